What follows belongs to an exercise in optimizing a design on an open flow for small area; a production flow would make more cautious choices.
At most, simulation tests tie the RTL to the original design; equivalence was not proved.
The runs stand in the order in which they began. Some may have run side by side, so a run need not build on the results above it, and the first need not be the original design.
Some runs may be left out. An edit can pass the tests and still lose a function that they never use.
Function not checked in runs 2 and 3: the RTL went through the layout flow alone.
Power figures rest on the tool's default switching activity, not on a simulated workload.

## flow/design.v

```verilog
`timescale 1ns / 1ps
module mmu_l2tlb_plru_4way (
    input            clk,
    input            rstn,
    input      [3:0] i_update_way_4,
    output reg [3:0] o_replace_way_4
);
    reg [2:0] state;
    always @(posedge clk or negedge rstn) begin
        if (!rstn) begin
            state <= 3'b000;
        end else begin
            case (i_update_way_4)
                4'b1000: begin
                    state[2] <= 1'b1;
                    state[0] <= 1'b1;
                end
                4'b0100: begin
                    state[2] <= 1'b1;
                    state[0] <= 1'b0;
                end
                4'b0010: begin
                    state[2] <= 1'b0;
                    state[1] <= 1'b1;
                end
                4'b0001: begin
                    state[2] <= 1'b0;
                    state[1] <= 1'b0;
                end
                default: begin
                    state <= state;
                end
            endcase
        end
    end
    always @(*) begin
        case (state)
            3'b000:  o_replace_way_4 = 4'b0001;
            3'b001:  o_replace_way_4 = 4'b0010;
            3'b010:  o_replace_way_4 = 4'b0100;
            3'b011:  o_replace_way_4 = 4'b1000;
            3'b100:  o_replace_way_4 = 4'b0100;
            3'b101:  o_replace_way_4 = 4'b1000;
            3'b110:  o_replace_way_4 = 4'b0001;
            3'b111:  o_replace_way_4 = 4'b0010;
        endcase
    end
endmodule
`timescale 1ns / 1ps
module mmu_l2tlb_replace (
    input            rstn,
    input            clk,
    input      [1:0] i_update_en_2,
    input      [7:0] i_update_position_8,
    input      [3:0] i_update_way_4,
    input      [3:0] i_l21_valid_4,
    input      [3:0] i_l22_valid_4,
    input      [1:0] i_replace_en_2,
    input      [5:0] i_l21_replace_position_6,
    input      [7:0] i_l22_replace_position_8,
    output reg [3:0] o_replace_way_4
);
    wire [3:0] w_replace_way_64 [ 63:0];
    wire [3:0] w_replace_way_256[255:0];
    mmu_l2tlb_plru_4way plru_64_inst0 (
        .clk            (clk),
        .rstn           (rstn),
        .i_update_way_4 ((i_update_en_2 == 2'b10 && i_update_position_8 == 8'd0) ? i_update_way_4 : 4'b0),
        .o_replace_way_4(w_replace_way_64[0])
    );
    mmu_l2tlb_plru_4way plru_64_inst1 (
        .clk            (clk),
        .rstn           (rstn),
        .i_update_way_4 ((i_update_en_2 == 2'b10 && i_update_position_8 == 8'd1) ? i_update_way_4 : 4'b0),
        .o_replace_way_4(w_replace_way_64[1])
    );
    mmu_l2tlb_plru_4way plru_64_inst2 (
        .clk            (clk),
        .rstn           (rstn),
        .i_update_way_4 ((i_update_en_2 == 2'b10 && i_update_position_8 == 8'd2) ? i_update_way_4 : 4'b0),
        .o_replace_way_4(w_replace_way_64[2])
    );
    mmu_l2tlb_plru_4way plru_64_inst3 (
        .clk            (clk),
        .rstn           (rstn),
        .i_update_way_4 ((i_update_en_2 == 2'b10 && i_update_position_8 == 8'd3) ? i_update_way_4 : 4'b0),
        .o_replace_way_4(w_replace_way_64[3])
    );
    mmu_l2tlb_plru_4way plru_64_inst4 (
        .clk            (clk),
        .rstn           (rstn),
        .i_update_way_4 ((i_update_en_2 == 2'b10 && i_update_position_8 == 8'd4) ? i_update_way_4 : 4'b0),
        .o_replace_way_4(w_replace_way_64[4])
    );
    mmu_l2tlb_plru_4way plru_64_inst5 (
        .clk            (clk),
        .rstn           (rstn),
        .i_update_way_4 ((i_update_en_2 == 2'b10 && i_update_position_8 == 8'd5) ? i_update_way_4 : 4'b0),
        .o_replace_way_4(w_replace_way_64[5])
    );
    mmu_l2tlb_plru_4way plru_64_inst6 (
        .clk            (clk),
        .rstn           (rstn),
        .i_update_way_4 ((i_update_en_2 == 2'b10 && i_update_position_8 == 8'd6) ? i_update_way_4 : 4'b0),
        .o_replace_way_4(w_replace_way_64[6])
    );
    mmu_l2tlb_plru_4way plru_64_inst7 (
        .clk            (clk),
        .rstn           (rstn),
        .i_update_way_4 ((i_update_en_2 == 2'b10 && i_update_position_8 == 8'd7) ? i_update_way_4 : 4'b0),
        .o_replace_way_4(w_replace_way_64[7])
    );
    mmu_l2tlb_plru_4way plru_64_inst8 (
        .clk            (clk),
        .rstn           (rstn),
        .i_update_way_4 ((i_update_en_2 == 2'b10 && i_update_position_8 == 8'd8) ? i_update_way_4 : 4'b0),
        .o_replace_way_4(w_replace_way_64[8])
    );
    mmu_l2tlb_plru_4way plru_64_inst9 (
        .clk            (clk),
        .rstn           (rstn),
        .i_update_way_4 ((i_update_en_2 == 2'b10 && i_update_position_8 == 8'd9) ? i_update_way_4 : 4'b0),
        .o_replace_way_4(w_replace_way_64[9])
    );
    mmu_l2tlb_plru_4way plru_64_inst10 (
        .clk            (clk),
        .rstn           (rstn),
        .i_update_way_4 ((i_update_en_2 == 2'b10 && i_update_position_8 == 8'd10) ? i_update_way_4 : 4'b0),
        .o_replace_way_4(w_replace_way_64[10])
    );
    mmu_l2tlb_plru_4way plru_64_inst11 (
        .clk            (clk),
        .rstn           (rstn),
        .i_update_way_4 ((i_update_en_2 == 2'b10 && i_update_position_8 == 8'd11) ? i_update_way_4 : 4'b0),
        .o_replace_way_4(w_replace_way_64[11])
    );
    mmu_l2tlb_plru_4way plru_64_inst12 (
        .clk            (clk),
        .rstn           (rstn),
        .i_update_way_4 ((i_update_en_2 == 2'b10 && i_update_position_8 == 8'd12) ? i_update_way_4 : 4'b0),
        .o_replace_way_4(w_replace_way_64[12])
    );
    mmu_l2tlb_plru_4way plru_64_inst13 (
        .clk            (clk),
        .rstn           (rstn),
        .i_update_way_4 ((i_update_en_2 == 2'b10 && i_update_position_8 == 8'd13) ? i_update_way_4 : 4'b0),
        .o_replace_way_4(w_replace_way_64[13])
    );
    mmu_l2tlb_plru_4way plru_64_inst14 (
        .clk            (clk),
        .rstn           (rstn),
        .i_update_way_4 ((i_update_en_2 == 2'b10 && i_update_position_8 == 8'd14) ? i_update_way_4 : 4'b0),
        .o_replace_way_4(w_replace_way_64[14])
    );
    mmu_l2tlb_plru_4way plru_64_inst15 (
        .clk            (clk),
        .rstn           (rstn),
        .i_update_way_4 ((i_update_en_2 == 2'b10 && i_update_position_8 == 8'd15) ? i_update_way_4 : 4'b0),
        .o_replace_way_4(w_replace_way_64[15])
    );
    mmu_l2tlb_plru_4way plru_64_inst16 (
        .clk            (clk),
        .rstn           (rstn),
        .i_update_way_4 ((i_update_en_2 == 2'b10 && i_update_position_8 == 8'd16) ? i_update_way_4 : 4'b0),
        .o_replace_way_4(w_replace_way_64[16])
    );
    mmu_l2tlb_plru_4way plru_64_inst17 (
        .clk            (clk),
        .rstn           (rstn),
        .i_update_way_4 ((i_update_en_2 == 2'b10 && i_update_position_8 == 8'd17) ? i_update_way_4 : 4'b0),
        .o_replace_way_4(w_replace_way_64[17])
    );
    mmu_l2tlb_plru_4way plru_64_inst18 (
        .clk            (clk),
        .rstn           (rstn),
        .i_update_way_4 ((i_update_en_2 == 2'b10 && i_update_position_8 == 8'd18) ? i_update_way_4 : 4'b0),
        .o_replace_way_4(w_replace_way_64[18])
    );
    mmu_l2tlb_plru_4way plru_64_inst19 (
        .clk            (clk),
        .rstn           (rstn),
        .i_update_way_4 ((i_update_en_2 == 2'b10 && i_update_position_8 == 8'd19) ? i_update_way_4 : 4'b0),
        .o_replace_way_4(w_replace_way_64[19])
    );
    mmu_l2tlb_plru_4way plru_64_inst20 (
        .clk            (clk),
        .rstn           (rstn),
        .i_update_way_4 ((i_update_en_2 == 2'b10 && i_update_position_8 == 8'd20) ? i_update_way_4 : 4'b0),
        .o_replace_way_4(w_replace_way_64[20])
    );
    mmu_l2tlb_plru_4way plru_64_inst21 (
        .clk            (clk),
        .rstn           (rstn),
        .i_update_way_4 ((i_update_en_2 == 2'b10 && i_update_position_8 == 8'd21) ? i_update_way_4 : 4'b0),
        .o_replace_way_4(w_replace_way_64[21])
    );
    mmu_l2tlb_plru_4way plru_64_inst22 (
        .clk            (clk),
        .rstn           (rstn),
        .i_update_way_4 ((i_update_en_2 == 2'b10 && i_update_position_8 == 8'd22) ? i_update_way_4 : 4'b0),
        .o_replace_way_4(w_replace_way_64[22])
    );
    mmu_l2tlb_plru_4way plru_64_inst23 (
        .clk            (clk),
        .rstn           (rstn),
        .i_update_way_4 ((i_update_en_2 == 2'b10 && i_update_position_8 == 8'd23) ? i_update_way_4 : 4'b0),
        .o_replace_way_4(w_replace_way_64[23])
    );
    mmu_l2tlb_plru_4way plru_64_inst24 (
        .clk            (clk),
        .rstn           (rstn),
        .i_update_way_4 ((i_update_en_2 == 2'b10 && i_update_position_8 == 8'd24) ? i_update_way_4 : 4'b0),
        .o_replace_way_4(w_replace_way_64[24])
    );
    mmu_l2tlb_plru_4way plru_64_inst25 (
        .clk            (clk),
        .rstn           (rstn),
        .i_update_way_4 ((i_update_en_2 == 2'b10 && i_update_position_8 == 8'd25) ? i_update_way_4 : 4'b0),
        .o_replace_way_4(w_replace_way_64[25])
    );
    mmu_l2tlb_plru_4way plru_64_inst26 (
        .clk            (clk),
        .rstn           (rstn),
        .i_update_way_4 ((i_update_en_2 == 2'b10 && i_update_position_8 == 8'd26) ? i_update_way_4 : 4'b0),
        .o_replace_way_4(w_replace_way_64[26])
    );
    mmu_l2tlb_plru_4way plru_64_inst27 (
        .clk            (clk),
        .rstn           (rstn),
        .i_update_way_4 ((i_update_en_2 == 2'b10 && i_update_position_8 == 8'd27) ? i_update_way_4 : 4'b0),
        .o_replace_way_4(w_replace_way_64[27])
    );
    mmu_l2tlb_plru_4way plru_64_inst28 (
        .clk            (clk),
        .rstn           (rstn),
        .i_update_way_4 ((i_update_en_2 == 2'b10 && i_update_position_8 == 8'd28) ? i_update_way_4 : 4'b0),
        .o_replace_way_4(w_replace_way_64[28])
    );
    mmu_l2tlb_plru_4way plru_64_inst29 (
        .clk            (clk),
        .rstn           (rstn),
        .i_update_way_4 ((i_update_en_2 == 2'b10 && i_update_position_8 == 8'd29) ? i_update_way_4 : 4'b0),
        .o_replace_way_4(w_replace_way_64[29])
    );
    mmu_l2tlb_plru_4way plru_64_inst30 (
        .clk            (clk),
        .rstn           (rstn),
        .i_update_way_4 ((i_update_en_2 == 2'b10 && i_update_position_8 == 8'd30) ? i_update_way_4 : 4'b0),
        .o_replace_way_4(w_replace_way_64[30])
    );
    mmu_l2tlb_plru_4way plru_64_inst31 (
        .clk            (clk),
        .rstn           (rstn),
        .i_update_way_4 ((i_update_en_2 == 2'b10 && i_update_position_8 == 8'd31) ? i_update_way_4 : 4'b0),
        .o_replace_way_4(w_replace_way_64[31])
    );
    mmu_l2tlb_plru_4way plru_64_inst32 (
        .clk            (clk),
        .rstn           (rstn),
        .i_update_way_4 ((i_update_en_2 == 2'b10 && i_update_position_8 == 8'd32) ? i_update_way_4 : 4'b0),
        .o_replace_way_4(w_replace_way_64[32])
    );
    mmu_l2tlb_plru_4way plru_64_inst33 (
        .clk            (clk),
        .rstn           (rstn),
        .i_update_way_4 ((i_update_en_2 == 2'b10 && i_update_position_8 == 8'd33) ? i_update_way_4 : 4'b0),
        .o_replace_way_4(w_replace_way_64[33])
    );
    mmu_l2tlb_plru_4way plru_64_inst34 (
        .clk            (clk),
        .rstn           (rstn),
        .i_update_way_4 ((i_update_en_2 == 2'b10 && i_update_position_8 == 8'd34) ? i_update_way_4 : 4'b0),
        .o_replace_way_4(w_replace_way_64[34])
    );
    mmu_l2tlb_plru_4way plru_64_inst35 (
        .clk            (clk),
        .rstn           (rstn),
        .i_update_way_4 ((i_update_en_2 == 2'b10 && i_update_position_8 == 8'd35) ? i_update_way_4 : 4'b0),
        .o_replace_way_4(w_replace_way_64[35])
    );
    mmu_l2tlb_plru_4way plru_64_inst36 (
        .clk            (clk),
        .rstn           (rstn),
        .i_update_way_4 ((i_update_en_2 == 2'b10 && i_update_position_8 == 8'd36) ? i_update_way_4 : 4'b0),
        .o_replace_way_4(w_replace_way_64[36])
    );
    mmu_l2tlb_plru_4way plru_64_inst37 (
        .clk            (clk),
        .rstn           (rstn),
        .i_update_way_4 ((i_update_en_2 == 2'b10 && i_update_position_8 == 8'd37) ? i_update_way_4 : 4'b0),
        .o_replace_way_4(w_replace_way_64[37])
    );
    mmu_l2tlb_plru_4way plru_64_inst38 (
        .clk            (clk),
        .rstn           (rstn),
        .i_update_way_4 ((i_update_en_2 == 2'b10 && i_update_position_8 == 8'd38) ? i_update_way_4 : 4'b0),
        .o_replace_way_4(w_replace_way_64[38])
    );
    mmu_l2tlb_plru_4way plru_64_inst39 (
        .clk            (clk),
        .rstn           (rstn),
        .i_update_way_4 ((i_update_en_2 == 2'b10 && i_update_position_8 == 8'd39) ? i_update_way_4 : 4'b0),
        .o_replace_way_4(w_replace_way_64[39])
    );
    mmu_l2tlb_plru_4way plru_64_inst40 (
        .clk            (clk),
        .rstn           (rstn),
        .i_update_way_4 ((i_update_en_2 == 2'b10 && i_update_position_8 == 8'd40) ? i_update_way_4 : 4'b0),
        .o_replace_way_4(w_replace_way_64[40])
    );
    mmu_l2tlb_plru_4way plru_64_inst41 (
        .clk            (clk),
        .rstn           (rstn),
        .i_update_way_4 ((i_update_en_2 == 2'b10 && i_update_position_8 == 8'd41) ? i_update_way_4 : 4'b0),
        .o_replace_way_4(w_replace_way_64[41])
    );
    mmu_l2tlb_plru_4way plru_64_inst42 (
        .clk            (clk),
        .rstn           (rstn),
        .i_update_way_4 ((i_update_en_2 == 2'b10 && i_update_position_8 == 8'd42) ? i_update_way_4 : 4'b0),
        .o_replace_way_4(w_replace_way_64[42])
    );
    mmu_l2tlb_plru_4way plru_64_inst43 (
        .clk            (clk),
        .rstn           (rstn),
        .i_update_way_4 ((i_update_en_2 == 2'b10 && i_update_position_8 == 8'd43) ? i_update_way_4 : 4'b0),
        .o_replace_way_4(w_replace_way_64[43])
    );
    mmu_l2tlb_plru_4way plru_64_inst44 (
        .clk            (clk),
        .rstn           (rstn),
        .i_update_way_4 ((i_update_en_2 == 2'b10 && i_update_position_8 == 8'd44) ? i_update_way_4 : 4'b0),
        .o_replace_way_4(w_replace_way_64[44])
    );
    mmu_l2tlb_plru_4way plru_64_inst45 (
        .clk            (clk),
        .rstn           (rstn),
        .i_update_way_4 ((i_update_en_2 == 2'b10 && i_update_position_8 == 8'd45) ? i_update_way_4 : 4'b0),
        .o_replace_way_4(w_replace_way_64[45])
    );
    mmu_l2tlb_plru_4way plru_64_inst46 (
        .clk            (clk),
        .rstn           (rstn),
        .i_update_way_4 ((i_update_en_2 == 2'b10 && i_update_position_8 == 8'd46) ? i_update_way_4 : 4'b0),
        .o_replace_way_4(w_replace_way_64[46])
    );
    mmu_l2tlb_plru_4way plru_64_inst47 (
        .clk            (clk),
        .rstn           (rstn),
        .i_update_way_4 ((i_update_en_2 == 2'b10 && i_update_position_8 == 8'd47) ? i_update_way_4 : 4'b0),
        .o_replace_way_4(w_replace_way_64[47])
    );
    mmu_l2tlb_plru_4way plru_64_inst48 (
        .clk            (clk),
        .rstn           (rstn),
        .i_update_way_4 ((i_update_en_2 == 2'b10 && i_update_position_8 == 8'd48) ? i_update_way_4 : 4'b0),
        .o_replace_way_4(w_replace_way_64[48])
    );
    mmu_l2tlb_plru_4way plru_64_inst49 (
        .clk            (clk),
        .rstn           (rstn),
        .i_update_way_4 ((i_update_en_2 == 2'b10 && i_update_position_8 == 8'd49) ? i_update_way_4 : 4'b0),
        .o_replace_way_4(w_replace_way_64[49])
    );
    mmu_l2tlb_plru_4way plru_64_inst50 (
        .clk            (clk),
        .rstn           (rstn),
        .i_update_way_4 ((i_update_en_2 == 2'b10 && i_update_position_8 == 8'd50) ? i_update_way_4 : 4'b0),
        .o_replace_way_4(w_replace_way_64[50])
    );
    mmu_l2tlb_plru_4way plru_64_inst51 (
        .clk            (clk),
        .rstn           (rstn),
        .i_update_way_4 ((i_update_en_2 == 2'b10 && i_update_position_8 == 8'd51) ? i_update_way_4 : 4'b0),
        .o_replace_way_4(w_replace_way_64[51])
    );
    mmu_l2tlb_plru_4way plru_64_inst52 (
        .clk            (clk),
        .rstn           (rstn),
        .i_update_way_4 ((i_update_en_2 == 2'b10 && i_update_position_8 == 8'd52) ? i_update_way_4 : 4'b0),
        .o_replace_way_4(w_replace_way_64[52])
    );
    mmu_l2tlb_plru_4way plru_64_inst53 (
        .clk            (clk),
        .rstn           (rstn),
        .i_update_way_4 ((i_update_en_2 == 2'b10 && i_update_position_8 == 8'd53) ? i_update_way_4 : 4'b0),
        .o_replace_way_4(w_replace_way_64[53])
    );
    mmu_l2tlb_plru_4way plru_64_inst54 (
        .clk            (clk),
        .rstn           (rstn),
        .i_update_way_4 ((i_update_en_2 == 2'b10 && i_update_position_8 == 8'd54) ? i_update_way_4 : 4'b0),
        .o_replace_way_4(w_replace_way_64[54])
    );
    mmu_l2tlb_plru_4way plru_64_inst55 (
        .clk            (clk),
        .rstn           (rstn),
        .i_update_way_4 ((i_update_en_2 == 2'b10 && i_update_position_8 == 8'd55) ? i_update_way_4 : 4'b0),
        .o_replace_way_4(w_replace_way_64[55])
    );
    mmu_l2tlb_plru_4way plru_64_inst56 (
        .clk            (clk),
        .rstn           (rstn),
        .i_update_way_4 ((i_update_en_2 == 2'b10 && i_update_position_8 == 8'd56) ? i_update_way_4 : 4'b0),
        .o_replace_way_4(w_replace_way_64[56])
    );
    mmu_l2tlb_plru_4way plru_64_inst57 (
        .clk            (clk),
        .rstn           (rstn),
        .i_update_way_4 ((i_update_en_2 == 2'b10 && i_update_position_8 == 8'd57) ? i_update_way_4 : 4'b0),
        .o_replace_way_4(w_replace_way_64[57])
    );
    mmu_l2tlb_plru_4way plru_64_inst58 (
        .clk            (clk),
        .rstn           (rstn),
        .i_update_way_4 ((i_update_en_2 == 2'b10 && i_update_position_8 == 8'd58) ? i_update_way_4 : 4'b0),
        .o_replace_way_4(w_replace_way_64[58])
    );
    mmu_l2tlb_plru_4way plru_64_inst59 (
        .clk            (clk),
        .rstn           (rstn),
        .i_update_way_4 ((i_update_en_2 == 2'b10 && i_update_position_8 == 8'd59) ? i_update_way_4 : 4'b0),
        .o_replace_way_4(w_replace_way_64[59])
    );
    mmu_l2tlb_plru_4way plru_64_inst60 (
        .clk            (clk),
        .rstn           (rstn),
        .i_update_way_4 ((i_update_en_2 == 2'b10 && i_update_position_8 == 8'd60) ? i_update_way_4 : 4'b0),
        .o_replace_way_4(w_replace_way_64[60])
    );
    mmu_l2tlb_plru_4way plru_64_inst61 (
        .clk            (clk),
        .rstn           (rstn),
        .i_update_way_4 ((i_update_en_2 == 2'b10 && i_update_position_8 == 8'd61) ? i_update_way_4 : 4'b0),
        .o_replace_way_4(w_replace_way_64[61])
    );
    mmu_l2tlb_plru_4way plru_64_inst62 (
        .clk            (clk),
        .rstn           (rstn),
        .i_update_way_4 ((i_update_en_2 == 2'b10 && i_update_position_8 == 8'd62) ? i_update_way_4 : 4'b0),
        .o_replace_way_4(w_replace_way_64[62])
    );
    mmu_l2tlb_plru_4way plru_64_inst63 (
        .clk            (clk),
        .rstn           (rstn),
        .i_update_way_4 ((i_update_en_2 == 2'b10 && i_update_position_8 == 8'd63) ? i_update_way_4 : 4'b0),
        .o_replace_way_4(w_replace_way_64[63])
    );
    mmu_l2tlb_plru_4way plru_256_inst0 (
        .clk            (clk),
        .rstn           (rstn),
        .i_update_way_4 ((i_update_en_2 == 2'b01 && i_update_position_8 == 8'd0) ? i_update_way_4 : 4'b0),
        .o_replace_way_4(w_replace_way_256[0])
    );
    mmu_l2tlb_plru_4way plru_256_inst1 (
        .clk            (clk),
        .rstn           (rstn),
        .i_update_way_4 ((i_update_en_2 == 2'b01 && i_update_position_8 == 8'd1) ? i_update_way_4 : 4'b0),
        .o_replace_way_4(w_replace_way_256[1])
    );
    mmu_l2tlb_plru_4way plru_256_inst2 (
        .clk            (clk),
        .rstn           (rstn),
        .i_update_way_4 ((i_update_en_2 == 2'b01 && i_update_position_8 == 8'd2) ? i_update_way_4 : 4'b0),
        .o_replace_way_4(w_replace_way_256[2])
    );
    mmu_l2tlb_plru_4way plru_256_inst3 (
        .clk            (clk),
        .rstn           (rstn),
        .i_update_way_4 ((i_update_en_2 == 2'b01 && i_update_position_8 == 8'd3) ? i_update_way_4 : 4'b0),
        .o_replace_way_4(w_replace_way_256[3])
    );
    mmu_l2tlb_plru_4way plru_256_inst4 (
        .clk            (clk),
        .rstn           (rstn),
        .i_update_way_4 ((i_update_en_2 == 2'b01 && i_update_position_8 == 8'd4) ? i_update_way_4 : 4'b0),
        .o_replace_way_4(w_replace_way_256[4])
    );
    mmu_l2tlb_plru_4way plru_256_inst5 (
        .clk            (clk),
        .rstn           (rstn),
        .i_update_way_4 ((i_update_en_2 == 2'b01 && i_update_position_8 == 8'd5) ? i_update_way_4 : 4'b0),
        .o_replace_way_4(w_replace_way_256[5])
    );
    mmu_l2tlb_plru_4way plru_256_inst6 (
        .clk            (clk),
        .rstn           (rstn),
        .i_update_way_4 ((i_update_en_2 == 2'b01 && i_update_position_8 == 8'd6) ? i_update_way_4 : 4'b0),
        .o_replace_way_4(w_replace_way_256[6])
    );
    mmu_l2tlb_plru_4way plru_256_inst7 (
        .clk            (clk),
        .rstn           (rstn),
        .i_update_way_4 ((i_update_en_2 == 2'b01 && i_update_position_8 == 8'd7) ? i_update_way_4 : 4'b0),
        .o_replace_way_4(w_replace_way_256[7])
    );
    mmu_l2tlb_plru_4way plru_256_inst8 (
        .clk            (clk),
        .rstn           (rstn),
        .i_update_way_4 ((i_update_en_2 == 2'b01 && i_update_position_8 == 8'd8) ? i_update_way_4 : 4'b0),
        .o_replace_way_4(w_replace_way_256[8])
    );
    mmu_l2tlb_plru_4way plru_256_inst9 (
        .clk            (clk),
        .rstn           (rstn),
        .i_update_way_4 ((i_update_en_2 == 2'b01 && i_update_position_8 == 8'd9) ? i_update_way_4 : 4'b0),
        .o_replace_way_4(w_replace_way_256[9])
    );
    mmu_l2tlb_plru_4way plru_256_inst10 (
        .clk            (clk),
        .rstn           (rstn),
        .i_update_way_4 ((i_update_en_2 == 2'b01 && i_update_position_8 == 8'd10) ? i_update_way_4 : 4'b0),
        .o_replace_way_4(w_replace_way_256[10])
    );
    mmu_l2tlb_plru_4way plru_256_inst11 (
        .clk            (clk),
        .rstn           (rstn),
        .i_update_way_4 ((i_update_en_2 == 2'b01 && i_update_position_8 == 8'd11) ? i_update_way_4 : 4'b0),
        .o_replace_way_4(w_replace_way_256[11])
    );
    mmu_l2tlb_plru_4way plru_256_inst12 (
        .clk            (clk),
        .rstn           (rstn),
        .i_update_way_4 ((i_update_en_2 == 2'b01 && i_update_position_8 == 8'd12) ? i_update_way_4 : 4'b0),
        .o_replace_way_4(w_replace_way_256[12])
    );
    mmu_l2tlb_plru_4way plru_256_inst13 (
        .clk            (clk),
        .rstn           (rstn),
        .i_update_way_4 ((i_update_en_2 == 2'b01 && i_update_position_8 == 8'd13) ? i_update_way_4 : 4'b0),
        .o_replace_way_4(w_replace_way_256[13])
    );
    mmu_l2tlb_plru_4way plru_256_inst14 (
        .clk            (clk),
        .rstn           (rstn),
        .i_update_way_4 ((i_update_en_2 == 2'b01 && i_update_position_8 == 8'd14) ? i_update_way_4 : 4'b0),
        .o_replace_way_4(w_replace_way_256[14])
    );
    mmu_l2tlb_plru_4way plru_256_inst15 (
        .clk            (clk),
        .rstn           (rstn),
        .i_update_way_4 ((i_update_en_2 == 2'b01 && i_update_position_8 == 8'd15) ? i_update_way_4 : 4'b0),
        .o_replace_way_4(w_replace_way_256[15])
    );
    mmu_l2tlb_plru_4way plru_256_inst16 (
        .clk            (clk),
        .rstn           (rstn),
        .i_update_way_4 ((i_update_en_2 == 2'b01 && i_update_position_8 == 8'd16) ? i_update_way_4 : 4'b0),
        .o_replace_way_4(w_replace_way_256[16])
    );
    mmu_l2tlb_plru_4way plru_256_inst17 (
        .clk            (clk),
        .rstn           (rstn),
        .i_update_way_4 ((i_update_en_2 == 2'b01 && i_update_position_8 == 8'd17) ? i_update_way_4 : 4'b0),
        .o_replace_way_4(w_replace_way_256[17])
    );
    mmu_l2tlb_plru_4way plru_256_inst18 (
        .clk            (clk),
        .rstn           (rstn),
        .i_update_way_4 ((i_update_en_2 == 2'b01 && i_update_position_8 == 8'd18) ? i_update_way_4 : 4'b0),
        .o_replace_way_4(w_replace_way_256[18])
    );
    mmu_l2tlb_plru_4way plru_256_inst19 (
        .clk            (clk),
        .rstn           (rstn),
        .i_update_way_4 ((i_update_en_2 == 2'b01 && i_update_position_8 == 8'd19) ? i_update_way_4 : 4'b0),
        .o_replace_way_4(w_replace_way_256[19])
    );
    mmu_l2tlb_plru_4way plru_256_inst20 (
        .clk            (clk),
        .rstn           (rstn),
        .i_update_way_4 ((i_update_en_2 == 2'b01 && i_update_position_8 == 8'd20) ? i_update_way_4 : 4'b0),
        .o_replace_way_4(w_replace_way_256[20])
    );
    mmu_l2tlb_plru_4way plru_256_inst21 (
        .clk            (clk),
        .rstn           (rstn),
        .i_update_way_4 ((i_update_en_2 == 2'b01 && i_update_position_8 == 8'd21) ? i_update_way_4 : 4'b0),
        .o_replace_way_4(w_replace_way_256[21])
    );
    mmu_l2tlb_plru_4way plru_256_inst22 (
        .clk            (clk),
        .rstn           (rstn),
        .i_update_way_4 ((i_update_en_2 == 2'b01 && i_update_position_8 == 8'd22) ? i_update_way_4 : 4'b0),
        .o_replace_way_4(w_replace_way_256[22])
    );
    mmu_l2tlb_plru_4way plru_256_inst23 (
        .clk            (clk),
        .rstn           (rstn),
        .i_update_way_4 ((i_update_en_2 == 2'b01 && i_update_position_8 == 8'd23) ? i_update_way_4 : 4'b0),
        .o_replace_way_4(w_replace_way_256[23])
    );
    mmu_l2tlb_plru_4way plru_256_inst24 (
        .clk            (clk),
        .rstn           (rstn),
        .i_update_way_4 ((i_update_en_2 == 2'b01 && i_update_position_8 == 8'd24) ? i_update_way_4 : 4'b0),
        .o_replace_way_4(w_replace_way_256[24])
    );
    mmu_l2tlb_plru_4way plru_256_inst25 (
        .clk            (clk),
        .rstn           (rstn),
        .i_update_way_4 ((i_update_en_2 == 2'b01 && i_update_position_8 == 8'd25) ? i_update_way_4 : 4'b0),
        .o_replace_way_4(w_replace_way_256[25])
    );
    mmu_l2tlb_plru_4way plru_256_inst26 (
        .clk            (clk),
        .rstn           (rstn),
        .i_update_way_4 ((i_update_en_2 == 2'b01 && i_update_position_8 == 8'd26) ? i_update_way_4 : 4'b0),
        .o_replace_way_4(w_replace_way_256[26])
    );
    mmu_l2tlb_plru_4way plru_256_inst27 (
        .clk            (clk),
        .rstn           (rstn),
        .i_update_way_4 ((i_update_en_2 == 2'b01 && i_update_position_8 == 8'd27) ? i_update_way_4 : 4'b0),
        .o_replace_way_4(w_replace_way_256[27])
    );
    mmu_l2tlb_plru_4way plru_256_inst28 (
        .clk            (clk),
        .rstn           (rstn),
        .i_update_way_4 ((i_update_en_2 == 2'b01 && i_update_position_8 == 8'd28) ? i_update_way_4 : 4'b0),
        .o_replace_way_4(w_replace_way_256[28])
    );
    mmu_l2tlb_plru_4way plru_256_inst29 (
        .clk            (clk),
        .rstn           (rstn),
        .i_update_way_4 ((i_update_en_2 == 2'b01 && i_update_position_8 == 8'd29) ? i_update_way_4 : 4'b0),
        .o_replace_way_4(w_replace_way_256[29])
    );
    mmu_l2tlb_plru_4way plru_256_inst30 (
        .clk            (clk),
        .rstn           (rstn),
        .i_update_way_4 ((i_update_en_2 == 2'b01 && i_update_position_8 == 8'd30) ? i_update_way_4 : 4'b0),
        .o_replace_way_4(w_replace_way_256[30])
    );
    mmu_l2tlb_plru_4way plru_256_inst31 (
        .clk            (clk),
        .rstn           (rstn),
        .i_update_way_4 ((i_update_en_2 == 2'b01 && i_update_position_8 == 8'd31) ? i_update_way_4 : 4'b0),
        .o_replace_way_4(w_replace_way_256[31])
    );
    mmu_l2tlb_plru_4way plru_256_inst32 (
        .clk            (clk),
        .rstn           (rstn),
        .i_update_way_4 ((i_update_en_2 == 2'b01 && i_update_position_8 == 8'd32) ? i_update_way_4 : 4'b0),
        .o_replace_way_4(w_replace_way_256[32])
    );
    mmu_l2tlb_plru_4way plru_256_inst33 (
        .clk            (clk),
        .rstn           (rstn),
        .i_update_way_4 ((i_update_en_2 == 2'b01 && i_update_position_8 == 8'd33) ? i_update_way_4 : 4'b0),
        .o_replace_way_4(w_replace_way_256[33])
    );
    mmu_l2tlb_plru_4way plru_256_inst34 (
        .clk            (clk),
        .rstn           (rstn),
        .i_update_way_4 ((i_update_en_2 == 2'b01 && i_update_position_8 == 8'd34) ? i_update_way_4 : 4'b0),
        .o_replace_way_4(w_replace_way_256[34])
    );
    mmu_l2tlb_plru_4way plru_256_inst35 (
        .clk            (clk),
        .rstn           (rstn),
        .i_update_way_4 ((i_update_en_2 == 2'b01 && i_update_position_8 == 8'd35) ? i_update_way_4 : 4'b0),
        .o_replace_way_4(w_replace_way_256[35])
    );
    mmu_l2tlb_plru_4way plru_256_inst36 (
        .clk            (clk),
        .rstn           (rstn),
        .i_update_way_4 ((i_update_en_2 == 2'b01 && i_update_position_8 == 8'd36) ? i_update_way_4 : 4'b0),
        .o_replace_way_4(w_replace_way_256[36])
    );
    mmu_l2tlb_plru_4way plru_256_inst37 (
        .clk            (clk),
        .rstn           (rstn),
        .i_update_way_4 ((i_update_en_2 == 2'b01 && i_update_position_8 == 8'd37) ? i_update_way_4 : 4'b0),
        .o_replace_way_4(w_replace_way_256[37])
    );
    mmu_l2tlb_plru_4way plru_256_inst38 (
        .clk            (clk),
        .rstn           (rstn),
        .i_update_way_4 ((i_update_en_2 == 2'b01 && i_update_position_8 == 8'd38) ? i_update_way_4 : 4'b0),
        .o_replace_way_4(w_replace_way_256[38])
    );
    mmu_l2tlb_plru_4way plru_256_inst39 (
        .clk            (clk),
        .rstn           (rstn),
        .i_update_way_4 ((i_update_en_2 == 2'b01 && i_update_position_8 == 8'd39) ? i_update_way_4 : 4'b0),
        .o_replace_way_4(w_replace_way_256[39])
    );
    mmu_l2tlb_plru_4way plru_256_inst40 (
        .clk            (clk),
        .rstn           (rstn),
        .i_update_way_4 ((i_update_en_2 == 2'b01 && i_update_position_8 == 8'd40) ? i_update_way_4 : 4'b0),
        .o_replace_way_4(w_replace_way_256[40])
    );
    mmu_l2tlb_plru_4way plru_256_inst41 (
        .clk            (clk),
        .rstn           (rstn),
        .i_update_way_4 ((i_update_en_2 == 2'b01 && i_update_position_8 == 8'd41) ? i_update_way_4 : 4'b0),
        .o_replace_way_4(w_replace_way_256[41])
    );
    mmu_l2tlb_plru_4way plru_256_inst42 (
        .clk            (clk),
        .rstn           (rstn),
        .i_update_way_4 ((i_update_en_2 == 2'b01 && i_update_position_8 == 8'd42) ? i_update_way_4 : 4'b0),
        .o_replace_way_4(w_replace_way_256[42])
    );
    mmu_l2tlb_plru_4way plru_256_inst43 (
        .clk            (clk),
        .rstn           (rstn),
        .i_update_way_4 ((i_update_en_2 == 2'b01 && i_update_position_8 == 8'd43) ? i_update_way_4 : 4'b0),
        .o_replace_way_4(w_replace_way_256[43])
    );
    mmu_l2tlb_plru_4way plru_256_inst44 (
        .clk            (clk),
        .rstn           (rstn),
        .i_update_way_4 ((i_update_en_2 == 2'b01 && i_update_position_8 == 8'd44) ? i_update_way_4 : 4'b0),
        .o_replace_way_4(w_replace_way_256[44])
    );
    mmu_l2tlb_plru_4way plru_256_inst45 (
        .clk            (clk),
        .rstn           (rstn),
        .i_update_way_4 ((i_update_en_2 == 2'b01 && i_update_position_8 == 8'd45) ? i_update_way_4 : 4'b0),
        .o_replace_way_4(w_replace_way_256[45])
    );
    mmu_l2tlb_plru_4way plru_256_inst46 (
        .clk            (clk),
        .rstn           (rstn),
        .i_update_way_4 ((i_update_en_2 == 2'b01 && i_update_position_8 == 8'd46) ? i_update_way_4 : 4'b0),
        .o_replace_way_4(w_replace_way_256[46])
    );
    mmu_l2tlb_plru_4way plru_256_inst47 (
        .clk            (clk),
        .rstn           (rstn),
        .i_update_way_4 ((i_update_en_2 == 2'b01 && i_update_position_8 == 8'd47) ? i_update_way_4 : 4'b0),
        .o_replace_way_4(w_replace_way_256[47])
    );
    mmu_l2tlb_plru_4way plru_256_inst48 (
        .clk            (clk),
        .rstn           (rstn),
        .i_update_way_4 ((i_update_en_2 == 2'b01 && i_update_position_8 == 8'd48) ? i_update_way_4 : 4'b0),
        .o_replace_way_4(w_replace_way_256[48])
    );
    mmu_l2tlb_plru_4way plru_256_inst49 (
        .clk            (clk),
        .rstn           (rstn),
        .i_update_way_4 ((i_update_en_2 == 2'b01 && i_update_position_8 == 8'd49) ? i_update_way_4 : 4'b0),
        .o_replace_way_4(w_replace_way_256[49])
    );
    mmu_l2tlb_plru_4way plru_256_inst50 (
        .clk            (clk),
        .rstn           (rstn),
        .i_update_way_4 ((i_update_en_2 == 2'b01 && i_update_position_8 == 8'd50) ? i_update_way_4 : 4'b0),
        .o_replace_way_4(w_replace_way_256[50])
    );
    mmu_l2tlb_plru_4way plru_256_inst51 (
        .clk            (clk),
        .rstn           (rstn),
        .i_update_way_4 ((i_update_en_2 == 2'b01 && i_update_position_8 == 8'd51) ? i_update_way_4 : 4'b0),
        .o_replace_way_4(w_replace_way_256[51])
    );
    mmu_l2tlb_plru_4way plru_256_inst52 (
        .clk            (clk),
        .rstn           (rstn),
        .i_update_way_4 ((i_update_en_2 == 2'b01 && i_update_position_8 == 8'd52) ? i_update_way_4 : 4'b0),
        .o_replace_way_4(w_replace_way_256[52])
    );
    mmu_l2tlb_plru_4way plru_256_inst53 (
        .clk            (clk),
        .rstn           (rstn),
        .i_update_way_4 ((i_update_en_2 == 2'b01 && i_update_position_8 == 8'd53) ? i_update_way_4 : 4'b0),
        .o_replace_way_4(w_replace_way_256[53])
    );
    mmu_l2tlb_plru_4way plru_256_inst54 (
        .clk            (clk),
        .rstn           (rstn),
        .i_update_way_4 ((i_update_en_2 == 2'b01 && i_update_position_8 == 8'd54) ? i_update_way_4 : 4'b0),
        .o_replace_way_4(w_replace_way_256[54])
    );
    mmu_l2tlb_plru_4way plru_256_inst55 (
        .clk            (clk),
        .rstn           (rstn),
        .i_update_way_4 ((i_update_en_2 == 2'b01 && i_update_position_8 == 8'd55) ? i_update_way_4 : 4'b0),
        .o_replace_way_4(w_replace_way_256[55])
    );
    mmu_l2tlb_plru_4way plru_256_inst56 (
        .clk            (clk),
        .rstn           (rstn),
        .i_update_way_4 ((i_update_en_2 == 2'b01 && i_update_position_8 == 8'd56) ? i_update_way_4 : 4'b0),
        .o_replace_way_4(w_replace_way_256[56])
    );
    mmu_l2tlb_plru_4way plru_256_inst57 (
        .clk            (clk),
        .rstn           (rstn),
        .i_update_way_4 ((i_update_en_2 == 2'b01 && i_update_position_8 == 8'd57) ? i_update_way_4 : 4'b0),
        .o_replace_way_4(w_replace_way_256[57])
    );
    mmu_l2tlb_plru_4way plru_256_inst58 (
        .clk            (clk),
        .rstn           (rstn),
        .i_update_way_4 ((i_update_en_2 == 2'b01 && i_update_position_8 == 8'd58) ? i_update_way_4 : 4'b0),
        .o_replace_way_4(w_replace_way_256[58])
    );
    mmu_l2tlb_plru_4way plru_256_inst59 (
        .clk            (clk),
        .rstn           (rstn),
        .i_update_way_4 ((i_update_en_2 == 2'b01 && i_update_position_8 == 8'd59) ? i_update_way_4 : 4'b0),
        .o_replace_way_4(w_replace_way_256[59])
    );
    mmu_l2tlb_plru_4way plru_256_inst60 (
        .clk            (clk),
        .rstn           (rstn),
        .i_update_way_4 ((i_update_en_2 == 2'b01 && i_update_position_8 == 8'd60) ? i_update_way_4 : 4'b0),
        .o_replace_way_4(w_replace_way_256[60])
    );
    mmu_l2tlb_plru_4way plru_256_inst61 (
        .clk            (clk),
        .rstn           (rstn),
        .i_update_way_4 ((i_update_en_2 == 2'b01 && i_update_position_8 == 8'd61) ? i_update_way_4 : 4'b0),
        .o_replace_way_4(w_replace_way_256[61])
    );
    mmu_l2tlb_plru_4way plru_256_inst62 (
        .clk            (clk),
        .rstn           (rstn),
        .i_update_way_4 ((i_update_en_2 == 2'b01 && i_update_position_8 == 8'd62) ? i_update_way_4 : 4'b0),
        .o_replace_way_4(w_replace_way_256[62])
    );
    mmu_l2tlb_plru_4way plru_256_inst63 (
        .clk            (clk),
        .rstn           (rstn),
        .i_update_way_4 ((i_update_en_2 == 2'b01 && i_update_position_8 == 8'd63) ? i_update_way_4 : 4'b0),
        .o_replace_way_4(w_replace_way_256[63])
    );
    mmu_l2tlb_plru_4way plru_256_inst64 (
        .clk            (clk),
        .rstn           (rstn),
        .i_update_way_4 ((i_update_en_2 == 2'b01 && i_update_position_8 == 8'd64) ? i_update_way_4 : 4'b0),
        .o_replace_way_4(w_replace_way_256[64])
    );
    mmu_l2tlb_plru_4way plru_256_inst65 (
        .clk            (clk),
        .rstn           (rstn),
        .i_update_way_4 ((i_update_en_2 == 2'b01 && i_update_position_8 == 8'd65) ? i_update_way_4 : 4'b0),
        .o_replace_way_4(w_replace_way_256[65])
    );
    mmu_l2tlb_plru_4way plru_256_inst66 (
        .clk            (clk),
        .rstn           (rstn),
        .i_update_way_4 ((i_update_en_2 == 2'b01 && i_update_position_8 == 8'd66) ? i_update_way_4 : 4'b0),
        .o_replace_way_4(w_replace_way_256[66])
    );
    mmu_l2tlb_plru_4way plru_256_inst67 (
        .clk            (clk),
        .rstn           (rstn),
        .i_update_way_4 ((i_update_en_2 == 2'b01 && i_update_position_8 == 8'd67) ? i_update_way_4 : 4'b0),
        .o_replace_way_4(w_replace_way_256[67])
    );
    mmu_l2tlb_plru_4way plru_256_inst68 (
        .clk            (clk),
        .rstn           (rstn),
        .i_update_way_4 ((i_update_en_2 == 2'b01 && i_update_position_8 == 8'd68) ? i_update_way_4 : 4'b0),
        .o_replace_way_4(w_replace_way_256[68])
    );
    mmu_l2tlb_plru_4way plru_256_inst69 (
        .clk            (clk),
        .rstn           (rstn),
        .i_update_way_4 ((i_update_en_2 == 2'b01 && i_update_position_8 == 8'd69) ? i_update_way_4 : 4'b0),
        .o_replace_way_4(w_replace_way_256[69])
    );
    mmu_l2tlb_plru_4way plru_256_inst70 (
        .clk            (clk),
        .rstn           (rstn),
        .i_update_way_4 ((i_update_en_2 == 2'b01 && i_update_position_8 == 8'd70) ? i_update_way_4 : 4'b0),
        .o_replace_way_4(w_replace_way_256[70])
    );
    mmu_l2tlb_plru_4way plru_256_inst71 (
        .clk            (clk),
        .rstn           (rstn),
        .i_update_way_4 ((i_update_en_2 == 2'b01 && i_update_position_8 == 8'd71) ? i_update_way_4 : 4'b0),
        .o_replace_way_4(w_replace_way_256[71])
    );
    mmu_l2tlb_plru_4way plru_256_inst72 (
        .clk            (clk),
        .rstn           (rstn),
        .i_update_way_4 ((i_update_en_2 == 2'b01 && i_update_position_8 == 8'd72) ? i_update_way_4 : 4'b0),
        .o_replace_way_4(w_replace_way_256[72])
    );
    mmu_l2tlb_plru_4way plru_256_inst73 (
        .clk            (clk),
        .rstn           (rstn),
        .i_update_way_4 ((i_update_en_2 == 2'b01 && i_update_position_8 == 8'd73) ? i_update_way_4 : 4'b0),
        .o_replace_way_4(w_replace_way_256[73])
    );
    mmu_l2tlb_plru_4way plru_256_inst74 (
        .clk            (clk),
        .rstn           (rstn),
        .i_update_way_4 ((i_update_en_2 == 2'b01 && i_update_position_8 == 8'd74) ? i_update_way_4 : 4'b0),
        .o_replace_way_4(w_replace_way_256[74])
    );
    mmu_l2tlb_plru_4way plru_256_inst75 (
        .clk            (clk),
        .rstn           (rstn),
        .i_update_way_4 ((i_update_en_2 == 2'b01 && i_update_position_8 == 8'd75) ? i_update_way_4 : 4'b0),
        .o_replace_way_4(w_replace_way_256[75])
    );
    mmu_l2tlb_plru_4way plru_256_inst76 (
        .clk            (clk),
        .rstn           (rstn),
        .i_update_way_4 ((i_update_en_2 == 2'b01 && i_update_position_8 == 8'd76) ? i_update_way_4 : 4'b0),
        .o_replace_way_4(w_replace_way_256[76])
    );
    mmu_l2tlb_plru_4way plru_256_inst77 (
        .clk            (clk),
        .rstn           (rstn),
        .i_update_way_4 ((i_update_en_2 == 2'b01 && i_update_position_8 == 8'd77) ? i_update_way_4 : 4'b0),
        .o_replace_way_4(w_replace_way_256[77])
    );
    mmu_l2tlb_plru_4way plru_256_inst78 (
        .clk            (clk),
        .rstn           (rstn),
        .i_update_way_4 ((i_update_en_2 == 2'b01 && i_update_position_8 == 8'd78) ? i_update_way_4 : 4'b0),
        .o_replace_way_4(w_replace_way_256[78])
    );
    mmu_l2tlb_plru_4way plru_256_inst79 (
        .clk            (clk),
        .rstn           (rstn),
        .i_update_way_4 ((i_update_en_2 == 2'b01 && i_update_position_8 == 8'd79) ? i_update_way_4 : 4'b0),
        .o_replace_way_4(w_replace_way_256[79])
    );
    mmu_l2tlb_plru_4way plru_256_inst80 (
        .clk            (clk),
        .rstn           (rstn),
        .i_update_way_4 ((i_update_en_2 == 2'b01 && i_update_position_8 == 8'd80) ? i_update_way_4 : 4'b0),
        .o_replace_way_4(w_replace_way_256[80])
    );
    mmu_l2tlb_plru_4way plru_256_inst81 (
        .clk            (clk),
        .rstn           (rstn),
        .i_update_way_4 ((i_update_en_2 == 2'b01 && i_update_position_8 == 8'd81) ? i_update_way_4 : 4'b0),
        .o_replace_way_4(w_replace_way_256[81])
    );
    mmu_l2tlb_plru_4way plru_256_inst82 (
        .clk            (clk),
        .rstn           (rstn),
        .i_update_way_4 ((i_update_en_2 == 2'b01 && i_update_position_8 == 8'd82) ? i_update_way_4 : 4'b0),
        .o_replace_way_4(w_replace_way_256[82])
    );
    mmu_l2tlb_plru_4way plru_256_inst83 (
        .clk            (clk),
        .rstn           (rstn),
        .i_update_way_4 ((i_update_en_2 == 2'b01 && i_update_position_8 == 8'd83) ? i_update_way_4 : 4'b0),
        .o_replace_way_4(w_replace_way_256[83])
    );
    mmu_l2tlb_plru_4way plru_256_inst84 (
        .clk            (clk),
        .rstn           (rstn),
        .i_update_way_4 ((i_update_en_2 == 2'b01 && i_update_position_8 == 8'd84) ? i_update_way_4 : 4'b0),
        .o_replace_way_4(w_replace_way_256[84])
    );
    mmu_l2tlb_plru_4way plru_256_inst85 (
        .clk            (clk),
        .rstn           (rstn),
        .i_update_way_4 ((i_update_en_2 == 2'b01 && i_update_position_8 == 8'd85) ? i_update_way_4 : 4'b0),
        .o_replace_way_4(w_replace_way_256[85])
    );
    mmu_l2tlb_plru_4way plru_256_inst86 (
        .clk            (clk),
        .rstn           (rstn),
        .i_update_way_4 ((i_update_en_2 == 2'b01 && i_update_position_8 == 8'd86) ? i_update_way_4 : 4'b0),
        .o_replace_way_4(w_replace_way_256[86])
    );
    mmu_l2tlb_plru_4way plru_256_inst87 (
        .clk            (clk),
        .rstn           (rstn),
        .i_update_way_4 ((i_update_en_2 == 2'b01 && i_update_position_8 == 8'd87) ? i_update_way_4 : 4'b0),
        .o_replace_way_4(w_replace_way_256[87])
    );
    mmu_l2tlb_plru_4way plru_256_inst88 (
        .clk            (clk),
        .rstn           (rstn),
        .i_update_way_4 ((i_update_en_2 == 2'b01 && i_update_position_8 == 8'd88) ? i_update_way_4 : 4'b0),
        .o_replace_way_4(w_replace_way_256[88])
    );
    mmu_l2tlb_plru_4way plru_256_inst89 (
        .clk            (clk),
        .rstn           (rstn),
        .i_update_way_4 ((i_update_en_2 == 2'b01 && i_update_position_8 == 8'd89) ? i_update_way_4 : 4'b0),
        .o_replace_way_4(w_replace_way_256[89])
    );
    mmu_l2tlb_plru_4way plru_256_inst90 (
        .clk            (clk),
        .rstn           (rstn),
        .i_update_way_4 ((i_update_en_2 == 2'b01 && i_update_position_8 == 8'd90) ? i_update_way_4 : 4'b0),
        .o_replace_way_4(w_replace_way_256[90])
    );
    mmu_l2tlb_plru_4way plru_256_inst91 (
        .clk            (clk),
        .rstn           (rstn),
        .i_update_way_4 ((i_update_en_2 == 2'b01 && i_update_position_8 == 8'd91) ? i_update_way_4 : 4'b0),
        .o_replace_way_4(w_replace_way_256[91])
    );
    mmu_l2tlb_plru_4way plru_256_inst92 (
        .clk            (clk),
        .rstn           (rstn),
        .i_update_way_4 ((i_update_en_2 == 2'b01 && i_update_position_8 == 8'd92) ? i_update_way_4 : 4'b0),
        .o_replace_way_4(w_replace_way_256[92])
    );
    mmu_l2tlb_plru_4way plru_256_inst93 (
        .clk            (clk),
        .rstn           (rstn),
        .i_update_way_4 ((i_update_en_2 == 2'b01 && i_update_position_8 == 8'd93) ? i_update_way_4 : 4'b0),
        .o_replace_way_4(w_replace_way_256[93])
    );
    mmu_l2tlb_plru_4way plru_256_inst94 (
        .clk            (clk),
        .rstn           (rstn),
        .i_update_way_4 ((i_update_en_2 == 2'b01 && i_update_position_8 == 8'd94) ? i_update_way_4 : 4'b0),
        .o_replace_way_4(w_replace_way_256[94])
    );
    mmu_l2tlb_plru_4way plru_256_inst95 (
        .clk            (clk),
        .rstn           (rstn),
        .i_update_way_4 ((i_update_en_2 == 2'b01 && i_update_position_8 == 8'd95) ? i_update_way_4 : 4'b0),
        .o_replace_way_4(w_replace_way_256[95])
    );
    mmu_l2tlb_plru_4way plru_256_inst96 (
        .clk            (clk),
        .rstn           (rstn),
        .i_update_way_4 ((i_update_en_2 == 2'b01 && i_update_position_8 == 8'd96) ? i_update_way_4 : 4'b0),
        .o_replace_way_4(w_replace_way_256[96])
    );
    mmu_l2tlb_plru_4way plru_256_inst97 (
        .clk            (clk),
        .rstn           (rstn),
        .i_update_way_4 ((i_update_en_2 == 2'b01 && i_update_position_8 == 8'd97) ? i_update_way_4 : 4'b0),
        .o_replace_way_4(w_replace_way_256[97])
    );
    mmu_l2tlb_plru_4way plru_256_inst98 (
        .clk            (clk),
        .rstn           (rstn),
        .i_update_way_4 ((i_update_en_2 == 2'b01 && i_update_position_8 == 8'd98) ? i_update_way_4 : 4'b0),
        .o_replace_way_4(w_replace_way_256[98])
    );
    mmu_l2tlb_plru_4way plru_256_inst99 (
        .clk            (clk),
        .rstn           (rstn),
        .i_update_way_4 ((i_update_en_2 == 2'b01 && i_update_position_8 == 8'd99) ? i_update_way_4 : 4'b0),
        .o_replace_way_4(w_replace_way_256[99])
    );
    mmu_l2tlb_plru_4way plru_256_inst100 (
        .clk            (clk),
        .rstn           (rstn),
        .i_update_way_4 ((i_update_en_2 == 2'b01 && i_update_position_8 == 8'd100) ? i_update_way_4 : 4'b0),
        .o_replace_way_4(w_replace_way_256[100])
    );
    mmu_l2tlb_plru_4way plru_256_inst101 (
        .clk            (clk),
        .rstn           (rstn),
        .i_update_way_4 ((i_update_en_2 == 2'b01 && i_update_position_8 == 8'd101) ? i_update_way_4 : 4'b0),
        .o_replace_way_4(w_replace_way_256[101])
    );
    mmu_l2tlb_plru_4way plru_256_inst102 (
        .clk            (clk),
        .rstn           (rstn),
        .i_update_way_4 ((i_update_en_2 == 2'b01 && i_update_position_8 == 8'd102) ? i_update_way_4 : 4'b0),
        .o_replace_way_4(w_replace_way_256[102])
    );
    mmu_l2tlb_plru_4way plru_256_inst103 (
        .clk            (clk),
        .rstn           (rstn),
        .i_update_way_4 ((i_update_en_2 == 2'b01 && i_update_position_8 == 8'd103) ? i_update_way_4 : 4'b0),
        .o_replace_way_4(w_replace_way_256[103])
    );
    mmu_l2tlb_plru_4way plru_256_inst104 (
        .clk            (clk),
        .rstn           (rstn),
        .i_update_way_4 ((i_update_en_2 == 2'b01 && i_update_position_8 == 8'd104) ? i_update_way_4 : 4'b0),
        .o_replace_way_4(w_replace_way_256[104])
    );
    mmu_l2tlb_plru_4way plru_256_inst105 (
        .clk            (clk),
        .rstn           (rstn),
        .i_update_way_4 ((i_update_en_2 == 2'b01 && i_update_position_8 == 8'd105) ? i_update_way_4 : 4'b0),
        .o_replace_way_4(w_replace_way_256[105])
    );
    mmu_l2tlb_plru_4way plru_256_inst106 (
        .clk            (clk),
        .rstn           (rstn),
        .i_update_way_4 ((i_update_en_2 == 2'b01 && i_update_position_8 == 8'd106) ? i_update_way_4 : 4'b0),
        .o_replace_way_4(w_replace_way_256[106])
    );
    mmu_l2tlb_plru_4way plru_256_inst107 (
        .clk            (clk),
        .rstn           (rstn),
        .i_update_way_4 ((i_update_en_2 == 2'b01 && i_update_position_8 == 8'd107) ? i_update_way_4 : 4'b0),
        .o_replace_way_4(w_replace_way_256[107])
    );
    mmu_l2tlb_plru_4way plru_256_inst108 (
        .clk            (clk),
        .rstn           (rstn),
        .i_update_way_4 ((i_update_en_2 == 2'b01 && i_update_position_8 == 8'd108) ? i_update_way_4 : 4'b0),
        .o_replace_way_4(w_replace_way_256[108])
    );
    mmu_l2tlb_plru_4way plru_256_inst109 (
        .clk            (clk),
        .rstn           (rstn),
        .i_update_way_4 ((i_update_en_2 == 2'b01 && i_update_position_8 == 8'd109) ? i_update_way_4 : 4'b0),
        .o_replace_way_4(w_replace_way_256[109])
    );
    mmu_l2tlb_plru_4way plru_256_inst110 (
        .clk            (clk),
        .rstn           (rstn),
        .i_update_way_4 ((i_update_en_2 == 2'b01 && i_update_position_8 == 8'd110) ? i_update_way_4 : 4'b0),
        .o_replace_way_4(w_replace_way_256[110])
    );
    mmu_l2tlb_plru_4way plru_256_inst111 (
        .clk            (clk),
        .rstn           (rstn),
        .i_update_way_4 ((i_update_en_2 == 2'b01 && i_update_position_8 == 8'd111) ? i_update_way_4 : 4'b0),
        .o_replace_way_4(w_replace_way_256[111])
    );
    mmu_l2tlb_plru_4way plru_256_inst112 (
        .clk            (clk),
        .rstn           (rstn),
        .i_update_way_4 ((i_update_en_2 == 2'b01 && i_update_position_8 == 8'd112) ? i_update_way_4 : 4'b0),
        .o_replace_way_4(w_replace_way_256[112])
    );
    mmu_l2tlb_plru_4way plru_256_inst113 (
        .clk            (clk),
        .rstn           (rstn),
        .i_update_way_4 ((i_update_en_2 == 2'b01 && i_update_position_8 == 8'd113) ? i_update_way_4 : 4'b0),
        .o_replace_way_4(w_replace_way_256[113])
    );
    mmu_l2tlb_plru_4way plru_256_inst114 (
        .clk            (clk),
        .rstn           (rstn),
        .i_update_way_4 ((i_update_en_2 == 2'b01 && i_update_position_8 == 8'd114) ? i_update_way_4 : 4'b0),
        .o_replace_way_4(w_replace_way_256[114])
    );
    mmu_l2tlb_plru_4way plru_256_inst115 (
        .clk            (clk),
        .rstn           (rstn),
        .i_update_way_4 ((i_update_en_2 == 2'b01 && i_update_position_8 == 8'd115) ? i_update_way_4 : 4'b0),
        .o_replace_way_4(w_replace_way_256[115])
    );
    mmu_l2tlb_plru_4way plru_256_inst116 (
        .clk            (clk),
        .rstn           (rstn),
        .i_update_way_4 ((i_update_en_2 == 2'b01 && i_update_position_8 == 8'd116) ? i_update_way_4 : 4'b0),
        .o_replace_way_4(w_replace_way_256[116])
    );
    mmu_l2tlb_plru_4way plru_256_inst117 (
        .clk            (clk),
        .rstn           (rstn),
        .i_update_way_4 ((i_update_en_2 == 2'b01 && i_update_position_8 == 8'd117) ? i_update_way_4 : 4'b0),
        .o_replace_way_4(w_replace_way_256[117])
    );
    mmu_l2tlb_plru_4way plru_256_inst118 (
        .clk            (clk),
        .rstn           (rstn),
        .i_update_way_4 ((i_update_en_2 == 2'b01 && i_update_position_8 == 8'd118) ? i_update_way_4 : 4'b0),
        .o_replace_way_4(w_replace_way_256[118])
    );
    mmu_l2tlb_plru_4way plru_256_inst119 (
        .clk            (clk),
        .rstn           (rstn),
        .i_update_way_4 ((i_update_en_2 == 2'b01 && i_update_position_8 == 8'd119) ? i_update_way_4 : 4'b0),
        .o_replace_way_4(w_replace_way_256[119])
    );
    mmu_l2tlb_plru_4way plru_256_inst120 (
        .clk            (clk),
        .rstn           (rstn),
        .i_update_way_4 ((i_update_en_2 == 2'b01 && i_update_position_8 == 8'd120) ? i_update_way_4 : 4'b0),
        .o_replace_way_4(w_replace_way_256[120])
    );
    mmu_l2tlb_plru_4way plru_256_inst121 (
        .clk            (clk),
        .rstn           (rstn),
        .i_update_way_4 ((i_update_en_2 == 2'b01 && i_update_position_8 == 8'd121) ? i_update_way_4 : 4'b0),
        .o_replace_way_4(w_replace_way_256[121])
    );
    mmu_l2tlb_plru_4way plru_256_inst122 (
        .clk            (clk),
        .rstn           (rstn),
        .i_update_way_4 ((i_update_en_2 == 2'b01 && i_update_position_8 == 8'd122) ? i_update_way_4 : 4'b0),
        .o_replace_way_4(w_replace_way_256[122])
    );
    mmu_l2tlb_plru_4way plru_256_inst123 (
        .clk            (clk),
        .rstn           (rstn),
        .i_update_way_4 ((i_update_en_2 == 2'b01 && i_update_position_8 == 8'd123) ? i_update_way_4 : 4'b0),
        .o_replace_way_4(w_replace_way_256[123])
    );
    mmu_l2tlb_plru_4way plru_256_inst124 (
        .clk            (clk),
        .rstn           (rstn),
        .i_update_way_4 ((i_update_en_2 == 2'b01 && i_update_position_8 == 8'd124) ? i_update_way_4 : 4'b0),
        .o_replace_way_4(w_replace_way_256[124])
    );
    mmu_l2tlb_plru_4way plru_256_inst125 (
        .clk            (clk),
        .rstn           (rstn),
        .i_update_way_4 ((i_update_en_2 == 2'b01 && i_update_position_8 == 8'd125) ? i_update_way_4 : 4'b0),
        .o_replace_way_4(w_replace_way_256[125])
    );
    mmu_l2tlb_plru_4way plru_256_inst126 (
        .clk            (clk),
        .rstn           (rstn),
        .i_update_way_4 ((i_update_en_2 == 2'b01 && i_update_position_8 == 8'd126) ? i_update_way_4 : 4'b0),
        .o_replace_way_4(w_replace_way_256[126])
    );
    mmu_l2tlb_plru_4way plru_256_inst127 (
        .clk            (clk),
        .rstn           (rstn),
        .i_update_way_4 ((i_update_en_2 == 2'b01 && i_update_position_8 == 8'd127) ? i_update_way_4 : 4'b0),
        .o_replace_way_4(w_replace_way_256[127])
    );
    mmu_l2tlb_plru_4way plru_256_inst128 (
        .clk            (clk),
        .rstn           (rstn),
        .i_update_way_4 ((i_update_en_2 == 2'b01 && i_update_position_8 == 8'd128) ? i_update_way_4 : 4'b0),
        .o_replace_way_4(w_replace_way_256[128])
    );
    mmu_l2tlb_plru_4way plru_256_inst129 (
        .clk            (clk),
        .rstn           (rstn),
        .i_update_way_4 ((i_update_en_2 == 2'b01 && i_update_position_8 == 8'd129) ? i_update_way_4 : 4'b0),
        .o_replace_way_4(w_replace_way_256[129])
    );
    mmu_l2tlb_plru_4way plru_256_inst130 (
        .clk            (clk),
        .rstn           (rstn),
        .i_update_way_4 ((i_update_en_2 == 2'b01 && i_update_position_8 == 8'd130) ? i_update_way_4 : 4'b0),
        .o_replace_way_4(w_replace_way_256[130])
    );
    mmu_l2tlb_plru_4way plru_256_inst131 (
        .clk            (clk),
        .rstn           (rstn),
        .i_update_way_4 ((i_update_en_2 == 2'b01 && i_update_position_8 == 8'd131) ? i_update_way_4 : 4'b0),
        .o_replace_way_4(w_replace_way_256[131])
    );
    mmu_l2tlb_plru_4way plru_256_inst132 (
        .clk            (clk),
        .rstn           (rstn),
        .i_update_way_4 ((i_update_en_2 == 2'b01 && i_update_position_8 == 8'd132) ? i_update_way_4 : 4'b0),
        .o_replace_way_4(w_replace_way_256[132])
    );
    mmu_l2tlb_plru_4way plru_256_inst133 (
        .clk            (clk),
        .rstn           (rstn),
        .i_update_way_4 ((i_update_en_2 == 2'b01 && i_update_position_8 == 8'd133) ? i_update_way_4 : 4'b0),
        .o_replace_way_4(w_replace_way_256[133])
    );
    mmu_l2tlb_plru_4way plru_256_inst134 (
        .clk            (clk),
        .rstn           (rstn),
        .i_update_way_4 ((i_update_en_2 == 2'b01 && i_update_position_8 == 8'd134) ? i_update_way_4 : 4'b0),
        .o_replace_way_4(w_replace_way_256[134])
    );
    mmu_l2tlb_plru_4way plru_256_inst135 (
        .clk            (clk),
        .rstn           (rstn),
        .i_update_way_4 ((i_update_en_2 == 2'b01 && i_update_position_8 == 8'd135) ? i_update_way_4 : 4'b0),
        .o_replace_way_4(w_replace_way_256[135])
    );
    mmu_l2tlb_plru_4way plru_256_inst136 (
        .clk            (clk),
        .rstn           (rstn),
        .i_update_way_4 ((i_update_en_2 == 2'b01 && i_update_position_8 == 8'd136) ? i_update_way_4 : 4'b0),
        .o_replace_way_4(w_replace_way_256[136])
    );
    mmu_l2tlb_plru_4way plru_256_inst137 (
        .clk            (clk),
        .rstn           (rstn),
        .i_update_way_4 ((i_update_en_2 == 2'b01 && i_update_position_8 == 8'd137) ? i_update_way_4 : 4'b0),
        .o_replace_way_4(w_replace_way_256[137])
    );
    mmu_l2tlb_plru_4way plru_256_inst138 (
        .clk            (clk),
        .rstn           (rstn),
        .i_update_way_4 ((i_update_en_2 == 2'b01 && i_update_position_8 == 8'd138) ? i_update_way_4 : 4'b0),
        .o_replace_way_4(w_replace_way_256[138])
    );
    mmu_l2tlb_plru_4way plru_256_inst139 (
        .clk            (clk),
        .rstn           (rstn),
        .i_update_way_4 ((i_update_en_2 == 2'b01 && i_update_position_8 == 8'd139) ? i_update_way_4 : 4'b0),
        .o_replace_way_4(w_replace_way_256[139])
    );
    mmu_l2tlb_plru_4way plru_256_inst140 (
        .clk            (clk),
        .rstn           (rstn),
        .i_update_way_4 ((i_update_en_2 == 2'b01 && i_update_position_8 == 8'd140) ? i_update_way_4 : 4'b0),
        .o_replace_way_4(w_replace_way_256[140])
    );
    mmu_l2tlb_plru_4way plru_256_inst141 (
        .clk            (clk),
        .rstn           (rstn),
        .i_update_way_4 ((i_update_en_2 == 2'b01 && i_update_position_8 == 8'd141) ? i_update_way_4 : 4'b0),
        .o_replace_way_4(w_replace_way_256[141])
    );
    mmu_l2tlb_plru_4way plru_256_inst142 (
        .clk            (clk),
        .rstn           (rstn),
        .i_update_way_4 ((i_update_en_2 == 2'b01 && i_update_position_8 == 8'd142) ? i_update_way_4 : 4'b0),
        .o_replace_way_4(w_replace_way_256[142])
    );
    mmu_l2tlb_plru_4way plru_256_inst143 (
        .clk            (clk),
        .rstn           (rstn),
        .i_update_way_4 ((i_update_en_2 == 2'b01 && i_update_position_8 == 8'd143) ? i_update_way_4 : 4'b0),
        .o_replace_way_4(w_replace_way_256[143])
    );
    mmu_l2tlb_plru_4way plru_256_inst144 (
        .clk            (clk),
        .rstn           (rstn),
        .i_update_way_4 ((i_update_en_2 == 2'b01 && i_update_position_8 == 8'd144) ? i_update_way_4 : 4'b0),
        .o_replace_way_4(w_replace_way_256[144])
    );
    mmu_l2tlb_plru_4way plru_256_inst145 (
        .clk            (clk),
        .rstn           (rstn),
        .i_update_way_4 ((i_update_en_2 == 2'b01 && i_update_position_8 == 8'd145) ? i_update_way_4 : 4'b0),
        .o_replace_way_4(w_replace_way_256[145])
    );
    mmu_l2tlb_plru_4way plru_256_inst146 (
        .clk            (clk),
        .rstn           (rstn),
        .i_update_way_4 ((i_update_en_2 == 2'b01 && i_update_position_8 == 8'd146) ? i_update_way_4 : 4'b0),
        .o_replace_way_4(w_replace_way_256[146])
    );
    mmu_l2tlb_plru_4way plru_256_inst147 (
        .clk            (clk),
        .rstn           (rstn),
        .i_update_way_4 ((i_update_en_2 == 2'b01 && i_update_position_8 == 8'd147) ? i_update_way_4 : 4'b0),
        .o_replace_way_4(w_replace_way_256[147])
    );
    mmu_l2tlb_plru_4way plru_256_inst148 (
        .clk            (clk),
        .rstn           (rstn),
        .i_update_way_4 ((i_update_en_2 == 2'b01 && i_update_position_8 == 8'd148) ? i_update_way_4 : 4'b0),
        .o_replace_way_4(w_replace_way_256[148])
    );
    mmu_l2tlb_plru_4way plru_256_inst149 (
        .clk            (clk),
        .rstn           (rstn),
        .i_update_way_4 ((i_update_en_2 == 2'b01 && i_update_position_8 == 8'd149) ? i_update_way_4 : 4'b0),
        .o_replace_way_4(w_replace_way_256[149])
    );
    mmu_l2tlb_plru_4way plru_256_inst150 (
        .clk            (clk),
        .rstn           (rstn),
        .i_update_way_4 ((i_update_en_2 == 2'b01 && i_update_position_8 == 8'd150) ? i_update_way_4 : 4'b0),
        .o_replace_way_4(w_replace_way_256[150])
    );
    mmu_l2tlb_plru_4way plru_256_inst151 (
        .clk            (clk),
        .rstn           (rstn),
        .i_update_way_4 ((i_update_en_2 == 2'b01 && i_update_position_8 == 8'd151) ? i_update_way_4 : 4'b0),
        .o_replace_way_4(w_replace_way_256[151])
    );
    mmu_l2tlb_plru_4way plru_256_inst152 (
        .clk            (clk),
        .rstn           (rstn),
        .i_update_way_4 ((i_update_en_2 == 2'b01 && i_update_position_8 == 8'd152) ? i_update_way_4 : 4'b0),
        .o_replace_way_4(w_replace_way_256[152])
    );
    mmu_l2tlb_plru_4way plru_256_inst153 (
        .clk            (clk),
        .rstn           (rstn),
        .i_update_way_4 ((i_update_en_2 == 2'b01 && i_update_position_8 == 8'd153) ? i_update_way_4 : 4'b0),
        .o_replace_way_4(w_replace_way_256[153])
    );
    mmu_l2tlb_plru_4way plru_256_inst154 (
        .clk            (clk),
        .rstn           (rstn),
        .i_update_way_4 ((i_update_en_2 == 2'b01 && i_update_position_8 == 8'd154) ? i_update_way_4 : 4'b0),
        .o_replace_way_4(w_replace_way_256[154])
    );
    mmu_l2tlb_plru_4way plru_256_inst155 (
        .clk            (clk),
        .rstn           (rstn),
        .i_update_way_4 ((i_update_en_2 == 2'b01 && i_update_position_8 == 8'd155) ? i_update_way_4 : 4'b0),
        .o_replace_way_4(w_replace_way_256[155])
    );
    mmu_l2tlb_plru_4way plru_256_inst156 (
        .clk            (clk),
        .rstn           (rstn),
        .i_update_way_4 ((i_update_en_2 == 2'b01 && i_update_position_8 == 8'd156) ? i_update_way_4 : 4'b0),
        .o_replace_way_4(w_replace_way_256[156])
    );
    mmu_l2tlb_plru_4way plru_256_inst157 (
        .clk            (clk),
        .rstn           (rstn),
        .i_update_way_4 ((i_update_en_2 == 2'b01 && i_update_position_8 == 8'd157) ? i_update_way_4 : 4'b0),
        .o_replace_way_4(w_replace_way_256[157])
    );
    mmu_l2tlb_plru_4way plru_256_inst158 (
        .clk            (clk),
        .rstn           (rstn),
        .i_update_way_4 ((i_update_en_2 == 2'b01 && i_update_position_8 == 8'd158) ? i_update_way_4 : 4'b0),
        .o_replace_way_4(w_replace_way_256[158])
    );
    mmu_l2tlb_plru_4way plru_256_inst159 (
        .clk            (clk),
        .rstn           (rstn),
        .i_update_way_4 ((i_update_en_2 == 2'b01 && i_update_position_8 == 8'd159) ? i_update_way_4 : 4'b0),
        .o_replace_way_4(w_replace_way_256[159])
    );
    mmu_l2tlb_plru_4way plru_256_inst160 (
        .clk            (clk),
        .rstn           (rstn),
        .i_update_way_4 ((i_update_en_2 == 2'b01 && i_update_position_8 == 8'd160) ? i_update_way_4 : 4'b0),
        .o_replace_way_4(w_replace_way_256[160])
    );
    mmu_l2tlb_plru_4way plru_256_inst161 (
        .clk            (clk),
        .rstn           (rstn),
        .i_update_way_4 ((i_update_en_2 == 2'b01 && i_update_position_8 == 8'd161) ? i_update_way_4 : 4'b0),
        .o_replace_way_4(w_replace_way_256[161])
    );
    mmu_l2tlb_plru_4way plru_256_inst162 (
        .clk            (clk),
        .rstn           (rstn),
        .i_update_way_4 ((i_update_en_2 == 2'b01 && i_update_position_8 == 8'd162) ? i_update_way_4 : 4'b0),
        .o_replace_way_4(w_replace_way_256[162])
    );
    mmu_l2tlb_plru_4way plru_256_inst163 (
        .clk            (clk),
        .rstn           (rstn),
        .i_update_way_4 ((i_update_en_2 == 2'b01 && i_update_position_8 == 8'd163) ? i_update_way_4 : 4'b0),
        .o_replace_way_4(w_replace_way_256[163])
    );
    mmu_l2tlb_plru_4way plru_256_inst164 (
        .clk            (clk),
        .rstn           (rstn),
        .i_update_way_4 ((i_update_en_2 == 2'b01 && i_update_position_8 == 8'd164) ? i_update_way_4 : 4'b0),
        .o_replace_way_4(w_replace_way_256[164])
    );
    mmu_l2tlb_plru_4way plru_256_inst165 (
        .clk            (clk),
        .rstn           (rstn),
        .i_update_way_4 ((i_update_en_2 == 2'b01 && i_update_position_8 == 8'd165) ? i_update_way_4 : 4'b0),
        .o_replace_way_4(w_replace_way_256[165])
    );
    mmu_l2tlb_plru_4way plru_256_inst166 (
        .clk            (clk),
        .rstn           (rstn),
        .i_update_way_4 ((i_update_en_2 == 2'b01 && i_update_position_8 == 8'd166) ? i_update_way_4 : 4'b0),
        .o_replace_way_4(w_replace_way_256[166])
    );
    mmu_l2tlb_plru_4way plru_256_inst167 (
        .clk            (clk),
        .rstn           (rstn),
        .i_update_way_4 ((i_update_en_2 == 2'b01 && i_update_position_8 == 8'd167) ? i_update_way_4 : 4'b0),
        .o_replace_way_4(w_replace_way_256[167])
    );
    mmu_l2tlb_plru_4way plru_256_inst168 (
        .clk            (clk),
        .rstn           (rstn),
        .i_update_way_4 ((i_update_en_2 == 2'b01 && i_update_position_8 == 8'd168) ? i_update_way_4 : 4'b0),
        .o_replace_way_4(w_replace_way_256[168])
    );
    mmu_l2tlb_plru_4way plru_256_inst169 (
        .clk            (clk),
        .rstn           (rstn),
        .i_update_way_4 ((i_update_en_2 == 2'b01 && i_update_position_8 == 8'd169) ? i_update_way_4 : 4'b0),
        .o_replace_way_4(w_replace_way_256[169])
    );
    mmu_l2tlb_plru_4way plru_256_inst170 (
        .clk            (clk),
        .rstn           (rstn),
        .i_update_way_4 ((i_update_en_2 == 2'b01 && i_update_position_8 == 8'd170) ? i_update_way_4 : 4'b0),
        .o_replace_way_4(w_replace_way_256[170])
    );
    mmu_l2tlb_plru_4way plru_256_inst171 (
        .clk            (clk),
        .rstn           (rstn),
        .i_update_way_4 ((i_update_en_2 == 2'b01 && i_update_position_8 == 8'd171) ? i_update_way_4 : 4'b0),
        .o_replace_way_4(w_replace_way_256[171])
    );
    mmu_l2tlb_plru_4way plru_256_inst172 (
        .clk            (clk),
        .rstn           (rstn),
        .i_update_way_4 ((i_update_en_2 == 2'b01 && i_update_position_8 == 8'd172) ? i_update_way_4 : 4'b0),
        .o_replace_way_4(w_replace_way_256[172])
    );
    mmu_l2tlb_plru_4way plru_256_inst173 (
        .clk            (clk),
        .rstn           (rstn),
        .i_update_way_4 ((i_update_en_2 == 2'b01 && i_update_position_8 == 8'd173) ? i_update_way_4 : 4'b0),
        .o_replace_way_4(w_replace_way_256[173])
    );
    mmu_l2tlb_plru_4way plru_256_inst174 (
        .clk            (clk),
        .rstn           (rstn),
        .i_update_way_4 ((i_update_en_2 == 2'b01 && i_update_position_8 == 8'd174) ? i_update_way_4 : 4'b0),
        .o_replace_way_4(w_replace_way_256[174])
    );
    mmu_l2tlb_plru_4way plru_256_inst175 (
        .clk            (clk),
        .rstn           (rstn),
        .i_update_way_4 ((i_update_en_2 == 2'b01 && i_update_position_8 == 8'd175) ? i_update_way_4 : 4'b0),
        .o_replace_way_4(w_replace_way_256[175])
    );
    mmu_l2tlb_plru_4way plru_256_inst176 (
        .clk            (clk),
        .rstn           (rstn),
        .i_update_way_4 ((i_update_en_2 == 2'b01 && i_update_position_8 == 8'd176) ? i_update_way_4 : 4'b0),
        .o_replace_way_4(w_replace_way_256[176])
    );
    mmu_l2tlb_plru_4way plru_256_inst177 (
        .clk            (clk),
        .rstn           (rstn),
        .i_update_way_4 ((i_update_en_2 == 2'b01 && i_update_position_8 == 8'd177) ? i_update_way_4 : 4'b0),
        .o_replace_way_4(w_replace_way_256[177])
    );
    mmu_l2tlb_plru_4way plru_256_inst178 (
        .clk            (clk),
        .rstn           (rstn),
        .i_update_way_4 ((i_update_en_2 == 2'b01 && i_update_position_8 == 8'd178) ? i_update_way_4 : 4'b0),
        .o_replace_way_4(w_replace_way_256[178])
    );
    mmu_l2tlb_plru_4way plru_256_inst179 (
        .clk            (clk),
        .rstn           (rstn),
        .i_update_way_4 ((i_update_en_2 == 2'b01 && i_update_position_8 == 8'd179) ? i_update_way_4 : 4'b0),
        .o_replace_way_4(w_replace_way_256[179])
    );
    mmu_l2tlb_plru_4way plru_256_inst180 (
        .clk            (clk),
        .rstn           (rstn),
        .i_update_way_4 ((i_update_en_2 == 2'b01 && i_update_position_8 == 8'd180) ? i_update_way_4 : 4'b0),
        .o_replace_way_4(w_replace_way_256[180])
    );
    mmu_l2tlb_plru_4way plru_256_inst181 (
        .clk            (clk),
        .rstn           (rstn),
        .i_update_way_4 ((i_update_en_2 == 2'b01 && i_update_position_8 == 8'd181) ? i_update_way_4 : 4'b0),
        .o_replace_way_4(w_replace_way_256[181])
    );
    mmu_l2tlb_plru_4way plru_256_inst182 (
        .clk            (clk),
        .rstn           (rstn),
        .i_update_way_4 ((i_update_en_2 == 2'b01 && i_update_position_8 == 8'd182) ? i_update_way_4 : 4'b0),
        .o_replace_way_4(w_replace_way_256[182])
    );
    mmu_l2tlb_plru_4way plru_256_inst183 (
        .clk            (clk),
        .rstn           (rstn),
        .i_update_way_4 ((i_update_en_2 == 2'b01 && i_update_position_8 == 8'd183) ? i_update_way_4 : 4'b0),
        .o_replace_way_4(w_replace_way_256[183])
    );
    mmu_l2tlb_plru_4way plru_256_inst184 (
        .clk            (clk),
        .rstn           (rstn),
        .i_update_way_4 ((i_update_en_2 == 2'b01 && i_update_position_8 == 8'd184) ? i_update_way_4 : 4'b0),
        .o_replace_way_4(w_replace_way_256[184])
    );
    mmu_l2tlb_plru_4way plru_256_inst185 (
        .clk            (clk),
        .rstn           (rstn),
        .i_update_way_4 ((i_update_en_2 == 2'b01 && i_update_position_8 == 8'd185) ? i_update_way_4 : 4'b0),
        .o_replace_way_4(w_replace_way_256[185])
    );
    mmu_l2tlb_plru_4way plru_256_inst186 (
        .clk            (clk),
        .rstn           (rstn),
        .i_update_way_4 ((i_update_en_2 == 2'b01 && i_update_position_8 == 8'd186) ? i_update_way_4 : 4'b0),
        .o_replace_way_4(w_replace_way_256[186])
    );
    mmu_l2tlb_plru_4way plru_256_inst187 (
        .clk            (clk),
        .rstn           (rstn),
        .i_update_way_4 ((i_update_en_2 == 2'b01 && i_update_position_8 == 8'd187) ? i_update_way_4 : 4'b0),
        .o_replace_way_4(w_replace_way_256[187])
    );
    mmu_l2tlb_plru_4way plru_256_inst188 (
        .clk            (clk),
        .rstn           (rstn),
        .i_update_way_4 ((i_update_en_2 == 2'b01 && i_update_position_8 == 8'd188) ? i_update_way_4 : 4'b0),
        .o_replace_way_4(w_replace_way_256[188])
    );
    mmu_l2tlb_plru_4way plru_256_inst189 (
        .clk            (clk),
        .rstn           (rstn),
        .i_update_way_4 ((i_update_en_2 == 2'b01 && i_update_position_8 == 8'd189) ? i_update_way_4 : 4'b0),
        .o_replace_way_4(w_replace_way_256[189])
    );
    mmu_l2tlb_plru_4way plru_256_inst190 (
        .clk            (clk),
        .rstn           (rstn),
        .i_update_way_4 ((i_update_en_2 == 2'b01 && i_update_position_8 == 8'd190) ? i_update_way_4 : 4'b0),
        .o_replace_way_4(w_replace_way_256[190])
    );
    mmu_l2tlb_plru_4way plru_256_inst191 (
        .clk            (clk),
        .rstn           (rstn),
        .i_update_way_4 ((i_update_en_2 == 2'b01 && i_update_position_8 == 8'd191) ? i_update_way_4 : 4'b0),
        .o_replace_way_4(w_replace_way_256[191])
    );
    mmu_l2tlb_plru_4way plru_256_inst192 (
        .clk            (clk),
        .rstn           (rstn),
        .i_update_way_4 ((i_update_en_2 == 2'b01 && i_update_position_8 == 8'd192) ? i_update_way_4 : 4'b0),
        .o_replace_way_4(w_replace_way_256[192])
    );
    mmu_l2tlb_plru_4way plru_256_inst193 (
        .clk            (clk),
        .rstn           (rstn),
        .i_update_way_4 ((i_update_en_2 == 2'b01 && i_update_position_8 == 8'd193) ? i_update_way_4 : 4'b0),
        .o_replace_way_4(w_replace_way_256[193])
    );
    mmu_l2tlb_plru_4way plru_256_inst194 (
        .clk            (clk),
        .rstn           (rstn),
        .i_update_way_4 ((i_update_en_2 == 2'b01 && i_update_position_8 == 8'd194) ? i_update_way_4 : 4'b0),
        .o_replace_way_4(w_replace_way_256[194])
    );
    mmu_l2tlb_plru_4way plru_256_inst195 (
        .clk            (clk),
        .rstn           (rstn),
        .i_update_way_4 ((i_update_en_2 == 2'b01 && i_update_position_8 == 8'd195) ? i_update_way_4 : 4'b0),
        .o_replace_way_4(w_replace_way_256[195])
    );
    mmu_l2tlb_plru_4way plru_256_inst196 (
        .clk            (clk),
        .rstn           (rstn),
        .i_update_way_4 ((i_update_en_2 == 2'b01 && i_update_position_8 == 8'd196) ? i_update_way_4 : 4'b0),
        .o_replace_way_4(w_replace_way_256[196])
    );
    mmu_l2tlb_plru_4way plru_256_inst197 (
        .clk            (clk),
        .rstn           (rstn),
        .i_update_way_4 ((i_update_en_2 == 2'b01 && i_update_position_8 == 8'd197) ? i_update_way_4 : 4'b0),
        .o_replace_way_4(w_replace_way_256[197])
    );
    mmu_l2tlb_plru_4way plru_256_inst198 (
        .clk            (clk),
        .rstn           (rstn),
        .i_update_way_4 ((i_update_en_2 == 2'b01 && i_update_position_8 == 8'd198) ? i_update_way_4 : 4'b0),
        .o_replace_way_4(w_replace_way_256[198])
    );
    mmu_l2tlb_plru_4way plru_256_inst199 (
        .clk            (clk),
        .rstn           (rstn),
        .i_update_way_4 ((i_update_en_2 == 2'b01 && i_update_position_8 == 8'd199) ? i_update_way_4 : 4'b0),
        .o_replace_way_4(w_replace_way_256[199])
    );
    mmu_l2tlb_plru_4way plru_256_inst200 (
        .clk            (clk),
        .rstn           (rstn),
        .i_update_way_4 ((i_update_en_2 == 2'b01 && i_update_position_8 == 8'd200) ? i_update_way_4 : 4'b0),
        .o_replace_way_4(w_replace_way_256[200])
    );
    mmu_l2tlb_plru_4way plru_256_inst201 (
        .clk            (clk),
        .rstn           (rstn),
        .i_update_way_4 ((i_update_en_2 == 2'b01 && i_update_position_8 == 8'd201) ? i_update_way_4 : 4'b0),
        .o_replace_way_4(w_replace_way_256[201])
    );
    mmu_l2tlb_plru_4way plru_256_inst202 (
        .clk            (clk),
        .rstn           (rstn),
        .i_update_way_4 ((i_update_en_2 == 2'b01 && i_update_position_8 == 8'd202) ? i_update_way_4 : 4'b0),
        .o_replace_way_4(w_replace_way_256[202])
    );
    mmu_l2tlb_plru_4way plru_256_inst203 (
        .clk            (clk),
        .rstn           (rstn),
        .i_update_way_4 ((i_update_en_2 == 2'b01 && i_update_position_8 == 8'd203) ? i_update_way_4 : 4'b0),
        .o_replace_way_4(w_replace_way_256[203])
    );
    mmu_l2tlb_plru_4way plru_256_inst204 (
        .clk            (clk),
        .rstn           (rstn),
        .i_update_way_4 ((i_update_en_2 == 2'b01 && i_update_position_8 == 8'd204) ? i_update_way_4 : 4'b0),
        .o_replace_way_4(w_replace_way_256[204])
    );
    mmu_l2tlb_plru_4way plru_256_inst205 (
        .clk            (clk),
        .rstn           (rstn),
        .i_update_way_4 ((i_update_en_2 == 2'b01 && i_update_position_8 == 8'd205) ? i_update_way_4 : 4'b0),
        .o_replace_way_4(w_replace_way_256[205])
    );
    mmu_l2tlb_plru_4way plru_256_inst206 (
        .clk            (clk),
        .rstn           (rstn),
        .i_update_way_4 ((i_update_en_2 == 2'b01 && i_update_position_8 == 8'd206) ? i_update_way_4 : 4'b0),
        .o_replace_way_4(w_replace_way_256[206])
    );
    mmu_l2tlb_plru_4way plru_256_inst207 (
        .clk            (clk),
        .rstn           (rstn),
        .i_update_way_4 ((i_update_en_2 == 2'b01 && i_update_position_8 == 8'd207) ? i_update_way_4 : 4'b0),
        .o_replace_way_4(w_replace_way_256[207])
    );
    mmu_l2tlb_plru_4way plru_256_inst208 (
        .clk            (clk),
        .rstn           (rstn),
        .i_update_way_4 ((i_update_en_2 == 2'b01 && i_update_position_8 == 8'd208) ? i_update_way_4 : 4'b0),
        .o_replace_way_4(w_replace_way_256[208])
    );
    mmu_l2tlb_plru_4way plru_256_inst209 (
        .clk            (clk),
        .rstn           (rstn),
        .i_update_way_4 ((i_update_en_2 == 2'b01 && i_update_position_8 == 8'd209) ? i_update_way_4 : 4'b0),
        .o_replace_way_4(w_replace_way_256[209])
    );
    mmu_l2tlb_plru_4way plru_256_inst210 (
        .clk            (clk),
        .rstn           (rstn),
        .i_update_way_4 ((i_update_en_2 == 2'b01 && i_update_position_8 == 8'd210) ? i_update_way_4 : 4'b0),
        .o_replace_way_4(w_replace_way_256[210])
    );
    mmu_l2tlb_plru_4way plru_256_inst211 (
        .clk            (clk),
        .rstn           (rstn),
        .i_update_way_4 ((i_update_en_2 == 2'b01 && i_update_position_8 == 8'd211) ? i_update_way_4 : 4'b0),
        .o_replace_way_4(w_replace_way_256[211])
    );
    mmu_l2tlb_plru_4way plru_256_inst212 (
        .clk            (clk),
        .rstn           (rstn),
        .i_update_way_4 ((i_update_en_2 == 2'b01 && i_update_position_8 == 8'd212) ? i_update_way_4 : 4'b0),
        .o_replace_way_4(w_replace_way_256[212])
    );
    mmu_l2tlb_plru_4way plru_256_inst213 (
        .clk            (clk),
        .rstn           (rstn),
        .i_update_way_4 ((i_update_en_2 == 2'b01 && i_update_position_8 == 8'd213) ? i_update_way_4 : 4'b0),
        .o_replace_way_4(w_replace_way_256[213])
    );
    mmu_l2tlb_plru_4way plru_256_inst214 (
        .clk            (clk),
        .rstn           (rstn),
        .i_update_way_4 ((i_update_en_2 == 2'b01 && i_update_position_8 == 8'd214) ? i_update_way_4 : 4'b0),
        .o_replace_way_4(w_replace_way_256[214])
    );
    mmu_l2tlb_plru_4way plru_256_inst215 (
        .clk            (clk),
        .rstn           (rstn),
        .i_update_way_4 ((i_update_en_2 == 2'b01 && i_update_position_8 == 8'd215) ? i_update_way_4 : 4'b0),
        .o_replace_way_4(w_replace_way_256[215])
    );
    mmu_l2tlb_plru_4way plru_256_inst216 (
        .clk            (clk),
        .rstn           (rstn),
        .i_update_way_4 ((i_update_en_2 == 2'b01 && i_update_position_8 == 8'd216) ? i_update_way_4 : 4'b0),
        .o_replace_way_4(w_replace_way_256[216])
    );
    mmu_l2tlb_plru_4way plru_256_inst217 (
        .clk            (clk),
        .rstn           (rstn),
        .i_update_way_4 ((i_update_en_2 == 2'b01 && i_update_position_8 == 8'd217) ? i_update_way_4 : 4'b0),
        .o_replace_way_4(w_replace_way_256[217])
    );
    mmu_l2tlb_plru_4way plru_256_inst218 (
        .clk            (clk),
        .rstn           (rstn),
        .i_update_way_4 ((i_update_en_2 == 2'b01 && i_update_position_8 == 8'd218) ? i_update_way_4 : 4'b0),
        .o_replace_way_4(w_replace_way_256[218])
    );
    mmu_l2tlb_plru_4way plru_256_inst219 (
        .clk            (clk),
        .rstn           (rstn),
        .i_update_way_4 ((i_update_en_2 == 2'b01 && i_update_position_8 == 8'd219) ? i_update_way_4 : 4'b0),
        .o_replace_way_4(w_replace_way_256[219])
    );
    mmu_l2tlb_plru_4way plru_256_inst220 (
        .clk            (clk),
        .rstn           (rstn),
        .i_update_way_4 ((i_update_en_2 == 2'b01 && i_update_position_8 == 8'd220) ? i_update_way_4 : 4'b0),
        .o_replace_way_4(w_replace_way_256[220])
    );
    mmu_l2tlb_plru_4way plru_256_inst221 (
        .clk            (clk),
        .rstn           (rstn),
        .i_update_way_4 ((i_update_en_2 == 2'b01 && i_update_position_8 == 8'd221) ? i_update_way_4 : 4'b0),
        .o_replace_way_4(w_replace_way_256[221])
    );
    mmu_l2tlb_plru_4way plru_256_inst222 (
        .clk            (clk),
        .rstn           (rstn),
        .i_update_way_4 ((i_update_en_2 == 2'b01 && i_update_position_8 == 8'd222) ? i_update_way_4 : 4'b0),
        .o_replace_way_4(w_replace_way_256[222])
    );
    mmu_l2tlb_plru_4way plru_256_inst223 (
        .clk            (clk),
        .rstn           (rstn),
        .i_update_way_4 ((i_update_en_2 == 2'b01 && i_update_position_8 == 8'd223) ? i_update_way_4 : 4'b0),
        .o_replace_way_4(w_replace_way_256[223])
    );
    mmu_l2tlb_plru_4way plru_256_inst224 (
        .clk            (clk),
        .rstn           (rstn),
        .i_update_way_4 ((i_update_en_2 == 2'b01 && i_update_position_8 == 8'd224) ? i_update_way_4 : 4'b0),
        .o_replace_way_4(w_replace_way_256[224])
    );
    mmu_l2tlb_plru_4way plru_256_inst225 (
        .clk            (clk),
        .rstn           (rstn),
        .i_update_way_4 ((i_update_en_2 == 2'b01 && i_update_position_8 == 8'd225) ? i_update_way_4 : 4'b0),
        .o_replace_way_4(w_replace_way_256[225])
    );
    mmu_l2tlb_plru_4way plru_256_inst226 (
        .clk            (clk),
        .rstn           (rstn),
        .i_update_way_4 ((i_update_en_2 == 2'b01 && i_update_position_8 == 8'd226) ? i_update_way_4 : 4'b0),
        .o_replace_way_4(w_replace_way_256[226])
    );
    mmu_l2tlb_plru_4way plru_256_inst227 (
        .clk            (clk),
        .rstn           (rstn),
        .i_update_way_4 ((i_update_en_2 == 2'b01 && i_update_position_8 == 8'd227) ? i_update_way_4 : 4'b0),
        .o_replace_way_4(w_replace_way_256[227])
    );
    mmu_l2tlb_plru_4way plru_256_inst228 (
        .clk            (clk),
        .rstn           (rstn),
        .i_update_way_4 ((i_update_en_2 == 2'b01 && i_update_position_8 == 8'd228) ? i_update_way_4 : 4'b0),
        .o_replace_way_4(w_replace_way_256[228])
    );
    mmu_l2tlb_plru_4way plru_256_inst229 (
        .clk            (clk),
        .rstn           (rstn),
        .i_update_way_4 ((i_update_en_2 == 2'b01 && i_update_position_8 == 8'd229) ? i_update_way_4 : 4'b0),
        .o_replace_way_4(w_replace_way_256[229])
    );
    mmu_l2tlb_plru_4way plru_256_inst230 (
        .clk            (clk),
        .rstn           (rstn),
        .i_update_way_4 ((i_update_en_2 == 2'b01 && i_update_position_8 == 8'd230) ? i_update_way_4 : 4'b0),
        .o_replace_way_4(w_replace_way_256[230])
    );
    mmu_l2tlb_plru_4way plru_256_inst231 (
        .clk            (clk),
        .rstn           (rstn),
        .i_update_way_4 ((i_update_en_2 == 2'b01 && i_update_position_8 == 8'd231) ? i_update_way_4 : 4'b0),
        .o_replace_way_4(w_replace_way_256[231])
    );
    mmu_l2tlb_plru_4way plru_256_inst232 (
        .clk            (clk),
        .rstn           (rstn),
        .i_update_way_4 ((i_update_en_2 == 2'b01 && i_update_position_8 == 8'd232) ? i_update_way_4 : 4'b0),
        .o_replace_way_4(w_replace_way_256[232])
    );
    mmu_l2tlb_plru_4way plru_256_inst233 (
        .clk            (clk),
        .rstn           (rstn),
        .i_update_way_4 ((i_update_en_2 == 2'b01 && i_update_position_8 == 8'd233) ? i_update_way_4 : 4'b0),
        .o_replace_way_4(w_replace_way_256[233])
    );
    mmu_l2tlb_plru_4way plru_256_inst234 (
        .clk            (clk),
        .rstn           (rstn),
        .i_update_way_4 ((i_update_en_2 == 2'b01 && i_update_position_8 == 8'd234) ? i_update_way_4 : 4'b0),
        .o_replace_way_4(w_replace_way_256[234])
    );
    mmu_l2tlb_plru_4way plru_256_inst235 (
        .clk            (clk),
        .rstn           (rstn),
        .i_update_way_4 ((i_update_en_2 == 2'b01 && i_update_position_8 == 8'd235) ? i_update_way_4 : 4'b0),
        .o_replace_way_4(w_replace_way_256[235])
    );
    mmu_l2tlb_plru_4way plru_256_inst236 (
        .clk            (clk),
        .rstn           (rstn),
        .i_update_way_4 ((i_update_en_2 == 2'b01 && i_update_position_8 == 8'd236) ? i_update_way_4 : 4'b0),
        .o_replace_way_4(w_replace_way_256[236])
    );
    mmu_l2tlb_plru_4way plru_256_inst237 (
        .clk            (clk),
        .rstn           (rstn),
        .i_update_way_4 ((i_update_en_2 == 2'b01 && i_update_position_8 == 8'd237) ? i_update_way_4 : 4'b0),
        .o_replace_way_4(w_replace_way_256[237])
    );
    mmu_l2tlb_plru_4way plru_256_inst238 (
        .clk            (clk),
        .rstn           (rstn),
        .i_update_way_4 ((i_update_en_2 == 2'b01 && i_update_position_8 == 8'd238) ? i_update_way_4 : 4'b0),
        .o_replace_way_4(w_replace_way_256[238])
    );
    mmu_l2tlb_plru_4way plru_256_inst239 (
        .clk            (clk),
        .rstn           (rstn),
        .i_update_way_4 ((i_update_en_2 == 2'b01 && i_update_position_8 == 8'd239) ? i_update_way_4 : 4'b0),
        .o_replace_way_4(w_replace_way_256[239])
    );
    mmu_l2tlb_plru_4way plru_256_inst240 (
        .clk            (clk),
        .rstn           (rstn),
        .i_update_way_4 ((i_update_en_2 == 2'b01 && i_update_position_8 == 8'd240) ? i_update_way_4 : 4'b0),
        .o_replace_way_4(w_replace_way_256[240])
    );
    mmu_l2tlb_plru_4way plru_256_inst241 (
        .clk            (clk),
        .rstn           (rstn),
        .i_update_way_4 ((i_update_en_2 == 2'b01 && i_update_position_8 == 8'd241) ? i_update_way_4 : 4'b0),
        .o_replace_way_4(w_replace_way_256[241])
    );
    mmu_l2tlb_plru_4way plru_256_inst242 (
        .clk            (clk),
        .rstn           (rstn),
        .i_update_way_4 ((i_update_en_2 == 2'b01 && i_update_position_8 == 8'd242) ? i_update_way_4 : 4'b0),
        .o_replace_way_4(w_replace_way_256[242])
    );
    mmu_l2tlb_plru_4way plru_256_inst243 (
        .clk            (clk),
        .rstn           (rstn),
        .i_update_way_4 ((i_update_en_2 == 2'b01 && i_update_position_8 == 8'd243) ? i_update_way_4 : 4'b0),
        .o_replace_way_4(w_replace_way_256[243])
    );
    mmu_l2tlb_plru_4way plru_256_inst244 (
        .clk            (clk),
        .rstn           (rstn),
        .i_update_way_4 ((i_update_en_2 == 2'b01 && i_update_position_8 == 8'd244) ? i_update_way_4 : 4'b0),
        .o_replace_way_4(w_replace_way_256[244])
    );
    mmu_l2tlb_plru_4way plru_256_inst245 (
        .clk            (clk),
        .rstn           (rstn),
        .i_update_way_4 ((i_update_en_2 == 2'b01 && i_update_position_8 == 8'd245) ? i_update_way_4 : 4'b0),
        .o_replace_way_4(w_replace_way_256[245])
    );
    mmu_l2tlb_plru_4way plru_256_inst246 (
        .clk            (clk),
        .rstn           (rstn),
        .i_update_way_4 ((i_update_en_2 == 2'b01 && i_update_position_8 == 8'd246) ? i_update_way_4 : 4'b0),
        .o_replace_way_4(w_replace_way_256[246])
    );
    mmu_l2tlb_plru_4way plru_256_inst247 (
        .clk            (clk),
        .rstn           (rstn),
        .i_update_way_4 ((i_update_en_2 == 2'b01 && i_update_position_8 == 8'd247) ? i_update_way_4 : 4'b0),
        .o_replace_way_4(w_replace_way_256[247])
    );
    mmu_l2tlb_plru_4way plru_256_inst248 (
        .clk            (clk),
        .rstn           (rstn),
        .i_update_way_4 ((i_update_en_2 == 2'b01 && i_update_position_8 == 8'd248) ? i_update_way_4 : 4'b0),
        .o_replace_way_4(w_replace_way_256[248])
    );
    mmu_l2tlb_plru_4way plru_256_inst249 (
        .clk            (clk),
        .rstn           (rstn),
        .i_update_way_4 ((i_update_en_2 == 2'b01 && i_update_position_8 == 8'd249) ? i_update_way_4 : 4'b0),
        .o_replace_way_4(w_replace_way_256[249])
    );
    mmu_l2tlb_plru_4way plru_256_inst250 (
        .clk            (clk),
        .rstn           (rstn),
        .i_update_way_4 ((i_update_en_2 == 2'b01 && i_update_position_8 == 8'd250) ? i_update_way_4 : 4'b0),
        .o_replace_way_4(w_replace_way_256[250])
    );
    mmu_l2tlb_plru_4way plru_256_inst251 (
        .clk            (clk),
        .rstn           (rstn),
        .i_update_way_4 ((i_update_en_2 == 2'b01 && i_update_position_8 == 8'd251) ? i_update_way_4 : 4'b0),
        .o_replace_way_4(w_replace_way_256[251])
    );
    mmu_l2tlb_plru_4way plru_256_inst252 (
        .clk            (clk),
        .rstn           (rstn),
        .i_update_way_4 ((i_update_en_2 == 2'b01 && i_update_position_8 == 8'd252) ? i_update_way_4 : 4'b0),
        .o_replace_way_4(w_replace_way_256[252])
    );
    mmu_l2tlb_plru_4way plru_256_inst253 (
        .clk            (clk),
        .rstn           (rstn),
        .i_update_way_4 ((i_update_en_2 == 2'b01 && i_update_position_8 == 8'd253) ? i_update_way_4 : 4'b0),
        .o_replace_way_4(w_replace_way_256[253])
    );
    mmu_l2tlb_plru_4way plru_256_inst254 (
        .clk            (clk),
        .rstn           (rstn),
        .i_update_way_4 ((i_update_en_2 == 2'b01 && i_update_position_8 == 8'd254) ? i_update_way_4 : 4'b0),
        .o_replace_way_4(w_replace_way_256[254])
    );
    mmu_l2tlb_plru_4way plru_256_inst255 (
        .clk            (clk),
        .rstn           (rstn),
        .i_update_way_4 ((i_update_en_2 == 2'b01 && i_update_position_8 == 8'd255) ? i_update_way_4 : 4'b0),
        .o_replace_way_4(w_replace_way_256[255])
    );
    always @(*) begin
        o_replace_way_4 = 4'b0000;
        if (i_replace_en_2[1]) begin
            if (i_l21_valid_4[0] == 1'b0) begin
                o_replace_way_4 = 4'b0001;
            end else if (i_l21_valid_4[1] == 1'b0) begin
                o_replace_way_4 = 4'b0010;
            end else if (i_l21_valid_4[2] == 1'b0) begin
                o_replace_way_4 = 4'b0100;
            end else if (i_l21_valid_4[3] == 1'b0) begin
                o_replace_way_4 = 4'b1000;
            end else begin
                o_replace_way_4 = w_replace_way_64[i_l21_replace_position_6];
            end
        end else if (i_replace_en_2[0]) begin
            if (i_l22_valid_4[0] == 1'b0) begin
                o_replace_way_4 = 4'b0001;
            end else if (i_l22_valid_4[1] == 1'b0) begin
                o_replace_way_4 = 4'b0010;
            end else if (i_l22_valid_4[2] == 1'b0) begin
                o_replace_way_4 = 4'b0100;
            end else if (i_l22_valid_4[3] == 1'b0) begin
                o_replace_way_4 = 4'b1000;
            end else begin
                o_replace_way_4 = w_replace_way_256[i_l22_replace_position_8];
            end
        end else begin
            o_replace_way_4 = 4'b0000;   
        end
    end
endmodule
```

## flow/run.sh

```bash
#!/bin/bash
# synth_recipe.tcl (not shown) runs the flow's synth.tcl, then flattens the netlist and writes it again
# the make line also repeats each setting of config.mk as NAME=value (left out here)
make -C /OpenROAD-flow-scripts/flow DESIGN_CONFIG=/design/flow/config.mk WORK_HOME=/design/flow/orfs CLKGATE_MAP_FILE= SYNTH_SCRIPT=/design/flow/synth_recipe.tcl finish
```

## flow/config.mk

```make
export PLATFORM = sky130hd
export DESIGN_NAME = mmu_l2tlb_replace
export DESIGN_NICKNAME = mmu_l2tlb_replace
export VERILOG_FILES = /design/flow/design.v
export SDC_FILE = /design/flow/constraint.sdc
export NUM_CORES = 4
export LEC_CHECK = 0
export CAP_MARGIN = 20
export CORE_MARGIN = 2
export CORE_UTILIZATION = 25
export SLEW_MARGIN = 20
```

## flow/constraint.sdc

```tcl
create_clock -name core_clock -period 14.0 [get_ports {clk}]
set_input_delay 2.8000 -clock core_clock [delete_from_list [all_inputs] [get_ports {clk}]]
set_output_delay 2.8000 -clock core_clock [all_outputs]
set_load 0.01 [all_outputs]
```

==> results of run 1 <==
==> final timing paths <==
path	from	end	depth (start not counted)
min in group asynchronous	rstn	plru_64_inst52.state[1]	1
setup reg to reg	plru_256_inst255.state[0]	plru_256_inst255.state[0]	2
setup / recovery	i_l22_replace_position_8[7]	o_replace_way_4[1]	12
hold / removal	plru_256_inst158.state[1]	plru_256_inst158.state[1]	2
max in group asynchronous	rstn	plru_256_inst75.state[2]	3
hold reg to reg	plru_256_inst158.state[1]	plru_256_inst158.state[1]	2
==> cells in the final DEF (no fill, tap or decap), types with 12 or more instances in the layout <==
master,n
nand2_1,499
clkinv_2,22
and4_1,17
nand2b_1,17
o2111ai_1,43
o21ai_0,1523
a21oi_1,172
clkbuf_8,22
o22ai_1,25
xnor2_1,228
xnor2_2,12
nor3_2,12
a2111oi_0,38
a221oi_1,43
or4_1,42
dfrtp_1,960
a22oi_1,20
buf_4,289
a32oi_1,15
nor2b_1,73
nand3_1,203
nand4_1,471
diode_2,27
clkbuf_16,112
nand4b_1,30
xor2_1,201
inv_1,72
nor4_2,38
nor2_1,250
buf_12,15
a31oi_1,516
nor4_1,405
nor4b_1,38
clkbuf_1,21
clkdlybuf4s50_1,32
nand4bb_1,13
nor2_4,22
nor3_1,180
==> cells in the mapped netlist (all sizes together), types with 72 or more instances <==
cell and n:
nor2 273, nor3 192, nand4 471, xnor2 241, buf 179, nor2b 73
nand2 502, a31oi 516, o21ai 1525, nor4 444, xor2 211, a21oi 174
dfrtp 960, inv 72, clkbuf 531, nand3 203
==> power by group <==
group          total [mW]  internal, mW  switching [mW]
sequential           2.81          2.79          0.0226
clock                3.11          1.78            1.33
combinational       0.591         0.105           0.486
total                6.51          4.68            1.83
==> final cells by class <==
cell class	instances	area (um2)
Timing Repair Buffer	351	2902
Sequential cell	960	24020
Multi-Input combinational cell	5378	32550
Clock inverter	51	663.1
Fill cell	24760	165400
Tap cell	3132	3919
Antenna cell	27	67.56
Inverter	72	270.3
Clock buffer	155	3184
==> logic make-up (layout without fill, tap and decap cells) <==
logic type | Yosys count | after routing
simple gates | 2420 | 2420
other cells | 0 | 27
compound gates | 2502 | 2502
fa+ha+maj | 1 | 1
buf+inv | 782 | 629
mux | 3 | 3
flops | 960 | 960
xor+xnor | 452 | 452
==> worst min-delay path, stage by stage (launching register included) <==
cell and delay [ns]:
dfrtp_1 0.35, o21ai_0 0.08, o21ai_0 0.06
==> per-stage QoR <==
step | hold WS (ns) | utilization [%]
5_1_grt | 0.5492 | 28.98
6_report | 0.5272 | 29.00
3_3_place_gp | 0.5059 | 27.22
3_5_place_dp | 0.5148 | 27.30
4_1_cts | 0.5266 | 28.95
2_1_floorplan | 0.4911 | -
==> layer usage <==
| metal | global-route usage, % | routed length (um) |
|---|---|---|
| met5 | 0 | 218 |
| met4 | 23.33 | 33430 |
| met3 | 8.521 | 38700 |
| met2 | 54.09 | 191800 |
| met1 | 45.78 | 176100 |
==> qor.yml, run 1 <==
run_status:
  outcome: "no timing/DRC/antenna violations"
placement:
  place.gp.congestion: 1.109
  dpl.hpwl_mm: 318.9
  place_area_mm2: 0.06360
  pre_cts_ws_ns: 2.481
  portBuffers: 43
  place_inst: 9892
sta:
  rsz0062_at_grt: "false"
  min_period_over_period_pct: 84.44
  slew_viol_final: 0
  tns_ns: 0
  fin_worst_skew_ns: 0
  max_slew_margin_pct: 12.50
  finalSetupViolCount: 0
  setup_ws_ns: 2.178
  hold_violations: 0
  worst_pin_slew_ns: 1.303
  max_freq_ghz: 0.08459
  period_needed_ns: 11.82
detailed_routing:
  first_pass_iters: 8
  drtIter0Drc: 10380
  antenna_left: 0
  wl_per_cell_um: 43.48
  drcViolationCount: 0
  totalWireLength_mm: 440.3
  viasPerCell: 6.553
  via_count: 66350
clocking:
  path_clk_slew_ns: 0.06
  cts_tree: "yes"
  worstSkewPairLatency_ns: 0.83
  cts_buffer_depth: 3
  cts_buffers: 111
  ctsHoldBuffers: 0
  postCtsResizedCells: 0
  clkSinkCount: 960
  htree_levels: 3
  cts-root-buf: "clkbuf_16"
  cts_setup_buffers: 0
floorplan:
  dieArea_mm2: 0.2385
  die_w_um: 488.4
  core-area_mm2: 0.2330
  io_pins: 44
  core.rowCount: 177
  die_h_um: 488.4
  initial_core_util_pct: 25.18
yosys:
  netlist.area_leader.share_pct: 40.96
  netlist_instances: 7120
  ys_seq_area_share_pct: 40.96
  synth_seq_cells: 960
  ys_async_sr_fraction_pct: 100.0
  synth-xor-area-share_pct: 6.749
  synthAdderAreaFrac_pct: 0.01706
  netlist_top_cells_area: "dfrtp_1, o21ai_0, a31oi_1"
  synth_compound_area_share_pct: 24.14
  synth_edf_count: 0
  yosysTopAreaCell: "dfrtp_1"
  ys_types: 79
  syn_area_mm2: 0.05866
  synthFlopType: "dfrtp_1"
  yosys-mux-area-fraction_pct: 0.05119
  synth_warnings: 2
  syn-num-nets: 7160
  synth-simple-area-share_pct: 22.72
  synth_top_family_by_area: "compound AO/OA/AOI/OAI gates"
  avgSynthCellArea_um2: 8.238
critical_path:
  cp_top_family: "simple AND/OR/NAND/NOR gates"
  cp-start-kind: "primary input"
  required_ns: 11.20
  critPathMaxStageDelay_ns: 1.06
  criticalPathCategory: "in2out"
  rrSetupSlack_ns: 12.43
  crit_fanout: 17
  slowest_stage: "nor3_1"
  crit_arrival_ns: 9.02
  critPathCaptureType: "output pin"
  cp_cell_sequence: "clkdlybuf4s50_1, and4b_1, buf_4, nand4_1, o21ai_0, nor3_1, and4_1, nand3_1, nor4_1, buf_4, o2111ai_1, clkdlybuf4s50_1"
  critical_path_buf_inv_count: 4
global_route:
  gr-total-overflow: 0
  grt_max_degree: 161
  antenna_found_initial: 56
  grt_pass1_vias: 60830
  track_usage_pct: 35.90
  grt_pass1_wl_mm: 581.2
flow_run:
  drv_cap: 0
cells_and_area:
  synthToLayoutAreaGrowth_pct: 15.20
  fin_area_mm2: 0.06757
  drive_above_1_share_pct: 9.602
  final_nets: 6914
  fin_cells: 10130
pwr:
  power_density_mw_per_mm2: 96.37
  peakVddDrop_mv: 0.09594
  total_power_mw: 6.512
  p_leak_nw: 23.80
worst_hold_path:
  hold_class: "reg2reg"
==> run 2: changes to the inputs <==
==> flow/design.v (replaced) <==
`timescale 1ns / 1ps
module mmu_l2tlb_plru_4way (
    input            clk,
    input            r,
    input            rv,
    input            c_hi,
    input            c1,
    input            c3,
    input            cv_lo,
    input            cv_hi,
    output reg [2:0] state
);
    wire k_lo = ~(rv & cv_lo);   
    wire k_hi = ~(rv & cv_hi);   
    always @(posedge clk) begin
        state[2] <= (state[2] & k_lo) | (r & c_hi);
        state[1] <= (state[1] & k_lo) | (r & c1);
        state[0] <= (state[0] & k_hi) | (r & c3);
    end
endmodule
module mmu_l2tlb_plru_rd16 (
    input  [47:0] states,   
    input  [15:0] sel,
    output [ 2:0] state
);
    wire [15:0] b2, b1, b0;
    genvar c;
    generate
        for (c = 0; c < 16; c = c + 1) begin : g_c
            assign b2[c] = states[3*c+2];
            assign b1[c] = states[3*c+1];
            assign b0[c] = states[3*c];
        end
    endgenerate
    assign state = {|(b2 & sel), |(b1 & sel), |(b0 & sel)};
endmodule
`timescale 1ns / 1ps
module mmu_l2tlb_replace (
    input            rstn,
    input            clk,
    input      [1:0] i_update_en_2,
    input      [7:0] i_update_position_8,
    input      [3:0] i_update_way_4,
    input      [3:0] i_l21_valid_4,
    input      [3:0] i_l22_valid_4,
    input      [1:0] i_replace_en_2,
    input      [5:0] i_l21_replace_position_6,
    input      [7:0] i_l22_replace_position_8,
    output reg [3:0] o_replace_way_4
);
    localparam NR = 20;
    localparam NC = 16;
    reg valid;
    always @(posedge clk or negedge rstn) begin
        if (!rstn) valid <= 1'b0;
        else valid <= 1'b1;
    end
    wire upd22 = (i_update_en_2 == 2'b01);
    wire upd21 = (i_update_en_2 == 2'b10) && (i_update_position_8[7:6] == 2'b00);
    wire w3 = (i_update_way_4 == 4'b1000);
    wire w2 = (i_update_way_4 == 4'b0100);
    wire w1 = (i_update_way_4 == 4'b0010);
    wire w0 = (i_update_way_4 == 4'b0001);
    wire [NR-1:0] r_sel;
    wire [NR-1:0] rv_sel;
    wire [NC-1:0] c_hi, c1, c3, cv_lo, cv_hi;
    genvar gr, gc;
    generate
        for (gr = 0; gr < NR; gr = gr + 1) begin : g_row
            if (gr < 16) begin : g_l22
                assign r_sel[gr] = upd22 && (i_update_position_8[7:4] == gr);
            end else begin : g_l21
                assign r_sel[gr] = upd21 && (i_update_position_8[5:4] == gr - 16);
            end
            assign rv_sel[gr] = r_sel[gr] | ~valid;
        end
        for (gc = 0; gc < NC; gc = gc + 1) begin : g_col
            wire cm = (i_update_position_8[3:0] == gc);
            assign c_hi[gc]  = cm & (w3 | w2);
            assign c1[gc]    = cm & w1;
            assign c3[gc]    = cm & w3;
            assign cv_lo[gc] = (cm & (w1 | w0)) | ~valid;
            assign cv_hi[gc] = (cm & (w3 | w2)) | ~valid;
        end
    endgenerate
    wire [2:0] st[0:NR*NC-1];
    generate
        for (gr = 0; gr < NR; gr = gr + 1) begin : g_r
            for (gc = 0; gc < NC; gc = gc + 1) begin : g_c
                mmu_l2tlb_plru_4way plru (
                    .clk  (clk),
                    .r    (r_sel[gr]),
                    .rv   (rv_sel[gr]),
                    .c_hi (c_hi[gc]),
                    .c1   (c1[gc]),
                    .c3   (c3[gc]),
                    .cv_lo(cv_lo[gc]),
                    .cv_hi(cv_hi[gc]),
                    .state(st[gr*NC+gc])
                );
            end
        end
    endgenerate
    wire       rd21 = i_replace_en_2[1];
    wire [3:0] rd_col = rd21 ? i_l21_replace_position_6[3:0] : i_l22_replace_position_8[3:0];
    wire [3:0] vbits = rd21 ? i_l21_valid_4 : i_l22_valid_4;
    wire [NR-1:0] rd_row;
    wire [NC-1:0] rd_colsel;
    wire [NR-1:0] row_s2, row_s1, row_s0;
    generate
        for (gr = 0; gr < NR; gr = gr + 1) begin : g_rdrow
            if (gr < 16) begin : g_l22
                assign rd_row[gr] = valid & ~rd21 & (i_l22_replace_position_8[7:4] == gr);
            end else begin : g_l21
                assign rd_row[gr] = valid & rd21 & (i_l21_replace_position_6[5:4] == gr - 16);
            end
            wire [3*NC-1:0] row_states;
            for (gc = 0; gc < NC; gc = gc + 1) begin : g_rdcol
                assign row_states[3*gc+2:3*gc] = st[gr*NC+gc];
            end
            mmu_l2tlb_plru_rd16 rd (
                .states(row_states),
                .sel   (rd_colsel),
                .state ({row_s2[gr], row_s1[gr], row_s0[gr]})
            );
        end
        for (gc = 0; gc < NC; gc = gc + 1) begin : g_rdcolsel
            assign rd_colsel[gc] = (rd_col == gc);
        end
    endgenerate
    wire [2:0] s = {|(row_s2 & rd_row), |(row_s1 & rd_row), |(row_s0 & rd_row)};
    wire [1:0] idx = {s[1] ^ s[2], s[0]};
    always @(*) begin
        if (i_replace_en_2 == 2'b00) begin
            o_replace_way_4 = 4'b0000;
        end else if (!vbits[0]) begin
            o_replace_way_4 = 4'b0001;
        end else if (!vbits[1]) begin
            o_replace_way_4 = 4'b0010;
        end else if (!vbits[2]) begin
            o_replace_way_4 = 4'b0100;
        end else if (!vbits[3]) begin
            o_replace_way_4 = 4'b1000;
        end else begin
            o_replace_way_4 = 4'b0001 << idx;
        end
    end
endmodule
--- a/flow/config.mk
+++ b/flow/config.mk
@@ -5,7 +5,10 @@
 export SDC_FILE = /design/flow/constraint.sdc
 export NUM_CORES = 4
 export LEC_CHECK = 0
+export ABC_AREA = 0
 export CAP_MARGIN = 20
 export CORE_MARGIN = 2
-export CORE_UTILIZATION = 25
+export CORE_UTILIZATION = 70
 export SLEW_MARGIN = 20
+export SYNTH_HIERARCHICAL = 1
+export SYNTH_MINIMUM_KEEP_SIZE = 0
==> run 2 against run 1 <==
Against the previous run:
- clock skew is 0.017 ns higher
- highest routed layer unchanged
- synthesized area is 37% lower
- non-clock buffer count is 158 lower
- combinational power is 46% lower
- final area is 36% lower
- hold slack worse by 0.052 ns
- critical path type unchanged
- largest power group is now sequential cells
- core utilization is 53 points higher
- clock power is 14% lower
- largest cell class is now flip-flops and latches
- flip-flop and latch count is 1 higher
- first-iteration DRC count is 36% lower
- synthesized cell count is 52% lower
- clock-buffer cell count is 19 lower
==> qor.yml, run 2 <==
clocking:
  cts_tree: "yes"
  cts-root-buf: "clkbuf_16"
  cts_setup_buffers: 0
  path_clk_slew_ns: 0.06
  ctsHoldBuffers: 0
  postCtsResizedCells: 0
  worstSkewPairLatency_ns: 0.68
  clkSinkCount: 961
  htree_levels: 3
  cts_buffer_depth: 3
  cts_buffers: 93
sta:
  max_slew_margin_pct: 10.59
  worst_pin_slew_ns: 1.341
  fin_worst_skew_ns: 0.01717
  period_needed_ns: 11.78
  slew_viol_final: 0
  rsz0062_at_grt: "false"
  finalSetupViolCount: 0
  min_period_over_period_pct: 84.17
  hold_violations: 0
  tns_ns: 0
  setup_ws_ns: 2.217
  max_freq_ghz: 0.08487
cells_and_area:
  multiInputGateArea_mm2: 0.01793
  ff_latch_area_mm2: 0.01924
  final_common_cell: "a22o_1"
  regMostFlops: "g_r.g_c.plru.state"
  final_nets: 3744
  drive_above_1_share_pct: 11.43
  fin_util_pct: 82.00
  nFillCells: 3104
  mostFrequentLayoutCells: "a22o_1, dfxtp_1, nand2_1, a221oi_1, buf_4"
  synthToLayoutAreaGrowth_pct: 16.51
  fin_area_mm2: 0.04292
  largest_reg_flops: 960
  top_regs: "g_r.g_c.plru.state: 960 flops, valid: 1 flops"
detailed_routing:
  drcViolationCount: 0
  first_pass_iters: 16
  met2WireLength_mm: 61.52
  top_layer: "met5"
  antenna_left: 0
  drtIter0Drc: 6681
  via_count: 36840
  wl_met3_mm: 24.40
  m1WireLength_mm: 49.90
  totalWireLength_mm: 153.8
  viasPerCell: 8.239
  wl_per_cell_um: 34.39
critical_path:
  cp_top_family: "compound AO/OA/AOI/OAI gates"
  critPathCaptureType: "output pin"
  crit_arrival_ns: 8.98
  cp-start-kind: "primary input"
  cp_cell_sequence: "clkdlybuf4s50_1, buf_4, nor2_1, a32oi_1, nor2_4, buf_4, a22o_1, a221oi_1, nand4_1, mux2i_1, o21ai_0, or4b_1, o2111ai_2, xor2_2, a32o_1, clkdlybuf4s50_1"
  criticalPathCategory: "in2out"
  required_ns: 11.20
  critical_path_buf_inv_count: 4
  rrSetupSlack_ns: 11.28
  critPathMaxStageDelay_ns: 0.97
  slowest_stage: "a221oi_1"
  crit_fanout: 33
global_route:
  gr-total-overflow: 0
  grt_pass1_wl_mm: 224.6
  track_usage_pct: 55.49
  antenna_found_initial: 2
  grt_max_degree: 61
  grt_pass1_vias: 35250
flow_run:
  drv_cap: 0
yosys:
  synth_seq_cells: 961
  syn-num-nets: 3483
  yosysTopAreaCell: "dfxtp_1"
  synthFlopType: "dfxtp_1"
  avgSynthCellArea_um2: 10.70
  netlist.area_leader.share_pct: 52.17
  syn_area_mm2: 0.03684
  synth_edf_count: 0
  netlist_instances: 3443
  netlist_top_cells_area: "dfxtp_1, a22o_1, nand2_1"
  ys_async_sr_fraction_pct: 0.1041
  ys_types: 60
  synth_common_cells: "a22o_1, dfxtp_1, nand2_1"
  synth_most_common_cell: "a22o_1"
  ys_seq_area_share_pct: 52.24
  synth_warnings: 8
floorplan:
  core-area_mm2: 0.05234
  dieArea_mm2: 0.05448
  die_h_um: 233.4
  core.rowCount: 84
  initial_core_util_pct: 70.38
  io_pins: 44
  die_w_um: 233.4
run_status:
  outcome: "no timing/DRC/antenna violations"
pwr:
  p_leak_nw: 16.63
  peakVddDrop_mv: 0.1310
  total_power_mw: 5.727
  power_density_mw_per_mm2: 133.4
placement:
  dpl.hpwl_mm: 91.59
  place_area_mm2: 0.03948
  pre_cts_ws_ns: 2.861
  place.gp.congestion: 1.046
  portBuffers: 43
worst_hold_path:
  hold_class: "reg2reg"
run 2: cell count changes in the layout (fill, tap and decap cells not counted), moves of 201 or more:
| cell | change |
|---|---|
| dfxtp_1 | +960 |
| xor2_1 | -201 |
| a22o_1 | +1198 |
| xnor2_1 | -226 |
| a31oi_1 | -510 |
| nand4_1 | -407 |
| o21ai_0 | -1518 |
| dfrtp_1 | -960 |
| nor4_1 | -404 |
run 2: per-stage QoR:
step / hold slack, ns / instances
6_report: 0.4753 / 4471
5_1_grt: 0.4833 / 4469
4_1_cts: 0.4731 / 4456
3_5_place_dp: 0.4531 / 4284
3_3_place_gp: 0.4521 / 4283
2_1_floorplan: 0.4398 / 3443
run 2: worst paths after layout:
path                                                   start                           end  depth (start not counted)
worst min-delay path            g_r[1].g_c[14].plru.state[2]  g_r[1].g_c[14].plru.state[2]                          1
worst max register to register                         valid  g_r[8].g_c[15].plru.state[2]                          5
max in group asynchronous                               rstn                         valid                          1
worst max-delay path                       i_replace_en_2[1]            o_replace_way_4[2]                         16
min in group asynchronous                               rstn                         valid                          1
worst min register to register  g_r[1].g_c[14].plru.state[2]  g_r[1].g_c[14].plru.state[2]                          1
run 2: cell type report:
class                   instances  area share (%)
well taps                     688           2.006
flip-flops and latches        961           44.84
clock buffers                 136           6.460
inverters                       8         0.06996
repair buffers                193           3.737
diodes                          2         0.01166
multi-input cells            2447           41.77
clock inverters                36           1.111
run 2: logic make-up after synthesis:
group | synth area share [%]
XOR/XNOR | 0.09172
multiplexers | 0.6351
flip-flops | 52.24
AO/OA/AOI/OAI | 36.56
AND/OR/NAND/NOR | 10.01
buffers and inverters | 0.4585
other | 0.01018
run 2: where the power goes:
group | switching (mW) | internal, mW | leakage (nW)
sequential | 0.00288 | 2.73 | 7.74
combinational | 0.254 | 0.0639 | 7.29
clock | 1.11 | 1.56 | 1.60
run 2: per-module statistics from Yosys (local to each module, per instance):
module,flip-flops and latches,times used
mmu_l2tlb_plru_4way,3,320
mmu_l2tlb_replace,1,1
mmu_l2tlb_plru_rd16,0,20
run 2: layer usage:
metal  up-vias  global-route usage (%)
li1      14500                       -
met1     17410                   64.45
met4         2                   51.23
met3      1128                   23.52
met5         -                  0.1838
met2      3798                   76.84
==> run 3: changes to the inputs <==
--- a/flow/config.mk
+++ b/flow/config.mk
@@ -8,7 +8,7 @@
 export ABC_AREA = 0
 export CAP_MARGIN = 20
 export CORE_MARGIN = 2
-export CORE_UTILIZATION = 70
+export CORE_UTILIZATION = 55
 export SLEW_MARGIN = 20
 export SYNTH_HIERARCHICAL = 1
 export SYNTH_MINIMUM_KEEP_SIZE = 0
==> run 3 against run 2 <==
Against the previous run:
- core utilization is 17 points lower
- clock power is 1% lower
- routed wire length is 3.7% higher
==> qor.yml, run 3 <==
run_status:
  outcome: "no timing/DRC/antenna violations"
cells_and_area:
  mostFrequentLayoutCells: "a22o_1, dfxtp_1, nand2_1, a221oi_1, buf_4"
  largest_reg_flops: 960
  fin_util_pct: 65.28
  final_common_cell: "a22o_1"
  drive_above_1_share_pct: 11.47
  top_regs: "g_r.g_c.plru.state: 960 flops, valid: 1 flops"
  final_nets: 3733
  nFillCells: 5210
  fin_area_mm2: 0.04308
  fin_cells: 4632
  regMostFlops: "g_r.g_c.plru.state"
  synthToLayoutAreaGrowth_pct: 16.93
critical_path:
  critPathMaxStageDelay_ns: 0.89
  slowest_stage: "a221oi_1"
  criticalPathCategory: "in2out"
  cp_cell_sequence: "clkdlybuf4s50_1, buf_4, nor2_1, a31oi_1, nor2_4, buf_4, a22o_1, a221oi_1, nand4_1, mux4_2, nand4_1, o2111ai_2, xor2_2, a32o_1, clkdlybuf4s50_1"
  critPathCaptureType: "output pin"
  required_ns: 11.20
  cp-start-kind: "primary input"
  crit_fanout: 40
  crit_arrival_ns: 8.86
  r2r_start: "valid"
  cp-startpoint: "i_replace_en_2[1]"
clocking:
  cts_buffers: 98
  cts_buffer_depth: 3
  worstSkewPairLatency_ns: 0.68
  cts-root-buf: "clkbuf_16"
  ctsHoldBuffers: 0
  cts_tree: "yes"
  path_clk_slew_ns: 0.06
  cts_setup_buffers: 0
  clkSinkCount: 961
  htree_levels: 3
  postCtsResizedCells: 0
sta:
  fin_worst_skew_ns: 0.02381
  hold_violations: 0
  rsz0062_at_grt: "false"
  period_needed_ns: 11.66
  tns_ns: 0
  max_slew_margin_pct: 13.18
  worst_pin_slew_ns: 1.302
  finalSetupViolCount: 0
  whs_ns: 0.4716
  min_period_over_period_pct: 83.31
  slew_viol_final: 0
  max_freq_ghz: 0.08574
  setup_ws_ns: 2.337
global_route:
  antenna_found_initial: 2
  grt_pass1_wl_mm: 228.6
  gr-total-overflow: 0
  track_usage_pct: 44.46
  grt_max_degree: 61
  grt_pass1_vias: 33230
yosys:
  yosysTopAreaCell: "dfxtp_1"
  synth_seq_cells: 961
  avgSynthCellArea_um2: 10.70
  syn_area_mm2: 0.03684
  ys_seq_area_share_pct: 52.24
  synth_common_cells: "a22o_1, dfxtp_1, nand2_1"
  syn-num-nets: 3483
  synth_most_common_cell: "a22o_1"
  netlist_instances: 3443
  synth_warnings: 8
  netlist.area_leader.share_pct: 52.17
  ys_types: 60
  synth_edf_count: 0
  ys_async_sr_fraction_pct: 0.1041
  synthFlopType: "dfxtp_1"
  netlist_top_cells_area: "dfxtp_1, a22o_1, nand2_1"
pwr:
  p_leak_nw: 16.55
  power_density_mw_per_mm2: 132.1
  p_clk_share_pct: 46.3
  seqPwrFrac_pct: 48.1
  total_power_mw: 5.690
  switching_share_pct: 24.41
  p_sw_mw: 1.389
  power_frac_comb_pct: 5.6
  p_int_mw: 4.301
  peakVddDrop_mv: 0.09809
floorplan:
  die_w_um: 262.8
  core-area_mm2: 0.06598
  io_pins: 44
  core.rowCount: 94
  dieArea_mm2: 0.06907
  initial_core_util_pct: 55.83
  die_h_um: 262.8
placement:
  place.gp.congestion: 0.9882
  pre_cts_ws_ns: 2.567
  place_area_mm2: 0.03977
  place_inst: 4452
  dpl.hpwl_mm: 97.41
  portBuffers: 43
detailed_routing:
  drtIter0Drc: 5215
  viasPerCell: 7.590
  wl_per_cell_um: 34.42
  via_count: 35160
  first_pass_iters: 6
  drcViolationCount: 0
  antenna_left: 0
  totalWireLength_mm: 159.4
worst_hold_path:
  min_from: "g_r[18].g_c[10].plru.state[2]"
  hold_class: "reg2reg"
flow_run:
  drv_cap: 0
==> run 3: worst paths after layout <==
kind | endpoint | slack (ns) | cells after the start
min in group asynchronous | valid | 2.28 | 1
setup reg to reg | g_r[15].g_c[6].plru.state[1] | 11.34 | 6
setup / recovery | o_replace_way_4[2] | 2.34 | 15
max in group asynchronous | valid | 11.61 | 1
hold reg to reg | g_r[18].g_c[10].plru.state[2] | 0.47 | 1
hold / removal | g_r[18].g_c[10].plru.state[2] | 0.47 | 1
==> run 3: layout make-up <==
type	count	area (um2)	share of cell area, %
inverter	8	30.03	0.06971
tap	864	1081	2.510
clock inverter	33	320.3	0.7436
timing repair buffer	177	1519	3.526
clock buffer	141	2875	6.675
multi-input combinational	2447	18000	41.79
antenna	1	2.502	0.005809
sequential	961	19240	44.68
==> run 3: kinds of logic after synthesis <==
kind of cell	synth area share, %
DFF	52.24
xor gates and xnor gates	0.09172
muxes	0.6351
AOI/OAI and AO/OA	36.56
buffers and inverters	0.4585
and+or+nand+nor	10.01
other	0.01018
==> run 3: worst max-delay path: cells and delay by family <==
family,cells,cell delay (ns)
AOI/OAI and AO/OA,5,2.33
xor gates and xnor gates,1,0.52
buffers and inverters,4,1.77
muxes,1,0.55
and+or+nand+nor,4,0.83
==> run 3: power groups by stage <==
stage / Clock [mW] / Sequential (mW) / Combinational (mW)
5_1_grt: 2.73 / 2.74 / 0.330
2_1_floorplan: 0 / 2.80 / 0.154
3_3_place_gp: 0 / 2.80 / 0.293
6_report: 2.63 / 2.74 / 0.321
4_1_cts: 2.63 / 2.74 / 0.303
3_5_place_dp: 0 / 2.80 / 0.303
==> run 3: metal layers <==
metal	routed length, um	vias to the layer above	global-route usage [%]	share of wire, %
li1	-	14500	-	-
met4	15550	4	37.45	9.8
met3	19530	638	11.01	12
met1	58160	17210	55.45	36
met5	25	-	0	0.016
met2	66170	2813	64.76	42
==> run 3: Yosys stat by module (local to each module, per instance) <==
module / flip-flops and latches / cells inside / area, um2 / times used
mmu_l2tlb_plru_4way: 3 / 8 / 93.84 / 320
mmu_l2tlb_replace: 1 / 343 / 1981 / 1
mmu_l2tlb_plru_rd16: 0 / 27 / 241.5 / 20
==> run 4: changes to the inputs <==
--- a/flow/design.v
+++ b/flow/design.v
@@ -18,21 +18,34 @@
         state[0] <= (state[0] & k_hi) | (r & c3);
     end
 endmodule
-module mmu_l2tlb_plru_rd16 (
+module mmu_l2tlb_plru_rd3 (
+    input  [8:0] states,   
+    input  [2:0] sel,
+    output [2:0] state_n
+);
+    assign state_n = ~((states[8:6] & {3{sel[2]}}) |
+                       (states[5:3] & {3{sel[1]}}) |
+                       (states[2:0] & {3{sel[0]}}));
+endmodule
+module mmu_l2tlb_plru_rdrow (
     input  [47:0] states,   
     input  [15:0] sel,
+    input         row_sel,
     output [ 2:0] state
 );
-    wire [15:0] b2, b1, b0;
-    genvar c;
+    wire [2:0] g_n[0:4];
+    genvar g;
     generate
-        for (c = 0; c < 16; c = c + 1) begin : g_c
-            assign b2[c] = states[3*c+2];
-            assign b1[c] = states[3*c+1];
-            assign b0[c] = states[3*c];
+        for (g = 0; g < 5; g = g + 1) begin : g_grp
+            mmu_l2tlb_plru_rd3 rd (
+                .states (states[9*g+8:9*g]),
+                .sel    (sel[3*g+2:3*g]),
+                .state_n(g_n[g])
+            );
         end
     endgenerate
-    assign state = {|(b2 & sel), |(b1 & sel), |(b0 & sel)};
+    assign state = {3{row_sel}} & (~g_n[0] | ~g_n[1] | ~g_n[2] | ~g_n[3] | ~g_n[4] |
+                                   (states[47:45] & {3{sel[15]}}));
 endmodule
 `timescale 1ns / 1ps
 module mmu_l2tlb_replace (
@@ -106,7 +119,7 @@
     wire [3:0] vbits = rd21 ? i_l21_valid_4 : i_l22_valid_4;
     wire [NR-1:0] rd_row;
     wire [NC-1:0] rd_colsel;
-    wire [NR-1:0] row_s2, row_s1, row_s0;
+    wire [2:0] row_st[0:NR-1];
     generate
         for (gr = 0; gr < NR; gr = gr + 1) begin : g_rdrow
             if (gr < 16) begin : g_l22
@@ -118,17 +131,23 @@
             for (gc = 0; gc < NC; gc = gc + 1) begin : g_rdcol
                 assign row_states[3*gc+2:3*gc] = st[gr*NC+gc];
             end
-            mmu_l2tlb_plru_rd16 rd (
-                .states(row_states),
-                .sel   (rd_colsel),
-                .state ({row_s2[gr], row_s1[gr], row_s0[gr]})
+            mmu_l2tlb_plru_rdrow rd (
+                .states (row_states),
+                .sel    (rd_colsel),
+                .row_sel(rd_row[gr]),
+                .state  (row_st[gr])
             );
         end
         for (gc = 0; gc < NC; gc = gc + 1) begin : g_rdcolsel
             assign rd_colsel[gc] = (rd_col == gc);
         end
     endgenerate
-    wire [2:0] s = {|(row_s2 & rd_row), |(row_s1 & rd_row), |(row_s0 & rd_row)};
+    reg [2:0] s;
+    integer i;
+    always @(*) begin
+        s = 3'b000;
+        for (i = 0; i < NR; i = i + 1) s = s | row_st[i];
+    end
     wire [1:0] idx = {s[1] ^ s[2], s[0]};
     always @(*) begin
         if (i_replace_en_2 == 2'b00) begin
==> run 4 against run 3 <==
Against the previous run:
- critical path type unchanged
- synthesized cell count decreased by 2.4%
- routed wire length decreased by 5.5%
- total power increased by 0.62%
- still clean on timing, DRC and antenna
- critical endpoint is now o_replace_way_4[0]
==> qor.yml, run 4 <==
run_status:
  outcome: "no timing/DRC/antenna violations"
sta:
  tns_ns: 0
  rsz0062_at_grt: "false"
  slew_viol_final: 0
  min_period_over_period_pct: 86.58
  hold_violations: 0
  max_slew_margin_pct: 13.40
  max_freq_ghz: 0.08250
  fin_worst_skew_ns: 0.01948
  worst_pin_slew_ns: 1.299
  setup_ws_ns: 1.879
  finalSetupViolCount: 0
  period_needed_ns: 12.12
yosys:
  syn-num-nets: 3401
  avgSynthCellArea_um2: 10.64
  ys_types: 42
  netlist_instances: 3361
  synth_most_common_cell: "a22o_1"
  ys_seq_area_share_pct: 53.82
  yosysTopAreaCell: "dfxtp_1"
  syn_area_mm2: 0.03575
  synth_warnings: 9
  synth_edf_count: 0
  synth_common_cells: "a22o_1, dfxtp_1, nand2_1"
  ys_async_sr_fraction_pct: 0.1041
  synthFlopType: "dfxtp_1"
  netlist.area_leader.share_pct: 53.75
  synth_seq_cells: 961
  netlist_top_cells_area: "dfxtp_1, a22o_1, a222oi_1"
cells_and_area:
  final_common_cell: "a22o_1"
  ff_latch_area_mm2: 0.01924
  nFillCells: 5057
  drive_above_1_share_pct: 10.60
  final_nets: 3643
  fin_area_mm2: 0.04218
  mostFrequentLayoutCells: "a22o_1, dfxtp_1, nand2_1, a222oi_1, buf_4"
  top_regs: "g_r.g_c.plru.state: 960 flops, valid: 1 flops"
  synthToLayoutAreaGrowth_pct: 17.97
  multiInputGateArea_mm2: 0.01703
  largest_reg_flops: 960
  regMostFlops: "g_r.g_c.plru.state"
placement:
  place_area_mm2: 0.03884
  portBuffers: 43
  place.gp.congestion: 0.9667
  dpl.hpwl_mm: 91.51
  pre_cts_ws_ns: 2.149
clocking:
  cts-root-buf: "clkbuf_16"
  cts_buffers: 97
  cts_tree: "yes"
  path_clk_slew_ns: 0.06
  ctsHoldBuffers: 0
  worstSkewPairLatency_ns: 0.66
  postCtsResizedCells: 0
  clkSinkCount: 961
  htree_levels: 3
  cts_setup_buffers: 0
  cts_buffer_depth: 3
global_route:
  antenna_found_initial: 8
  track_usage_pct: 43.63
  grt_max_degree: 61
  grt_pass1_vias: 33260
  gr-total-overflow: 0
  grt_pass1_wl_mm: 219.5
detailed_routing:
  drtIter0Drc: 6852
  first_pass_iters: 9
  wl_per_cell_um: 33.20
  viasPerCell: 7.640
  totalWireLength_mm: 150.7
  antenna_left: 0
  drcViolationCount: 0
  via_count: 34680
floorplan:
  dieArea_mm2: 0.06706
  io_pins: 44
  die_h_um: 259.0
  die_w_um: 259.0
  core-area_mm2: 0.06435
  initial_core_util_pct: 55.56
  core.rowCount: 93
flow_run:
  drv_cap: 0
worst_hold_path:
  hold_class: "reg2reg"
critical_path:
  crit_arrival_ns: 9.32
  critPathCaptureType: "output pin"
  criticalPathCategory: "in2out"
  required_ns: 11.20
  cp-start-kind: "primary input"
  crit_fanout: 31
pwr:
  power_density_mw_per_mm2: 135.7
  peakVddDrop_mv: 0.1009
  p_leak_nw: 15.28
## run 4: worst paths after layout
check | start | to | slack, ns | cells after the start
worst max register to register | valid | g_r[5].g_c[4].plru.state[2] | 11.50 | 5
worst min register to register | g_r[13].g_c[7].plru.state[2] | g_r[13].g_c[7].plru.state[2] | 0.47 | 1
max in group asynchronous | rstn | valid | 11.60 | 1
worst min-delay path | g_r[13].g_c[7].plru.state[2] | g_r[13].g_c[7].plru.state[2] | 0.47 | 1
min in group asynchronous | rstn | valid | 2.28 | 1
worst max-delay path | i_replace_en_2[1] | o_replace_way_4[0] | 1.88 | 12
## run 4: critical path, stage by stage
cell and delay, ns:
clkdlybuf4s50_1 1.14, nor2_1 0.12, a32oi_1 0.74, nor2_4 0.36
a222oi_1 1.20, a31oi_1 0.16, nor4_1 0.99, and3_1 0.40
nand3_2 0.14, or4_1 0.50, o21ai_1 0.17, clkdlybuf4s50_1 0.57
## run 4: where the power goes
group	internal, mW	switching, mW	total [mW]
registers	2.74	0.00132	2.74
clock network	1.56	1.13	2.68
logic	0.0619	0.243	0.305
total	4.36	1.37	5.73
## run 4: logic make-up after synthesis
group / share of synthesized area, %
AOI/OAI and AO/OA: 33.95
and+or+nand+nor: 11.59
DFF: 53.82
buffers and inverters: 0.4969
xor gates and xnor gates: 0.07350
muxes: 0.05599
other: 0.01049
## run 4: per-layer routing
layer	track usage [%]	part of all wire, %	wire [um]
met1	57.87	38	56880
met2	63.61	42	63430
met3	12.75	14	21450
met4	24.45	5.9	8881
met5	0.4274	0.051	77
## run 4: stage by stage
step | hold WS, ns | util (%) | instances | total power, mW
5_1_grt | 0.4815 | 65.55 | 4539 | 5.845
6_report | 0.4708 | 65.55 | 4539 | 5.725
4_1_cts | 0.4720 | 65.44 | 4532 | 5.707
3_5_place_dp | 0.4535 | 60.35 | 4356 | 3.087
2_1_floorplan | 0.4390 | - | 3361 | 2.942
3_3_place_gp | 0.4512 | 60.23 | 4352 | 3.078
## run 4: Yosys stat by module, one instance, submodules excluded
module,cells inside,flip-flops and latches,area [um2]
mmu_l2tlb_plru_4way,8,3,93.84
mmu_l2tlb_plru_rd3,3,0,30.03
mmu_l2tlb_plru_rdrow,10,0,60.06
mmu_l2tlb_replace,301,1,1521
## run 4: cell type report
type	count	share of cell area [%]
Antenna cell	4	0.02373
Clock buffer	144	6.755
Clock inverter	32	1.003
Inverter	25	0.2225
Multi-Input combinational cell	2357	40.39
Sequential cell	961	45.63
Tap cell	855	2.536
Timing Repair Buffer	161	3.447
==> run 5: changes to the inputs <==
--- a/flow/config.mk
+++ b/flow/config.mk
@@ -9,6 +9,8 @@
 export CAP_MARGIN = 20
 export CORE_MARGIN = 2
 export CORE_UTILIZATION = 55
+export CTS_BUF_LIST = sky130_fd_sc_hd__clkbuf_4 sky130_fd_sc_hd__clkbuf_8
+export GPL_TIMING_DRIVEN = 0
 export SLEW_MARGIN = 20
 export SYNTH_HIERARCHICAL = 1
 export SYNTH_MINIMUM_KEEP_SIZE = 0
==> run 5 against run 4 <==
Against the previous run:
- via count increased by 1.3%
- largest cell class unchanged
- critical path depth increased by 4
- still clean on timing, DRC and antenna
- final area increased by 6.8%
- largest power group unchanged
- critical path type unchanged
- critical endpoint is now o_replace_way_4[3]
==> qor.yml, run 5 <==
run_status:
  outcome: "no timing/DRC/antenna violations"
sta:
  max_slew_margin_pct: 15.88
  slew_viol_final: 0
  finalSetupViolCount: 0
  whs_ns: 0.4688
  rsz0062_at_grt: "false"
  worst_pin_slew_ns: 1.250
  fin_worst_skew_ns: 0.02311
  max_freq_ghz: 0.08096
  hold_violations: 0
  period_needed_ns: 12.35
  min_period_over_period_pct: 88.23
global_route:
  grt_pass1_wl_mm: 222.8
  grt_max_degree: 35
  grt_pass1_vias: 34340
  gr-total-overflow: 0
  antenna_found_initial: 7
  track_usage_pct: 44.35
detailed_routing:
  via_count: 35140
  totalWireLength_mm: 151.5
  wl_per_cell_um: 32.30
  antenna_left: 0
  drcViolationCount: 0
  first_pass_iters: 13
  drtIter0Drc: 6922
  viasPerCell: 7.491
cells_and_area:
  synthToLayoutAreaGrowth_pct: 26.00
  largest_reg_flops: 960
  top_regs: "g_r.g_c.plru.state: 960 flops, valid: 1 flops"
  fin_cells: 4691
  mostFrequentLayoutCells: "a22o_1, dfxtp_1, nand2_1, a222oi_1, clkbuf_8"
  final_common_cell: "a22o_1"
  drive_above_1_share_pct: 15.14
  regMostFlops: "g_r.g_c.plru.state"
  final_nets: 3757
critical_path:
  crit_fanout: 24
  required_ns: 11.20
  criticalPathCategory: "in2out"
  rrSetupSlack_ns: 11.24
  reg2reg_depth: 6
  cp_cell_sequence: "clkdlybuf4s50_1, buf_6, clkbuf_1, nor2_1, a31oi_1, nor2_4, buf_12, a222oi_1, and4_1, a31oi_1, nor4_1, and3_1, nand3_1, xor2_1, a22o_1, clkdlybuf4s50_1"
  cp-start-kind: "primary input"
  critPathCaptureType: "output pin"
  critPathMaxStageDelay_ns: 0.94
  crit_arrival_ns: 9.55
  slowest_stage: "xor2_1"
pwr:
  p_leak_nw: 16.39
  p_sw_mw: 1.421
  p_int_mw: 4.248
  power_frac_comb_pct: 6.5
  switching_share_pct: 25.06
  p_clk_share_pct: 45.2
  seqPwrFrac_pct: 48.3
  peakVddDrop_mv: 0.08825
  power_density_mw_per_mm2: 125.8
yosys:
  synth_warnings: 9
  syn_area_mm2: 0.03575
  netlist_top_cells_area: "dfxtp_1, a22o_1, a222oi_1"
  ys_types: 42
  yosysTopAreaCell: "dfxtp_1"
  synth_most_common_cell: "a22o_1"
  netlist_instances: 3361
  ys_async_sr_fraction_pct: 0.1041
  ys_seq_area_share_pct: 53.82
  syn-num-nets: 3401
  netlist.area_leader.share_pct: 53.75
  synthFlopType: "dfxtp_1"
  synth_seq_cells: 961
  synth_edf_count: 0
  synth_common_cells: "a22o_1, dfxtp_1, nand2_1"
  avgSynthCellArea_um2: 10.64
worst_hold_path:
  hold-path-cell-count: 1
  hold_class: "reg2reg"
clocking:
  cts_tree: "yes"
  cts-root-buf: "clkbuf_8"
  ctsHoldBuffers: 0
  htree_levels: 4
  path_clk_slew_ns: 0.05
  clkSinkCount: 961
  cts_setup_buffers: 0
  cts_buffer_depth: 3
  postCtsResizedCells: 0
  worstSkewPairLatency_ns: 0.84
  cts_buffers: 154
flow_run:
  drv_cap: 0
floorplan:
  initial_core_util_pct: 55.56
  dieArea_mm2: 0.06706
  core.rowCount: 93
  die_w_um: 259.0
  core-area_mm2: 0.06435
  die_h_um: 259.0
  io_pins: 44
placement:
  place_inst: 4416
  dpl.hpwl_mm: 100.6
  place.gp.congestion: 0.9008
  portBuffers: 42
==> run 5: cell counts after synthesis <==
Identical to the previous run, type by type.
==> run 5: final timing paths <==
kind,from,to
max reg2reg,valid,g_r[1].g_c[0].plru.state[2]
min in group asynchronous,rstn,valid
max in group asynchronous,rstn,valid
min,g_r[13].g_c[1].plru.state[2],g_r[13].g_c[1].plru.state[2]
min reg2reg,g_r[13].g_c[1].plru.state[2],g_r[13].g_c[1].plru.state[2]
max,i_replace_en_2[1],o_replace_way_4[3]
==> run 5: critical path: cells and delay by family <==
| family | cells | cell delay (ns) |
|---|---|---|
| and+or+nand+nor | 6 | 2.12 |
| AOI/OAI and AO/OA | 4 | 1.69 |
| xor gates and xnor gates | 1 | 0.94 |
| buffers and inverters | 5 | 1.97 |
==> run 5: cell families (layout without fill, tap and decap cells) <==
family,Yosys count,count (layout),synth area share (%)
AO/OA/AOI/OAI,1384,1384,33.95
AND/OR/NAND/NOR,967,967,11.59
flip-flops,961,961,53.82
buffers and inverters,43,513,0.4969
XOR/XNOR,3,3,0.07350
multiplexers,2,2,0.05599
other,1,6,0.01049
==> run 5: area by class of cell <==
type,instances,area [um2]
clock inverters,36,264.0
fillers,4499,19300
diodes,5,12.51
plain buffers,18,95.09
flip-flops and latches,961,19240
clock buffers,234,3008
multi-input cells,2357,17440
repair buffers,200,3821
inverters,25,93.84
well taps,855,1070
==> run 5: modules after synthesis, one instance, submodules excluded <==
module                cells  copies in the design  flops+latches
mmu_l2tlb_replace       301                     1              1
mmu_l2tlb_plru_rd3        3                   100              0
mmu_l2tlb_plru_rdrow     10                    20              0
mmu_l2tlb_plru_4way       8                   320              3
==> run 5: power by group through the flow <==
stage	Sequential [mW]	Combinational (mW)	Clock, mW
floorplan	2.80	0.145	0
global placement	2.80	0.265	0
detailed placement	2.80	0.349	0
CTS	2.74	0.350	2.56
global route	2.74	0.378	2.69
finish	2.74	0.368	2.56
==> run 5: layer usage <==
metal / GRT usage, % / up-vias / wire (um)
li1: - / 14540 / -
met3: 16.77 / 732 / 21220
met1: 54.01 / 16990 / 54790
met2: 65.03 / 2883 / 64790
met5: 0 / - / 17
met4: 30.20 / 2 / 10720
==> run 5: through the flow <==
stage	utilization (%)	TNS, ns	instance area (um2)	total power [mW]	setup WS [ns]
floorplan	-	0	35750	2.942	4.471
detailed placement	64.89	0	41760	3.146	2.244
global route	70.01	0	45050	5.802	1.572
global placement	57.88	-2.629	37240	3.062	-0.7021
finish	70.01	0	45050	5.669	1.648
CTS	69.97	0	45030	5.648	2.217
==> run 6: changes to the inputs <==
==> flow/config.mk (replaced) <==
export PLATFORM = sky130hd
export DESIGN_NAME = mmu_l2tlb_replace
export DESIGN_NICKNAME = mmu_l2tlb_replace
export VERILOG_FILES = /design/flow/design.v
export SDC_FILE = /design/flow/constraint.sdc
export NUM_CORES = 4
export LEC_CHECK = 0
export ABC_AREA = 0
export CAP_MARGIN = 0
export CORE_MARGIN = 2
export CORE_UTILIZATION = 55
export SLEW_MARGIN = 0
export SYNTH_HIERARCHICAL = 1
export SYNTH_MINIMUM_KEEP_SIZE = 0
==> run 6 against run 5 <==
Against the previous run:
- routed wire length down 0.67%
- die area unchanged
- still clean
- clock skew is 0.0058 ns higher
- combinational power shrank 17%
- clock-buffer cell count shrank 89
- via count decreased by 1.6%
- sequential power about the same
- core utilization fell by 4.8 points
- total power decreased by 0.38%
- hold slack better by 0.0030 ns
- cell count decreased by 3.5%
- register-to-register slack better by 0.27 ns
==> qor.yml, run 6 <==
detailed_routing:
  antenna_left: 0
  wl_per_cell_um: 33.24
  via_count: 34580
  viasPerCell: 7.636
  first_pass_iters: 14
  totalWireLength_mm: 150.5
  drtIter0Drc: 7139
  drcViolationCount: 0
floorplan:
  dieArea_mm2: 0.06706
  core-area_mm2: 0.06435
  die_h_um: 259.0
  core.rowCount: 93
  io_pins: 44
  die_w_um: 259.0
  initial_core_util_pct: 55.56
sta:
  tns_ns: 0
  setup_ws_ns: 1.926
  min_period_over_period_pct: 86.24
  max_slew_margin_pct: 7.503
  fin_worst_skew_ns: 0.02888
  period_needed_ns: 12.07
  max_freq_ghz: 0.08282
  finalSetupViolCount: 0
  worst_pin_slew_ns: 1.384
  slew_viol_final: 0
  hold_violations: 0
  rsz0062_at_grt: "false"
  whs_ns: 0.4718
flow_run:
  drv_cap: 0
clocking:
  cts_setup_buffers: 0
  postCtsResizedCells: 0
  cts_buffers: 96
  ctsHoldBuffers: 0
  path_clk_slew_ns: 0.06
  clkSinkCount: 961
  worstSkewPairLatency_ns: 0.68
  cts_tree: "yes"
  cts-root-buf: "clkbuf_16"
  cts_buffer_depth: 3
  htree_levels: 3
cells_and_area:
  top_regs: "g_r.g_c.plru.state: 960 flops, valid: 1 flops"
  fin_area_mm2: 0.04194
  fin_cells: 4528
  final_common_cell: "a22o_1"
  regMostFlops: "g_r.g_c.plru.state"
  mostFrequentLayoutCells: "a22o_1, dfxtp_1, nand2_1, a222oi_1, buf_4"
  fin_util_pct: 65.17
  drive_above_1_share_pct: 10.39
  final_nets: 3635
  synthToLayoutAreaGrowth_pct: 17.29
  largest_reg_flops: 960
yosys:
  avgSynthCellArea_um2: 10.64
  synth_common_cells: "a22o_1, dfxtp_1, nand2_1"
  ys_types: 42
  ys_async_sr_fraction_pct: 0.1041
  synth_seq_cells: 961
  synthFlopType: "dfxtp_1"
  netlist_instances: 3361
  syn_area_mm2: 0.03575
  syn-num-nets: 3401
  ys_seq_area_share_pct: 53.82
  netlist_top_cells_area: "dfxtp_1, a22o_1, a222oi_1"
  netlist.area_leader.share_pct: 53.75
  synth_most_common_cell: "a22o_1"
  synth_edf_count: 0
  synth_warnings: 9
  yosysTopAreaCell: "dfxtp_1"
global_route:
  gr-total-overflow: 0
  grt_max_degree: 61
  use_met1_pct: 57.46
  antenna_found_initial: 7
  grt_pass1_vias: 33070
  track_usage_pct: 43.50
  grt.busiest_layer: "met2"
  grt_use_met2_pct: 62.81
  grt_pass1_wl_mm: 218.4
  grtUsageMet3_pct: 13.46
pwr:
  p_int_mw: 4.289
  p_clk_share_pct: 46.1
  p_sw_mw: 1.359
  seqPwrFrac_pct: 48.5
  peakVddDrop_mv: 0.1296
  power_density_mw_per_mm2: 134.7
  p_leak_nw: 15.18
  total_power_mw: 5.648
  switching_share_pct: 24.06
  power_frac_comb_pct: 5.4
worst_hold_path:
  min_from: "g_r[0].g_c[5].plru.state[0]"
  hold_class: "reg2reg"
critical_path:
  cp-startpoint: "i_replace_en_2[1]"
  rrSetupSlack_ns: 11.51
  criticalPathCategory: "in2out"
  critPathCaptureType: "output pin"
  cp-start-kind: "primary input"
  required_ns: 11.20
  crit_arrival_ns: 9.27
  crit_fanout: 33
  r2r_start: "valid"
placement:
  portBuffers: 43
  place_area_mm2: 0.03876
  pre_cts_ws_ns: 2.151
  dpl.hpwl_mm: 90.90
  place_inst: 4352
  place.gp.congestion: 0.9667
run_status:
  outcome: "no timing/DRC/antenna violations"
[run 6: cell counts after synthesis]
Identical to the previous run, type by type.
[run 6: per-layer routing]
metal,up-vias,wire (um)
li1,14270,-
met4,2,8978
met1,16940,57420
met2,2820,63130
met3,548,20870
met5,-,119
[run 6: Yosys stat by module (local to each module, per instance)]
module | area (um2) | copies in the design | cells inside | flip-flops and latches
mmu_l2tlb_plru_rd3 | 30.03 | 100 | 3 | 0
mmu_l2tlb_plru_rdrow | 60.06 | 20 | 10 | 0
mmu_l2tlb_replace | 1521 | 1 | 301 | 1
mmu_l2tlb_plru_4way | 93.84 | 320 | 8 | 3
[run 6: cell families after synthesis]
kind of cell,count (synthesis),share of synthesized area [%]
AOI/OAI and AO/OA,1384,33.95
xor gates and xnor gates,3,0.07350
buffers and inverters,43,0.4969
DFF,961,53.82
muxes,2,0.05599
other,1,0.01049
and+or+nand+nor,967,11.59
[run 6: power by group through the flow]
| stage | clock network [mW] | logic (mW) | registers, mW |
|---|---|---|---|
| final | 2.61 | 0.305 | 2.74 |
| after global routing | 2.72 | 0.313 | 2.74 |
| after CTS | 2.61 | 0.290 | 2.74 |
| after detailed placement | 0 | 0.289 | 2.80 |
| after global placement | 0 | 0.281 | 2.80 |
| after floorplan | 0 | 0.145 | 2.80 |
[run 6: layout make-up]
type	instances	area [um2]
tap	855	1070
fill	5097	22410
sequential	961	19240
clock inverter	25	286.5
inverter	25	93.84
clock buffer	145	2880
multi-input combinational	2357	17030
antenna	6	15.01
timing repair buffer	154	1314
[run 6: final timing paths]
check,cells after the start,endpoint
max,15,o_replace_way_4[3]
min,1,g_r[0].g_c[5].plru.state[0]
max reg2reg,5,g_r[5].g_c[7].plru.state[1]
min reg2reg,1,g_r[0].g_c[5].plru.state[0]
max in group asynchronous,1,valid
min in group asynchronous,1,valid
[run 6: worst max-delay path: stages]
cell	delay, ns
clkdlybuf4s50_1	1.12
nor3_1	0.14
a21oi_1	0.71
nor2_4	0.05
buf_4	0.32
buf_4	0.35
a222oi_1	0.51
and4_1	0.26
a31oi_1	0.10
nor4_1	0.96
and3_1	0.30
nand3_1	0.09
xor2_1	0.70
a22o_1	0.27
clkdlybuf4s50_1	0.54
==> run 7: changes to the inputs <==
==> flow/flow/run.sh (new file) <==
#!/bin/bash
set -euo pipefail
export CTS_ARGS="-sink_clustering_enable -repair_clock_nets -dont_use_dummy_load"
bash standard.sh finish > standard_flow.log 2>&1
==> flow/standard.sh (new file) <==
#!/bin/bash
# synth_recipe.tcl (not shown) runs the flow's synth.tcl, then flattens the netlist and writes it again
# the make line also repeats each setting of config.mk as NAME=value (left out here)
make -C /OpenROAD-flow-scripts/flow DESIGN_CONFIG=/design/flow/config.mk WORK_HOME=/design/flow/orfs CLKGATE_MAP_FILE= SYNTH_SCRIPT=/design/flow/synth_recipe.tcl "${@:-finish}"
--- a/flow/config.mk
+++ b/flow/config.mk
@@ -6,9 +6,9 @@
 export NUM_CORES = 4
 export LEC_CHECK = 0
 export ABC_AREA = 0
-export CAP_MARGIN = 0
+export CAP_MARGIN = 20
 export CORE_MARGIN = 2
 export CORE_UTILIZATION = 55
-export SLEW_MARGIN = 0
+export SLEW_MARGIN = 20
 export SYNTH_HIERARCHICAL = 1
 export SYNTH_MINIMUM_KEEP_SIZE = 0
removed: flow/run.sh
==> run 7 against run 6 <==
Against the previous run:
- still clean
- worst setup slack worse by 0.012 ns
- clock skew is 0.027 ns higher
- critical path depth stayed put
- total power is 6.7% lower
- global-route usage hardly changed
- critical endpoint unchanged
==> qor.yml, run 7 <==
yosys:
  syn-num-nets: 3401
  synth_edf_count: 0
  netlist_top_cells_area: "dfxtp_1, a22o_1, a222oi_1"
  syn_area_mm2: 0.03575
  synth_seq_cells: 961
  synth_common_cells: "a22o_1, dfxtp_1, nand2_1"
  synth_most_common_cell: "a22o_1"
  synth_warnings: 9
  netlist.area_leader.share_pct: 53.75
  yosysTopAreaCell: "dfxtp_1"
  synthFlopType: "dfxtp_1"
  netlist_instances: 3361
  ys_types: 42
  ys_seq_area_share_pct: 53.82
  avgSynthCellArea_um2: 10.64
  ys_async_sr_fraction_pct: 0.1041
clocking:
  cts-root-buf: "clkbuf_16"
  ctsHoldBuffers: 0
  cts_tree: "yes"
  cts_buffer_depth: 3
  htree_levels: 3
  postCtsResizedCells: 0
  cts_setup_buffers: 0
  worstSkewPairLatency_ns: 0.65
  clkSinkCount: 961
  path_clk_slew_ns: 0.05
  cts_buffers: 97
global_route:
  grt_max_degree: 61
  gr-total-overflow: 0
  antenna_found_initial: 7
  grtUsageMet3_pct: 12.93
  track_usage_pct: 43.51
  grt_use_met2_pct: 63.66
  grt_pass1_vias: 33070
  use_met1_pct: 57.56
  grt_pass1_wl_mm: 218.5
  grt.busiest_layer: "met2"
critical_path:
  cp-start-kind: "primary input"
  cp_cell_sequence: "clkdlybuf4s50_1, nor3_1, a21oi_1, nor2_4, buf_4, buf_4, a222oi_1, and4_1, a31oi_1, nor4_1, and3_1, nand3_1, xor2_1, a22o_1, clkdlybuf4s50_1"
  cp_top_family: "buffers and inverters"
  crit_arrival_ns: 9.29
  crit_fanout: 33
  slowest_stage: "clkdlybuf4s50_1"
  critPathMaxStageDelay_ns: 1.12
  critical_path_buf_inv_count: 4
  required_ns: 11.20
  critPathCaptureType: "output pin"
  criticalPathCategory: "in2out"
placement:
  place.gp.congestion: 0.9667
  portBuffers: 43
  place_inst: 4356
  dpl.hpwl_mm: 91.51
detailed_routing:
  totalWireLength_mm: 150.4
  drtIter0Drc: 7119
  drcViolationCount: 0
  first_pass_iters: 14
  via_count: 34440
  antenna_left: 0
  viasPerCell: 7.718
  wl_per_cell_um: 33.71
cells_and_area:
  mostFrequentLayoutCells: "a22o_1, dfxtp_1, nand2_1, a222oi_1, buf_4"
  fin_cells: 4462
  drive_above_1_share_pct: 9.411
  final_nets: 3644
  synthToLayoutAreaGrowth_pct: 15.63
  top_regs: "g_r.g_c.plru.state: 960 flops, valid: 1 flops"
  final_common_cell: "a22o_1"
  largest_reg_flops: 960
  ff_latch_area_mm2: 0.01924
  nFillCells: 5123
  multiInputGateArea_mm2: 0.01703
  regMostFlops: "g_r.g_c.plru.state"
sta:
  tns_ns: 0
  max_slew_margin_pct: 14.14
  fin_worst_skew_ns: 0.05552
  slew_viol_final: 0
  rsz0062_at_grt: "false"
  max_freq_ghz: 0.08274
  period_needed_ns: 12.09
  worst_pin_slew_ns: 1.283
  min_period_over_period_pct: 86.33
  hold_violations: 0
  finalSetupViolCount: 0
pwr:
  power_density_mw_per_mm2: 127.4
  p_leak_nw: 14.87
  peakVddDrop_mv: 0.09059
flow_run:
  drv_cap: 0
floorplan:
  io_pins: 44
  core-area_mm2: 0.06435
  initial_core_util_pct: 55.56
  dieArea_mm2: 0.06706
  die_h_um: 259.0
  core.rowCount: 93
  die_w_um: 259.0
worst_hold_path:
  hold_class: "reg2reg"
run_status:
  outcome: "no timing/DRC/antenna violations"
run 7: cell counts after synthesis:
No cell type changed its count.
run 7: stage by stage:
step	setup WS [ns]	hold WS (ns)	instance area (um2)	power, mW	utilization [%]
6_report	1.914	0.4703	41340	5.267	64.25
4_1_cts	2.158	0.4717	41260	5.247	64.13
3_5_place_dp	2.149	0.4535	38840	3.087	60.35
5_1_grt	1.835	0.4809	41340	5.380	64.24
3_3_place_gp	2.314	0.4512	38760	3.078	60.23
2_1_floorplan	4.471	0.4390	35750	2.942	-
run 7: Yosys stat by module, one instance, submodules excluded:
| module | area, um2 | copies in the design | flip-flops and latches | cells |
|---|---|---|---|---|
| mmu_l2tlb_replace | 1521 | 1 | 1 | 301 |
| mmu_l2tlb_plru_rdrow | 60.06 | 20 | 0 | 10 |
| mmu_l2tlb_plru_4way | 93.84 | 320 | 3 | 8 |
| mmu_l2tlb_plru_rd3 | 30.03 | 100 | 0 | 3 |
run 7: logic make-up (layout without fill, tap and decap cells):
family / after synthesis / after routing / share of synthesized area, %
and+or+nand+nor: 967 / 967 / 11.59
other: 1 / 6 / 0.01049
muxes: 2 / 2 / 0.05599
buffers and inverters: 43 / 284 / 0.4969
AOI/OAI and AO/OA: 1384 / 1384 / 33.95
xor gates and xnor gates: 3 / 3 / 0.07350
DFF: 961 / 961 / 53.82
run 7: layout make-up:
cell class / count / share of cell area, %
multi-input combinational: 2357 / 41.20
timing repair buffer: 162 / 3.535
inverter: 25 / 0.2270
antenna: 5 / 0.03026
sequential: 961 / 46.55
clock buffer: 97 / 5.871
tap: 855 / 2.588
run 7: metal layers:
layer / wire, um / part of all wire, % / vias to the layer above
li1: - / - / 14230
met1: 57320 / 38 / 16860
met2: 63450 / 42 / 2823
met3: 21070 / 14 / 514
met4: 8557 / 5.7 / 4
met5: 28 / 0.019 / -
run 7: worst paths after layout:
check                                       startpoint                            to  slack [ns]  depth (start not counted)
max                                  i_replace_en_2[1]            o_replace_way_4[3]        1.91                         15
min                        g_r[0].g_c[5].plru.state[0]   g_r[0].g_c[5].plru.state[0]        0.47                          1
max reg2reg                                      valid  g_r[18].g_c[6].plru.state[1]       11.50                          5
min reg2reg                g_r[0].g_c[5].plru.state[0]   g_r[0].g_c[5].plru.state[0]        0.47                          1
max in group asynchronous                         rstn                         valid       11.58                          1
min in group asynchronous                         rstn                         valid        2.30                          1
run 7: where the power goes:
part,switching (mW),total (mW),internal [mW]
clock network,1.01,2.22,1.21
logic,0.244,0.305,0.0619
registers,0.00131,2.74,2.74
==> run 8: changes to the inputs <==
==> flow/flow/run.sh (replaced) <==
#!/bin/bash
set -euo pipefail
export CTS_ARGS="-sink_clustering_enable -repair_clock_nets -dont_use_dummy_load -sink_clustering_size 24 -sink_clustering_max_diameter 100"
bash standard.sh finish > standard_flow.log 2>&1
==> run 8 against run 7 <==
Against the previous run:
- still clean on timing, DRC and antenna
- synthesized area did not move
- critical path depth stayed put
- non-clock buffer count unchanged
- global-route usage shrank 0.47 points
- routed wire length shrank 1.2%
- first-iteration DRC count down 3.6%
- sequential share of layout area increased by 1.5 points
- clock-buffer cell count is 51 lower
- final area decreased by 3.1%
- flip-flop and latch count unchanged
- critical path type unchanged
==> qor.yml, run 8 <==
sta:
  period_needed_ns: 12.01
  max_slew_margin_pct: 12.22
  finalSetupViolCount: 0
  rsz0062_at_grt: "false"
  min_period_over_period_pct: 85.80
  tns_ns: 0
  hold_violations: 0
  worst_pin_slew_ns: 1.312
  slew_viol_final: 0
  fin_worst_skew_ns: 0.04044
  max_freq_ghz: 0.08325
pwr:
  power_density_mw_per_mm2: 112.2
  total_power_mw: 4.498
  peakVddDrop_mv: 0.1122
  p_leak_nw: 14.24
global_route:
  grt_pass1_wl_mm: 216.4
  grt_max_degree: 61
  track_usage_pct: 43.05
  grt_pass1_vias: 32590
  gr-total-overflow: 0
  antenna_found_initial: 12
floorplan:
  initial_core_util_pct: 55.56
  core-area_mm2: 0.06435
  dieArea_mm2: 0.06706
  die_h_um: 259.0
  die_w_um: 259.0
  core.rowCount: 93
  io_pins: 44
clocking:
  worstSkewPairLatency_ns: 0.65
  clkSinkCount: 961
  cts_setup_buffers: 0
  cts-root-buf: "clkbuf_16"
  htree_levels: 2
  cts_buffer_depth: 3
  ctsHoldBuffers: 0
  postCtsResizedCells: 0
  path_clk_slew_ns: 0.07
  cts_tree: "yes"
  cts_buffers: 46
yosys:
  netlist_instances: 3361
  synthAdderAreaFrac_pct: 0
  netlist_top_cells_area: "dfxtp_1, a22o_1, a222oi_1"
  synth_common_cells: "a22o_1, dfxtp_1, nand2_1"
  synth_edf_count: 0
  ys_seq_area_share_pct: 53.82
  yosys-mux-area-fraction_pct: 0.05599
  syn_area_mm2: 0.03575
  synth-xor-area-share_pct: 0.07349
  synth_compound_area_share_pct: 33.95
  ys_async_sr_fraction_pct: 0.1041
  netlist.area_leader.share_pct: 53.75
  synth_warnings: 9
  synth_most_common_cell: "a22o_1"
  syn-num-nets: 3401
  ys_types: 42
  avgSynthCellArea_um2: 10.64
  synth_top_family_by_area: "compound AO/OA/AOI/OAI gates"
  synthFlopType: "dfxtp_1"
  synth_seq_cells: 961
  synth-simple-area-share_pct: 11.59
  yosysTopAreaCell: "dfxtp_1"
detailed_routing:
  drtIter0Drc: 6866
  totalWireLength_mm: 148.6
  wl_per_cell_um: 33.66
  first_pass_iters: 12
  viasPerCell: 7.749
  drcViolationCount: 0
  antenna_left: 0
  via_count: 34200
cells_and_area:
  final_common_cell: "a22o_1"
  final_nets: 3593
  ff_latch_area_mm2: 0.01924
  multiInputGateArea_mm2: 0.01704
  fin_area_mm2: 0.04008
  nFillCells: 5235
  regMostFlops: "g_r.g_c.plru.state"
  drive_above_1_share_pct: 8.139
  top_regs: "g_r.g_c.plru.state: 960 flops, valid: 1 flops"
  mostFrequentLayoutCells: "a22o_1, dfxtp_1, nand2_1, a222oi_1, buf_4"
  largest_reg_flops: 960
  synthToLayoutAreaGrowth_pct: 12.09
critical_path:
  crit_fanout: 33
  rr_endpoint: "g_r[17].g_c[6].plru.state[1]"
  r2r_start: "valid"
  rrSetupSlack_ns: 11.50
  required_ns: 11.20
  cp-start-kind: "primary input"
  reg2reg_depth: 5
  crit_arrival_ns: 9.21
  critPathCaptureType: "output pin"
  criticalPathCategory: "in2out"
placement:
  dpl.hpwl_mm: 91.51
  portBuffers: 43
  place_area_mm2: 0.03884
  place.gp.congestion: 0.9667
worst_hold_path:
  min_to: "g_r[7].g_c[6].plru.state[0]"
  hold_class: "reg2reg"
  hold-path-cell-count: 1
  min_from: "g_r[7].g_c[6].plru.state[0]"
flow_run:
  drv_cap: 0
run_status:
  outcome: "no timing/DRC/antenna violations"
[run 8: layer usage]
metal	wire length [um]	GRT usage (%)	vias to the layer above
li1	-	-	14130
met4	8101	22.94	2
met2	63210	63.47	2757
met5	45	0.4274	-
met3	20370	12.08	477
met1	56850	57.30	16840
[run 8: critical path, cell delays in order]
cell	delay (ns)
clkdlybuf4s50_1	1.11
nor3_1	0.14
a21oi_1	0.73
nor2_4	0.05
buf_4	0.31
buf_4	0.35
a222oi_1	0.55
and4_1	0.27
a31oi_1	0.11
nor4_1	0.86
and3_1	0.28
nand3_1	0.08
xor2_1	0.71
a22o_1	0.26
clkdlybuf4s50_1	0.54
[run 8: final cells by class]
| type | count | area share (%) |
|---|---|---|
| clock buffers | 46 | 2.872 |
| repair buffers | 162 | 3.640 |
| multi-input cells | 2357 | 42.52 |
| inverters | 25 | 0.2341 |
| diodes | 8 | 0.04995 |
| flip-flops and latches | 961 | 48.02 |
| well taps | 855 | 2.669 |
[run 8: modules after synthesis (local to each module, per instance)]
module	cells inside	flip-flops and latches	times used
mmu_l2tlb_plru_4way	8	3	320
mmu_l2tlb_plru_rd3	3	0	100
mmu_l2tlb_plru_rdrow	10	0	20
mmu_l2tlb_replace	301	1	1
[run 8: cells by family after synthesis]
kind of cell	after synthesis
XOR/XNOR	3
other	1
AND/OR/NAND/NOR	967
flip-flops	961
buffers and inverters	43
AO/OA/AOI/OAI	1384
multiplexers	2
[run 8: power by group]
group	switching (mW)	total (mW)	internal [mW]	leakage, nW
combinational	0.243	0.305	0.0619	5.94
sequential	0.00130	2.73	2.73	7.74
clock	0.870	1.46	0.589	0.567
[run 8: worst max-delay path by stage]
| stage | from | endpoint | slack (ns) | cells after the start |
|---|---|---|---|---|
| final | i_replace_en_2[1] | o_replace_way_4[3] | 1.99 | 15 |
| after detailed placement | i_replace_en_2[1] | o_replace_way_4[3] | 2.15 | 15 |
| after floorplan | i_replace_en_2[1] | o_replace_way_4[2] | 4.47 | 13 |
| after global routing | i_replace_en_2[1] | o_replace_way_4[3] | 1.86 | 15 |
| after CTS | i_replace_en_2[1] | o_replace_way_4[3] | 2.16 | 15 |
| after global placement | i_replace_en_2[1] | o_replace_way_4[3] | 2.31 | 15 |
[run 8: per-stage QoR]
step / util [%] / cells / hold WS [ns] / setup slack (ns)
after floorplan: - / 3361 / 0.4390 / 4.471
after global placement: 60.23 / 4352 / 0.4512 / 2.314
after detailed placement: 60.35 / 4356 / 0.4535 / 2.149
after CTS: 62.14 / 4402 / 0.4769 / 2.159
after global routing: 62.27 / 4410 / 0.4886 / 1.862
final: 62.28 / 4414 / 0.4791 / 1.988
==> run 9: changes to the inputs <==
==> flow/flow/run.sh (replaced) <==
#!/bin/bash
set -euo pipefail
export CTS_ARGS="-sink_clustering_enable -repair_clock_nets -dont_use_dummy_load -sink_clustering_size 28 -sink_clustering_max_diameter 100"
bash standard.sh finish > standard_flow.log 2>&1
--- a/flow/config.mk
+++ b/flow/config.mk
@@ -6,9 +6,9 @@
 export NUM_CORES = 4
 export LEC_CHECK = 0
 export ABC_AREA = 0
-export CAP_MARGIN = 20
+export CAP_MARGIN = 0
 export CORE_MARGIN = 2
 export CORE_UTILIZATION = 55
-export SLEW_MARGIN = 20
+export SLEW_MARGIN = 0
 export SYNTH_HIERARCHICAL = 1
 export SYNTH_MINIMUM_KEEP_SIZE = 0
==> run 9 against run 8 <==
Against the previous run:
- first-iteration DRC count increased by 4.1%
- cell count is 0.36% lower
- hold slack worse by 0.0058 ns
- clock skew down 0.0072 ns
- synthesized cell count did not move
- global-route usage decreased by 0.20 points
- core utilization down 0.48 points
==> qor.yml, run 9 <==
global_route:
  grt_use_met2_pct: 62.32
  antenna_found_initial: 9
  grtUsageMet3_pct: 11.64
  track_usage_pct: 42.85
  gr-total-overflow: 0
  grt_pass1_vias: 32380
  grt.busiest_layer: "met2"
  grt_pass1_wl_mm: 215.6
  grt_max_degree: 61
  use_met1_pct: 57.75
cells_and_area:
  final_common_cell: "a22o_1"
  synthToLayoutAreaGrowth_pct: 11.24
  regMostFlops: "g_r.g_c.plru.state"
  nFillCells: 5303
  top_regs: "g_r.g_c.plru.state: 960 flops, valid: 1 flops"
  drive_above_1_share_pct: 7.747
  final_nets: 3579
  mostFrequentLayoutCells: "a22o_1, dfxtp_1, nand2_1, a222oi_1, buf_4"
  largest_reg_flops: 960
sta:
  rsz0062_at_grt: "false"
  hold_violations: 0
  max_slew_margin_pct: 6.950
  finalSetupViolCount: 0
  setup_ws_ns: 1.708
  slew_viol_final: 0
  fin_worst_skew_ns: 0.03328
  period_needed_ns: 12.29
  tns_ns: 0
  worst_pin_slew_ns: 1.383
  max_freq_ghz: 0.08136
  min_period_over_period_pct: 87.80
floorplan:
  core.rowCount: 93
  initial_core_util_pct: 55.56
  io_pins: 44
  die_h_um: 259.0
  dieArea_mm2: 0.06706
  core-area_mm2: 0.06435
  die_w_um: 259.0
yosys:
  syn_area_mm2: 0.03575
  ys_seq_area_share_pct: 53.82
  synth_warnings: 9
  synth_seq_cells: 961
  avgSynthCellArea_um2: 10.64
  ys_types: 42
  ys_async_sr_fraction_pct: 0.1041
  synth_most_common_cell: "a22o_1"
  synthFlopType: "dfxtp_1"
  netlist_top_cells_area: "dfxtp_1, a22o_1, a222oi_1"
  syn-num-nets: 3401
  yosysTopAreaCell: "dfxtp_1"
  synth_common_cells: "a22o_1, dfxtp_1, nand2_1"
  netlist.area_leader.share_pct: 53.75
  synth_edf_count: 0
  netlist_instances: 3361
detailed_routing:
  wl_per_cell_um: 33.78
  drcViolationCount: 0
  viasPerCell: 7.774
  first_pass_iters: 10
  drtIter0Drc: 7150
  via_count: 34190
  antenna_left: 0
  totalWireLength_mm: 148.6
run_status:
  outcome: "no timing/DRC/antenna violations"
placement:
  place.gp.congestion: 0.9667
  portBuffers: 43
  dpl.hpwl_mm: 90.90
  pre_cts_ws_ns: 2.151
critical_path:
  crit_arrival_ns: 9.49
  cp-start-kind: "primary input"
  criticalPathCategory: "in2out"
  crit_fanout: 33
  critPathCaptureType: "output pin"
  required_ns: 11.20
clocking:
  cts_setup_buffers: 0
  worstSkewPairLatency_ns: 0.64
  cts_tree: "yes"
  clkSinkCount: 961
  cts-root-buf: "clkbuf_16"
  cts_buffers: 40
  cts_buffer_depth: 3
  ctsHoldBuffers: 0
  htree_levels: 2
  path_clk_slew_ns: 0.05
  postCtsResizedCells: 0
pwr:
  p_leak_nw: 14.11
  power_density_mw_per_mm2: 111.1
  peakVddDrop_mv: 0.09764
flow_run:
  drv_cap: 0
worst_hold_path:
  hold_class: "reg2reg"
[run 9: metal layers]
| metal | up-vias | wire (um) |
|---|---|---|
| met2 | 2778 | 62080 |
| li1 | 14080 | - |
| met4 | 2 | 8869 |
| met5 | - | 10 |
| met3 | 505 | 20730 |
| met1 | 16820 | 56850 |
[run 9: power by group]
| part | switching (mW) | total [mW] | internal, mW |
|---|---|---|---|
| registers | 0.00131 | 2.74 | 2.73 |
| clock network | 0.861 | 1.38 | 0.518 |
| logic | 0.242 | 0.304 | 0.0612 |
| total | 1.10 | 4.42 | 3.31 |
[run 9: stage by stage]
| step | utilization [%] | cells | hold slack [ns] | power, mW | area (um2) |
|---|---|---|---|---|---|
| final | 61.81 | 4398 | 0.4733 | 4.418 | 39770 |
| after global routing | 61.80 | 4396 | 0.4856 | 4.519 | 39770 |
| after CTS | 61.78 | 4392 | 0.4732 | 4.395 | 39760 |
| after detailed placement | 60.23 | 4352 | 0.4543 | 3.087 | 38760 |
| after global placement | 60.23 | 4352 | 0.4512 | 3.078 | 38760 |
| after floorplan | - | 3361 | 0.4390 | 2.942 | 35750 |
[run 9: worst max-delay path: stages]
cell and delay (ns):
clkdlybuf4s50_1 1.10, nor3_1 0.14, a21oi_1 0.70, nor2_4 0.05, buf_4 0.32, buf_4 0.34, a222oi_1 0.53, and4_1 0.27
a31oi_1 0.11, nor4_1 1.13, and3_1 0.31, nand3_1 0.09, xor2_1 0.72, a22o_1 0.27, clkdlybuf4s50_1 0.54
[run 9: layout make-up]
cell class	instances	area (um2)	area share, %
repair buffers	154	1314	3.303
inverters	25	93.84	0.2359
well taps	855	1070	2.690
clock buffers	40	1001	2.517
multi-input cells	2357	17030	42.83
flip-flops and latches	961	19240	48.39
diodes	6	15.01	0.03775
[run 9: kinds of logic after synthesis]
kind of cell / after synthesis / share of synthesized area (%)
DFF: 961 / 53.82
AOI/OAI and AO/OA: 1384 / 33.95
muxes: 2 / 0.05599
buffers and inverters: 43 / 0.4969
and+or+nand+nor: 967 / 11.59
xor gates and xnor gates: 3 / 0.07350
other: 1 / 0.01049
[run 9: worst paths after layout]
kind,start,endpoint,slack [ns],cells after the start
worst max-delay path,i_replace_en_2[1],o_replace_way_4[3],1.71,15
worst min-delay path,g_r[13].g_c[3].plru.state[2],g_r[13].g_c[3].plru.state[2],0.47,1
worst max register to register,valid,g_r[5].g_c[7].plru.state[1],11.50,5
worst min register to register,g_r[13].g_c[3].plru.state[2],g_r[13].g_c[3].plru.state[2],0.47,1
max in group asynchronous,rstn,valid,11.55,1
min in group asynchronous,rstn,valid,2.33,1
[run 9: modules after synthesis, one instance, submodules excluded]
module | times used | area [um2] | flops+latches | cells inside
mmu_l2tlb_plru_4way | 320 | 93.84 | 3 | 8
mmu_l2tlb_plru_rdrow | 20 | 60.06 | 0 | 10
mmu_l2tlb_replace | 1 | 1521 | 1 | 301
mmu_l2tlb_plru_rd3 | 100 | 30.03 | 0 | 3
==> run 10: changes to the inputs <==
--- a/flow/design.v
+++ b/flow/design.v
@@ -46,6 +46,42 @@
     endgenerate
     assign state = {3{row_sel}} & (~g_n[0] | ~g_n[1] | ~g_n[2] | ~g_n[3] | ~g_n[4] |
                                    (states[47:45] & {3{sel[15]}}));
+endmodule
+module mmu_l2tlb_plru_rowdrv (
+    input  a_n,     
+    input  b_n,     
+    input  valid,
+    output r,
+    output rv
+);
+    assign r  = ~(a_n | b_n);
+    assign rv = ~((a_n | b_n) & valid);
+endmodule
+module mmu_l2tlb_plru_coldrv (
+    input  cm_n,    
+    input  hi_n,    
+    input  lo_n,    
+    input  w1_n,    
+    input  w3_n,    
+    input  valid,
+    output c_hi,
+    output c1,
+    output c3,
+    output cv_lo,
+    output cv_hi
+);
+    assign c_hi  = ~(cm_n | hi_n);
+    assign c1    = ~(cm_n | w1_n);
+    assign c3    = ~(cm_n | w3_n);
+    assign cv_lo = ~((cm_n | lo_n) & valid);
+    assign cv_hi = ~((cm_n | hi_n) & valid);
+endmodule
+module mmu_l2tlb_plru_and2n (
+    input  a_n,
+    input  b_n,
+    output y
+);
+    assign y = ~(a_n | b_n);
 endmodule
 `timescale 1ns / 1ps
 module mmu_l2tlb_replace (
@@ -68,32 +104,61 @@
         if (!rstn) valid <= 1'b0;
         else valid <= 1'b1;
     end
+    wire [7:0] up = i_update_position_8;
     wire upd22 = (i_update_en_2 == 2'b01);
     wire upd21 = (i_update_en_2 == 2'b10) && (i_update_position_8[7:6] == 2'b00);
     wire w3 = (i_update_way_4 == 4'b1000);
     wire w2 = (i_update_way_4 == 4'b0100);
     wire w1 = (i_update_way_4 == 4'b0010);
     wire w0 = (i_update_way_4 == 4'b0001);
-    wire [NR-1:0] r_sel;
-    wire [NR-1:0] rv_sel;
-    wire [NC-1:0] c_hi, c1, c3, cv_lo, cv_hi;
-    genvar gr, gc;
+    wire [NR-1:0] r_sel[0:1];
+    wire [NR-1:0] rv_sel[0:1];
+    wire [NC-1:0] c_hi[0:1], c1[0:1], c3[0:1], cv_lo[0:1], cv_hi[0:1];
+    wire [4:0] ra_n;
+    wire [3:0] rb_n;
+    assign ra_n[0] = ~(upd22 && up[7:6] == 2'd0);
+    assign ra_n[1] = ~(upd22 && up[7:6] == 2'd1);
+    assign ra_n[2] = ~(upd22 && up[7:6] == 2'd2);
+    assign ra_n[3] = ~(upd22 && up[7:6] == 2'd3);
+    assign ra_n[4] = ~upd21;
+    assign rb_n[0] = ~(up[5:4] == 2'd0);
+    assign rb_n[1] = ~(up[5:4] == 2'd1);
+    assign rb_n[2] = ~(up[5:4] == 2'd2);
+    assign rb_n[3] = ~(up[5:4] == 2'd3);
+    wire hi_n = ~(w3 | w2);
+    wire lo_n = ~(w1 | w0);
+    wire w1_n = ~w1;
+    wire w3_n = ~w3;
+    genvar gr, gc, gh;
     generate
         for (gr = 0; gr < NR; gr = gr + 1) begin : g_row
-            if (gr < 16) begin : g_l22
-                assign r_sel[gr] = upd22 && (i_update_position_8[7:4] == gr);
-            end else begin : g_l21
-                assign r_sel[gr] = upd21 && (i_update_position_8[5:4] == gr - 16);
-            end
-            assign rv_sel[gr] = r_sel[gr] | ~valid;
+            for (gh = 0; gh < 2; gh = gh + 1) begin : g_half
+                mmu_l2tlb_plru_rowdrv drv (
+                    .a_n  (ra_n[gr/4]),
+                    .b_n  (rb_n[gr%4]),
+                    .valid(valid),
+                    .r    (r_sel[gh][gr]),
+                    .rv   (rv_sel[gh][gr])
+                );
+            end
         end
         for (gc = 0; gc < NC; gc = gc + 1) begin : g_col
-            wire cm = (i_update_position_8[3:0] == gc);
-            assign c_hi[gc]  = cm & (w3 | w2);
-            assign c1[gc]    = cm & w1;
-            assign c3[gc]    = cm & w3;
-            assign cv_lo[gc] = (cm & (w1 | w0)) | ~valid;
-            assign cv_hi[gc] = (cm & (w3 | w2)) | ~valid;
+            wire cm_n = ~(up[3:0] == gc);
+            for (gh = 0; gh < 2; gh = gh + 1) begin : g_half
+                mmu_l2tlb_plru_coldrv drv (
+                    .cm_n (cm_n),
+                    .hi_n (hi_n),
+                    .lo_n (lo_n),
+                    .w1_n (w1_n),
+                    .w3_n (w3_n),
+                    .valid(valid),
+                    .c_hi (c_hi[gh][gc]),
+                    .c1   (c1[gh][gc]),
+                    .c3   (c3[gh][gc]),
+                    .cv_lo(cv_lo[gh][gc]),
+                    .cv_hi(cv_hi[gh][gc])
+                );
+            end
         end
     endgenerate
     wire [2:0] st[0:NR*NC-1];
@@ -102,13 +167,13 @@
             for (gc = 0; gc < NC; gc = gc + 1) begin : g_c
                 mmu_l2tlb_plru_4way plru (
                     .clk  (clk),
-                    .r    (r_sel[gr]),
-                    .rv   (rv_sel[gr]),
-                    .c_hi (c_hi[gc]),
-                    .c1   (c1[gc]),
-                    .c3   (c3[gc]),
-                    .cv_lo(cv_lo[gc]),
-                    .cv_hi(cv_hi[gc]),
+                    .r    (r_sel[gc/8][gr]),
+                    .rv   (rv_sel[gc/8][gr]),
+                    .c_hi (c_hi[gr/10][gc]),
+                    .c1   (c1[gr/10][gc]),
+                    .c3   (c3[gr/10][gc]),
+                    .cv_lo(cv_lo[gr/10][gc]),
+                    .cv_hi(cv_hi[gr/10][gc]),
                     .state(st[gr*NC+gc])
                 );
             end
@@ -118,7 +183,7 @@
     wire [3:0] rd_col = rd21 ? i_l21_replace_position_6[3:0] : i_l22_replace_position_8[3:0];
     wire [3:0] vbits = rd21 ? i_l21_valid_4 : i_l22_valid_4;
     wire [NR-1:0] rd_row;
-    wire [NC-1:0] rd_colsel;
+    wire [NC-1:0] rd_colsel[0:1];
     wire [2:0] row_st[0:NR-1];
     generate
         for (gr = 0; gr < NR; gr = gr + 1) begin : g_rdrow
@@ -133,13 +198,21 @@
             end
             mmu_l2tlb_plru_rdrow rd (
                 .states (row_states),
-                .sel    (rd_colsel),
+                .sel    (rd_colsel[gr/10]),
                 .row_sel(rd_row[gr]),
                 .state  (row_st[gr])
             );
         end
         for (gc = 0; gc < NC; gc = gc + 1) begin : g_rdcolsel
-            assign rd_colsel[gc] = (rd_col == gc);
+            wire lo_n = ~(rd_col[1:0] == gc % 4);
+            wire hi_n = ~(rd_col[3:2] == gc / 4);
+            for (gh = 0; gh < 2; gh = gh + 1) begin : g_half
+                mmu_l2tlb_plru_and2n drv (
+                    .a_n(lo_n),
+                    .b_n(hi_n),
+                    .y  (rd_colsel[gh][gc])
+                );
+            end
         end
     endgenerate
     reg [2:0] s;
==> flow/flow/run.sh (replaced) <==
#!/bin/bash
set -euo pipefail
export CTS_ARGS="-sink_clustering_enable -repair_clock_nets -dont_use_dummy_load -sink_clustering_size 28 -sink_clustering_max_diameter 100"
export BUFFER_PORTS_ARGS="-buffer_cell sky130_fd_sc_hd__buf_2"
bash standard.sh finish > standard_flow.log 2>&1
--- a/flow/config.mk
+++ b/flow/config.mk
@@ -6,9 +6,9 @@
 export NUM_CORES = 4
 export LEC_CHECK = 0
 export ABC_AREA = 0
-export CAP_MARGIN = 0
+export CAP_MARGIN = 10
 export CORE_MARGIN = 2
 export CORE_UTILIZATION = 55
-export SLEW_MARGIN = 0
+export SLEW_MARGIN = 10
 export SYNTH_HIERARCHICAL = 1
 export SYNTH_MINIMUM_KEEP_SIZE = 0
==> run 10 against run 9 <==
Against the previous run:
- now fails the layout checks on capacitance limit
- first-iteration DRC count is 12% lower
- flip-flop and latch count unchanged
- non-clock buffer count shrank 21
- die area up 1.4%
- routed wire length fell by 4.6%
- synthesized cell count increased by 3.6%
- via count is 0.98% lower
==> qor.yml, run 10 <==
run_status:
  outcome: "complete, but fails checks"
  so_faults: "capacitance limit"
flow_run:
  drv_cap: 1
cells_and_area:
  nFillCells: 5504
  drive_above_1_share_pct: 7.012
  regMostFlops: "g_r.g_c.plru.state"
  mostFrequentLayoutCells: "a22o_1, dfxtp_1, nand2_1, a222oi_1, nor2_1"
  final_common_cell: "a22o_1"
  top_regs: "g_r.g_c.plru.state: 960 flops, valid: 1 flops"
  ff_latch_area_mm2: 0.01925
  final_nets: 3693
  largest_reg_flops: 960
  synthToLayoutAreaGrowth_pct: 8.754
  multiInputGateArea_mm2: 0.01708
critical_path:
  critPathCapture: "o_replace_way_4[1]"
  r2r_start: "valid"
  cp-startpoint: "i_replace_en_2[1]"
  crit_arrival_ns: 8.14
  required_ns: 11.20
  rrSetupSlack_ns: 11.07
  cp-start-kind: "primary input"
  critPathCaptureType: "output pin"
  rr_endpoint: "g_r[7].g_c[12].plru.state[1]"
  reg2reg_depth: 5
  crit_fanout: 31
  criticalPathCategory: "in2out"
clocking:
  htree_levels: 2
  cts_buffer_depth: 3
  worstSkewPairLatency_ns: 0.63
  ctsHoldBuffers: 0
  cts_buffers: 40
  cts_tree: "yes"
  cts-root-buf: "clkbuf_16"
  cts_setup_buffers: 0
  postCtsResizedCells: 0
  path_clk_slew_ns: 0.10
  clkSinkCount: 961
yosys:
  ys_types: 40
  synth_common_cells: "a22o_1, dfxtp_1, nand2_1"
  netlist_instances: 3481
  syn-num-nets: 3521
  avgSynthCellArea_um2: 10.41
  synth_warnings: 9
  ys_async_sr_fraction_pct: 0.1041
  synth_most_common_cell: "a22o_1"
  ys_seq_area_share_pct: 53.09
  netlist.area_leader.share_pct: 53.02
  yosysTopAreaCell: "dfxtp_1"
  synthFlopType: "dfxtp_1"
  synth_edf_count: 0
  netlist_top_cells_area: "dfxtp_1, a22o_1, a222oi_1"
  syn_area_mm2: 0.03624
  synth_seq_cells: 961
sta:
  fin_worst_skew_ns: 0.03064
  worst_pin_slew_ns: 1.467
  max_freq_ghz: 0.09142
  finalSetupViolCount: 0
  min_period_over_period_pct: 78.13
  period_needed_ns: 10.94
  slew_viol_final: 0
  tns_ns: 0
  hold_violations: 0
  max_slew_margin_pct: 1.291
  rsz0062_at_grt: "false"
floorplan:
  die_w_um: 260.7
  die_h_um: 260.7
  core-area_mm2: 0.06551
  initial_core_util_pct: 55.33
  core.rowCount: 94
  dieArea_mm2: 0.06797
  io_pins: 44
pwr:
  power_density_mw_per_mm2: 111.4
  switching_share_pct: 24.71
  p_clk_share_pct: 31.4
  power_frac_comb_pct: 6.3
  seqPwrFrac_pct: 62.3
  p_sw_mw: 1.085
  peakVddDrop_mv: 0.09721
  total_power_mw: 4.393
  p_int_mw: 3.308
  p_leak_nw: 14.03
detailed_routing:
  first_pass_iters: 14
  wl_per_cell_um: 31.36
  drcViolationCount: 0
  drtIter0Drc: 6268
  totalWireLength_mm: 141.8
  antenna_left: 0
  via_count: 33850
  viasPerCell: 7.488
global_route:
  gr-total-overflow: 0
  track_usage_pct: 40.55
  grt_max_degree: 78
  antenna_found_initial: 6
  grt_pass1_vias: 31970
  grt_pass1_wl_mm: 207.3
worst_hold_path:
  hold_class: "reg2reg"
placement:
  portBuffers: 43
  dpl.hpwl_mm: 92.82
  place.gp.congestion: 1.013
## run 10: cell types whose count changed in the layout (fill, tap and decap cells not counted), moves of 18 or more
cell             change
buf_4               -18
nor2_1              +93
o21ai_2             -23
nor2_2              +48
nor2_4              -51
buf_2               +43
o21ai_1             +91
clkdlybuf4s50_1     -43
## run 10: how the worst min path moves through the flow
stage / start / end / slack (ns) / cells past startpoint
floorplan: g_r[0].g_c[10].plru.state[2] / g_r[0].g_c[10].plru.state[2] / 0.44 / 1
global placement: g_r[2].g_c[5].plru.state[2] / g_r[2].g_c[5].plru.state[2] / 0.45 / 1
detailed placement: g_r[9].g_c[14].plru.state[2] / g_r[9].g_c[14].plru.state[2] / 0.45 / 1
CTS: g_r[16].g_c[2].plru.state[2] / g_r[16].g_c[2].plru.state[2] / 0.48 / 1
global route: g_r[10].g_c[6].plru.state[2] / g_r[10].g_c[6].plru.state[2] / 0.49 / 1
finish: g_r[12].g_c[2].plru.state[2] / g_r[12].g_c[2].plru.state[2] / 0.48 / 1
## run 10: worst max-delay path: stages
cell	delay, ns
buf_2	0.41
nor2_1	0.10
a32oi_1	0.90
nor2_2	0.07
buf_4	0.29
a222oi_1	0.51
and4_1	0.39
a31oi_1	0.12
nor4_1	1.13
and3_1	0.33
nand3_1	0.09
xor2_1	0.58
o21ai_0	0.20
buf_2	0.18
## run 10: per-module statistics from Yosys, one instance, submodules excluded
| module | cell area, um2 | flops+latches |
|---|---|---|
| mmu_l2tlb_replace | 860.8 | 1 |
| mmu_l2tlb_plru_and2n | 3.754 | 0 |
| mmu_l2tlb_plru_rowdrv | 8.758 | 0 |
| mmu_l2tlb_plru_4way | 93.84 | 3 |
| mmu_l2tlb_plru_rd3 | 30.03 | 0 |
| mmu_l2tlb_plru_coldrv | 21.27 | 0 |
| mmu_l2tlb_plru_rdrow | 60.06 | 0 |
## run 10: cell families (layout without fill, tap and decap cells)
logic type / after synthesis / count (layout) / synth area share [%]
compound gates: 1441 / 1441 / 34.28
simple gates: 1045 / 1045 / 12.15
flops: 961 / 961 / 53.09
buf+inv: 28 / 198 / 0.3383
xor+xnor: 3 / 3 / 0.07251
mux: 2 / 2 / 0.05524
other cells: 1 / 7 / 0.01035
## run 10: layout make-up
type	count	area share (%)
sequential	961	48.83
multi-input combinational	2492	43.33
antenna	6	0.03809
timing repair buffer	133	2.279
clock buffer	40	2.539
tap	864	2.743
inverter	25	0.2381
## run 10: per-stage QoR
step                      setup slack (ns)  utilization [%]  hold slack, ns  cell area, um2  std cells
after floorplan                      5.337                -          0.4390           36240       3481
after global placement               3.376            58.59          0.4518           38380       4474
after detailed placement             3.405            58.59          0.4522           38380       4474
after CTS                            3.369            60.12          0.4820           39380       4514
after global routing                 3.021            60.16          0.4926           39410       4518
final                                3.062            60.17          0.4811           39420       4521
## run 10: per-layer routing
layer  vias up  GRT usage, %  routed length, um
li1      14500             -                  -
met1     16710         49.01              51750
met2      2126         65.46              64950
met3       512         4.817              11310
met4         4         32.63              13740
met5         -             0                 29
## run 10: power groups by stage
stage | logic (mW) | clock network (mW) | registers (mW)
3_3_place_gp | 0.259 | 0 | 2.80
6_report | 0.278 | 1.38 | 2.74
2_1_floorplan | 0.147 | 0 | 2.80
4_1_cts | 0.267 | 1.38 | 2.74
3_5_place_dp | 0.267 | 0 | 2.80
5_1_grt | 0.295 | 1.47 | 2.74
==> run 11: changes to the inputs <==
--- a/flow/config.mk
+++ b/flow/config.mk
@@ -6,7 +6,7 @@
 export NUM_CORES = 4
 export LEC_CHECK = 0
 export ABC_AREA = 0
-export CAP_MARGIN = 10
+export CAP_MARGIN = 20
 export CORE_MARGIN = 2
 export CORE_UTILIZATION = 55
 export SLEW_MARGIN = 10
==> run 11 against run 10 <==
Against the previous run:
- the run now finishes clean
- critical path type unchanged
- largest power group unchanged
- critical path depth unchanged
- sequential power hardly changed
- clock power about the same
- register-to-register slack better by 0.08 ns
- routed wire length up 0.20%
- maximum frequency fell by 0.58%
- total power decreased by 0.13%
==> qor.yml, run 11 <==
floorplan:
  dieArea_mm2: 0.06797
  core.rowCount: 94
  initial_core_util_pct: 55.33
  io_pins: 44
  die_w_um: 260.7
  core-area_mm2: 0.06551
  die_h_um: 260.7
sta:
  rsz0062_at_grt: "false"
  max_freq_ghz: 0.09089
  fin_worst_skew_ns: 0.02574
  hold_violations: 0
  period_needed_ns: 11.00
  slew_viol_final: 0
  finalSetupViolCount: 0
  min_period_over_period_pct: 78.59
  max_slew_margin_pct: 14.08
  worst_pin_slew_ns: 1.289
  tns_ns: 0
  setup_ws_ns: 2.998
global_route:
  track_usage_pct: 40.60
  antenna_found_initial: 8
  grt_max_degree: 78
  grt_pass1_vias: 32120
  gr-total-overflow: 0
  grt_pass1_wl_mm: 208.0
yosys:
  avgSynthCellArea_um2: 10.41
  synth_common_cells: "a22o_1, dfxtp_1, nand2_1"
  synth_most_common_cell: "a22o_1"
  syn_area_mm2: 0.03624
  netlist.area_leader.share_pct: 53.02
  synth_edf_count: 0
  syn-num-nets: 3521
  synthFlopType: "dfxtp_1"
  netlist_instances: 3481
  ys_types: 40
  ys_async_sr_fraction_pct: 0.1041
  netlist_top_cells_area: "dfxtp_1, a22o_1, a222oi_1"
  synth_warnings: 9
  yosysTopAreaCell: "dfxtp_1"
  ys_seq_area_share_pct: 53.09
  synth_seq_cells: 961
detailed_routing:
  drtIter0Drc: 5768
  via_count: 33930
  antenna_left: 0
  totalWireLength_mm: 142.1
  viasPerCell: 7.449
  first_pass_iters: 12
  wl_per_cell_um: 31.19
  drcViolationCount: 0
worst_hold_path:
  hold_class: "reg2reg"
  hold-path-cell-count: 1
  min_from: "g_r[17].g_c[2].plru.state[1]"
  min_to: "g_r[17].g_c[2].plru.state[1]"
placement:
  portBuffers: 43
  dpl.hpwl_mm: 93.62
  pre_cts_ws_ns: 3.389
  place.gp.congestion: 1.013
cells_and_area:
  regMostFlops: "g_r.g_c.plru.state"
  top_regs: "g_r.g_c.plru.state: 960 flops, valid: 1 flops"
  final_nets: 3725
  synthToLayoutAreaGrowth_pct: 10.08
  largest_reg_flops: 960
  nFillCells: 5492
  drive_above_1_share_pct: 7.820
  final_common_cell: "a22o_1"
  mostFrequentLayoutCells: "a22o_1, dfxtp_1, nand2_1, a222oi_1, nor2_1"
critical_path:
  required_ns: 11.20
  criticalPathCategory: "in2out"
  crit_fanout: 31
  crit_arrival_ns: 8.20
  rr_endpoint: "g_r[11].g_c[2].plru.state[1]"
  rrSetupSlack_ns: 11.15
  critPathCaptureType: "output pin"
  cp-start-kind: "primary input"
  reg2reg_depth: 5
  r2r_start: "valid"
run_status:
  outcome: "no timing/DRC/antenna violations"
clocking:
  path_clk_slew_ns: 0.07
  cts_buffers: 40
  cts_setup_buffers: 0
  postCtsResizedCells: 0
  ctsHoldBuffers: 0
  cts_buffer_depth: 3
  cts-root-buf: "clkbuf_16"
  htree_levels: 2
  cts_tree: "yes"
  clkSinkCount: 961
  worstSkewPairLatency_ns: 0.62
pwr:
  power_density_mw_per_mm2: 110.0
  p_leak_nw: 14.26
  peakVddDrop_mv: 0.09167
flow_run:
  drv_cap: 0
==> run 11: cell counts after synthesis <==
Identical to the previous run, type by type.
==> run 11: cell type report <==
type                    count  area (um2)  share of cell area (%)
multi-input cells        2492       17090                   42.83
well taps                 864        1081                   2.710
flip-flops and latches    961       19250                   48.24
inverters                  25       93.84                  0.2352
clock buffers              40        1001                   2.509
repair buffers            165        1368                   3.428
diodes                      8       20.02                 0.05018
==> run 11: metrics by stage <==
stage               hold slack (ns)  area [um2]  utilization [%]  total power [mW]  std cells
floorplan                    0.4390       36240                -             2.947       3481
global placement             0.4518       38380            58.59             3.059       4474
detailed placement           0.4526       38520            58.80             3.068       4483
CTS                          0.4751       39520            60.33             4.386       4523
global route                 0.4933       39890            60.89             4.503       4551
finish                       0.4816       39900            60.90             4.387       4555
==> run 11: kinds of logic after synthesis <==
| family | share of synthesized area [%] |
|---|---|
| buffers and inverters | 0.3383 |
| multiplexers | 0.05524 |
| other | 0.01035 |
| XOR/XNOR | 0.07251 |
| AND/OR/NAND/NOR | 12.15 |
| AO/OA/AOI/OAI | 34.28 |
| flip-flops | 53.09 |
==> run 11: worst max-delay path by stage <==
stage                      start                 end  cells after the start
4_1_cts        i_replace_en_2[1]  o_replace_way_4[1]                     14
3_3_place_gp   i_replace_en_2[1]  o_replace_way_4[1]                     14
5_1_grt        i_replace_en_2[1]  o_replace_way_4[1]                     14
2_1_floorplan  i_replace_en_2[1]  o_replace_way_4[0]                     13
3_5_place_dp   i_replace_en_2[1]  o_replace_way_4[1]                     14
6_report       i_replace_en_2[1]  o_replace_way_4[1]                     14
==> run 11: report_power, final <==
| group | switching [mW] | internal (mW) |
|---|---|---|
| Combinational | 0.224 | 0.0581 |
| Clock | 0.850 | 0.518 |
| Sequential | 0.00305 | 2.73 |
| Total | 1.08 | 3.31 |
==> run 11: per-layer routing <==
layer  part of all wire [%]  track usage [%]  vias up
met5                 0.0070                0        -
met4                    9.4            31.25        2
met3                    8.2            5.439      515
met2                     46            65.82     2186
met1                     36            49.00    16660
li1                       -                -    14570
==> run 11: modules after synthesis (local to each module, per instance) <==
module / times used / cells
mmu_l2tlb_plru_4way: 320 / 8
mmu_l2tlb_plru_and2n: 32 / 1
mmu_l2tlb_plru_coldrv: 32 / 5
mmu_l2tlb_plru_rd3: 100 / 3
mmu_l2tlb_plru_rdrow: 20 / 10
mmu_l2tlb_plru_rowdrv: 40 / 2
mmu_l2tlb_replace: 1 / 149
==> run 11: worst max-delay path, cell delays in order <==
cell,delay [ns]
buf_2,0.40
nor2_1,0.10
a32oi_1,0.94
nor2_2,0.07
buf_4,0.28
a222oi_1,0.63
and4_1,0.43
a31oi_1,0.13
nor4_1,0.99
and3_1,0.34
nand3_1,0.10
xor2_1,0.59
o21ai_0,0.19
buf_2,0.17
==> run 12: changes to the inputs <==
==> flow/flow/run.sh (replaced) <==
#!/bin/bash
set -euo pipefail
export CTS_ARGS="-sink_clustering_enable -repair_clock_nets -dont_use_dummy_load -sink_clustering_size 28 -sink_clustering_max_diameter 100"
bash standard.sh finish > standard_flow.log 2>&1
--- a/flow/config.mk
+++ b/flow/config.mk
@@ -6,9 +6,10 @@
 export NUM_CORES = 4
 export LEC_CHECK = 0
 export ABC_AREA = 0
-export CAP_MARGIN = 20
+export CAP_MARGIN = 0
 export CORE_MARGIN = 2
 export CORE_UTILIZATION = 55
-export SLEW_MARGIN = 10
+export GPL_ROUTABILITY_DRIVEN = 0
+export SLEW_MARGIN = 0
 export SYNTH_HIERARCHICAL = 1
 export SYNTH_MINIMUM_KEEP_SIZE = 0
==> run 12 against run 11 <==
Against the previous run:
- hold slack gained 0.00066 ns
- flip-flop and latch count stayed put
- final area down 0.66%
- non-clock buffer count is 28 lower
- critical path depth up 1
- maximum frequency is 6.1% lower
- clock power about the same
- via count increased by 0.62%
- sequential share of layout area rose by 0.32 points
- critical path type unchanged
- largest power group unchanged
==> qor.yml, run 12 <==
floorplan:
  die_h_um: 260.7
  initial_core_util_pct: 55.33
  core.rowCount: 94
  io_pins: 44
  die_w_um: 260.7
  dieArea_mm2: 0.06797
  core-area_mm2: 0.06551
detailed_routing:
  via_count: 34140
  totalWireLength_mm: 142.0
  wl_met3_mm: 13.02
  drtIter0Drc: 6545
  top_layer: "met5"
  met2WireLength_mm: 64.30
  drcViolationCount: 0
  first_pass_iters: 14
  wl_per_cell_um: 31.41
  antenna_left: 0
  viasPerCell: 7.551
  m1WireLength_mm: 50.74
sta:
  max_slew_margin_pct: 6.229
  tns_ns: 0
  finalSetupViolCount: 0
  min_period_over_period_pct: 83.66
  rsz0062_at_grt: "false"
  max_freq_ghz: 0.08538
  setup_ws_ns: 2.287
  period_needed_ns: 11.71
  slew_viol_final: 0
  hold_violations: 0
  worst_pin_slew_ns: 1.407
  fin_worst_skew_ns: 0.03395
  whs_ns: 0.4822
worst_hold_path:
  hold_class: "reg2reg"
pwr:
  p_leak_nw: 14.04
  peakVddDrop_mv: 0.1090
  power_density_mw_per_mm2: 110.9
  total_power_mw: 4.394
clocking:
  path_clk_slew_ns: 0.10
  cts_buffers: 40
  cts_setup_buffers: 0
  cts_buffer_depth: 3
  worstSkewPairLatency_ns: 0.63
  cts-root-buf: "clkbuf_16"
  htree_levels: 2
  postCtsResizedCells: 0
  clkSinkCount: 961
  ctsHoldBuffers: 0
  cts_tree: "yes"
yosys:
  synth_seq_cells: 961
  syn-num-nets: 3521
  synth_most_common_cell: "a22o_1"
  netlist_instances: 3481
  synth_common_cells: "a22o_1, dfxtp_1, nand2_1"
  synthFlopType: "dfxtp_1"
  ys_types: 40
  yosysTopAreaCell: "dfxtp_1"
  synth_edf_count: 0
  avgSynthCellArea_um2: 10.41
  syn_area_mm2: 0.03624
  synth_warnings: 9
  netlist.area_leader.share_pct: 53.02
  netlist_top_cells_area: "dfxtp_1, a22o_1, a222oi_1"
  ys_seq_area_share_pct: 53.09
  ys_async_sr_fraction_pct: 0.1041
cells_and_area:
  largest_reg_flops: 960
  fin_cells: 4521
  final_common_cell: "a22o_1"
  fin_util_pct: 60.50
  final_nets: 3697
  fin_area_mm2: 0.03963
  regMostFlops: "g_r.g_c.plru.state"
  mostFrequentLayoutCells: "a22o_1, dfxtp_1, nand2_1, a222oi_1, nor2_1"
  top_regs: "g_r.g_c.plru.state: 960 flops, valid: 1 flops"
  synthToLayoutAreaGrowth_pct: 9.348
  drive_above_1_share_pct: 5.882
critical_path:
  crit_fanout: 31
  crit_arrival_ns: 8.91
  critPathCaptureType: "output pin"
  cp-start-kind: "primary input"
  criticalPathCategory: "in2out"
  required_ns: 11.20
run_status:
  outcome: "no timing/DRC/antenna violations"
global_route:
  grt_max_degree: 65
  gr-total-overflow: 0
  grt_pass1_vias: 32230
  track_usage_pct: 40.38
  grt_pass1_wl_mm: 206.7
  antenna_found_initial: 0
placement:
  pre_cts_ws_ns: 2.533
  portBuffers: 43
  place_area_mm2: 0.03863
  place_inst: 4479
  dpl.hpwl_mm: 93.48
flow_run:
  drv_cap: 0
run 12: cell counts after synthesis:
Identical to the previous run, type by type.
run 12: kinds of logic (layout without fill, tap and decap cells):
group                  count (synthesis)  count (layout)  share of synthesized area (%)
other                                  1               3                        0.01035
AND/OR/NAND/NOR                     1045            1045                          12.15
buffers and inverters                 28             202                         0.3383
AO/OA/AOI/OAI                       1441            1441                          34.28
multiplexers                           2               2                        0.05524
flip-flops                           961             961                          53.09
XOR/XNOR                               3               3                        0.07251
run 12: power breakdown:
| group | internal (mW) | switching (mW) | total [mW] |
|---|---|---|---|
| sequential | 2.73 | 0.00386 | 2.74 |
| clock | 0.518 | 0.852 | 1.37 |
| combinational | 0.0617 | 0.224 | 0.286 |
| total | 3.31 | 1.08 | 4.39 |
run 12: final cells by class:
type | instances | area [um2]
sequential | 961 | 19250
antenna | 2 | 5.005
multi-input combinational | 2492 | 17070
clock buffer | 40 | 1001
inverter | 25 | 93.84
timing repair buffer | 137 | 1136
tap | 864 | 1081
fill | 5419 | 25880
run 12: path summary, 6_finish.rpt:
check	from	to	slack, ns	cells past startpoint
max in group asynchronous	rstn	valid	11.60	1
max reg2reg	valid	g_r[8].g_c[4].plru.state[2]	11.15	5
min reg2reg	g_r[2].g_c[13].plru.state[2]	g_r[2].g_c[13].plru.state[2]	0.48	1
max	i_replace_en_2[1]	o_replace_way_4[2]	2.29	15
min	g_r[2].g_c[13].plru.state[2]	g_r[2].g_c[13].plru.state[2]	0.48	1
min in group asynchronous	rstn	valid	2.29	1
run 12: worst max-delay path: stages:
cell and delay [ns]:
clkdlybuf4s50_1 0.45, buf_4 0.28, nor2_1 0.09, a32oi_1 0.87
nor2_2 0.07, buf_4 0.28, a222oi_1 0.57, and4_1 0.41
a31oi_1 0.12, nor4_1 1.10, and3_1 0.35, nand3_1 0.10
xor2_1 0.61, a22o_1 0.23, clkdlybuf4s50_1 0.54
run 12: per-module statistics from Yosys, one instance, submodules excluded:
module                 cells inside  times used  cell area [um2]  flip-flops and latches
mmu_l2tlb_plru_rowdrv             2          40            8.758                       0
mmu_l2tlb_plru_rdrow             10          20            60.06                       0
mmu_l2tlb_plru_and2n              1          32            3.754                       0
mmu_l2tlb_plru_coldrv             5          32            21.27                       0
mmu_l2tlb_plru_rd3                3         100            30.03                       0
mmu_l2tlb_plru_4way               8         320            93.84                       3
mmu_l2tlb_replace               149           1            860.8                       1
run 12: metal layers:
metal  global-route usage [%]  vias to the layer above
met3                    5.070                      556
met5                   0.3561                        -
li1                         -                    14500
met4                    33.59                        2
met1                    48.64                    16680
met2                    64.64                     2400
==> run 13: changes to the inputs <==
--- a/flow/config.mk
+++ b/flow/config.mk
@@ -6,10 +6,9 @@
 export NUM_CORES = 4
 export LEC_CHECK = 0
 export ABC_AREA = 0
-export CAP_MARGIN = 0
+export CAP_MARGIN = 5
 export CORE_MARGIN = 2
 export CORE_UTILIZATION = 55
-export GPL_ROUTABILITY_DRIVEN = 0
-export SLEW_MARGIN = 0
+export SLEW_MARGIN = 10
 export SYNTH_HIERARCHICAL = 1
 export SYNTH_MINIMUM_KEEP_SIZE = 0
==> run 13 against run 12 <==
Against the previous run:
- cell count barely moved
- clock skew fell by 0.012 ns
- maximum frequency fell by 1.7%
- clock power barely moved
- first-iteration DRC count fell by 1.3%
- die area did not move
- global-route usage rose by 2.6 points
- sequential power barely moved
- critical path depth did not move
- synthesized cell count did not move
- combinational power barely moved
- largest cell class unchanged
- highest routed layer unchanged
==> qor.yml, run 13 <==
run_status:
  outcome: "no timing/DRC/antenna violations"
clocking:
  cts_tree: "yes"
  cts_buffer_depth: 3
  cts_buffers: 40
  cts-root-buf: "clkbuf_16"
  ctsHoldBuffers: 0
  postCtsResizedCells: 0
  htree_levels: 2
  path_clk_slew_ns: 0.10
  cts_setup_buffers: 0
  clkSinkCount: 961
  worstSkewPairLatency_ns: 0.63
global_route:
  grt_pass1_wl_mm: 218.2
  grt_pass1_vias: 32660
  antenna_found_initial: 2
  gr-total-overflow: 0
  track_usage_pct: 43.00
  grt_max_degree: 74
yosys:
  synth_warnings: 9
  netlist.area_leader.share_pct: 53.02
  netlist_instances: 3481
  syn_area_mm2: 0.03624
  ys_seq_area_share_pct: 53.09
  synthFlopType: "dfxtp_1"
  netlist_top_cells_area: "dfxtp_1, a22o_1, a222oi_1"
  synth_common_cells: "a22o_1, dfxtp_1, nand2_1"
  synth_most_common_cell: "a22o_1"
  yosysTopAreaCell: "dfxtp_1"
  syn-num-nets: 3521
  ys_types: 40
  synth_edf_count: 0
  ys_async_sr_fraction_pct: 0.1041
  synth_seq_cells: 961
  avgSynthCellArea_um2: 10.41
critical_path:
  crit_fanout: 31
  criticalPathCategory: "in2out"
  required_ns: 11.20
  critPathCaptureType: "output pin"
  crit_arrival_ns: 9.11
  cp-start-kind: "primary input"
sta:
  min_period_over_period_pct: 85.07
  fin_worst_skew_ns: 0.02157
  slew_viol_final: 0
  hold_violations: 0
  setup_ws_ns: 2.090
  finalSetupViolCount: 0
  rsz0062_at_grt: "false"
  period_needed_ns: 11.91
  whs_ns: 0.4822
  worst_pin_slew_ns: 1.381
  max_freq_ghz: 0.08396
  tns_ns: 0
  max_slew_margin_pct: 7.598
detailed_routing:
  first_pass_iters: 12
  drcViolationCount: 0
  wl_per_cell_um: 33.15
  totalWireLength_mm: 149.8
  viasPerCell: 7.674
  antenna_left: 0
  drtIter0Drc: 6457
  via_count: 34670
pwr:
  power_density_mw_per_mm2: 111.1
  p_leak_nw: 14.02
  total_power_mw: 4.405
  peakVddDrop_mv: 0.09000
cells_and_area:
  final_common_cell: "a22o_1"
  mostFrequentLayoutCells: "a22o_1, dfxtp_1, nand2_1, a222oi_1, nor2_1"
  fin_area_mm2: 0.03963
  largest_reg_flops: 960
  regMostFlops: "g_r.g_c.plru.state"
  fin_cells: 4518
  fin_util_pct: 60.50
  nFillCells: 5474
  synthToLayoutAreaGrowth_pct: 9.348
  final_nets: 3691
  drive_above_1_share_pct: 5.837
  top_regs: "g_r.g_c.plru.state: 960 flops, valid: 1 flops"
placement:
  place_inst: 4472
  place.gp.congestion: 1.058
  portBuffers: 43
  pre_cts_ws_ns: 2.443
  place_area_mm2: 0.03859
  dpl.hpwl_mm: 100.5
floorplan:
  io_pins: 44
  core-area_mm2: 0.06551
  die_h_um: 260.7
  initial_core_util_pct: 55.33
  die_w_um: 260.7
  core.rowCount: 94
  dieArea_mm2: 0.06797
flow_run:
  drv_cap: 0
worst_hold_path:
  hold_class: "reg2reg"
## run 13: cell types whose count changed in the layout (fill, tap and decap cells not counted), sizes merged
cell / before / now
diode: 2 / 5
buf: 94 / 88
## run 13: where the power goes
group | internal, mW | total, mW | switching, mW
logic | 0.0614 | 0.288 | 0.227
clock network | 0.518 | 1.38 | 0.861
registers | 2.73 | 2.74 | 0.00309
## run 13: cell type report
type / instances / area, um2 / share of cell area, %
multi-input combinational: 2492 / 17110 / 43.17
sequential: 961 / 19250 / 48.56
clock buffer: 40 / 1001 / 2.526
tap: 864 / 1081 / 2.728
inverter: 25 / 93.84 / 0.2368
antenna: 5 / 12.51 / 0.03157
timing repair buffer: 131 / 1089 / 2.747
## run 13: modules after synthesis, one instance, submodules excluded
module,cells inside,area (um2)
mmu_l2tlb_replace,149,860.8
mmu_l2tlb_plru_4way,8,93.84
mmu_l2tlb_plru_rdrow,10,60.06
mmu_l2tlb_plru_rd3,3,30.03
mmu_l2tlb_plru_coldrv,5,21.27
mmu_l2tlb_plru_rowdrv,2,8.758
mmu_l2tlb_plru_and2n,1,3.754
## run 13: path summary, 6_finish.rpt
kind                                                   start                           end  slack, ns  cells past startpoint
max in group asynchronous                               rstn                         valid      11.60                      1
worst min register to register  g_r[17].g_c[4].plru.state[2]  g_r[17].g_c[4].plru.state[2]       0.48                      1
worst max-delay path                       i_replace_en_2[1]            o_replace_way_4[1]       2.09                     15
min in group asynchronous                               rstn                         valid       2.29                      1
worst max register to register                         valid  g_r[12].g_c[3].plru.state[2]      11.01                      5
worst min-delay path            g_r[17].g_c[4].plru.state[2]  g_r[17].g_c[4].plru.state[2]       0.48                      1
## run 13: cells by family after synthesis
logic type	synth area share, %
other	0.01035
multiplexers	0.05524
AND/OR/NAND/NOR	12.15
AO/OA/AOI/OAI	34.28
XOR/XNOR	0.07251
flip-flops	53.09
buffers and inverters	0.3383
## run 13: critical path, stage by stage
cell and delay (ns):
clkdlybuf4s50_1 0.46, buf_4 0.28, nor2_1 0.09, a32oi_1 0.96, nor2_2 0.07, buf_4 0.30
a222oi_1 0.75, and4_1 0.33, a31oi_1 0.10, nor4_1 0.57, and3_1 0.48, nand3_1 0.15
xor2_1 0.93, o21ai_0 0.26, clkdlybuf4s50_1 0.54
## run 13: metal layers
layer	track usage, %	vias up	part of all wire (%)
met5	0	-	0.012
met4	37.57	2	11
met3	6.022	675	8.5
met2	69.67	2597	46
met1	50.02	16920	35
li1	-	14480	-
==> run 14: changes to the inputs <==
--- a/flow/config.mk
+++ b/flow/config.mk
@@ -9,6 +9,7 @@
 export CAP_MARGIN = 5
 export CORE_MARGIN = 2
 export CORE_UTILIZATION = 55
+export PLACE_DENSITY = 0.7
 export SLEW_MARGIN = 10
 export SYNTH_HIERARCHICAL = 1
 export SYNTH_MINIMUM_KEEP_SIZE = 0
==> run 14 against run 13 <==
Against the previous run:
- still clean
- non-clock buffer count is 4 higher
- cell count is essentially flat
- combinational power hardly changed
- flip-flop and latch count unchanged
- critical path depth down 2
- clock skew grew 0.00053 ns
- total power down 0.20%
- global-route usage decreased by 0.88 points
- worst setup slack lost 0.030 ns
- first-iteration DRC count fell by 7.7%
- maximum frequency down 0.25%
- largest power group unchanged
==> qor.yml, run 14 <==
run_status:
  outcome: "no timing/DRC/antenna violations"
floorplan:
  core-area_mm2: 0.06551
  die_w_um: 260.7
  die_h_um: 260.7
  io_pins: 44
  initial_core_util_pct: 55.33
  core.rowCount: 94
  dieArea_mm2: 0.06797
yosys:
  synth_edf_count: 0
  avgSynthCellArea_um2: 10.41
  netlist.area_leader.share_pct: 53.02
  synth-xor-area-share_pct: 0.07249
  ys_async_sr_fraction_pct: 0.1041
  synthAdderAreaFrac_pct: 0
  synth_most_common_cell: "a22o_1"
  synth_seq_cells: 961
  netlist_instances: 3481
  ys_seq_area_share_pct: 53.09
  yosysTopAreaCell: "dfxtp_1"
  synth-simple-area-share_pct: 12.15
  synthFlopType: "dfxtp_1"
  synth_common_cells: "a22o_1, dfxtp_1, nand2_1"
  yosys-mux-area-fraction_pct: 0.05523
  synth_top_family_by_area: "compound AO/OA/AOI/OAI gates"
  synth_compound_area_share_pct: 34.28
  netlist_top_cells_area: "dfxtp_1, a22o_1, a222oi_1"
  syn_area_mm2: 0.03624
  ys_types: 40
  syn-num-nets: 3521
  synth_warnings: 9
critical_path:
  path_common_cell: "clkdlybuf4s50_1"
  critical_path_buf_inv_count: 3
  crit_fanout: 31
  slowest_stage: "clkdlybuf4s50_1"
  cp_top_family: "buffers and inverters"
  rrSetupSlack_ns: 11.23
  cp_cell_sequence: "clkdlybuf4s50_1, o32a_1, nor2_2, buf_4, a222oi_1, and4_1, a31oi_1, nor4_1, and3_1, nand3_1, xor2_1, a22o_1, clkdlybuf4s50_1"
  rr_endpoint: "g_r[5].g_c[11].plru.state[2]"
  crit_arrival_ns: 9.14
  critPathCaptureType: "output pin"
  criticalPathCategory: "in2out"
  r2r_start: "valid"
  required_ns: 11.20
  critPathMaxStageDelay_ns: 1.16
  cp-start-kind: "primary input"
  reg2reg_depth: 5
detailed_routing:
  first_pass_iters: 14
  viasPerCell: 7.540
  totalWireLength_mm: 147.6
  antenna_left: 0
  wl_per_cell_um: 32.65
  via_count: 34100
  drcViolationCount: 0
  drtIter0Drc: 5962
global_route:
  grt_use_met2_pct: 68.99
  grt.busiest_layer: "met2"
  grt_pass1_wl_mm: 213.6
  antenna_found_initial: 9
  grtUsageMet3_pct: 6.420
  use_met1_pct: 48.54
  grt_pass1_vias: 32150
  gr-total-overflow: 0
  grt_max_degree: 65
  track_usage_pct: 42.12
worst_hold_path:
  min_from: "g_r[5].g_c[15].plru.state[2]"
  min_to: "g_r[5].g_c[15].plru.state[2]"
  hold-path-cell-count: 1
  hold_class: "reg2reg"
sta:
  finalSetupViolCount: 0
  min_period_over_period_pct: 85.29
  slew_viol_final: 0
  worst_pin_slew_ns: 1.392
  fin_worst_skew_ns: 0.02209
  max_freq_ghz: 0.08375
  hold_violations: 0
  period_needed_ns: 11.94
  tns_ns: 0
  rsz0062_at_grt: "false"
  max_slew_margin_pct: 7.099
  setup_ws_ns: 2.060
placement:
  place_area_mm2: 0.03862
  pre_cts_ws_ns: 2.223
  place.gp.congestion: 1.026
  place_inst: 4477
  dpl.hpwl_mm: 98.75
  portBuffers: 43
cells_and_area:
  mostFrequentLayoutCells: "a22o_1, dfxtp_1, nand2_1, a222oi_1, nor2_1"
  fin_cells: 4522
  nFillCells: 5442
  largest_reg_flops: 960
  final_common_cell: "a22o_1"
  fin_area_mm2: 0.03964
  regMostFlops: "g_r.g_c.plru.state"
  final_nets: 3695
  drive_above_1_share_pct: 5.831
  synthToLayoutAreaGrowth_pct: 9.366
  top_regs: "g_r.g_c.plru.state: 960 flops, valid: 1 flops"
  fin_util_pct: 60.51
clocking:
  cts-root-buf: "clkbuf_16"
  cts_setup_buffers: 0
  worstSkewPairLatency_ns: 0.64
  clkSinkCount: 961
  cts_tree: "yes"
  ctsHoldBuffers: 0
  cts_buffers: 40
  cts_buffer_depth: 3
  path_clk_slew_ns: 0.10
  postCtsResizedCells: 0
  htree_levels: 2
pwr:
  peakVddDrop_mv: 0.1257
  power_density_mw_per_mm2: 110.9
  p_leak_nw: 14.04
flow_run:
  drv_cap: 0
## run 14: cell counts after synthesis
No cell type changed its count.
## run 14: final cells by class
| class | instances | area, um2 | area share, % |
|---|---|---|---|
| inverters | 25 | 93.84 | 0.2367 |
| repair buffers | 135 | 1121 | 2.828 |
| clock buffers | 40 | 1001 | 2.525 |
| flip-flops and latches | 961 | 19250 | 48.56 |
| well taps | 864 | 1081 | 2.727 |
| multi-input cells | 2492 | 17080 | 43.10 |
| diodes | 5 | 12.51 | 0.03156 |
## run 14: worst register-to-register path, cell delays in order, from the launching register on
cell and delay (ns):
dfrtp_4 0.85, buf_4 0.72, o21ai_1 0.57, buf_4 0.34, nand2_1 0.10, a22o_1 0.15
## run 14: where the power goes
part | internal (mW) | switching, mW | total (mW)
Sequential | 2.73 | 0.00376 | 2.74
Clock | 0.518 | 0.855 | 1.37
Combinational | 0.0613 | 0.224 | 0.286
Total | 3.31 | 1.08 | 4.40
## run 14: Yosys stat by module, one instance, submodules excluded, excerpt
| module | cell area (um2) | times used | cells inside | flip-flops and latches |
|---|---|---|---|---|
| mmu_l2tlb_plru_rowdrv | 8.758 | 40 | 2 | 0 |
| mmu_l2tlb_replace | 860.8 | 1 | 149 | 1 |
| mmu_l2tlb_plru_rd3 | 30.03 | 100 | 3 | 0 |
| mmu_l2tlb_plru_rdrow | 60.06 | 20 | 10 | 0 |
| mmu_l2tlb_plru_4way | 93.84 | 320 | 8 | 3 |
| mmu_l2tlb_plru_coldrv | 21.27 | 32 | 5 | 0 |
## run 14: routing by layer
metal | vias up | routed length [um]
li1 | 14480 | -
met1 | 16670 | 51590
met2 | 2385 | 68050
met3 | 554 | 12870
met4 | 8 | 15070
met5 | - | 49
## run 14: through the flow
stage               hold slack (ns)  total power, mW
global route                 0.4929            4.502
CTS                          0.4802            4.387
finish                       0.4800            4.396
floorplan                    0.4390            2.947
global placement             0.4522            3.065
detailed placement           0.4540            3.074
## run 14: how the worst max path moves through the flow
stage,startpoint,end,slack (ns),cells after the start
2_1_floorplan,i_replace_en_2[1],o_replace_way_4[0],5.34,13
3_3_place_gp,i_replace_en_2[1],o_replace_way_4[2],2.28,13
3_5_place_dp,i_replace_en_2[1],o_replace_way_4[3],2.22,13
4_1_cts,i_replace_en_2[1],o_replace_way_4[3],2.20,13
5_1_grt,i_replace_en_2[1],o_replace_way_4[3],1.81,14
6_report,i_replace_en_2[1],o_replace_way_4[3],2.06,13
## run 14: cell families after synthesis
logic type,count (synthesis)
flip-flops,961
multiplexers,2
other,1
AO/OA/AOI/OAI,1441
AND/OR/NAND/NOR,1045
buffers and inverters,28
XOR/XNOR,3

[re-timing with driven ports]
Ports are ideal in the flow. The routed layouts listed here were re-timed in OpenROAD. Step 1: set_driving_cell puts a clkbuf_16 on clk and a buf_2 on each other input, an assumption about the parent block. Step 2 moves the port delays by t, midway between the first and last clock arrival at a register: inputs arrive t later, outputs are due t later. That takes back most of the time a late clock gives input paths. a / b / c = ideal ports / drivers / drivers and shift; a / b = the first two.
run | shift t [ns] | setup slack, ns | hold slack, ns | worst setup path at the end | cell pins on the clock port's net
run 1 | 0.922 | 2.178 / 2.152 / 2.152 | 0.527 / 0.527 / 0.527 | input to output | 1
run 2 | 0.742 | 2.217 / 2.190 / 2.190 | 0.475 / 0.475 / 0.475 | input to output | 1
run 3 | 0.745 | 2.337 / 2.308 / 2.308 | 0.472 / 0.472 / 0.472 | input to output | 1
run 4 | 0.722 | 1.879 / 1.852 / 1.852 | 0.471 / 0.471 / 0.471 | input to output | 1
run 5 | 0.886 | 1.648 / 1.621 / 1.621 | 0.469 / 0.469 / 0.469 | input to output | 1
run 6 | 0.734 | 1.926 / 1.899 / 1.899 | 0.472 / 0.472 / 0.472 | input to output | 1
run 7 | 0.694 | 1.914 / 1.887 / 1.887 | 0.470 / 0.470 / 0.470 | input to output | 1
run 8 | 0.690 | 1.988 / 1.960 / 1.960 | 0.479 / 0.479 / 0.479 | input to output | 1
run 9 | 0.674 | 1.708 / 1.681 / 1.681 | 0.473 / 0.473 / 0.473 | input to output | 1
run 10 | 0.684 | 3.062 / 3.038 / 3.038 | 0.481 / 0.481 / 0.481 | input to output | 1
run 11 | 0.681 | 2.998 / 2.974 / 2.974 | 0.482 / 0.482 / 0.482 | input to output | 1
run 12 | 0.679 | 2.287 / 2.263 / 2.263 | 0.482 / 0.482 / 0.482 | input to output | 1
run 13 | 0.699 | 2.090 / 2.063 / 2.063 | 0.482 / 0.482 / 0.482 | input to output | 1
run 14 | 0.695 | 2.060 / 2.019 / 2.019 | 0.480 / 0.480 / 0.480 | input to output | 1
For run 14, which loses most, drivers alone change the setup slack by -0.041 ns; drivers and shift together by -0.041 ns.
